Source: an optimization exercise on an open RTL-to-GDS flow (aim: small area, a short achievable clock period and few clock cycles per item). Production flows keep margins and buffers that such runs may drop. Where RTL was checked, it was by simulation tests only, not by an equivalence proof against the original. Runs are listed by start time; runs that overlapped did not see each other's results, and the first one shown may already differ from the original design. The series may have gaps, and a smaller design here may also do less where the tests do not look. Only the layout flow was run in runs 1 to 6, 9 to 11 and 23; the RTL was not checked for function there. No activity file was given, so power comes from the tool's default toggle rates.

<file path="flow/run.sh">
#!/bin/bash
# synth_recipe.tcl (not shown) runs the flow's synth.tcl, then flattens the netlist and writes it again
# the make line also repeats each setting of config.mk as NAME=value (left out here)
make -C /OpenROAD-flow-scripts/flow DESIGN_CONFIG=/design/flow/config.mk WORK_HOME=/design/flow/orfs CLKGATE_MAP_FILE= SYNTH_SCRIPT=/design/flow/synth_recipe.tcl finish
</file>
<file path="flow/config.mk">
export PLATFORM = sky130hd
export DESIGN_NAME = reorder_buffer
export DESIGN_NICKNAME = reorder_buffer
export VERILOG_FILES = /design/flow/design.v
export SDC_FILE = /design/flow/constraint.sdc
export NUM_CORES = 4
export LEC_CHECK = 0
export CAP_MARGIN = 20
export CORE_MARGIN = 2
export CORE_UTILIZATION = 40
export SLEW_MARGIN = 20
</file>
<file path="flow/constraint.sdc">
create_clock -name core_clock -period 4.7 [get_ports {clk}]
set_input_delay 0.9400 -clock core_clock [delete_from_list [all_inputs] [get_ports {clk}]]
set_output_delay 0.9400 -clock core_clock [all_outputs]
set_load 0.01 [all_outputs]
</file>
<file path="flow/design.v">
`timescale 1ns / 1ps
module fifo(
  input  logic       clk_i,
  input  logic       resetn_i,
  input  logic       push_i,
  input  logic [3:0] data_i,
  input  logic       pop_i,
  output logic [3:0] head_o,
  output logic       hvalid_o
);
  logic [3:0] mem [15:0];
  logic [4:0] write, read, read1;
  logic [3:0] head;
  logic       hvalid;
  logic       more;        
  assign head_o   = head;
  assign hvalid_o = hvalid;
  assign more     = ( write != read ) && ( write != read1 );
  always @( posedge clk_i )
    if( push_i )
      mem[write[3:0]] <= data_i;
  always @( posedge clk_i )
    if( !resetn_i )
      begin
        write  <= 5'd0;
        read   <= 5'd0;
        read1  <= 5'd1;
        hvalid <= 1'b0;
      end
    else
      begin
        if( push_i )
          write <= write + 5'd1;
        if( pop_i )
          begin
            read  <= read1;
            read1 <= read1 + 5'd1;
          end
        hvalid <= pop_i ? ( more || push_i ) : ( hvalid || push_i );
      end
  always @( posedge clk_i )
    if( pop_i )
      head <= more ? mem[read1[3:0]] : data_i;
    else if( !hvalid )
      head <= data_i;
endmodule
`timescale 1ns / 1ps
module memory #(
  parameter DATA_WIDTH = 8
)(
  input  logic                  clk_i,
  input  logic                  resetn_i,
  input  logic [3:0]            waddr_i,
  input  logic                  wr_i,
  input  logic                  set_i,      
  input  logic [DATA_WIDTH-1:0] data_i,
  input  logic [15:0]           rsel_i,     
  input  logic                  clr_i,      
  output logic [DATA_WIDTH-1:0] data_o,
  output logic                  valid_o
);
  logic [15:0]           valid;
  logic [15:0]           wsel;
  logic [DATA_WIDTH-1:0] mem [15:0];
  always_comb
    for( int k = 0; k < 16; k++ )
      wsel[k] = wr_i && ( waddr_i == k[3:0] );
  always @( posedge clk_i )
    for( int k = 0; k < 16; k++ )
      if( wsel[k] )
        mem[k] <= data_i;
  always @( posedge clk_i )
    if( !resetn_i )
      valid <= '0;
    else
      for( int k = 0; k < 16; k++ )
        if( wsel[k] && set_i )
          valid[k] <= 1'b1;
        else if( rsel_i[k] && clr_i )
          valid[k] <= 1'b0;
  always_comb
    begin
      data_o  = '0;
      valid_o = 1'b0;
      for( int k = 0; k < 16; k++ )
        begin
          data_o  = data_o  | ( mem[k] & {DATA_WIDTH{rsel_i[k]}} );
          valid_o = valid_o | ( valid[k] & rsel_i[k] );
        end
    end
endmodule
`timescale 1ns / 1ps
module reorder_buffer #(
  parameter DATA_WIDTH = 32
)(
  input  logic                    clk,
  input  logic                    rst_n,
  input  logic            [3:0]   s_arid_i,
  input  logic                    s_arvalid_i,
  output logic                    s_arready_o,
  output logic [DATA_WIDTH-1:0]   s_rdata_o,
  output logic            [3:0]   s_rid_o,
  output logic                    s_rvalid_o,
  input  logic                    s_rready_i,
  output logic            [3:0]   m_arid_o,
  output logic                    m_arvalid_o,
  input  logic                    m_arready_i,
  input  logic [DATA_WIDTH-1:0]   m_rdata_i,
  input  logic            [3:0]   m_rid_i,
  input  logic                    m_rvalid_i,
  output logic                    m_rready_o
);
  logic                  ar_hand_shake;
  logic [3:0]            head_id;
  logic                  head_valid;
  logic [15:0]           head_sel;
  logic [DATA_WIDTH-1:0] stored_data;
  logic                  stored;
  logic                  arrives;
  logic                  load;
  logic                  out_valid;
  logic [3:0]            out_id;
  logic [DATA_WIDTH-1:0] out_data;
  assign m_arid_o      = s_arid_i;
  assign m_arvalid_o   = s_arvalid_i;
  assign s_arready_o   = m_arready_i;
  assign ar_hand_shake = s_arvalid_i && m_arready_i;
  assign m_rready_o    = 1'b1;
  fifo FIFO(
    .clk_i    ( clk ),
    .resetn_i ( rst_n ),
    .push_i   ( ar_hand_shake ),
    .data_i   ( s_arid_i ),
    .pop_i    ( load ),
    .head_o   ( head_id ),
    .hvalid_o ( head_valid )
  );
  always_comb
    for( int k = 0; k < 16; k++ )
      head_sel[k] = ( head_id == k[3:0] );
  memory #(
    .DATA_WIDTH ( DATA_WIDTH )
  ) MEM (
    .clk_i    ( clk ),
    .resetn_i ( rst_n ),
    .waddr_i  ( m_rid_i ),
    .wr_i     ( m_rvalid_i ),
    .set_i    ( !( load && !stored ) ),
    .data_i   ( m_rdata_i ),
    .rsel_i   ( head_sel ),
    .clr_i    ( load ),
    .data_o   ( stored_data ),
    .valid_o  ( stored )
  );
  assign arrives = m_rvalid_i && ( m_rid_i == head_id );
  assign load    = head_valid && ( !out_valid || s_rready_i ) && ( stored || arrives );
  always @( posedge clk )
    if( !rst_n )
      out_valid <= 1'b0;
    else if( load )
      out_valid <= 1'b1;
    else if( s_rready_i )
      out_valid <= 1'b0;
  always @( posedge clk )
    if( load )
      begin
        out_id   <= head_id;
        out_data <= stored ? stored_data : m_rdata_i;
      end
  assign s_rvalid_o = out_valid;
  assign s_rid_o    = out_id;
  assign s_rdata_o  = out_data;
endmodule
</file>
==> flow_summary_export.csv, run 1 <==
group,metric,value,unit
outcome,status,"timing/DRC/antenna clean",
yosys,yosys_warnings,4,
setup_path,max_stage_delay,0.74,ns
placement,dp_cells,2369,
setup_path,required,5.11,ns
yosys,seq_area_frac_synth,0.772,
die,num_rows,91,
placement,dp_hpwl,41.9,mm
detailed_routing,routed_wl,71.2,mm
timing,tns,0,ns
yosys,syn_area_per_cell,17.0,um2
layout,n_antenna_cell,0,
timing,skew,0.0353,ns
setup_path,crit_slowest_cell,"nor3_4",
detailed_routing,num_vias,14700,
power,peakVddDrop,0.000225,V
clock_tree,clk_latency,0.62,ns
clock_tree,clkTransAtPathRegs,0.06,ns
layout,layout.nets,1653,
yosys,synth_ff_type,"edfxtp_1",
setup_path,end_kind,"register",
job,max_cap_violations,0,
global_route,track_usage,0.224,
worst_hold_path,hold_path.class,"reg2reg",
clock_tree,cts_hold_buffers,0,
setup_path,worstPathArrival,3.78,ns
timing,hold_viol,0,
yosys,synth-compound-area-share,0.114,
placement,place_ws,1.04,ns
yosys,synth.distinct_cells,69,
global_route,grt_pass1_vias,14500,
layout,layout_commonest_cell,"edfxtp_1",
layout,drive_above_1_share,0.155,
timing,period_share,0.717,
detailed_routing,routed-wl-met2,33.5,mm
placement,io_buffers,88,
detailed_routing,top_layer,"met5",
yosys,synth_xor_area_frac,0.00698,
clock_tree,htree_levels,3,
die,start_util,0.404,
global_route,antenna_found_initial,1,
yosys,muxShareOfSynthArea,0.0341,
layout,final_cell_mix,"edfxtp_1 (616), a22oi_1 (109), clkdlybuf4s50_1 (87)",
layout,fin_util,0.478,
die,dieWidth,254,um
die,io_pins,90,
timing,rsz0062_at_grt,"no",
clock_tree,cts_resized,0,
detailed_routing,drt_iter0_markers,1757,
clock_tree,post_cts_buffers,0,
setup_path,path_max_fanout,23,
clock_tree,cts_sinks,653,
placement,placed_area,0.0272,mm2
clock_tree,tritoncts,"yes",
detailed_routing,drc,0,
detailed_routing,wire_per_inst,28.6,um
layout,fin_area,0.0295,mm2
detailed_routing,met3_length,7.37,mm
detailed_routing,wl_met1,28.2,mm
yosys,synthAdderAreaFrac,0.00251,
clock_tree,cts_made_buffers,68,
power,power_leakage,9.24,nW
setup_path,rrSetupSlack,1.33,ns
detailed_routing,dr.pass1.iters,5,
yosys,synth_edf_count,616,
timing,tightestPinTransition,1.05,ns
timing,setup_ws,1.33,ns
timing,finalSetupViolations,0,
timing,maxSlewViolCount,0,
setup_path,crit_type,"reg2reg",
global_route,overflow,0,
layout,fillerInstances,5205,
layout,syn2layout_area_growth,18.4,%
setup_path,path_cells,"buf_4 > nand2_1 > nor3_4 > buf_4 > a221oi_1 > o2111a_1 > a31oi_1",
yosys,synthArstFlopShare,0,
yosys,synth_fp_nets,1517,
die,dieArea,0.0643,mm2
timing,max_freq,297,MHz
yosys,postSynthCellCount,1466,
placement,gp_congestion,0.800,
die,die_h,254,um
yosys,syn-cell-area,0.0249,mm2
clock_tree,clock_path_buffers,3,
global_route,grt_max_degree,33,
die,core,0.0617,mm2
global_route,grt_pass1_wl,102,mm
setup_path,cp-start-kind,"register",
timing,min_period,3.37,ns
detailed_routing,avgViaCountPerCell,5.92,
detailed_routing,drt.antenna.violating_nets,0,
power,p_per_area,436,mW/mm2
layout,finalNonFillerCells,2492,
yosys,post_synth_and_or_nand_nor_area_fraction,0.0515,
yosys,synth_top_family_by_area,"compound AO/OA/AOI/OAI gates",
timing,relSlewSlack,0.300,
setup_path,cp_common_cell,"buf_4",
yosys,ys_ff_latch,653,
clock_tree,cts_root_buf,"clkbuf_16",
[worst paths after layout]
kind / from / end / depth (start not counted)
hold / removal: FIFO.read[3]$_SDFFE_PN0N_ / FIFO.read[3]$_SDFFE_PN0N_ / 2
setup reg to reg: FIFO.head[1]$_DFFE_PP_ / out_data[20]$_DFFE_PN_ / 7
hold reg to reg: FIFO.read[3]$_SDFFE_PN0N_ / FIFO.read[3]$_SDFFE_PN0N_ / 2
setup / recovery: FIFO.head[1]$_DFFE_PP_ / out_data[20]$_DFFE_PN_ / 7
[power breakdown]
part	internal [mW]	leakage, nW	switching (mW)
Combinational	0.250	2.26	0.548
Sequential	6.48	5.87	0.0382
Clock	3.32	1.12	2.22
[cells by family after synthesis]
group | Yosys count
compound gates | 361
xor+xnor | 19
fa+ha+maj | 5
buf+inv | 104
flops | 653
mux | 57
other cells | 1
simple gates | 266
[through the flow]
stage	power [mW]	hold slack, ns
6_report	12.9	0.474
5_1_grt	13.2	0.512
4_1_cts	12.9	0.476
3_5_place_dp	7.43	0.467
3_3_place_gp	7.42	0.459
2_1_floorplan	7.01	0.421
[worst max-delay path, delay by kind of cell (launching register included)]
kind | cells | cell delay, ns
buffers and inverters | 2 | 0.76
AO/OA/AOI/OAI | 3 | 0.75
AND/OR/NAND/NOR | 2 | 1.18
flip-flops | 1 | 0.45
[Yosys cell counts, types with 4 or more instances]
library cell | n | area share
and2_1 | 9 | 0.0023
a22oi_1 | 109 | 0.033
clkbuf_1 | 48 | 0.0072
nor2_1 | 88 | 0.013
buf_4 | 10 | 0.0030
a32oi_1 | 18 | 0.0063
o211ai_1 | 14 | 0.0042
o21ai_1 | 6 | 0.0012
a41oi_1 | 10 | 0.0035
nand3b_1 | 6 | 0.0018
a21oi_1 | 29 | 0.0058
o31ai_1 | 15 | 0.0045
nor3_1 | 28 | 0.0056
a221oi_1 | 28 | 0.0098
o2111a_1 | 5 | 0.0023
a22o_1 | 32 | 0.011
xor2_1 | 9 | 0.0032
xnor2_1 | 9 | 0.0032
o2111ai_1 | 6 | 0.0021
a31oi_1 | 10 | 0.0025
o311ai_1 | 4 | 0.0014
and3_1 | 8 | 0.0020
edfxtp_1 | 616 | 0.74
dfxtp_1 | 37 | 0.030
inv_1 | 8 | 0.0012
mux2i_1 | 14 | 0.0056
buf_2 | 30 | 0.0060
a222oi_1 | 22 | 0.0088
nor2b_1 | 9 | 0.0023
o21ai_0 | 17 | 0.0034
a32o_1 | 9 | 0.0036
nand2b_1 | 11 | 0.0028
mux4_2 | 20 | 0.018
nand4_1 | 7 | 0.0018
nand3_1 | 25 | 0.0050
ha_1 | 5 | 0.0025
nand2_1 | 58 | 0.0087
mux2_2 | 23 | 0.010
buf_1 | 6 | 0.00090
[layout make-up]
class                      instances  area, um2  share of cell area
sequential                       653      19200               0.652
clock buffer                      84       1780              0.0604
clock inverter                    39        504              0.0171
inverter                           8       30.0             0.00102
tap                              837       1050              0.0355
timing repair buffer             162       1520              0.0515
multi-input combinational        709       5390               0.182
[sequential cells by signal, indices dropped and copies added, names as in the netlist, named ones only]
register / count
MEM.mem: 512
FIFO.mem: 64
out_data: 32
MEM.valid: 16
FIFO.read1: 5
FIFO.read: 5
FIFO.write: 5
FIFO.head: 4
out_id: 4
FIFO.hvalid: 1
out_valid: 1
[metal layers]
| layer | global-route usage | vias up |
|---|---|---|
| met3 | 0.0576 | 132 |
| met5 | 0 | - |
| met2 | 0.357 | 816 |
| met4 | 0.0787 | 2 |
| met1 | 0.297 | 7505 |
| li1 | - | 6287 |
==> inputs of run 2 (changes only) <==
--- a/flow/config.mk
+++ b/flow/config.mk
@@ -9,3 +9,4 @@
 export CORE_MARGIN = 2
 export CORE_UTILIZATION = 40
+export SETUP_SLACK_MARGIN = 2.5
 export SLEW_MARGIN = 20
==> flow_summary_export.csv, run 2 <==
group,metric,value,unit
power,p_per_area,412,mW/mm2
die,dieArea,0.0643,mm2
detailed_routing,dr.pass1.iters,7,
detailed_routing,wire_per_inst,30.2,um
yosys,synth.most_common_cell,"edfxtp_1",
power,peakVddDrop,0.000247,V
detailed_routing,num_vias,15700,
placement,gp_congestion,0.835,
worst_hold_path,hold_path.class,"reg2reg",
placement,placed_area,0.0273,mm2
yosys,synth_ff_type,"edfxtp_1",
layout,regMostFlops,"MEM.mem",
detailed_routing,drt.antenna.violating_nets,0,
timing,maxSlewViolCount,0,
clock_tree,clkTransAtPathRegs,0.06,ns
yosys,synth_fp_nets,1517,
global_route,grt_max_degree,38,
detailed_routing,drt_iter0_markers,1968,
timing,tightestPinTransition,1.09,ns
power,swShare,0.227,
job,max_cap_violations,0,
yosys,ys_ff_latch,653,
power,power_leakage,10.0,nW
timing,period_share,0.586,
power,switchingPower,2.91,mW
global_route,grt_pass1_wl,110,mm
setup_path,path_cells,"buf_6 > buf_12 > nand2b_4 > a21oi_1 > or4_4 > buf_6 > or2_4 > buf_12 > clkbuf_16 > o22a_1",
setup_path,worstPathArrival,3.13,ns
timing,tns,0,ns
timing,max_freq,363,MHz
layout,syn2layout_area_growth,25.1,%
clock_tree,cts_hold_buffers,0,
yosys,synth_top_cell_area_share,0.742,
die,start_util,0.404,
clock_tree,cts_made_buffers,69,
detailed_routing,drc,0,
timing,rsz0062_at_grt,"yes",
layout,largest_reg_flops,512,
yosys,muxShareOfSynthArea,0.0341,
power,pwr-share-comb,0.076,
yosys,synth_top_cells_by_count,"edfxtp_1 (616), a22oi_1 (109), nor2_1 (88)",
yosys,synthAdderAreaFrac,0.00251,
layout,fin_area,0.0312,mm2
timing,skew,0.0179,ns
layout,layout.nets,1759,
yosys,synth_xor_area_frac,0.00698,
global_route,overflow,0,
global_route,track_usage,0.240,
power,p_int,9.92,mW
setup_path,max_stage_delay,0.57,ns
clock_tree,tritoncts,"yes",
setup_path,crit_slowest_cell,"or4_4",
layout,layout_commonest_cell,"edfxtp_1",
power,power,12.8,mW
layout,fillerInstances,5132,
power,sequentialPowerShare,0.507,
detailed_routing,avgViaCountPerCell,6.03,
layout,reg_top3,"MEM.mem: 512 flops, FIFO.mem: 64 flops, out_data: 32 flops",
timing,hold_viol,0,
yosys,yosys.area.top_type,"edfxtp_1",
clock_tree,htree_levels,3,
global_route,antenna_found_initial,2,
die,core,0.0617,mm2
setup_path,end_kind,"register",
die,io_pins,90,
global_route,grt_pass1_vias,15200,
yosys,post_synth_and_or_nand_nor_area_fraction,0.0515,
setup_path,cp-start-kind,"register",
setup_path,required,5.07,ns
yosys,synth.distinct_cells,69,
clock_tree,clk_latency,0.61,ns
yosys,seq_area_frac_synth,0.772,
die,num_rows,91,
clock_tree,clock_path_buffers,3,
yosys,syn_area_per_cell,17.0,um2
timing,relSlewSlack,0.271,
timing,min_period,2.76,ns
layout,drive_above_1_share,0.260,
clock_tree,cts_root_buf,"clkbuf_16",
yosys,postSynthCellCount,1466,
setup_path,crit_type,"reg2reg",
outcome,status,"timing/DRC/antenna clean",
yosys,synth-compound-area-share,0.114,
die,dieWidth,254,um
placement,io_buffers,88,
clock_tree,cts_sinks,653,
die,die_h,254,um
yosys,synth_top_family_by_area,"compound AO/OA/AOI/OAI gates",
yosys,synth_edf_count,616,
layout,final_cell_mix,"edfxtp_1 (616), buf_4 (109), a22oi_1 (108)",
power,p_clk_frac,0.416,
yosys,ys_top_cells_by_area,"edfxtp_1 (74%), a22oi_1 (3.3%), dfxtp_1 (3.0%), mux4_2 (1.8%), nor2_1 (1.3%)",
yosys,synthArstFlopShare,0,
yosys,syn-cell-area,0.0249,mm2
yosys,yosys_warnings,4,
detailed_routing,routed_wl,78.4,mm
setup_path,path_max_fanout,7,
layout,fin_util,0.505,
placement,dp_hpwl,42.6,mm
timing,finalSetupViolations,0,
## run 2: cell counts after synthesis
Identical to the previous run, type by type.
## run 2: worst max-delay path: cells and delay by family, from the launching register on
family          cells  cell delay, ns
compound gates      2            0.25
simple gates        3            0.93
buf+inv             5            0.81
flops               1            0.51
## run 2: through the flow
step	std cells	hold slack (ns)	worst slack, ns
2_1_floorplan	1466	0.421	1.91
3_5_place_dp	2376	0.474	0.943
6_report	2597	0.480	1.94
5_1_grt	2597	0.510	1.86
3_3_place_gp	2376	0.462	0.912
4_1_cts	2566	0.482	1.98
## run 2: layer usage
layer / wire, um / global-route usage / share of wire
met1: 30900 / 0.331 / 0.39
met2: 36500 / 0.380 / 0.47
met5: 0 / 0 / 0
met3: 8100 / 0.0431 / 0.10
met4: 2920 / 0.0913 / 0.037
## run 2: path summary, 6_finish.rpt
| path | start | endpoint | slack (ns) | cells past startpoint |
|---|---|---|---|---|
| max reg2reg | FIFO.head[1]$_DFFE_PP_ | out_data[5]$_DFFE_PN_ | 1.94 | 10 |
| min | FIFO.read[4]$_SDFFE_PN0N_ | FIFO.read[4]$_SDFFE_PN0N_ | 0.48 | 2 |
| min reg2reg | FIFO.read[4]$_SDFFE_PN0N_ | FIFO.read[4]$_SDFFE_PN0N_ | 0.48 | 2 |
| max | FIFO.head[1]$_DFFE_PP_ | out_data[5]$_DFFE_PN_ | 1.94 | 10 |
## run 2: repair_timing
action                     CTS  global route
setup endpoints to repair  674           265
setup buffers               62            24
gates resized for setup    271            93
pin swaps                   19            11
gates cloned                 7             5
## run 2: area by class of cell
type | count | area [um2] | area share
Sequential cell | 653 | 19200 | 0.617
Multi-Input combinational cell | 710 | 5920 | 0.190
Timing Repair Buffer | 266 | 2780 | 0.0891
Clock buffer | 90 | 1840 | 0.0589
Tap cell | 837 | 1050 | 0.0336
Clock inverter | 31 | 334 | 0.0107
Inverter | 8 | 33.8 | 0.00108
Antenna cell | 2 | 5.00 | 0.000160
## run 2: logic make-up after synthesis
family,count (synthesis)
AND/OR/NAND/NOR,266
adder cells (fa/ha/maj),5
buffers and inverters,104
XOR/XNOR,19
flip-flops,653
multiplexers,57
AO/OA/AOI/OAI,361
other,1
## run 2: power groups by stage
stage	clock, mW	combinational, mW	sequential [mW]
2_1_floorplan	0	0.406	6.62
3_3_place_gp	0	0.778	6.64
3_5_place_dp	0	0.784	6.65
4_1_cts	5.38	0.886	6.51
5_1_grt	5.59	1.02	6.52
6_report	5.34	0.980	6.51
==> inputs of run 3 (changes only) <==
--- a/flow/design.v
+++ b/flow/design.v
@@ -1,47 +1,48 @@
 `timescale 1ns / 1ps
 module fifo(
-  input  logic       clk_i,
-  input  logic       resetn_i,
-  input  logic       push_i,
-  input  logic [3:0] data_i,
-  input  logic       pop_i,
-  output logic [3:0] head_o,
-  output logic       hvalid_o
+  input  logic        clk_i,
+  input  logic        resetn_i,
+  input  logic        push_i,
+  input  logic [3:0]  data_i,
+  input  logic        pop_i,
+  output logic [3:0]  head_o,
+  output logic [15:0] hsel_o,
+  output logic        hvalid_o
 );
-  logic [3:0] mem [15:0];
-  logic [4:0] write, read, read1;
-  logic [3:0] head;
-  logic       hvalid;
-  logic       more;        
+  logic [3:0]  next [15:0];
+  logic [3:0]  head, tail, head_next, head_new;
+  logic [15:0] hsel;
+  logic        hvalid;
+  logic        more;
   assign head_o   = head;
+  assign hsel_o   = hsel;
   assign hvalid_o = hvalid;
-  assign more     = ( write != read ) && ( write != read1 );
+  assign more     = hvalid && ( head != tail );
+  always @( posedge clk_i )
+    for( int k = 0; k < 16; k++ )
+      if( push_i && tail == k[3:0] )
+        next[k] <= data_i;
   always @( posedge clk_i )
     if( push_i )
-      mem[write[3:0]] <= data_i;
+      tail <= data_i;
+  always_comb
+    begin
+      head_next = '0;
+      for( int k = 0; k < 16; k++ )
+        head_next = head_next | ( next[k] & {4{hsel[k]}} );
+    end
+  assign head_new = ( pop_i && more ) ? head_next : data_i;
   always @( posedge clk_i )
     if( !resetn_i )
+      hvalid <= 1'b0;
+    else
+      hvalid <= pop_i ? ( more || push_i ) : ( hvalid || push_i );
+  always @( posedge clk_i )
+    if( pop_i || !hvalid )
       begin
-        write  <= 5'd0;
-        read   <= 5'd0;
-        read1  <= 5'd1;
-        hvalid <= 1'b0;
+        head <= head_new;
+        for( int k = 0; k < 16; k++ )
+          hsel[k] <= ( head_new == k[3:0] );
       end
-    else
-      begin
-        if( push_i )
-          write <= write + 5'd1;
-        if( pop_i )
-          begin
-            read  <= read1;
-            read1 <= read1 + 5'd1;
-          end
-        hvalid <= pop_i ? ( more || push_i ) : ( hvalid || push_i );
-      end
-  always @( posedge clk_i )
-    if( pop_i )
-      head <= more ? mem[read1[3:0]] : data_i;
-    else if( !hvalid )
-      head <= data_i;
 endmodule
 `timescale 1ns / 1ps
@@ -134,9 +135,7 @@
     .pop_i    ( load ),
     .head_o   ( head_id ),
+    .hsel_o   ( head_sel ),
     .hvalid_o ( head_valid )
   );
-  always_comb
-    for( int k = 0; k < 16; k++ )
-      head_sel[k] = ( head_id == k[3:0] );
   memory #(
     .DATA_WIDTH ( DATA_WIDTH )
==> flow_summary_export.csv, run 3 <==
group,metric,value,unit
outcome,status,"timing/DRC/antenna clean",
die,start_util,0.405,
power,power_leakage,9.42,nW
layout,layout.nets,1618,
yosys,yosys.area.top_type,"edfxtp_1",
placement,placed_area,0.0263,mm2
timing,period_share,0.474,
layout,drive_above_1_share,0.174,
placement,io_buffers,88,
setup_path,critical-path-top-delay-family,"simple AND/OR/NAND/NOR gates",
setup_path,rrSetupSlack,2.47,ns
clock_tree,cts_root_buf,"clkbuf_16",
worst_hold_path,hold_path.class,"reg2reg",
yosys,synth_top_cells_by_count,"edfxtp_1 (636), a22oi_1 (150), nor2_1 (98)",
placement,dp_hpwl,32.3,mm
worst_hold_path,hold_depth,2,
detailed_routing,avgViaCountPerCell,6.03,
layout,layout_commonest_cell,"edfxtp_1",
layout,fillerInstances,4972,
die,io_pins,90,
detailed_routing,routed_wl,67.3,mm
setup_path,end_kind,"register",
placement,dp_cells,2234,
setup_path,crit_type,"reg2reg",
setup_path,crit-reg2reg-launch,"FIFO.hsel[4]$_DFFE_PP_",
worst_hold_path,min_to,"MEM.valid[3]$_SDFFE_PN0P_",
clock_tree,htree_levels,3,
timing,finalSetupViolations,0,
yosys,yosys_warnings,5,
layout,final_cell_mix,"edfxtp_1 (636), a22oi_1 (143), nor2_1 (82)",
global_route,grt_pass1_wl,95.7,mm
setup_path,max_stage_delay,0.64,ns
detailed_routing,dr.pass1.iters,5,
layout,regMostFlops,"MEM.mem",
timing,hold_viol,0,
yosys,ys_top_cells_by_area,"edfxtp_1 (78%), a22oi_1 (4.6%), a221oi_1 (2.4%), a22o_1 (2.4%), nor2_1 (1.5%)",
layout,finalNonFillerCells,2406,
yosys,seq_area_frac_synth,0.795,
die,dieArea,0.0632,mm2
setup_path,path_max_fanout,37,
power,peakVddDrop,0.000326,V
clock_tree,cts_made_buffers,68,
layout,fin_area,0.0294,mm2
setup_path,timing.critical_path.buf_inv,1,
power,p_per_area,469,mW/mm2
timing,min_period,2.23,ns
yosys,postSynthCellCount,1417,
detailed_routing,num_vias,14500,
yosys,synthArstFlopShare,0,
yosys,synth_edf_count,636,
timing,maxSlewViolCount,0,
setup_path,required,5.04,ns
yosys,synth.distinct_cells,43,
job,max_cap_violations,0,
placement,gp_congestion,0.790,
detailed_routing,drt_iter0_markers,1469,
global_route,grt_pass1_vias,14500,
detailed_routing,wire_per_inst,28.0,um
global_route,track_usage,0.208,
layout,syn2layout_area_growth,19.9,%
layout,final-seq-area,0.0195,mm2
setup_path,path_cells,"buf_12 > a22oi_2 > nand2_1 > or4_4 > mux2_2",
timing,tns,0,ns
yosys,synth_ff_type,"edfxtp_1",
layout,n_antenna_cell,0,
global_route,antenna_found_initial,1,
setup_path,cp-start-kind,"register",
layout,largest_reg_flops,512,
yosys,synth_fp_nets,1463,
clock_tree,tritoncts,"yes",
die,die_h,251,um
layout,reg_top3,"MEM.mem: 512 flops, FIFO.next: 64 flops, out_data: 32 flops",
timing,skew,0.0188,ns
clock_tree,clock_path_buffers,3,
yosys,ys_ff_latch,654,
setup_path,worstPathArrival,2.57,ns
setup_path,r2r_end,"FIFO.head[3]$_DFFE_PP_",
die,dieWidth,251,um
timing,rsz0062_at_grt,"yes",
timing,relSlewSlack,0.491,
timing,max_freq,448,MHz
die,core,0.0605,mm2
yosys,synth_top_cell_area_share,0.780,
setup_path,r2r_cells,5,
worst_hold_path,hp-start,"MEM.valid[3]$_SDFFE_PN0P_",
yosys,syn-cell-area,0.0245,mm2
clock_tree,clk_latency,0.60,ns
clock_tree,clkTransAtPathRegs,0.06,ns
yosys,syn_area_per_cell,17.3,um2
global_route,overflow,0,
timing,tightestPinTransition,0.758,ns
clock_tree,cts_sinks,654,
setup_path,crit_slowest_cell,"or4_4",
yosys,synth.most_common_cell,"edfxtp_1",
placement,place_ws,0.928,ns
layout,multi_input_area,0.00488,mm2
detailed_routing,drc,0,
detailed_routing,drt.antenna.violating_nets,0,
timing,setup_ws,2.47,ns
global_route,grt_max_degree,81,
clock_tree,cts_hold_buffers,0,
die,num_rows,90,
-- run 3: cell count changes after synthesis, sizes merged, moves of 20 or more --
cell,change
edfxtp,+20
nand4,+28
a22o,+36
a221oi,+40
mux4,-20
a22oi,+51
a222oi,-22
nor3,-26
-- run 3: where the power goes --
part	internal [mW]	switching (mW)	total [mW]
combinational	0.662	1.18	1.84
clock	2.99	2.17	5.16
sequential	6.65	0.107	6.76
-- run 3: worst min-delay path: cells and delay by family, from the launching register on --
kind | cells | cell delay (ns)
AO/OA/AOI/OAI | 1 | 0.10
flip-flops | 1 | 0.32
AND/OR/NAND/NOR | 1 | 0.06
-- run 3: area by class of cell --
type | count | share of cell area
Sequential cell | 654 | 0.663
Multi-Input combinational cell | 668 | 0.166
Inverter | 2 | 0.000256
Timing Repair Buffer | 178 | 0.0650
Clock inverter | 34 | 0.00989
Tap cell | 782 | 0.0333
Clock buffer | 88 | 0.0627
-- run 3: routing by layer --
metal  GRT usage  share of wire
met1       0.280           0.41
met2       0.336           0.48
met3      0.0435          0.084
met4      0.0718          0.032
met5           0        0.00019
-- run 3: kinds of logic (layout without fill, tap and decap cells) --
logic type | count (synthesis) | in the layout | share of synthesized area
simple gates | 267 | 270 | 0.0529
buf+inv | 99 | 302 | 0.0211
compound gates | 368 | 369 | 0.120
mux | 20 | 20 | 0.00838
flops | 654 | 654 | 0.795
other cells | 1 | 1 | 0.000153
xor+xnor | 8 | 8 | 0.00286
-- run 3: how the worst max path moves through the flow --
stage | depth (start not counted) | start | endpoint | slack [ns]
floorplan | 2 | m_rid_i[0] | MEM.mem[12][0]$_DFFE_PP_ | 2.38
global placement | 6 | m_rid_i[0] | out_data[4]$_DFFE_PN_ | 0.99
detailed placement | 6 | m_rid_i[0] | out_data[28]$_DFFE_PN_ | 0.93
CTS | 5 | FIFO.hsel[11]$_DFFE_PP_ | FIFO.head[2]$_DFFE_PP_ | 2.47
global route | 1 | out_data[1]$_DFFE_PN_ | s_rdata_o[1] | 2.44
finish | 5 | FIFO.hsel[4]$_DFFE_PP_ | FIFO.head[3]$_DFFE_PP_ | 2.47
-- run 3: repair_timing --
action,CTS,global route
gates resized for setup,181,70
cloned,4,7
pin swaps,11,6
setup endpoints to repair,696,171
buffers inserted,23,16
hold endpoints to repair,0,0
-- run 3: metrics by stage --
stage          utilization  hold WS [ns]  total power [mW]
2_1_floorplan            -         0.491              7.80
3_3_place_gp         0.435         0.514              8.42
3_5_place_dp         0.436         0.528              8.45
4_1_cts              0.479         0.536              13.7
5_1_grt              0.486         0.573              14.2
6_report             0.486         0.539              13.8
==> inputs of run 4 (changes only) <==
--- a/flow/config.mk
+++ b/flow/config.mk
@@ -9,4 +9,6 @@
 export CORE_MARGIN = 2
 export CORE_UTILIZATION = 40
+export CTS_CLUSTER_DIAMETER = 100
+export CTS_CLUSTER_SIZE = 30
 export SETUP_SLACK_MARGIN = 2.5
 export SLEW_MARGIN = 20
==> flow_summary_export.csv, run 4 <==
group,metric,value,unit
timing,hold_viol,0,
placement,dp_hpwl,32.3,mm
die,start_util,0.405,
timing,maxSlewViolCount,0,
power,power_leakage,8.69,nW
placement,gp_congestion,0.790,
worst_hold_path,min_to,"MEM.valid[3]$_SDFFE_PN0P_",
die,dieWidth,251,um
timing,max_freq,442,MHz
detailed_routing,drc,0,
yosys,yosys.area.top_type,"edfxtp_1",
clock_tree,clk_latency,0.60,ns
clock_tree,cts_hold_buffers,0,
layout,layout_commonest_cell,"edfxtp_1",
layout,syn2layout_area_growth,13.4,%
layout,layout.nets,1568,
layout,multi_input_area,0.00481,mm2
global_route,overflow,0,
worst_hold_path,hold_depth,2,
yosys,synth_edf_count,636,
timing,min_period,2.26,ns
layout,drive_above_1_share,0.140,
clock_tree,cts_root_buf,"clkbuf_16",
worst_hold_path,hp-start,"MEM.valid[3]$_SDFFE_PN0P_",
yosys,ys_ff_latch,654,
setup_path,crit_type,"reg2reg",
yosys,synthArstFlopShare,0,
global_route,track_usage,0.202,
clock_tree,tritoncts,"yes",
setup_path,rrSetupSlack,2.44,ns
detailed_routing,drt_iter0_markers,1362,
global_route,grt_pass1_wl,94.2,mm
yosys,syn_area_per_cell,17.3,um2
clock_tree,clock_path_buffers,3,
yosys,synth_fp_nets,1463,
layout,finalNonFillerCells,2308,
timing,tns,0,ns
clock_tree,htree_levels,1,
layout,reg_top3,"MEM.mem: 512 flops, FIFO.next: 64 flops, out_data: 32 flops",
setup_path,worstPathArrival,2.62,ns
die,dieArea,0.0632,mm2
timing,period_share,0.481,
layout,n_antenna_cell,0,
setup_path,crit_slowest_cell,"or4_4",
yosys,synth.distinct_cells,43,
yosys,synth.most_common_cell,"edfxtp_1",
setup_path,path_cells,"buf_12 > a22oi_1 > nand2_1 > or4_4 > mux2_2",
setup_path,crit_start,"FIFO.hsel[6]$_DFFE_PP_",
job,max_cap_violations,0,
detailed_routing,wire_per_inst,28.1,um
global_route,grt_max_degree,81,
die,num_rows,90,
global_route,grt_pass1_vias,14100,
power,p_per_area,410,mW/mm2
die,io_pins,90,
timing,rsz0062_at_grt,"yes",
worst_hold_path,hold_path.class,"reg2reg",
timing,relSlewSlack,0.464,
yosys,syn-cell-area,0.0245,mm2
detailed_routing,num_vias,14100,
detailed_routing,drt.antenna.violating_nets,0,
layout,final_cell_mix,"edfxtp_1 (636), a22oi_1 (149), nor2_1 (81)",
setup_path,cp-start-kind,"register",
placement,io_buffers,88,
yosys,synth_top_cells_by_count,"edfxtp_1 (636), a22oi_1 (150), nor2_1 (98)",
layout,fillerInstances,5138,
die,die_h,251,um
clock_tree,cts_made_buffers,26,
timing,tightestPinTransition,0.798,ns
detailed_routing,dr.pass1.iters,5,
setup_path,required,5.06,ns
setup_path,crit-reg2reg-launch,"FIFO.hsel[6]$_DFFE_PP_",
timing,finalSetupViolations,0,
setup_path,path_max_fanout,37,
yosys,ys_top_cells_by_area,"edfxtp_1 (78%), a22oi_1 (4.6%), a221oi_1 (2.4%), a22o_1 (2.4%), nor2_1 (1.5%)",
placement,dp_cells,2234,
layout,largest_reg_flops,512,
detailed_routing,routed_wl,64.7,mm
detailed_routing,avgViaCountPerCell,6.10,
setup_path,end_kind,"register",
yosys,yosys_warnings,5,
yosys,synth_top_cell_area_share,0.780,
yosys,postSynthCellCount,1417,
setup_path,max_stage_delay,0.63,ns
die,core,0.0605,mm2
global_route,antenna_found_initial,1,
setup_path,r2r_cells,5,
power,peakVddDrop,0.000348,V
layout,regMostFlops,"MEM.mem",
outcome,status,"timing/DRC/antenna clean",
timing,skew,0.0339,ns
yosys,synth_ff_type,"edfxtp_1",
clock_tree,clkTransAtPathRegs,0.12,ns
yosys,seq_area_frac_synth,0.795,
setup_path,r2r_end,"FIFO.head[2]$_DFFE_PP_",
clock_tree,cts_sinks,654,
layout,final-seq-area,0.0195,mm2
run 4: critical path: cells and delay by family (launching register included):
family,cells,cell delay (ns)
flip-flops,1,0.45
AO/OA/AOI/OAI,1,0.24
buffers and inverters,1,0.23
AND/OR/NAND/NOR,2,0.79
multiplexers,1,0.30
run 4: worst max path at each step:
stage                                     endpoint  slack (ns)  depth (start not counted)
after CTS                             s_rdata_o[1]        2.45                          1
after global routing        FIFO.head[1]$_DFFE_PP_        2.41                          8
after global placement       out_data[4]$_DFFE_PN_        0.99                          6
after floorplan           MEM.mem[12][0]$_DFFE_PP_        2.38                          2
after detailed placement    out_data[28]$_DFFE_PN_        0.93                          6
final                       FIFO.head[2]$_DFFE_PP_        2.44                          5
run 4: layout make-up:
cell class / instances / share of cell area
tap: 782 / 0.0352
sequential: 654 / 0.701
inverter: 2 / 0.000270
multi-input combinational: 667 / 0.173
timing repair buffer: 171 / 0.0626
clock inverter: 4 / 0.00342
clock buffer: 28 / 0.0245
run 4: metrics by stage:
step | instance area (um2) | worst slack [ns] | hold slack [ns] | util | total power [mW]
after global routing | 27800 | 2.41 | 0.580 | 0.459 | 11.8
after detailed placement | 26300 | 0.928 | 0.528 | 0.436 | 8.45
after floorplan | 24700 | 2.38 | 0.491 | - | 7.80
final | 27800 | 2.44 | 0.546 | 0.459 | 11.4
after CTS | 27600 | 2.45 | 0.545 | 0.457 | 11.4
after global placement | 26300 | 0.994 | 0.514 | 0.435 | 8.42
run 4: logic make-up (layout without fill, tap and decap cells):
| family | after synthesis | count (layout) | share of synthesized area |
|---|---|---|---|
| xor gates and xnor gates | 8 | 8 | 0.00286 |
| buffers and inverters | 99 | 205 | 0.0211 |
| and+or+nand+nor | 267 | 269 | 0.0529 |
| other | 1 | 1 | 0.000153 |
| DFF | 654 | 654 | 0.795 |
| muxes | 20 | 20 | 0.00838 |
| AOI/OAI and AO/OA | 368 | 369 | 0.120 |
run 4: what timing repair did:
action,in CTS,in global routing
gates resized for setup,202,52
pin swaps,10,3
setup endpoints to repair,684,218
gates cloned,4,3
setup buffers,26,9
run 4: where the power goes:
part | internal (mW) | leakage (nW) | total (mW) | switching [mW]
clock network | 1.16 | 0.377 | 2.85 | 1.68
registers | 6.64 | 5.93 | 6.74 | 0.104
logic | 0.646 | 2.38 | 1.79 | 1.15
total | 8.45 | 8.69 | 11.4 | 2.94
run 4: per-layer routing:
layer / global-route usage / vias up / share of wire
met1: 0.284 / 7434 / 0.42
met2: 0.337 / 565 / 0.48
li1: - / 5998 / -
met5: 0 / - / 0.00020
met4: 0.0514 / 2 / 0.027
met3: 0.0248 / 85 / 0.067
==> inputs of run 5 (changes only) <==
--- a/flow/config.mk
+++ b/flow/config.mk
@@ -8,5 +8,5 @@
 export CAP_MARGIN = 20
 export CORE_MARGIN = 2
-export CORE_UTILIZATION = 40
+export CORE_UTILIZATION = 60
 export CTS_CLUSTER_DIAMETER = 100
 export CTS_CLUSTER_SIZE = 30
==> flow_summary_export.csv, run 5 <==
group,metric,value,unit
setup_path,path_max_fanout,2,
yosys,synthArstFlopShare,0,
worst_hold_path,hold_path.class,"reg2reg",
detailed_routing,drt.antenna.violating_nets,0,
setup_path,path_cells,"buf_4 > buf_12 > buf_2",
yosys,synth_top_cells_by_count,"edfxtp_1 (636), a22oi_1 (150), nor2_1 (98)",
clock_tree,cts_hold_buffers,0,
detailed_routing,drt_iter0_markers,1693,
timing,hold_viol,0,
yosys,synth.most_common_cell,"edfxtp_1",
layout,largest_reg_flops,512,
power,power_leakage,8.82,nW
yosys,yosys_warnings,5,
clock_tree,clkTransAtPathRegs,0.11,ns
yosys,synth_top_cell_area_share,0.780,
placement,dp_hpwl,32.9,mm
global_route,track_usage,0.307,
global_route,overflow,0,
die,die_h,206,um
detailed_routing,avgViaCountPerCell,6.91,
placement,placed_area,0.0261,mm2
outcome,status,"timing/DRC/antenna clean",
yosys,synth_edf_count,636,
job,max_cap_violations,0,
layout,fin_util,0.684,
timing,maxSlewViolCount,0,
clock_tree,htree_levels,1,
yosys,ys_ff_latch,654,
detailed_routing,routed_wl,67.1,mm
timing,tns,0,ns
timing,tightestPinTransition,0.844,ns
layout,syn2layout_area_growth,13.4,%
die,num_rows,74,
layout,regMostFlops,"MEM.mem",
global_route,grt_max_degree,51,
yosys,synth_ff_type,"edfxtp_1",
yosys,ys_top_cells_by_area,"edfxtp_1 (78%), a22oi_1 (4.6%), a221oi_1 (2.4%), a22o_1 (2.4%), nor2_1 (1.5%)",
global_route,grt_pass1_wl,92.3,mm
yosys,synth.distinct_cells,43,
yosys,synth_fp_nets,1463,
timing,min_period,2.26,ns
placement,dp_cells,1988,
power,peakVddDrop,0.000319,V
yosys,syn_area_per_cell,17.3,um2
timing,relSlewSlack,0.433,
global_route,antenna_found_initial,0,
detailed_routing,num_vias,14400,
clock_tree,cts_made_buffers,25,
timing,max_freq,443,MHz
clock_tree,cts_sinks,654,
timing,period_share,0.480,
setup_path,max_stage_delay,0.13,ns
die,dieArea,0.0424,mm2
setup_path,critical-path-top-delay-family,"buffers and inverters",
timing,rsz0062_at_grt,"yes",
layout,final_cell_mix,"edfxtp_1 (636), a22oi_1 (145), nor2_1 (81)",
die,start_util,0.604,
die,dieWidth,206,um
clock_tree,clk_latency,0.60,ns
yosys,seq_area_frac_synth,0.795,
clock_tree,clock_path_buffers,3,
setup_path,timing.critical_path.buf_inv,3,
layout,drive_above_1_share,0.144,
yosys,postSynthCellCount,1417,
placement,io_buffers,88,
setup_path,crit_slowest_cell,"buf_4",
setup_path,worstPathArrival,1.32,ns
layout,fin_area,0.0278,mm2
yosys,yosys.area.top_type,"edfxtp_1",
clock_tree,cts_root_buf,"clkbuf_16",
layout,reg_top3,"MEM.mem: 512 flops, FIFO.next: 64 flops, out_data: 32 flops",
layout,layout_commonest_cell,"edfxtp_1",
timing,finalSetupViolations,0,
layout,finalNonFillerCells,2085,
power,p_per_area,408,mW/mm2
global_route,grt_pass1_vias,13500,
die,core,0.0406,mm2
detailed_routing,drc,0,
yosys,syn-cell-area,0.0245,mm2
placement,gp_congestion,0.795,
setup_path,required,3.76,ns
setup_path,crit_type,"in2out",
timing,skew,0.0234,ns
layout,layout.nets,1590,
setup_path,end_kind,"primary output",
clock_tree,tritoncts,"yes",
detailed_routing,wire_per_inst,32.2,um
setup_path,cp-start-kind,"input port",
detailed_routing,dr.pass1.iters,5,
die,io_pins,90,
[run 5: cell types whose count changed in the layout (fill, tap and decap cells not counted), moves of 4 or more]
cell	delta
buf_2	-6
a22oi_1	-4
nand2_1	-4
nand2_2	+4
buf_4	+17
buf_12	+7
clkdlybuf4s15_1	+16
clkbuf_1	+7
a22oi_2	+4
clkbuf_2	-12
[run 5: power breakdown]
| group | leakage, nW | internal [mW] | switching (mW) |
|---|---|---|---|
| Combinational | 2.56 | 0.714 | 1.22 |
| Clock | 0.326 | 0.997 | 1.66 |
| Sequential | 5.93 | 6.64 | 0.108 |
| Total | 8.82 | 8.35 | 2.99 |
[run 5: path summary, 6_finish.rpt]
kind	startpoint	endpoint	slack, ns	depth (start not counted)
max	s_arid_i[2]	m_arid_o[2]	2.44	3
min	MEM.valid[0]$_SDFFE_PN0P_	MEM.valid[0]$_SDFFE_PN0P_	0.54	2
max reg2reg	FIFO.hsel[6]$_DFFE_PP_	FIFO.hsel[6]$_DFFE_PP_	2.45	8
min reg2reg	MEM.valid[0]$_SDFFE_PN0P_	MEM.valid[0]$_SDFFE_PN0P_	0.54	2
[run 5: what timing repair did]
item                                   in CTS  in global routing
setup endpoints to repair                 676                210
buffers inserted                           30                 20
endpoints found under the hold margin       0                  0
resized for setup                         173                 68
pin swaps                                  13                  6
cloned                                      6                  5
[run 5: cell type report]
class	count	area (um2)
Sequential cell	654	19500
Fill cell	2731	12800
Inverter	2	7.51
Timing Repair Buffer	193	2100
Antenna cell	1	2.50
Multi-Input combinational cell	668	4850
Tap cell	532	666
Clock buffer	33	656
Clock inverter	2	17.5
[run 5: routing by layer]
metal  wire [um]  vias up  track usage
met5           0        -            0
met2       32800      776        0.511
met4        1930        0       0.0778
li1            -     6055            -
met3        6120      113       0.0342
met1       26200     7453        0.440
[run 5: stage by stage]
stage / hold slack (ns) / setup slack [ns] / power (mW)
after floorplan: 0.491 / 2.38 / 7.80
after global placement: 0.514 / 1.17 / 8.44
after detailed placement: 0.529 / 1.13 / 8.46
after CTS: 0.545 / 2.11 / 11.1
after global routing: 0.577 / 2.40 / 11.6
final: 0.543 / 2.44 / 11.3
[run 5: cells by family after synthesis]
logic type,Yosys count,synth area share
mux,20,0.00838
flops,654,0.795
buf+inv,99,0.0211
compound gates,368,0.120
simple gates,267,0.0529
xor+xnor,8,0.00286
other cells,1,0.000153
[run 5: worst reg2reg max path, delay by kind of cell, from the launching register on]
kind / cells / cell delay (ns)
AO/OA/AOI/OAI: 3 / 0.65
flip-flops: 1 / 0.49
AND/OR/NAND/NOR: 1 / 0.22
multiplexers: 1 / 0.23
buffers and inverters: 3 / 0.51
==> inputs of run 6 (changes only) <==
--- a/flow/config.mk
+++ b/flow/config.mk
@@ -11,4 +11,4 @@
 export CTS_CLUSTER_DIAMETER = 100
 export CTS_CLUSTER_SIZE = 30
-export SETUP_SLACK_MARGIN = 2.5
+export SETUP_SLACK_MARGIN = 2.3
 export SLEW_MARGIN = 20
==> flow_summary_export.csv, run 6 <==
group,metric,value,unit
power,p_per_area,405,mW/mm2
yosys,synth_top_cells_by_count,"edfxtp_1 (636), a22oi_1 (150), nor2_1 (98)",
power,p_int,8.17,mW
die,die_h,206,um
timing,maxSlewViolCount,0,
yosys,syn-cell-area,0.0245,mm2
timing,relSlewSlack,0.510,
detailed_routing,num_vias,13900,
layout,fin_util,0.671,
clock_tree,cts_made_buffers,25,
global_route,overflow,0,
layout,reg_top3,"MEM.mem: 512 flops, FIFO.next: 64 flops, out_data: 32 flops",
layout,layout.nets,1554,
clock_tree,clk_latency,0.60,ns
layout,fin_area,0.0272,mm2
detailed_routing,wl_met1,25.9,mm
power,power,11.0,mW
clock_tree,clock_path_buffers,3,
timing,rsz0062_at_grt,"yes",
detailed_routing,met3_length,4.86,mm
yosys,synth_top_cell_area_share,0.780,
yosys,synth_edf_count,636,
detailed_routing,routed_wl,63.3,mm
power,p_clk_frac,0.238,
layout,layout_commonest_cell,"edfxtp_1",
outcome,status,"timing/DRC/antenna clean",
timing,period_share,0.526,
power,switchingPower,2.84,mW
die,dieWidth,206,um
die,num_rows,74,
clock_tree,cts_sinks,654,
yosys,synth_ff_type,"edfxtp_1",
yosys,synth.distinct_cells,43,
layout,largest_reg_flops,512,
clock_tree,tritoncts,"yes",
detailed_routing,routed-wl-met2,30.6,mm
yosys,seq_area_frac_synth,0.795,
timing,tightestPinTransition,0.730,ns
detailed_routing,drt.antenna.violating_nets,0,
yosys,postSynthCellCount,1417,
detailed_routing,dr.pass1.iters,6,
yosys,synthArstFlopShare,0,
timing,min_period,2.47,ns
die,core,0.0406,mm2
layout,drive_above_1_share,0.104,
yosys,yosys_warnings,5,
placement,dp_hpwl,31.8,mm
global_route,grt_max_degree,73,
yosys,syn_area_per_cell,17.3,um2
timing,skew,0.0192,ns
setup_path,end_kind,"primary output",
placement,io_buffers,88,
layout,regMostFlops,"MEM.mem",
global_route,track_usage,0.300,
timing,setup_ws,2.23,ns
timing,hold_viol,0,
yosys,ys_top_cells_by_area,"edfxtp_1 (78%), a22oi_1 (4.6%), a221oi_1 (2.4%), a22o_1 (2.4%), nor2_1 (1.5%)",
power,swShare,0.258,
placement,gp_congestion,0.840,
power,sequentialPowerShare,0.611,
detailed_routing,wire_per_inst,30.9,um
worst_hold_path,hold_path.class,"reg2reg",
placement,place_ws,1.12,ns
setup_path,crit_type,"in2out",
timing,finalSetupViolations,0,
clock_tree,cts_root_buf,"clkbuf_16",
yosys,ys_ff_latch,654,
setup_path,worstPathArrival,1.53,ns
layout,syn2layout_area_growth,11.2,%
setup_path,cp-start-kind,"input port",
layout,fillerInstances,2816,
global_route,antenna_found_initial,1,
layout,final_cell_mix,"edfxtp_1 (636), a22oi_1 (149), nor2_1 (82)",
setup_path,required,3.76,ns
detailed_routing,drt_iter0_markers,1707,
yosys,synth_fp_nets,1463,
clock_tree,htree_levels,1,
timing,max_freq,405,MHz
global_route,grt_pass1_vias,13200,
placement,placed_area,0.0260,mm2
power,peakVddDrop,0.000333,V
die,io_pins,90,
yosys,synth.most_common_cell,"edfxtp_1",
die,dieArea,0.0424,mm2
job,max_cap_violations,0,
power,pwr-share-comb,0.151,
yosys,yosys.area.top_type,"edfxtp_1",
die,start_util,0.604,
timing,tns,0,ns
global_route,grt_pass1_wl,90.9,mm
detailed_routing,drc,0,
detailed_routing,top_layer,"met4",
power,power_leakage,8.61,nW
clock_tree,clkTransAtPathRegs,0.12,ns
setup_path,path_max_fanout,13,
detailed_routing,avgViaCountPerCell,6.79,
[run 6: through the flow]
step,hold slack [ns],cells
global route,0.567,2049
floorplan,0.491,1417
global placement,0.514,1984
CTS,0.549,2043
detailed placement,0.532,1984
finish,0.546,2049
[run 6: routing by layer]
layer  vias up  track usage
met5         -            0
met3       115       0.0334
met2       662        0.482
met4         0       0.0816
li1       5968            -
met1      7163        0.444
[run 6: timing repair]
item | CTS | global route
setup buffers | 21 | 4
resized for setup | 94 | 24
hold buffers | 0 | 0
gates cloned | 3 | 1
endpoints found under the setup margin | 621 | 261
pin swaps | 10 | 3
[run 6: final timing paths]
| check | from | endpoint | cells after the start | slack (ns) |
|---|---|---|---|---|
| setup reg to reg | FIFO.hsel[7]$_DFFE_PP_ | FIFO.head[2]$_DFFE_PP_ | 5 | 2.33 |
| setup / recovery | s_arid_i[2] | m_arid_o[2] | 3 | 2.23 |
| hold reg to reg | MEM.valid[5]$_SDFFE_PN0P_ | MEM.valid[5]$_SDFFE_PN0P_ | 2 | 0.55 |
| hold / removal | MEM.valid[5]$_SDFFE_PN0P_ | MEM.valid[5]$_SDFFE_PN0P_ | 2 | 0.55 |
[run 6: kinds of logic (layout without fill, tap and decap cells)]
kind of cell	count (synthesis)	count (layout)	synth area share
buffers and inverters	99	197	0.0211
flip-flops	654	654	0.795
AND/OR/NAND/NOR	267	267	0.0529
other	1	2	0.000153
multiplexers	20	20	0.00838
XOR/XNOR	8	8	0.00286
AO/OA/AOI/OAI	368	369	0.120
[run 6: critical path, cell delays in order]
cell and delay, ns:
dlymetal6s2s_1 0.26, buf_12 0.19, clkbuf_2 0.15
[run 6: power groups by stage]
stage          clock network [mW]  registers [mW]  logic (mW)
3_3_place_gp                    0            6.86        1.59
4_1_cts                      2.66            6.73        1.64
6_report                     2.63            6.73        1.66
2_1_floorplan                   0            6.85       0.937
3_5_place_dp                    0            6.86        1.60
5_1_grt                      2.85            6.75        1.77
[run 6: final cells by class]
cell class / count / area [um2] / area share
inverters: 2 / 7.51 / 0.000276
multi-input cells: 665 / 4730 / 0.174
repair buffers: 160 / 1690 / 0.0620
well taps: 532 / 666 / 0.0245
flip-flops and latches: 654 / 19500 / 0.715
clock buffers: 34 / 659 / 0.0242
clock inverters: 1 / 8.76 / 0.000322
diodes: 1 / 2.50 / 0.0000919
==> inputs of run 7 (changes only) <==
--- a/flow/design.v
+++ b/flow/design.v
@@ -86,5 +86,5 @@
       for( int k = 0; k < 16; k++ )
         begin
-          data_o  = data_o  | ( mem[k] & {DATA_WIDTH{rsel_i[k]}} );
+          data_o  = data_o  | ( mem[k] & {DATA_WIDTH{rsel_i[k] && valid[k]}} );
           valid_o = valid_o | ( valid[k] & rsel_i[k] );
         end
@@ -165,5 +165,5 @@
       begin
         out_id   <= head_id;
-        out_data <= stored ? stored_data : m_rdata_i;
+        out_data <= stored_data | ( m_rdata_i & {DATA_WIDTH{!stored}} );
       end
   assign s_rvalid_o = out_valid;
--- a/flow/config.mk
+++ b/flow/config.mk
@@ -8,7 +8,7 @@
 export CAP_MARGIN = 20
 export CORE_MARGIN = 2
-export CORE_UTILIZATION = 60
+export CORE_UTILIZATION = 40
 export CTS_CLUSTER_DIAMETER = 100
 export CTS_CLUSTER_SIZE = 30
-export SETUP_SLACK_MARGIN = 2.3
+export SETUP_SLACK_MARGIN = 2.5
 export SLEW_MARGIN = 20
==> flow_summary_export.csv, run 7 <==
group,metric,value,unit
outcome,status,"timing/DRC/antenna clean",
die,start_util,0.403,
timing,tns,0,ns
power,sequentialPowerShare,0.600,
global_route,antenna_found_initial,5,
clock_tree,cts_root_buf,"clkbuf_16",
detailed_routing,num_vias,14300,
yosys,synth_top_cell_area_share,0.790,
clock_tree,tritoncts,"yes",
yosys,synth_ff_type,"edfxtp_1",
setup_path,cp-start-kind,"register",
clock_tree,cts_hold_buffers,0,
clock_tree,cts_made_buffers,26,
layout,fillerInstances,5094,
setup_path,crit_type,"reg2reg",
die,core,0.0600,mm2
yosys,yosys_warnings,5,
detailed_routing,drt.antenna.violating_nets,0,
global_route,overflow,0,
die,io_pins,90,
setup_path,crit_path_end,"FIFO.head[2]$_DFFE_PP_",
layout,reg_top3,"MEM.mem: 512 flops, FIFO.next: 64 flops, out_data: 32 flops",
die,dieArea,0.0624,mm2
timing,skew,0.0232,ns
layout,layout.nets,1556,
clock_tree,clkTransAtPathRegs,0.12,ns
power,p_per_area,403,mW/mm2
setup_path,crit_start,"FIFO.hsel[8]$_DFFE_PP_",
layout,final_cell_mix,"edfxtp_1 (636), a22oi_1 (288), nand4_1 (82)",
setup_path,rrSetupSlack,2.12,ns
detailed_routing,avgViaCountPerCell,6.23,
power,p_clk_frac,0.245,
yosys,seq_area_frac_synth,0.805,
placement,dp_hpwl,32.8,mm
layout,final-seq-area,0.0195,mm2
timing,setup_ws,2.12,ns
clock_tree,clock_path_buffers,3,
setup_path,r2r_end,"FIFO.head[2]$_DFFE_PP_",
layout,syn2layout_area_growth,15.4,%
yosys,synth_fp_nets,1428,
timing,tightestPinTransition,0.875,ns
detailed_routing,routed_wl,70.4,mm
yosys,postSynthCellCount,1382,
die,num_rows,90,
detailed_routing,drt_iter0_markers,1964,
setup_path,path_max_fanout,6,
yosys,synth.most_common_cell,"edfxtp_1",
layout,multi_input_area,0.00475,mm2
global_route,grt_max_degree,33,
timing,finalSetupViolations,0,
yosys,syn-cell-area,0.0242,mm2
yosys,yosys.area.top_type,"edfxtp_1",
clock_tree,clk_latency,0.61,ns
timing,min_period,2.58,ns
job,max_cap_violations,0,
power,peakVddDrop,0.000305,V
detailed_routing,dr.pass1.iters,5,
yosys,ys_ff_latch,654,
setup_path,worstPathArrival,2.93,ns
clock_tree,htree_levels,1,
clock_tree,cts_sinks,654,
layout,drive_above_1_share,0.165,
power,pwr-share-comb,0.156,
yosys,synth_top_cells_by_count,"edfxtp_1 (636), a22oi_1 (288), nand4_1 (82)",
global_route,track_usage,0.221,
timing,rsz0062_at_grt,"yes",
placement,gp_congestion,0.863,
die,dieWidth,250,um
layout,regMostFlops,"MEM.mem",
detailed_routing,drc,0,
setup_path,r2r_cells,7,
global_route,grt_pass1_vias,14100,
timing,period_share,0.548,
die,die_h,250,um
worst_hold_path,hold_path.class,"reg2reg",
worst_hold_path,hp-start,"MEM.valid[10]$_SDFFE_PN0P_",
power,p_int,8.41,mW
power,swShare,0.252,
timing,hold_viol,0,
layout,largest_reg_flops,512,
yosys,synthArstFlopShare,0,
setup_path,required,5.06,ns
placement,place_ws,1.36,ns
timing,max_freq,388,MHz
timing,relSlewSlack,0.411,
yosys,ys_top_cells_by_area,"edfxtp_1 (79%), a22oi_1 (8.9%), nand4_1 (2.1%), dfxtp_1 (1.5%), a211o_1 (1.2%)",
global_route,grt_pass1_wl,100,mm
layout,layout_commonest_cell,"edfxtp_1",
yosys,synth.distinct_cells,39,
yosys,synth_edf_count,636,
setup_path,end_kind,"register",
detailed_routing,wire_per_inst,30.6,um
power,switchingPower,2.84,mW
setup_path,crit-reg2reg-launch,"FIFO.hsel[8]$_DFFE_PP_",
power,power_leakage,8.83,nW
timing,maxSlewViolCount,0,
placement,io_buffers,88,
yosys,syn_area_per_cell,17.5,um2
## run 7: how the worst min path moves through the flow
stage	endpoint	slack, ns	depth (start not counted)
finish	MEM.valid[10]$_SDFFE_PN0P_	0.53	2
global route	MEM.valid[6]$_SDFFE_PN0P_	0.57	2
CTS	MEM.valid[14]$_SDFFE_PN0P_	0.52	2
detailed placement	MEM.valid[6]$_SDFFE_PN0P_	0.52	2
global placement	MEM.valid[8]$_SDFFE_PN0P_	0.51	2
floorplan	out_id[0]$_DFFE_PN_	0.49	0
## run 7: cells by family after synthesis
family	after synthesis	share of synthesized area
simple gates	238	0.0526
compound gates	367	0.115
buf+inv	94	0.0162
other cells	1	0.000155
mux	20	0.00848
flops	654	0.805
xor+xnor	8	0.00290
## run 7: final cells by class
class | count | area share
multi-input cells | 640 | 0.170
repair buffers | 186 | 0.0713
flip-flops and latches | 654 | 0.697
well taps | 782 | 0.0351
clock buffers | 28 | 0.0236
inverters | 2 | 0.000269
diodes | 1 | 0.0000897
clock inverters | 4 | 0.00215
## run 7: routing by layer
metal / track usage / share of wire / vias up
met5: 0 / 0.00098 / -
met4: 0.0537 / 0.024 / 10
met3: 0.0329 / 0.093 / 117
met2: 0.354 / 0.47 / 818
met1: 0.318 / 0.41 / 7433
li1: - / - / 5943
## run 7: stage by stage
step	area, um2	utilization	power (mW)	instances	hold WS [ns]
finish	27900	0.465	11.2	2297	0.530
global route	27900	0.465	11.6	2296	0.568
CTS	27800	0.464	11.1	2286	0.524
detailed placement	26200	0.437	8.15	2200	0.516
global placement	26200	0.436	8.14	2200	0.506
floorplan	24400	-	7.56	1382	0.491
## run 7: timing repair
item | CTS | global route
gates cloned | 17 | 2
pin swaps | 26 | 24
setup endpoints to repair | 681 | 191
setup buffers | 37 | 8
endpoints found under the hold margin | 0 | 0
gates resized for setup | 225 | 47
## run 7: power by group through the flow
stage               sequential [mW]  combinational (mW)  clock (mW)
finish                         6.75                1.75        2.75
global route                   6.77                1.84        2.96
CTS                            6.74                1.61        2.78
detailed placement             6.88                1.27           0
global placement               6.88                1.26           0
floorplan                      6.86               0.696           0
## run 7: critical path, cell delays in order, from the launching register on
cell,delay [ns]
edfxtp_1,0.44
and2_4,0.17
buf_12,0.12
or4_4,0.55
nor4_4,0.34
buf_6,0.17
a211o_4,0.23
mux2_4,0.31
Testbench counts for the RTL of run 7, summed over its fixed seeds: cycles 15,082, items 8,192.
==> inputs of run 8 (changes only) <==
--- a/flow/config.mk
+++ b/flow/config.mk
@@ -6,5 +6,5 @@
 export NUM_CORES = 4
 export LEC_CHECK = 0
-export CAP_MARGIN = 20
+export CAP_MARGIN = 0
 export CORE_MARGIN = 2
 export CORE_UTILIZATION = 40
@@ -12,3 +12,3 @@
 export CTS_CLUSTER_SIZE = 30
 export SETUP_SLACK_MARGIN = 2.5
-export SLEW_MARGIN = 20
+export SLEW_MARGIN = 0
==> flow_summary_export.csv, run 8 <==
group,metric,value,unit
setup_path,max_stage_delay,0.53,ns
power,switchingPower,2.93,mW
detailed_routing,drt_iter0_markers,2034,
timing,rsz0062_at_grt,"yes",
timing,max_freq,381,MHz
setup_path,crit_type,"reg2reg",
layout,drive_above_1_share,0.170,
yosys,synth_edf_count,636,
setup_path,rrSetupSlack,2.08,ns
yosys,synth_fp_nets,1428,
layout,layout_commonest_cell,"edfxtp_1",
setup_path,crit-reg2reg-launch,"FIFO.hsel[6]$_DFFE_PP_",
yosys,yosys_warnings,5,
detailed_routing,drc,0,
yosys,ys_top_cells_by_area,"edfxtp_1 (79%), a22oi_1 (8.9%), nand4_1 (2.1%), dfxtp_1 (1.5%), a211o_1 (1.2%)",
die,dieWidth,250,um
worst_hold_path,hold_depth,2,
layout,regMostFlops,"MEM.mem",
clock_tree,tritoncts,"yes",
clock_tree,clkTransAtPathRegs,0.12,ns
die,core,0.0600,mm2
global_route,antenna_found_initial,6,
setup_path,path_max_fanout,8,
setup_path,end_kind,"register",
placement,io_buffers,88,
setup_path,r2r_end,"out_data[3]$_DFFE_PN_",
power,power,11.4,mW
timing,hold_viol,0,
detailed_routing,routed_wl,71.6,mm
power,p_clk_frac,0.251,
clock_tree,clock_path_buffers,3,
yosys,synthArstFlopShare,0,
die,start_util,0.403,
timing,finalSetupViolations,0,
yosys,ys_ff_latch,654,
setup_path,required,5.05,ns
outcome,status,"timing/DRC/antenna clean",
timing,min_period,2.62,ns
power,p_int,8.51,mW
job,max_cap_violations,0,
global_route,track_usage,0.224,
setup_path,path_cells,"and2_4 > buf_16 > or4_4 > nor4_4 > buf_6 > buf_12 > a21oi_4 > buf_8 > buf_12",
placement,dp_hpwl,32.8,mm
die,num_rows,90,
yosys,yosys.area.top_type,"edfxtp_1",
clock_tree,cts_root_buf,"clkbuf_16",
clock_tree,htree_levels,1,
layout,layout.nets,1568,
yosys,syn-cell-area,0.0242,mm2
layout,syn2layout_area_growth,16.6,%
die,die_h,250,um
timing,relSlewSlack,0.438,
setup_path,worstPathArrival,2.98,ns
yosys,synth_top_cell_area_share,0.790,
setup_path,cp-start-kind,"register",
detailed_routing,wire_per_inst,31.0,um
clock_tree,clk_latency,0.61,ns
layout,n_antenna_cell,0,
timing,period_share,0.558,
power,power_leakage,8.97,nW
global_route,grt_pass1_vias,14200,
worst_hold_path,hp-start,"MEM.valid[6]$_SDFFE_PN0P_",
timing,maxSlewViolCount,0,
power,p_per_area,406,mW/mm2
yosys,seq_area_frac_synth,0.805,
global_route,overflow,0,
setup_path,r2r_cells,9,
layout,final_cell_mix,"edfxtp_1 (636), a22oi_1 (288), nand4_1 (82)",
power,swShare,0.256,
power,sequentialPowerShare,0.590,
detailed_routing,num_vias,14400,
clock_tree,cts_sinks,654,
global_route,grt_pass1_wl,102,mm
detailed_routing,dr.pass1.iters,6,
setup_path,crit_start,"FIFO.hsel[6]$_DFFE_PP_",
layout,reg_top3,"MEM.mem: 512 flops, FIFO.next: 64 flops, out_data: 32 flops",
layout,largest_reg_flops,512,
timing,skew,0.0346,ns
yosys,synth.distinct_cells,39,
global_route,grt_max_degree,33,
yosys,synth.most_common_cell,"edfxtp_1",
yosys,postSynthCellCount,1382,
detailed_routing,avgViaCountPerCell,6.22,
placement,gp_congestion,0.863,
clock_tree,cts_made_buffers,27,
setup_path,cp_common_cell,"buf_12",
die,dieArea,0.0624,mm2
timing,tns,0,ns
die,io_pins,90,
yosys,synth_top_cells_by_count,"edfxtp_1 (636), a22oi_1 (288), nand4_1 (82)",
worst_hold_path,min_to,"MEM.valid[6]$_SDFFE_PN0P_",
detailed_routing,drt.antenna.violating_nets,0,
power,pwr-share-comb,0.159,
setup_path,crit_slowest_cell,"edfxtp_1",
power,peakVddDrop,0.000364,V
yosys,syn_area_per_cell,17.5,um2
worst_hold_path,hold_path.class,"reg2reg",
yosys,synth_ff_type,"edfxtp_1",
timing,tightestPinTransition,0.835,ns
run 8: cell counts after synthesis:
Identical to the previous run, type by type.
run 8: routing by layer:
metal	up-vias	share of wire	global-route usage
li1	5982	-	-
met1	7455	0.40	0.319
met2	812	0.47	0.359
met3	123	0.098	0.0411
met4	12	0.024	0.0504
met5	-	0.0011	0
run 8: how the worst max path moves through the flow:
stage                                         end  slack, ns  cells past startpoint
after CTS                  FIFO.head[2]$_DFFE_PP_       2.15                      7
after global routing       FIFO.hsel[8]$_DFFE_PP_       2.04                      8
after detailed placement  FIFO.hsel[15]$_DFFE_PP_       1.37                      7
after global placement     FIFO.hsel[8]$_DFFE_PP_       1.42                      7
final                       out_data[3]$_DFFE_PN_       2.08                      9
after floorplan            FIFO.head[0]$_DFFE_PP_       2.10                      7
run 8: cells by family after synthesis:
kind of cell    synth area share
compound gates             0.115
xor+xnor                 0.00290
buf+inv                   0.0162
flops                      0.805
mux                      0.00848
other cells             0.000155
simple gates              0.0526
run 8: power by group through the flow:
stage	registers (mW)	clock network, mW	logic [mW]
floorplan	6.86	0	0.696
global placement	6.88	0	1.26
detailed placement	6.88	0	1.26
CTS	6.75	2.90	1.64
global route	6.77	3.10	1.90
finish	6.75	2.87	1.82
run 8: layout make-up:
| type | count | area [um2] |
|---|---|---|
| Fill cell | 5066 | 31800 |
| Sequential cell | 654 | 19500 |
| Tap cell | 782 | 978 |
| Multi-Input combinational cell | 640 | 4730 |
| Clock inverter | 6 | 88.8 |
| Timing Repair Buffer | 197 | 2220 |
| Inverter | 2 | 7.51 |
| Clock buffer | 33 | 702 |
run 8: what timing repair did:
| item | in CTS | in global routing |
|---|---|---|
| gates cloned | 19 | 4 |
| endpoints found under the setup margin | 681 | 411 |
| hold buffers | 0 | 0 |
| buffers inserted | 42 | 10 |
| pin swaps | 26 | 29 |
| gates resized for setup | 255 | 35 |
| endpoints found under the hold margin | 0 | 0 |
run 8: critical path, delay by kind of cell (launching register included):
kind	cells	cell delay (ns)
AND/OR/NAND/NOR	3	0.98
buffers and inverters	5	0.73
flip-flops	1	0.53
AO/OA/AOI/OAI	1	0.09
run 8: through the flow:
| step | hold WS (ns) | worst slack [ns] | instances | instance area, um2 | util |
|---|---|---|---|---|---|
| 2_1_floorplan | 0.491 | 2.10 | 1382 | 24400 | - |
| 3_3_place_gp | 0.506 | 1.42 | 2200 | 26200 | 0.436 |
| 3_5_place_dp | 0.516 | 1.37 | 2200 | 26200 | 0.436 |
| 4_1_cts | 0.530 | 2.15 | 2300 | 28000 | 0.467 |
| 5_1_grt | 0.571 | 2.04 | 2314 | 28200 | 0.470 |
| 6_report | 0.543 | 2.08 | 2314 | 28200 | 0.470 |
==> inputs of run 9 (changes only) <==
--- a/flow/design.v
+++ b/flow/design.v
@@ -32,5 +32,5 @@
         head_next = head_next | ( next[k] & {4{hsel[k]}} );
     end
-  assign head_new = ( pop_i && more ) ? head_next : data_i;
+  assign head_new = more ? head_next : data_i;
   always @( posedge clk_i )
     if( !resetn_i )
--- a/flow/config.mk
+++ b/flow/config.mk
@@ -6,5 +6,5 @@
 export NUM_CORES = 4
 export LEC_CHECK = 0
-export CAP_MARGIN = 0
+export CAP_MARGIN = 20
 export CORE_MARGIN = 2
 export CORE_UTILIZATION = 40
@@ -12,3 +12,3 @@
 export CTS_CLUSTER_SIZE = 30
 export SETUP_SLACK_MARGIN = 2.5
-export SLEW_MARGIN = 0
+export SLEW_MARGIN = 20
==> flow_summary_export.csv, run 9 <==
group,metric,value,unit
outcome,status,"timing/DRC/antenna clean",
setup_path,crit_start,"FIFO.hsel[9]$_DFFE_PP_",
power,power_leakage,8.72,nW
setup_path,crit-reg2reg-launch,"FIFO.hsel[9]$_DFFE_PP_",
yosys,synthArstFlopShare,0,
clock_tree,clk_latency,0.62,ns
detailed_routing,drt.antenna.violating_nets,0,
setup_path,path_cells,"buf_6 > a22oi_1 > and4_1 > nand3_1 > buf_8 > a21oi_4 > clkinvlp_4 > buf_12 > buf_12",
timing,max_freq,432,MHz
layout,largest_reg_flops,512,
timing,min_period,2.31,ns
clock_tree,cts_made_buffers,26,
die,io_pins,90,
die,num_rows,89,
die,core,0.0592,mm2
layout,layout.nets,1535,
timing,maxSlewViolCount,0,
detailed_routing,wl_met1,27.2,mm
yosys,ys_ff_latch,654,
timing,skew,0.0370,ns
yosys,synth_top_cells_by_count,"edfxtp_1 (636), a22oi_1 (260), clkbuf_1 (81)",
setup_path,cp-start-kind,"register",
clock_tree,cts_root_buf,"clkbuf_16",
yosys,synth.distinct_cells,42,
global_route,grt_pass1_wl,94.5,mm
detailed_routing,avgViaCountPerCell,6.11,
setup_path,path_max_fanout,11,
timing,rsz0062_at_grt,"yes",
clock_tree,tritoncts,"yes",
timing,tns,0,ns
clock_tree,clkTransAtPathRegs,0.12,ns
detailed_routing,routed_wl,66.2,mm
setup_path,worstPathArrival,2.67,ns
setup_path,cp_common_cell,"buf_12",
power,peakVddDrop,0.000280,V
yosys,synth_edf_count,636,
placement,io_buffers,88,
clock_tree,clock_path_buffers,3,
detailed_routing,met3_length,5.21,mm
yosys,synth_top_cell_area_share,0.794,
layout,layout_commonest_cell,"edfxtp_1",
layout,syn2layout_area_growth,15.5,%
placement,dp_hpwl,33.2,mm
layout,n_antenna_cell,0,
setup_path,r2r_cells,9,
detailed_routing,num_vias,13900,
yosys,synth.most_common_cell,"edfxtp_1",
global_route,grt_pass1_vias,13600,
worst_hold_path,hold_path.class,"reg2reg",
setup_path,timing.critical_path.buf_inv,5,
layout,fillerInstances,5013,
setup_path,max_stage_delay,0.53,ns
power,p_per_area,387,mW/mm2
setup_path,crit_type,"reg2reg",
timing,tightestPinTransition,0.851,ns
detailed_routing,drt_iter0_markers,1527,
detailed_routing,routed-wl-met2,32.4,mm
global_route,track_usage,0.205,
timing,hold_viol,0,
yosys,yosys.area.top_type,"edfxtp_1",
placement,dp_cells,2143,
yosys,seq_area_frac_synth,0.809,
detailed_routing,wire_per_inst,29.2,um
setup_path,crit_path_end,"out_id[0]$_DFFE_PN_",
detailed_routing,dr.pass1.iters,5,
yosys,ys_top_cells_by_area,"edfxtp_1 (79%), a22oi_1 (8.1%), nand4_1 (1.8%), dfxtp_1 (1.5%), clkbuf_1 (1.3%)",
clock_tree,cts_sinks,654,
yosys,syn-cell-area,0.0241,mm2
layout,regMostFlops,"MEM.mem",
setup_path,critical-path-top-delay-family,"buffers and inverters",
clock_tree,cts_hold_buffers,0,
layout,final_cell_mix,"edfxtp_1 (636), a22oi_1 (259), buf_4 (91)",
timing,relSlewSlack,0.431,
layout,finalNonFillerCells,2270,
global_route,grt_max_degree,34,
setup_path,rrSetupSlack,2.39,ns
die,dieWidth,249,um
yosys,synth_fp_nets,1389,
global_route,overflow,0,
setup_path,required,5.05,ns
global_route,antenna_found_initial,4,
setup_path,crit_slowest_cell,"edfxtp_1",
detailed_routing,top_layer,"met5",
layout,reg_top3,"MEM.mem: 512 flops, FIFO.next: 64 flops, out_data: 32 flops",
detailed_routing,drc,0,
die,start_util,0.406,
die,die_h,249,um
die,dieArea,0.0621,mm2
timing,period_share,0.492,
yosys,yosys_warnings,5,
setup_path,end_kind,"register",
yosys,synth_ff_type,"edfxtp_1",
timing,finalSetupViolations,0,
setup_path,r2r_end,"out_id[0]$_DFFE_PN_",
placement,gp_congestion,0.830,
yosys,syn_area_per_cell,17.9,um2
job,max_cap_violations,0,
clock_tree,htree_levels,1,
yosys,postSynthCellCount,1343,
setup_path,crit_cells,9,
layout,drive_above_1_share,0.192,
==> run 9: changes by cell type in the layout (fill, tap and decap cells not counted), moves of 14 or more <==
| cell | change |
|---|---|
| mux2i_1 | -15 |
| o31ai_1 | +16 |
| nand4_1 | -14 |
| a22oi_1 | -29 |
| a22o_1 | +16 |
| a31oi_1 | +15 |
| buf_4 | +32 |
| nand2_1 | -47 |
==> run 9: routing by layer <==
layer / vias to the layer above / GRT usage
met5: - / 0
met4: 4 / 0.0408
met3: 84 / 0.0285
met2: 651 / 0.348
met1: 7234 / 0.285
li1: 5888 / -
==> run 9: per-stage QoR <==
stage	total power, mW	utilization	setup WS [ns]	hold slack (ns)	cell area [um2]
after CTS	10.7	0.464	2.10	0.638	27500
after floorplan	7.36	-	2.00	0.492	24400
after global routing	11.1	0.469	2.37	0.649	27800
after global placement	7.79	0.441	1.01	0.595	26100
after detailed placement	7.81	0.441	1.00	0.591	26100
final	10.7	0.469	2.39	0.626	27800
==> run 9: cell type report <==
cell class	count	area, um2	share of cell area
sequential	654	19500	0.701
tap	773	967	0.0348
multi-input combinational	586	4650	0.167
timing repair buffer	215	1940	0.0698
inverter	6	33.8	0.00122
clock inverter	3	52.6	0.00189
clock buffer	33	677	0.0244
==> run 9: timing repair <==
action | 4_1_cts | 5_1_grt
buffers inserted | 63 | 23
endpoints found under the setup margin | 670 | 145
gates cloned | 3 | 2
endpoints found under the hold margin | 0 | 0
pin swaps | 11 | 5
resized for setup | 205 | 62
==> run 9: cells by family (layout without fill, tap and decap cells) <==
group                  Yosys count  after routing  synth area share
AND/OR/NAND/NOR                177            180            0.0416
flip-flops                     654            654             0.809
XOR/XNOR                         8              8           0.00291
other                            1              1          0.000156
buffers and inverters          106            257            0.0185
AO/OA/AOI/OAI                  393            393             0.126
multiplexers                     4              4           0.00213
==> run 9: how the worst min path moves through the flow <==
stage / start / end / slack [ns] / depth (start not counted)
after floorplan: FIFO.head[3]$_DFFE_PP_ / out_id[3]$_DFFE_PN_ / 0.49 / 0
after global placement: MEM.valid[3]$_SDFFE_PN0P_ / MEM.valid[3]$_SDFFE_PN0P_ / 0.59 / 3
after detailed placement: FIFO.head[1]$_DFFE_PP_ / out_id[1]$_DFFE_PN_ / 0.59 / 0
after CTS: MEM.valid[3]$_SDFFE_PN0P_ / MEM.valid[3]$_SDFFE_PN0P_ / 0.64 / 3
after global routing: FIFO.head[1]$_DFFE_PP_ / out_id[1]$_DFFE_PN_ / 0.65 / 1
final: FIFO.head[1]$_DFFE_PP_ / out_id[1]$_DFFE_PN_ / 0.63 / 1
==> run 9: where the power goes <==
part | leakage [nW] | switching (mW) | total (mW) | internal [mW]
sequential | 5.92 | 0.121 | 6.74 | 6.62
combinational | 2.45 | 0.747 | 1.24 | 0.497
clock | 0.353 | 1.71 | 2.76 | 1.05
==> inputs of run 10 (changes only) <==
--- a/flow/design.v
+++ b/flow/design.v
@@ -86,5 +86,5 @@
       for( int k = 0; k < 16; k++ )
         begin
-          data_o  = data_o  | ( mem[k] & {DATA_WIDTH{rsel_i[k] && valid[k]}} );
+          data_o  = data_o  | ( mem[k] & {DATA_WIDTH{rsel_i[k]}} );
           valid_o = valid_o | ( valid[k] & rsel_i[k] );
         end
@@ -165,5 +165,5 @@
       begin
         out_id   <= head_id;
-        out_data <= stored_data | ( m_rdata_i & {DATA_WIDTH{!stored}} );
+        out_data <= stored ? stored_data : m_rdata_i;
       end
   assign s_rvalid_o = out_valid;
==> flow_summary_export.csv, run 10 <==
group,metric,value,unit
detailed_routing,avgViaCountPerCell,6.20,
die,num_rows,90,
die,io_pins,90,
worst_hold_path,hold_path.class,"reg2reg",
yosys,synth_ff_type,"edfxtp_1",
detailed_routing,num_vias,14500,
yosys,postSynthCellCount,1363,
placement,dp_cells,2183,
setup_path,path_max_fanout,16,
global_route,grt_pass1_vias,13900,
setup_path,required,5.06,ns
detailed_routing,drt_iter0_markers,1918,
timing,maxSlewViolCount,0,
yosys,synth_fp_nets,1409,
yosys,synth_edf_count,636,
yosys,synth_top_cell_area_share,0.791,
layout,multi_input_area,0.00530,mm2
yosys,syn-cell-area,0.0241,mm2
layout,reg_top3,"MEM.mem: 512 flops, FIFO.next: 64 flops, out_data: 32 flops",
global_route,overflow,0,
die,dieWidth,250,um
global_route,grt_max_degree,39,
timing,min_period,2.42,ns
layout,layout.nets,1581,
layout,finalNonFillerCells,2336,
clock_tree,clock_path_buffers,3,
layout,n_antenna_cell,0,
layout,syn2layout_area_growth,21.6,%
layout,drive_above_1_share,0.229,
worst_hold_path,hold_depth,0,
setup_path,critical-path-top-delay-family,"simple AND/OR/NAND/NOR gates",
clock_tree,cts_sinks,654,
worst_hold_path,hp-start,"FIFO.head[0]$_DFFE_PP_",
timing,relSlewSlack,0.387,
layout,final_cell_mix,"edfxtp_1 (636), a22oi_1 (139), a22o_1 (76)",
layout,regMostFlops,"MEM.mem",
timing,max_freq,413,MHz
setup_path,worstPathArrival,2.79,ns
timing,finalSetupViolations,0,
power,peakVddDrop,0.000247,V
die,die_h,250,um
yosys,syn_area_per_cell,17.7,um2
clock_tree,tritoncts,"yes",
detailed_routing,routed_wl,72.4,mm
placement,io_buffers,88,
placement,gp_congestion,0.769,
job,max_cap_violations,0,
die,start_util,0.402,
setup_path,r2r_end,"out_data[13]$_DFFE_PN_",
die,dieArea,0.0624,mm2
setup_path,crit_type,"reg2reg",
global_route,track_usage,0.220,
timing,rsz0062_at_grt,"yes",
timing,skew,0.0238,ns
setup_path,r2r_cells,7,
timing,hold_viol,0,
placement,dp_hpwl,31.8,mm
detailed_routing,wire_per_inst,31.0,um
yosys,synth.distinct_cells,42,
clock_tree,clk_latency,0.61,ns
detailed_routing,dr.pass1.iters,8,
yosys,synthArstFlopShare,0,
timing,tns,0,ns
setup_path,rrSetupSlack,2.28,ns
setup_path,cp-start-kind,"register",
yosys,synth_top_cells_by_count,"edfxtp_1 (636), a22oi_1 (144), a221oi_1 (76), a22o_1 (76), nor2_1 (75)",
yosys,seq_area_frac_synth,0.806,
timing,tightestPinTransition,0.912,ns
layout,fillerInstances,4783,
layout,layout_commonest_cell,"edfxtp_1",
setup_path,crit_slowest_cell,"or4_4",
clock_tree,cts_hold_buffers,0,
detailed_routing,drt.antenna.violating_nets,0,
yosys,synth.most_common_cell,"edfxtp_1",
yosys,yosys_warnings,5,
global_route,antenna_found_initial,1,
power,p_per_area,433,mW/mm2
worst_hold_path,min_to,"out_id[0]$_DFFE_PN_",
layout,final-seq-area,0.0195,mm2
layout,largest_reg_flops,512,
die,core,0.0600,mm2
clock_tree,cts_made_buffers,25,
clock_tree,cts_root_buf,"clkbuf_16",
setup_path,timing.critical_path.buf_inv,3,
setup_path,crit-reg2reg-launch,"FIFO.hsel[1]$_DFFE_PP_",
clock_tree,clkTransAtPathRegs,0.12,ns
setup_path,end_kind,"register",
yosys,ys_top_cells_by_area,"edfxtp_1 (79%), a22oi_1 (4.5%), a221oi_1 (2.8%), a22o_1 (2.8%), dfxtp_1 (1.5%)",
clock_tree,htree_levels,1,
setup_path,path_cells,"a22oi_2 > nand2_2 > or4_4 > a21oi_4 > clkinvlp_4 > buf_12 > buf_16",
yosys,yosys.area.top_type,"edfxtp_1",
global_route,grt_pass1_wl,98.8,mm
yosys,ys_ff_latch,654,
power,power_leakage,9.19,nW
outcome,status,"timing/DRC/antenna clean",
detailed_routing,drc,0,
setup_path,max_stage_delay,0.57,ns
timing,period_share,0.515,
==> run 10: cell count changes after synthesis, sizes merged, moves of 13 or more <==
cell | previous run | this run
nor3 | 9 | 27
nand4 | 68 | 22
a221oi | 16 | 76
a211o | 32 | 0
nand3 | 20 | 37
nor2 | 26 | 75
and2 | 17 | 1
a22oi | 260 | 144
buf | 18 | 47
clkbuf | 82 | 49
a22o | 16 | 76
and3 | 1 | 14
a41oi | 0 | 14
==> run 10: worst max-delay path by stage <==
| stage | end | from | cells after the start | slack [ns] |
|---|---|---|---|---|
| CTS | out_data[31]$_DFFE_PN_ | FIFO.hsel[2]$_DFFE_PP_ | 6 | 2.33 |
| global route | FIFO.hsel[3]$_DFFE_PP_ | FIFO.hsel[0]$_DFFE_PP_ | 8 | 2.23 |
| finish | out_data[13]$_DFFE_PN_ | FIFO.hsel[1]$_DFFE_PP_ | 7 | 2.28 |
| detailed placement | out_data[14]$_DFFE_PN_ | s_rready_i | 6 | 0.85 |
| global placement | out_data[13]$_DFFE_PN_ | s_rready_i | 6 | 0.95 |
| floorplan | MEM.valid[0]$_SDFFE_PN0P_ | m_rid_i[0] | 4 | 2.00 |
==> run 10: logic make-up after synthesis <==
group / count (synthesis) / synth area share
other cells: 1 / 0.000155
simple gates: 215 / 0.0443
xor+xnor: 8 / 0.00321
buf+inv: 102 / 0.0181
flops: 654 / 0.806
compound gates: 379 / 0.126
mux: 4 / 0.00212
==> run 10: final cells by class <==
class / count / area share
clock buffer: 44 / 0.0237
multi-input combinational: 609 / 0.181
clock inverter: 2 / 0.000596
sequential: 654 / 0.663
timing repair buffer: 239 / 0.0976
tap: 782 / 0.0333
inverter: 6 / 0.00149
==> run 10: power breakdown <==
part | switching [mW] | internal, mW | total (mW)
clock network | 1.70 | 1.03 | 2.73
registers | 0.114 | 6.62 | 6.73
logic | 2.02 | 1.25 | 3.26
==> run 10: worst reg2reg max path: cells and delay by family, from the launching register on <==
family | cells | cell delay, ns
AO/OA/AOI/OAI | 2 | 0.47
buffers and inverters | 3 | 0.52
flip-flops | 1 | 0.49
AND/OR/NAND/NOR | 2 | 0.70
==> run 10: per-layer routing <==
metal | GRT usage | part of all wire | wire (um)
met5 | 0 | 0.00018 | 13
met4 | 0.0556 | 0.018 | 1280
met3 | 0.0511 | 0.10 | 7350
met2 | 0.348 | 0.47 | 34100
met1 | 0.308 | 0.41 | 29600
==> run 10: through the flow <==
stage | utilization | total power, mW | hold slack [ns] | setup slack, ns | cell area [um2]
after floorplan | - | 8.13 | 0.492 | 2.00 | 24500
after global placement | 0.437 | 9.05 | 0.600 | 0.954 | 26200
after detailed placement | 0.437 | 9.07 | 0.584 | 0.851 | 26200
after CTS | 0.472 | 12.3 | 0.613 | 2.33 | 28400
after global routing | 0.489 | 13.1 | 0.625 | 2.23 | 29400
final | 0.489 | 12.7 | 0.600 | 2.28 | 29400
==> run 10: what timing repair did <==
action / in CTS / in global routing
setup endpoints to repair: 665 / 143
cloned: 12 / 6
pin swaps: 20 / 33
setup buffers: 57 / 32
resized for setup: 263 / 152
==> inputs of run 11 (changes only) <==
--- a/flow/design.v
+++ b/flow/design.v
@@ -54,8 +54,8 @@
   input  logic [3:0]            waddr_i,
   input  logic                  wr_i,
-  input  logic                  set_i,      
   input  logic [DATA_WIDTH-1:0] data_i,
+  input  logic [3:0]            caddr_i,    
+  input  logic                  clr_i,
   input  logic [15:0]           rsel_i,     
-  input  logic                  clr_i,      
   output logic [DATA_WIDTH-1:0] data_o,
   output logic                  valid_o
@@ -76,7 +76,7 @@
     else
       for( int k = 0; k < 16; k++ )
-        if( wsel[k] && set_i )
+        if( wsel[k] )
           valid[k] <= 1'b1;
-        else if( rsel_i[k] && clr_i )
+        else if( clr_i && caddr_i == k[3:0] )
           valid[k] <= 1'b0;
   always_comb
@@ -120,4 +120,5 @@
   logic                  arrives;
   logic                  load;
+  logic                  free;
   logic                  out_valid;
   logic [3:0]            out_id;
@@ -145,13 +146,13 @@
     .waddr_i  ( m_rid_i ),
     .wr_i     ( m_rvalid_i ),
-    .set_i    ( !( load && !stored ) ),
     .data_i   ( m_rdata_i ),
+    .caddr_i  ( s_arid_i ),
+    .clr_i    ( ar_hand_shake ),
     .rsel_i   ( head_sel ),
-    .clr_i    ( load ),
     .data_o   ( stored_data ),
     .valid_o  ( stored )
   );
   assign arrives = m_rvalid_i && ( m_rid_i == head_id );
-  assign load    = head_valid && ( !out_valid || s_rready_i ) && ( stored || arrives );
+  assign load    = head_valid && free && ( stored || arrives );
   always @( posedge clk )
     if( !rst_n )
@@ -161,6 +162,7 @@
     else if( s_rready_i )
       out_valid <= 1'b0;
+  assign free = !out_valid || s_rready_i;
   always @( posedge clk )
-    if( load )
+    if( free )
       begin
         out_id   <= head_id;
==> flow_summary_export.csv, run 11 <==
group,metric,value,unit
clock_tree,htree_levels,1,
detailed_routing,routed_wl,67.9,mm
global_route,grt_pass1_wl,95.8,mm
placement,placed_area,0.0259,mm2
detailed_routing,drc,0,
layout,fin_area,0.0282,mm2
global_route,grt_max_degree,37,
yosys,synth_top_cells_by_count,"edfxtp_1 (636), a22oi_1 (140), a22o_1 (78)",
detailed_routing,drt_iter0_markers,1768,
clock_tree,cts_sinks,654,
timing,finalSetupViolations,0,
yosys,syn-cell-area,0.0240,mm2
setup_path,end_kind,"register",
setup_path,crit_slowest_cell,"edfxtp_1",
setup_path,r2r_cells,8,
setup_path,max_stage_delay,0.52,ns
power,p_per_area,390,mW/mm2
yosys,yosys_warnings,5,
clock_tree,clock_path_buffers,3,
layout,multi_input_area,0.00465,mm2
worst_hold_path,hp-start,"MEM.valid[14]$_SDFFE_PN0P_",
yosys,synth_top_cell_area_share,0.797,
setup_path,path_cells,"buf_12 > a22o_1 > a221oi_2 > nand4_1 > mux2i_4 > clkinvlp_4 > buf_6 > nor4_4",
timing,relSlewSlack,0.353,
layout,final_cell_mix,"edfxtp_1 (636), a22oi_1 (140), buf_4 (90)",
detailed_routing,avgViaCountPerCell,6.14,
detailed_routing,drt.antenna.violating_nets,0,
placement,dp_hpwl,33.9,mm
clock_tree,clkTransAtPathRegs,0.11,ns
timing,period_share,0.501,
layout,syn2layout_area_growth,17.6,%
clock_tree,cts_hold_buffers,0,
layout,fin_util,0.476,
yosys,seq_area_frac_synth,0.812,
die,die_h,249,um
setup_path,rrSetupSlack,2.35,ns
clock_tree,cts_root_buf,"clkbuf_16",
outcome,status,"timing/DRC/antenna clean",
yosys,syn_area_per_cell,18.2,um2
yosys,yosys.area.top_type,"edfxtp_1",
global_route,grt_pass1_vias,13600,
yosys,ys_top_cells_by_area,"edfxtp_1 (80%), a22oi_1 (4.4%), a22o_1 (2.9%), a221oi_1 (2.6%), dfxtp_1 (1.5%)",
job,max_cap_violations,0,
layout,final-seq-area,0.0195,mm2
layout,regMostFlops,"MEM.mem",
placement,gp_congestion,0.784,
detailed_routing,wire_per_inst,29.8,um
clock_tree,tritoncts,"yes",
timing,maxSlewViolCount,0,
timing,min_period,2.35,ns
die,io_pins,90,
layout,layout_commonest_cell,"edfxtp_1",
clock_tree,cts_made_buffers,26,
power,power_leakage,8.86,nW
die,num_rows,89,
detailed_routing,dr.pass1.iters,20,
yosys,ys_ff_latch,654,
worst_hold_path,hold_path.class,"reg2reg",
setup_path,crit-reg2reg-launch,"FIFO.hsel[12]$_DFFE_PP_",
setup_path,timing.critical_path.buf_inv,3,
layout,n_antenna_cell,0,
timing,max_freq,425,MHz
setup_path,required,5.13,ns
setup_path,path_max_fanout,4,
die,start_util,0.405,
worst_hold_path,min_to,"MEM.valid[14]$_SDFFE_PN0P_",
setup_path,r2r_end,"FIFO.hsel[9]$_DFFE_PP_",
yosys,synthArstFlopShare,0,
die,dieWidth,249,um
layout,largest_reg_flops,512,
timing,hold_viol,0,
placement,io_buffers,88,
setup_path,cp-start-kind,"register",
timing,tns,0,ns
yosys,synth.most_common_cell,"edfxtp_1",
setup_path,worstPathArrival,2.79,ns
layout,layout.nets,1542,
setup_path,crit_type,"reg2reg",
yosys,postSynthCellCount,1319,
layout,fillerInstances,4905,
detailed_routing,num_vias,14000,
layout,drive_above_1_share,0.209,
die,core,0.0591,mm2
yosys,synth.distinct_cells,40,
timing,tightestPinTransition,0.971,ns
timing,rsz0062_at_grt,"yes",
die,dieArea,0.0619,mm2
setup_path,critical-path-top-delay-family,"buffers and inverters",
yosys,synth_fp_nets,1365,
global_route,track_usage,0.210,
yosys,synth_edf_count,636,
layout,reg_top3,"MEM.mem: 512 flops, FIFO.next: 64 flops, out_data: 32 flops",
yosys,synth_ff_type,"edfxtp_1",
global_route,overflow,0,
timing,skew,0.0411,ns
global_route,antenna_found_initial,3,
worst_hold_path,hold_depth,2,
power,peakVddDrop,0.000341,V
clock_tree,clk_latency,0.61,ns
-- run 11: cell count changes after synthesis, sizes merged, moves of 5 or more --
cell	delta
clkbuf	-9
nand3	-14
nor3	-20
a21boi	-12
o21ai	+9
o31ai	-16
nand2b	+5
a21oi	+18
a31oi	-16
-- run 11: area by class of cell --
type	instances	area share
clock buffer	35	0.0251
clock inverter	2	0.00164
inverter	10	0.00244
multi-input combinational	574	0.165
sequential	654	0.691
tap	773	0.0343
timing repair buffer	224	0.0788
timing repair inverter	6	0.00160
-- run 11: worst max-delay path by stage --
stage	start	end	slack (ns)	depth (start not counted)
finish	FIFO.hsel[12]$_DFFE_PP_	FIFO.hsel[9]$_DFFE_PP_	2.35	8
detailed placement	m_rid_i[0]	MEM.mem[2][8]$_DFFE_PP_	1.16	4
global placement	m_rid_i[0]	MEM.mem[2][8]$_DFFE_PP_	1.21	4
CTS	s_arid_i[0]	m_arid_o[0]	2.31	3
floorplan	m_rid_i[3]	MEM.mem[4][0]$_DFFE_PP_	2.10	2
global route	FIFO.hsel[12]$_DFFE_PP_	FIFO.hsel[10]$_DFFE_PP_	2.24	9
-- run 11: worst min-delay path, delay by kind of cell, from the launching register on --
| family | cells | cell delay [ns] |
|---|---|---|
| flops | 1 | 0.33 |
| compound gates | 2 | 0.15 |
-- run 11: through the flow --
| step | std cells | hold WS [ns] | setup WS, ns | power [mW] |
|---|---|---|---|---|
| floorplan | 1319 | 0.457 | 2.10 | 7.45 |
| global placement | 2139 | 0.522 | 1.21 | 8.03 |
| detailed placement | 2139 | 0.501 | 1.16 | 8.05 |
| CTS | 2253 | 0.517 | 2.31 | 10.9 |
| global route | 2278 | 0.550 | 2.24 | 11.3 |
| finish | 2278 | 0.523 | 2.35 | 11.0 |
-- run 11: kinds of logic (layout without fill, tap and decap cells) --
family / after synthesis / after routing / synth area share
multiplexers: 4 / 4 / 0.00376
XOR/XNOR: 8 / 8 / 0.00293
AND/OR/NAND/NOR: 193 / 196 / 0.0405
flip-flops: 654 / 654 / 0.812
buffers and inverters: 94 / 277 / 0.0184
other: 1 / 1 / 0.000157
AO/OA/AOI/OAI: 365 / 365 / 0.122
-- run 11: routing by layer --
metal,part of all wire,up-vias,global-route usage
met2,0.47,752,0.337
li1,-,5809,-
met4,0.019,6,0.0405
met3,0.095,77,0.0303
met1,0.41,7354,0.307
met5,0.00055,-,0
-- run 11: power breakdown --
| part | leakage, nW | internal, mW | switching (mW) |
|---|---|---|---|
| Sequential | 5.98 | 6.57 | 0.0900 |
| Combinational | 2.52 | 0.575 | 0.964 |
| Clock | 0.360 | 1.08 | 1.70 |
-- run 11: repair_timing --
action | 4_1_cts | 5_1_grt
gates cloned | 12 | 6
gates resized for setup | 215 | 100
buffers inserted | 65 | 19
pin swaps | 21 | 14
setup endpoints to repair | 662 | 116
==> inputs of run 12 (changes only) <==
--- a/flow/design.v
+++ b/flow/design.v
@@ -86,5 +86,5 @@
       for( int k = 0; k < 16; k++ )
         begin
-          data_o  = data_o  | ( mem[k] & {DATA_WIDTH{rsel_i[k]}} );
+          data_o  = data_o  | ( mem[k] & {DATA_WIDTH{rsel_i[k] && valid[k]}} );
           valid_o = valid_o | ( valid[k] & rsel_i[k] );
         end
@@ -167,5 +167,5 @@
       begin
         out_id   <= head_id;
-        out_data <= stored ? stored_data : m_rdata_i;
+        out_data <= stored_data | ( m_rdata_i & {DATA_WIDTH{!stored}} );
       end
   assign s_rvalid_o = out_valid;
==> flow_summary_export.csv, run 12 <==
group,metric,value,unit
setup_path,worstPathArrival,2.69,ns
die,dieWidth,248,um
worst_hold_path,hp-start,"FIFO.head[1]$_DFFE_PP_",
setup_path,path_max_fanout,7,
power,sequentialPowerShare,0.653,
setup_path,r2r_end,"out_data[20]$_DFFE_PN_",
setup_path,crit-reg2reg-launch,"FIFO.hsel[11]$_DFFE_PP_",
detailed_routing,drt_iter0_markers,2040,
detailed_routing,routed_wl,72.6,mm
clock_tree,cts_made_buffers,26,
placement,dp_hpwl,31.3,mm
setup_path,path_cells,"buf_4 > and2_4 > or4_4 > nor2_4 > and2_4 > buf_12 > a211o_1",
yosys,syn-cell-area,0.0239,mm2
global_route,grt_pass1_vias,13500,
clock_tree,cts_sinks,654,
clock_tree,clkTransAtPathRegs,0.12,ns
layout,reg_top3,"MEM.mem: 512 flops, FIFO.next: 64 flops, out_data: 32 flops",
outcome,status,"timing/DRC/antenna clean",
layout,drive_above_1_share,0.203,
yosys,synth_ff_type,"edfxtp_1",
timing,finalSetupViolations,0,
die,start_util,0.404,
power,pwr-share-comb,0.075,
yosys,yosys.area.top_type,"edfxtp_1",
detailed_routing,drc,0,
yosys,ys_ff_latch,654,
setup_path,cp_common_cell,"and2_4",
power,p_int,7.92,mW
global_route,overflow,0,
detailed_routing,dr.pass1.iters,5,
placement,gp_congestion,0.801,
timing,tns,0,ns
global_route,grt_use_met2,0.358,
layout,n_antenna_cell,0,
global_route,grt_max_degree,37,
worst_hold_path,min_to,"out_id[1]$_DFFE_PN_",
yosys,seq_area_frac_synth,0.815,
timing,tightestPinTransition,1.06,ns
yosys,postSynthCellCount,1295,
layout,layout_commonest_cell,"edfxtp_1",
global_route,use_met1,0.341,
setup_path,end_kind,"register",
setup_path,required,5.16,ns
power,p_clk_frac,0.272,
die,core,0.0590,mm2
power,p_per_area,370,mW/mm2
layout,finalNonFillerCells,2248,
layout,layout.nets,1512,
clock_tree,tritoncts,"yes",
yosys,synth.most_common_cell,"edfxtp_1",
placement,dp_cells,2098,
yosys,synth_fp_nets,1341,
yosys,syn_area_per_cell,18.4,um2
setup_path,crit_slowest_cell,"or4_4",
layout,regMostFlops,"MEM.mem",
power,power_leakage,8.72,nW
die,dieArea,0.0617,mm2
yosys,ys_top_cells_by_area,"edfxtp_1 (80%), a22oi_1 (8.1%), nand4_1 (1.8%), dfxtp_1 (1.5%), a211o_1 (1.2%)",
power,peakVddDrop,0.000264,V
timing,maxSlewViolCount,0,
clock_tree,htree_levels,1,
job,max_cap_violations,0,
placement,io_buffers,88,
timing,rsz0062_at_grt,"yes",
layout,largest_reg_flops,512,
detailed_routing,wire_per_inst,32.3,um
timing,skew,0.0277,ns
timing,relSlewSlack,0.290,
layout,syn2layout_area_growth,15.4,%
setup_path,timing.critical_path.buf_inv,2,
die,io_pins,90,
worst_hold_path,hold_depth,0,
timing,max_freq,447,MHz
setup_path,rrSetupSlack,2.46,ns
global_route,track_usage,0.234,
clock_tree,cts_root_buf,"clkbuf_16",
setup_path,r2r_cells,7,
detailed_routing,drt.antenna.violating_nets,0,
global_route,antenna_found_initial,4,
detailed_routing,avgViaCountPerCell,6.34,
yosys,synth.distinct_cells,45,
setup_path,critical-path-top-delay-family,"simple AND/OR/NAND/NOR gates",
yosys,synthArstFlopShare,0,
power,switchingPower,2.26,mW
yosys,synth_top_cells_by_count,"edfxtp_1 (636), a22oi_1 (256), nand4_1 (69)",
timing,hold_viol,0,
die,num_rows,89,
yosys,yosys_warnings,5,
global_route,grt_pass1_wl,101,mm
yosys,synth_top_cell_area_share,0.800,
global_route,gr-usage-met3,0.0436,
yosys,synth_edf_count,636,
detailed_routing,num_vias,14200,
clock_tree,clk_latency,0.61,ns
global_route,grt_most_used_layer,"met2",
power,swShare,0.222,
layout,fin_util,0.467,
clock_tree,clock_path_buffers,3,
timing,period_share,0.476,
worst_hold_path,hold_path.class,"reg2reg",
setup_path,cp-start-kind,"register",
timing,min_period,2.24,ns
die,die_h,248,um
layout,final_cell_mix,"edfxtp_1 (636), a22oi_1 (256), buf_4 (91)",
setup_path,max_stage_delay,0.49,ns
setup_path,crit_type,"reg2reg",
-- run 12: changes by cell type after synthesis, sizes merged, moves of 32 or more --
cell    delta
nor2      -48
a22oi    +116
a221oi    -62
nand4     +44
a22o      -62
a211o     +32
-- run 12: how the worst max path moves through the flow --
stage | slack, ns | start | depth (start not counted) | end
floorplan | 2.10 | m_rid_i[3] | 2 | MEM.mem[4][0]$_DFFE_PP_
global placement | 1.09 | m_rid_i[1] | 4 | MEM.mem[1][14]$_DFFE_PP_
detailed placement | 1.04 | m_rid_i[1] | 4 | MEM.mem[1][14]$_DFFE_PP_
CTS | 2.30 | s_arid_i[3] | 3 | m_arid_o[3]
global route | 2.42 | FIFO.hsel[13]$_DFFE_PP_ | 7 | FIFO.hsel[3]$_DFFE_PP_
finish | 2.46 | FIFO.hsel[11]$_DFFE_PP_ | 7 | out_data[20]$_DFFE_PN_
-- run 12: logic make-up (layout without fill, tap and decap cells) --
family                    after synthesis  after routing  synth area share
DFF                                   654            654             0.815
AOI/OAI and AO/OA                     357            357             0.115
and+or+nand+nor                       178            193            0.0445
buffers and inverters                  93            258            0.0193
xor gates and xnor gates                8              8           0.00294
muxes                                   4              4           0.00341
other                                   1              1          0.000157
-- run 12: metal layers --
layer / wire [um] / up-vias
li1: - / 5730
met1: 29300 / 7486
met2: 33100 / 875
met3: 7710 / 149
met4: 2440 / 4
met5: 30 / -
-- run 12: timing repair --
action	CTS	global route
pin swaps	27	15
setup endpoints to repair	666	226
hold buffers	0	0
buffers inserted	76	16
resized for setup	181	65
cloned	20	1
-- run 12: layout make-up --
cell class              count  area (um2)
fillers                  4957       31500
flip-flops and latches    654       19500
multi-input cells         563        4450
repair buffers            205        1830
well taps                 773         967
clock buffers              32         673
inverters                  12        71.3
clock inverters             5        60.1
repair inverters            4        30.0
-- run 12: through the flow --
| step | area (um2) | setup WS [ns] | hold slack, ns | power, mW |
|---|---|---|---|---|
| after global routing | 27500 | 2.42 | 0.558 | 10.4 |
| after global placement | 25700 | 1.09 | 0.500 | 7.35 |
| after floorplan | 24100 | 2.10 | 0.448 | 7.04 |
| final | 27500 | 2.46 | 0.557 | 10.2 |
| after CTS | 27400 | 2.30 | 0.551 | 10.2 |
| after detailed placement | 25700 | 1.04 | 0.477 | 7.37 |
-- run 12: power groups by stage --
stage	logic [mW]	registers [mW]	clock network, mW
after floorplan	0.250	6.79	0
after global placement	0.557	6.80	0
after detailed placement	0.564	6.80	0
after CTS	0.718	6.65	2.79
after global routing	0.796	6.67	2.97
final	0.761	6.65	2.77
Testbench counts for the RTL of run 12, summed over its fixed seeds: cycles 15,082, items 8,192.
==> inputs of run 13 (changes only) <==
--- a/flow/design.v
+++ b/flow/design.v
@@ -167,5 +167,5 @@
       begin
         out_id   <= head_id;
-        out_data <= stored_data | ( m_rdata_i & {DATA_WIDTH{!stored}} );
+        out_data <= stored_data | ( m_rdata_i & {DATA_WIDTH{arrives}} );
       end
   assign s_rvalid_o = out_valid;
--- a/flow/config.mk
+++ b/flow/config.mk
@@ -11,4 +11,4 @@
 export CTS_CLUSTER_DIAMETER = 100
 export CTS_CLUSTER_SIZE = 30
-export SETUP_SLACK_MARGIN = 2.5
+export SETUP_SLACK_MARGIN = 2.65
 export SLEW_MARGIN = 20
==> flow_summary_export.csv, run 13 <==
group,metric,value,unit
power,power_leakage,9.19,nW
timing,whs,0.509,ns
timing,tightestPinTransition,0.759,ns
setup_path,rrSetupSlack,2.40,ns
yosys,ys_ff_latch,654,
placement,io_buffers,88,
yosys,synth.most_common_cell,"edfxtp_1",
timing,hold_viol,0,
yosys,syn_area_per_cell,18.2,um2
setup_path,crit_slowest_cell,"edfxtp_1",
yosys,synth_ff_type,"edfxtp_1",
detailed_routing,drt.antenna.violating_nets,0,
timing,maxSlewViolCount,0,
yosys,synth_fp_nets,1348,
die,dieWidth,248,um
yosys,synth_edf_count,636,
die,start_util,0.403,
power,swShare,0.223,
timing,period_share,0.489,
yosys,synthArstFlopShare,0,
layout,largest_reg_flops,512,
die,core,0.0589,mm2
layout,drive_above_1_share,0.259,
detailed_routing,routed_wl,72.4,mm
detailed_routing,dr.pass1.iters,8,
global_route,track_usage,0.233,
timing,max_freq,435,MHz
power,pwr-share-comb,0.074,
timing,min_period,2.30,ns
clock_tree,clock_path_buffers,3,
yosys,ys_top_cells_by_area,"edfxtp_1 (80%), a22oi_1 (8.1%), nand4_1 (1.8%), dfxtp_1 (1.5%), a211o_1 (1.2%)",
power,p_per_area,357,mW/mm2
die,dieArea,0.0614,mm2
detailed_routing,num_vias,14100,
clock_tree,htree_levels,1,
setup_path,cp-start-kind,"register",
layout,layout_commonest_cell,"edfxtp_1",
power,switchingPower,2.27,mW
setup_path,crit_type,"reg2reg",
global_route,overflow,0,
global_route,grt_pass1_wl,101,mm
timing,rsz0062_at_grt,"yes",
yosys,synth_top_cell_area_share,0.804,
yosys,yosys_warnings,5,
detailed_routing,wire_per_inst,31.6,um
layout,syn2layout_area_growth,19.9,%
setup_path,worstPathArrival,2.74,ns
clock_tree,cts_made_buffers,26,
layout,layout.nets,1551,
worst_hold_path,hold_path.class,"reg2reg",
yosys,syn-cell-area,0.0238,mm2
clock_tree,clk_latency,0.62,ns
outcome,status,"timing/DRC/antenna clean",
detailed_routing,drt_iter0_markers,1965,
setup_path,path_max_fanout,4,
detailed_routing,drc,0,
setup_path,required,5.14,ns
clock_tree,clkTransAtPathRegs,0.12,ns
layout,final_cell_mix,"edfxtp_1 (636), a22oi_1 (229), buf_4 (75)",
power,peakVddDrop,0.000253,V
placement,dp_hpwl,32.4,mm
setup_path,timing.critical_path.buf_inv,3,
yosys,seq_area_frac_synth,0.819,
detailed_routing,avgViaCountPerCell,6.18,
die,num_rows,89,
setup_path,path_cells,"buf_6 > a22o_4 > a221oi_2 > nand4_1 > mux2i_4 > inv_4 > buf_8 > nor4_2",
die,die_h,248,um
clock_tree,cts_sinks,654,
layout,n_antenna_cell,0,
timing,finalSetupViolations,0,
setup_path,critical-path-top-delay-family,"flip-flops",
placement,gp_congestion,0.813,
clock_tree,tritoncts,"yes",
layout,reg_top3,"MEM.mem: 512 flops, FIFO.next: 64 flops, out_data: 32 flops",
timing,relSlewSlack,0.493,
power,p_int,7.91,mW
global_route,grt_max_degree,34,
global_route,antenna_found_initial,3,
job,max_cap_violations,0,
die,io_pins,90,
timing,setup_ws,2.40,ns
yosys,postSynthCellCount,1302,
setup_path,end_kind,"register",
yosys,yosys.area.top_type,"edfxtp_1",
power,sequentialPowerShare,0.653,
timing,skew,0.0223,ns
timing,tns,0,ns
layout,regMostFlops,"MEM.mem",
global_route,grt_pass1_vias,13700,
yosys,synth.distinct_cells,43,
power,p_clk_frac,0.273,
setup_path,max_stage_delay,0.53,ns
placement,place_ws,1.03,ns
clock_tree,cts_root_buf,"clkbuf_16",
yosys,synth_top_cells_by_count,"edfxtp_1 (636), a22oi_1 (256), clkbuf_1 (69)",
## run 13: cell count changes in the layout (fill, tap and decap cells not counted), moves of 8 or more
cell	previous run	this run
a21oi_1	1	15
a22oi_1	256	229
a22oi_2	0	27
and2_2	12	4
buf_12	15	36
buf_2	15	36
buf_4	91	75
buf_6	9	33
clkbuf_2	27	3
clkinvlp_4	9	23
nand2_2	0	11
o21a_1	20	1
## run 13: power by group through the flow
stage                     logic, mW  registers, mW  clock network [mW]
after floorplan               0.234           6.76                   0
after global placement        0.512           6.80                   0
after detailed placement      0.519           6.80                   0
after CTS                     0.694           6.65                2.79
after global routing          0.788           6.66                2.98
final                         0.751           6.65                2.78
## run 13: per-stage QoR
step	util	cells	cell area, um2	total power, mW
after floorplan	-	1302	24100	7.00
after global placement	0.437	2108	25700	7.31
after detailed placement	0.437	2108	25700	7.32
after CTS	0.475	2266	28000	10.1
after global routing	0.483	2288	28500	10.4
final	0.483	2288	28500	10.2
## run 13: area by class of cell
cell class                      count  area, um2
Clock buffer                       32        674
Clock inverter                      6       60.1
Fill cell                        4807      30400
Inverter                           17        120
Multi-Input combinational cell    565       4680
Sequential cell                   654      19500
Tap cell                          773        967
Timing Repair Buffer              229       2420
Timing Repair inverter             12       90.1
## run 13: timing repair
| item | CTS | global route |
|---|---|---|
| buffers inserted | 94 | 19 |
| resized for setup | 326 | 68 |
| endpoints found under the setup margin | 718 | 298 |
| hold buffers | 0 | 0 |
| gates cloned | 26 | 3 |
| pin swaps | 42 | 20 |
## run 13: cells by family (layout without fill, tap and decap cells)
logic type | Yosys count | in the layout | share of synthesized area
other cells | 1 | 1 | 0.000158
mux | 4 | 4 | 0.00379
xor+xnor | 8 | 8 | 0.00295
buf+inv | 97 | 296 | 0.0171
simple gates | 188 | 202 | 0.0450
flops | 654 | 654 | 0.819
compound gates | 350 | 350 | 0.112
## run 13: routing by layer
layer | wire (um) | GRT usage
met5 | 45 | 0
met2 | 33800 | 0.370
met4 | 1820 | 0.0629
met1 | 29100 | 0.339
met3 | 7550 | 0.0324
## run 13: worst register-to-register path: stages, from the launching register on
cell,delay (ns)
edfxtp_1,0.53
buf_6,0.17
a22o_4,0.26
a221oi_2,0.20
nand4_1,0.21
mux2i_4,0.29
inv_4,0.07
buf_8,0.14
nor4_2,0.27
## run 13: path summary, 6_finish.rpt
check                                  from                   endpoint  cells after the start
setup / recovery     FIFO.hsel[5]$_DFFE_PP_     FIFO.hsel[3]$_DFFE_PP_                      8
hold / removal    MEM.valid[3]$_SDFFE_PN0P_  MEM.valid[3]$_SDFFE_PN0P_                      2
setup reg to reg     FIFO.hsel[5]$_DFFE_PP_     FIFO.hsel[3]$_DFFE_PP_                      8
hold reg to reg   MEM.valid[3]$_SDFFE_PN0P_  MEM.valid[3]$_SDFFE_PN0P_                      2
Testbench counts for the RTL of run 13, summed over its fixed seeds: cycles 15,082, items 8,192.
==> inputs of run 14 (changes only) <==
--- a/flow/config.mk
+++ b/flow/config.mk
@@ -9,6 +9,6 @@
 export CORE_MARGIN = 2
 export CORE_UTILIZATION = 40
-export CTS_CLUSTER_DIAMETER = 100
-export CTS_CLUSTER_SIZE = 30
-export SETUP_SLACK_MARGIN = 2.65
+export CTS_CLUSTER_DIAMETER = 80
+export CTS_CLUSTER_SIZE = 25
+export SETUP_SLACK_MARGIN = 2.5
 export SLEW_MARGIN = 20
==> flow_summary_export.csv, run 14 <==
group,metric,value,unit
setup_path,worstPathArrival,2.56,ns
clock_tree,clock_path_buffers,3,
clock_tree,cts_sinks,654,
timing,max_freq,453,MHz
timing,whs,0.500,ns
global_route,grt_pass1_wl,104,mm
global_route,overflow,0,
yosys,synth_top_cell_area_share,0.804,
power,switchingPower,2.39,mW
power,pwr-share-comb,0.067,
detailed_routing,avgViaCountPerCell,6.31,
timing,min_period,2.21,ns
power,p_int,8.30,mW
timing,skew,0.0351,ns
global_route,grt_pass1_vias,14000,
power,p_per_area,380,mW/mm2
detailed_routing,wire_per_inst,33.0,um
setup_path,crit_slowest_cell,"edfxtp_1",
die,io_pins,90,
detailed_routing,num_vias,14500,
setup_path,max_stage_delay,0.55,ns
timing,period_share,0.470,
yosys,yosys_warnings,5,
detailed_routing,drc,0,
clock_tree,cts_made_buffers,34,
die,dieArea,0.0614,mm2
setup_path,crit_type,"reg2reg",
setup_path,crit_cells,5,
yosys,ys_ff_latch,654,
die,num_rows,89,
setup_path,critical-path-top-delay-family,"simple AND/OR/NAND/NOR gates",
layout,syn2layout_area_growth,18.3,%
clock_tree,tritoncts,"yes",
layout,layout_commonest_cell,"edfxtp_1",
layout,drive_above_1_share,0.224,
worst_hold_path,hold_path.class,"reg2reg",
global_route,track_usage,0.243,
clock_tree,clk_latency,0.60,ns
timing,rsz0062_at_grt,"yes",
placement,gp_congestion,0.840,
power,p_clk_frac,0.312,
timing,hold_viol,0,
power,swShare,0.224,
outcome,status,"timing/DRC/antenna clean",
yosys,synth_fp_nets,1348,
layout,multi_input_area,0.00443,mm2
layout,fillerInstances,4842,
layout,reg_top3,"MEM.mem: 512 flops, FIFO.next: 64 flops, out_data: 32 flops",
timing,maxSlewViolCount,0,
placement,io_buffers,88,
yosys,synth.most_common_cell,"edfxtp_1",
timing,tns,0,ns
setup_path,cp-start-kind,"register",
power,power_leakage,9.10,nW
yosys,synth_top_cells_by_count,"edfxtp_1 (636), a22oi_1 (256), clkbuf_1 (69)",
yosys,syn_area_per_cell,18.2,um2
layout,layout.nets,1550,
die,core,0.0589,mm2
yosys,synthArstFlopShare,0,
die,start_util,0.403,
timing,setup_ws,2.49,ns
detailed_routing,drt_iter0_markers,2266,
yosys,synth.distinct_cells,43,
layout,final-seq-area,0.0195,mm2
setup_path,r2r_cells,5,
clock_tree,cts_root_buf,"clkbuf_16",
detailed_routing,routed_wl,75.7,mm
yosys,synth_edf_count,636,
global_route,grt_max_degree,34,
power,peakVddDrop,0.000266,V
setup_path,rrSetupSlack,2.49,ns
setup_path,end_kind,"register",
yosys,ys_top_cells_by_area,"edfxtp_1 (80%), a22oi_1 (8.1%), nand4_1 (1.8%), dfxtp_1 (1.5%), a211o_1 (1.2%)",
detailed_routing,drt.antenna.violating_nets,0,
setup_path,path_max_fanout,16,
placement,dp_hpwl,30.7,mm
yosys,seq_area_frac_synth,0.819,
die,dieWidth,248,um
job,max_cap_violations,0,
yosys,synth_ff_type,"edfxtp_1",
clock_tree,cts_hold_buffers,0,
detailed_routing,dr.pass1.iters,6,
placement,place_ws,1.13,ns
layout,fin_util,0.477,
setup_path,required,5.05,ns
timing,relSlewSlack,0.445,
die,die_h,248,um
clock_tree,clkTransAtPathRegs,0.10,ns
yosys,yosys.area.top_type,"edfxtp_1",
layout,final_cell_mix,"edfxtp_1 (636), a22oi_1 (256), buf_4 (100)",
power,sequentialPowerShare,0.621,
worst_hold_path,hold_depth,2,
timing,tightestPinTransition,0.832,ns
setup_path,timing.critical_path.buf_inv,1,
global_route,antenna_found_initial,7,
layout,largest_reg_flops,512,
clock_tree,htree_levels,2,
timing,finalSetupViolations,0,
setup_path,path_cells,"buf_4 > and2_2 > a22oi_1 > nand4_1 > a211o_1",
yosys,postSynthCellCount,1302,
layout,regMostFlops,"MEM.mem",
yosys,syn-cell-area,0.0238,mm2
[run 14: cell counts after synthesis]
Identical to the previous run, type by type.
[run 14: path summary, 6_finish.rpt]
| kind | from | end |
|---|---|---|
| worst max-delay path | FIFO.hsel[3]$_DFFE_PP_ | out_data[17]$_DFFE_PN_ |
| worst min-delay path | MEM.valid[4]$_SDFFE_PN0P_ | MEM.valid[4]$_SDFFE_PN0P_ |
| worst max register to register | FIFO.hsel[3]$_DFFE_PP_ | out_data[17]$_DFFE_PN_ |
| worst min register to register | MEM.valid[4]$_SDFFE_PN0P_ | MEM.valid[4]$_SDFFE_PN0P_ |
[run 14: worst min-delay path, cell delays in order, from the launching register on]
cell and delay, ns:
dfxtp_1 0.32, o21ai_0 0.07, a21oi_1 0.07
[run 14: logic make-up after synthesis]
group | Yosys count | synth area share
flops | 654 | 0.819
other cells | 1 | 0.000158
xor+xnor | 8 | 0.00295
buf+inv | 97 | 0.0171
compound gates | 350 | 0.112
simple gates | 188 | 0.0450
mux | 4 | 0.00379
[run 14: per-layer routing]
layer / up-vias / GRT usage / wire (um)
met4: 8 / 0.0914 / 2890
met3: 179 / 0.0619 / 9320
met1: 7495 / 0.338 / 28900
met5: - / 0 / 50
li1: 5812 / - / -
met2: 985 / 0.371 / 34500
[run 14: through the flow]
stage | power (mW) | instance area (um2) | std cells
4_1_cts | 10.6 | 27600 | 2251
2_1_floorplan | 6.99 | 23900 | 1302
3_5_place_dp | 7.30 | 25600 | 2100
6_report | 10.7 | 28100 | 2293
5_1_grt | 11.0 | 28100 | 2292
3_3_place_gp | 7.30 | 25600 | 2100
[run 14: area by class of cell]
type / instances / share of cell area
Sequential cell: 654 / 0.692
Multi-Input combinational cell: 566 / 0.158
Timing Repair Buffer: 219 / 0.0713
Tap cell: 773 / 0.0344
Clock buffer: 39 / 0.0317
Clock inverter: 10 / 0.00499
Inverter: 17 / 0.00414
Timing Repair inverter: 12 / 0.00320
Antenna cell: 3 / 0.000267
[run 14: power by group through the flow]
stage	Sequential (mW)	Combinational, mW	Clock, mW
2_1_floorplan	6.76	0.225	0
3_3_place_gp	6.79	0.503	0
3_5_place_dp	6.79	0.509	0
4_1_cts	6.65	0.622	3.37
5_1_grt	6.66	0.748	3.56
6_report	6.65	0.714	3.33
[run 14: repair_timing]
item                                    4_1_cts  5_1_grt
pin swaps                                    18       14
setup buffers                                76       36
endpoints found under the setup margin      642      403
gates cloned                                 26        3
endpoints found under the hold margin         0        0
resized for setup                           201       67
==> inputs of run 15 (changes only) <==
==> flow/flow/run.sh (new file) <==
#!/bin/bash
# The standard layout, with the port buffers that buffer_ports inserts made
# plain sky130_fd_sc_hd__buf_2 cells instead of the delay cells it picks by
# default. The make output goes to standard.log in the work folder; each
# ORFS step keeps its own log under orfs/logs as usual.
set -euo pipefail
export BUFFER_PORTS_ARGS="-buffer_cell sky130_fd_sc_hd__buf_2"
bash standard.sh > standard.log 2>&1
==> flow/standard.sh (new file) <==
#!/bin/bash
# synth_recipe.tcl (not shown) runs the flow's synth.tcl, then flattens the netlist and writes it again
# the make line also repeats each setting of config.mk as NAME=value (left out here)
make -C /OpenROAD-flow-scripts/flow DESIGN_CONFIG=/design/flow/config.mk WORK_HOME=/design/flow/orfs CLKGATE_MAP_FILE= SYNTH_SCRIPT=/design/flow/synth_recipe.tcl "${@:-finish}"
removed: flow/run.sh
==> flow_summary_export.csv, run 15 <==
group,metric,value,unit
yosys,synth_xor_area_frac,0.00295,
global_route,grt_pass1_vias,13100,
clock_tree,clk_latency,0.65,ns
yosys,synth_edf_count,636,
die,start_util,0.403,
timing,rsz0062_at_grt,"yes",
setup_path,path_cells,"buf_4 > buf_4 > and2_2 > a22oi_1 > nand4_1 > a211o_1",
setup_path,cp_common_cell,"buf_4",
yosys,synthAdderAreaFrac,0,
layout,syn2layout_area_growth,13.0,%
worst_hold_path,hold_path.class,"reg2reg",
placement,gp_congestion,0.825,
yosys,muxShareOfSynthArea,0.00379,
yosys,synth_top_cell_area_share,0.804,
die,num_rows,89,
setup_path,end_kind,"register",
detailed_routing,dr.pass1.iters,6,
job,max_cap_violations,0,
yosys,ys_ff_latch,654,
global_route,antenna_found_initial,3,
timing,tightestPinTransition,0.775,ns
global_route,grt_pass1_wl,97.7,mm
setup_path,rrSetupSlack,2.50,ns
detailed_routing,avgViaCountPerCell,6.18,
yosys,synth_ff_type,"edfxtp_1",
setup_path,max_stage_delay,0.50,ns
timing,period_share,0.469,
yosys,seq_area_frac_synth,0.819,
yosys,synth.most_common_cell,"edfxtp_1",
global_route,track_usage,0.225,
global_route,grt_max_degree,34,
placement,placed_area,0.0251,mm2
yosys,synthArstFlopShare,0,
timing,min_period,2.20,ns
detailed_routing,drt.antenna.violating_nets,0,
setup_path,crit_type,"reg2reg",
setup_path,path_max_fanout,16,
yosys,yosys_warnings,5,
outcome,status,"timing/DRC/antenna clean",
layout,layout.nets,1478,
setup_path,r2r_cells,6,
timing,maxSlewViolCount,0,
setup_path,crit_slowest_cell,"edfxtp_1",
yosys,yosys.area.top_type,"edfxtp_1",
detailed_routing,wire_per_inst,32.1,um
setup_path,timing.critical_path.buf_inv,2,
die,core,0.0589,mm2
detailed_routing,drt_iter0_markers,2000,
yosys,postSynthCellCount,1302,
setup_path,crit_cells,6,
power,p_per_area,385,mW/mm2
yosys,synth_top_cells_by_count,"edfxtp_1 (636), a22oi_1 (256), clkbuf_1 (69)",
clock_tree,htree_levels,1,
timing,skew,0.0326,ns
layout,regMostFlops,"MEM.mem",
setup_path,crit_path_end,"out_data[10]$_DFFE_PN_",
clock_tree,clkTransAtPathRegs,0.10,ns
layout,reg_top3,"MEM.mem: 512 flops, FIFO.next: 64 flops, out_data: 32 flops",
placement,io_buffers,88,
yosys,syn_area_per_cell,18.2,um2
yosys,ys_top_cells_by_area,"edfxtp_1 (80%), a22oi_1 (8.1%), nand4_1 (1.8%), dfxtp_1 (1.5%), a211o_1 (1.2%)",
die,dieArea,0.0614,mm2
setup_path,worstPathArrival,2.58,ns
timing,hold_viol,0,
worst_hold_path,hp-start,"MEM.valid[6]$_SDFFE_PN0P_",
detailed_routing,drc,0,
yosys,synth_fp_nets,1348,
clock_tree,clock_path_buffers,3,
layout,final_cell_mix,"edfxtp_1 (636), a22oi_1 (256), buf_2 (83)",
detailed_routing,num_vias,13700,
timing,max_freq,454,MHz
setup_path,required,5.08,ns
layout,fillerInstances,4993,
clock_tree,cts_root_buf,"clkbuf_16",
yosys,synth-compound-area-share,0.112,
setup_path,cp-start-kind,"register",
layout,fin_util,0.456,
layout,drive_above_1_share,0.202,
global_route,overflow,0,
yosys,post_synth_and_or_nand_nor_area_fraction,0.0450,
layout,largest_reg_flops,512,
power,peakVddDrop,0.000317,V
clock_tree,tritoncts,"yes",
yosys,synth_top_family_by_area,"compound AO/OA/AOI/OAI gates",
yosys,synth.distinct_cells,43,
die,io_pins,90,
placement,dp_hpwl,32.1,mm
timing,tns,0,ns
power,power_leakage,8.61,nW
clock_tree,cts_made_buffers,31,
die,die_h,248,um
detailed_routing,routed_wl,71.4,mm
die,dieWidth,248,um
yosys,syn-cell-area,0.0238,mm2
layout,fin_area,0.0268,mm2
timing,finalSetupViolations,0,
setup_path,r2r_end,"out_data[10]$_DFFE_PN_",
layout,layout_commonest_cell,"edfxtp_1",
setup_path,critical-path-top-delay-family,"simple AND/OR/NAND/NOR gates",
setup_path,crit-reg2reg-launch,"FIFO.hsel[0]$_DFFE_PP_",
clock_tree,cts_sinks,654,
timing,relSlewSlack,0.483,
setup_path,crit_start,"FIFO.hsel[0]$_DFFE_PP_",
## run 15: final cells by class
type / count / area, um2 / share of cell area
multi-input combinational: 565 / 4250 / 0.158
timing repair buffer: 152 / 1060 / 0.0396
inverter: 17 / 113 / 0.00420
tap: 773 / 967 / 0.0360
clock inverter: 10 / 105 / 0.00392
clock buffer: 38 / 802 / 0.0299
sequential: 654 / 19500 / 0.725
timing repair inverter: 11 / 82.6 / 0.00308
antenna: 3 / 7.51 / 0.000280
## run 15: worst min-delay path, stage by stage, from the launching register on
cell and delay, ns:
dfxtp_1 0.32, o21ai_0 0.07, a21oi_1 0.06
## run 15: cells by family (layout without fill, tap and decap cells)
logic type	count (synthesis)	in the layout
xor+xnor	8	8
buf+inv	97	228
mux	4	4
other cells	1	4
flops	654	654
simple gates	188	202
compound gates	350	350
## run 15: report_power, final
group | switching [mW] | internal, mW | leakage [nW]
sequential | 0.0798 | 6.56 | 6.04
combinational | 0.410 | 0.210 | 2.13
clock | 1.78 | 1.29 | 0.445
total | 2.27 | 8.06 | 8.61
## run 15: how the worst min path moves through the flow
stage	endpoint	slack, ns	cells past startpoint
after floorplan	MEM.valid[12]$_SDFFE_PN0P_	0.44	2
after global placement	MEM.valid[9]$_SDFFE_PN0P_	0.46	2
after detailed placement	MEM.valid[5]$_SDFFE_PN0P_	0.46	2
after CTS	MEM.valid[6]$_SDFFE_PN0P_	0.48	2
after global routing	MEM.valid[6]$_SDFFE_PN0P_	0.52	2
final	MEM.valid[6]$_SDFFE_PN0P_	0.49	2
## run 15: what timing repair did
| item | CTS | global route |
|---|---|---|
| gates cloned | 20 | 5 |
| pin swaps | 16 | 11 |
| setup endpoints to repair | 389 | 106 |
| hold buffers | 0 | 0 |
| gates resized for setup | 45 | 23 |
| endpoints found under the hold margin | 0 | 0 |
| setup buffers | 29 | 24 |
## run 15: metrics by stage
stage          cells  worst slack, ns  hold slack (ns)  power (mW)
2_1_floorplan   1302             2.10            0.444        6.99
3_3_place_gp    2093             1.57            0.462        7.24
3_5_place_dp    2094             1.67            0.465        7.25
4_1_cts         2191             2.50            0.485        10.3
5_1_grt         2220             2.42            0.519        10.6
6_report        2223             2.50            0.491        10.3
## run 15: per-layer routing
layer / track usage / vias to the layer above / routed length [um]
met3: 0.0471 / 127 / 8050
met1: 0.321 / 7108 / 28600
met2: 0.356 / 833 / 32600
li1: - / 5668 / -
met5: 0 / - / 37
met4: 0.0551 / 6 / 2090
==> inputs of run 16 (changes only) <==
==> flow/flow/run.sh (replaced) <==
#!/bin/bash
# The standard layout, with the port buffers that buffer_ports inserts made
# plain sky130_fd_sc_hd__buf_1 cells instead of the delay cells it picks by
# default. The make output goes to standard.log in the work folder; each
# ORFS step keeps its own log under orfs/logs as usual.
set -euo pipefail
export BUFFER_PORTS_ARGS="-buffer_cell sky130_fd_sc_hd__buf_1"
bash standard.sh > standard.log 2>&1
==> flow_summary_export.csv, run 16 <==
group,metric,value,unit
yosys,syn-cell-area,0.0238,mm2
die,core,0.0589,mm2
detailed_routing,drt.antenna.violating_nets,0,
die,dieArea,0.0614,mm2
setup_path,path_max_fanout,2,
yosys,synthAdderAreaFrac,0,
clock_tree,tritoncts,"yes",
placement,io_buffers,88,
global_route,grt_most_used_layer,"met2",
power,power_leakage,8.59,nW
yosys,synth_edf_count,636,
placement,gp_congestion,0.805,
layout,final_cell_mix,"edfxtp_1 (636), a22oi_1 (256), buf_1 (83)",
yosys,synth_ff_type,"edfxtp_1",
yosys,synth_fp_nets,1348,
timing,period_share,0.467,
global_route,gr-usage-met3,0.0470,
yosys,postSynthCellCount,1302,
yosys,synth_top_cells_by_count,"edfxtp_1 (636), a22oi_1 (256), clkbuf_1 (69)",
timing,skew,0.0443,ns
clock_tree,cts_made_buffers,34,
setup_path,cp-start-kind,"input port",
placement,dp_cells,2103,
global_route,use_met1,0.339,
yosys,synth.distinct_cells,43,
setup_path,path_cells,"buf_8 > buf_12 > buf_6",
detailed_routing,wire_per_inst,31.7,um
yosys,synth-compound-area-share,0.112,
clock_tree,clkTransAtPathRegs,0.10,ns
timing,setup_ws,2.50,ns
setup_path,worstPathArrival,1.26,ns
layout,fin_area,0.0273,mm2
setup_path,max_stage_delay,0.11,ns
yosys,synthArstFlopShare,0,
job,max_cap_violations,0,
die,die_h,248,um
power,p_per_area,389,mW/mm2
power,power,10.6,mW
layout,fillerInstances,4943,
timing,tns,0,ns
layout,drive_above_1_share,0.169,
clock_tree,clock_path_buffers,3,
setup_path,timing.critical_path.buf_inv,3,
layout,reg_top3,"MEM.mem: 512 flops, FIFO.next: 64 flops, out_data: 32 flops",
setup_path,crit_type,"in2out",
setup_path,crit_start,"s_arid_i[0]",
timing,rsz0062_at_grt,"yes",
setup_path,critical-path-top-delay-family,"buffers and inverters",
yosys,post_synth_and_or_nand_nor_area_fraction,0.0450,
layout,largest_reg_flops,512,
detailed_routing,routed_wl,71.2,mm
placement,placed_area,0.0250,mm2
detailed_routing,dr.pass1.iters,7,
detailed_routing,num_vias,13900,
setup_path,r2r_cells,5,
detailed_routing,drc,0,
timing,finalSetupViolations,0,
setup_path,required,3.76,ns
setup_path,crit_slowest_cell,"buf_12",
clock_tree,htree_levels,2,
yosys,ys_ff_latch,654,
die,num_rows,89,
worst_hold_path,hold_depth,2,
die,start_util,0.403,
placement,place_ws,1.55,ns
layout,finalNonFillerCells,2245,
clock_tree,cts_root_buf,"clkbuf_16",
layout,layout_commonest_cell,"edfxtp_1",
global_route,grt_max_degree,38,
yosys,synth.most_common_cell,"edfxtp_1",
clock_tree,cts_sinks,654,
yosys,synth_xor_area_frac,0.00295,
global_route,overflow,0,
global_route,antenna_found_initial,3,
setup_path,crit-reg2reg-launch,"FIFO.hsel[0]$_DFFE_PP_",
yosys,syn_area_per_cell,18.2,um2
timing,maxSlewViolCount,0,
yosys,synth_top_family_by_area,"compound AO/OA/AOI/OAI gates",
global_route,grt_use_met2,0.358,
global_route,grt_pass1_vias,13400,
die,io_pins,90,
power,peakVddDrop,0.000357,V
timing,tightestPinTransition,0.913,ns
global_route,grt_pass1_wl,101,mm
timing,hold_viol,0,
clock_tree,clk_latency,0.61,ns
setup_path,crit_cells,3,
timing,relSlewSlack,0.391,
setup_path,end_kind,"primary output",
yosys,synth_top_cell_area_share,0.804,
yosys,yosys_warnings,5,
placement,dp_hpwl,32.4,mm
global_route,track_usage,0.233,
yosys,muxShareOfSynthArea,0.00379,
yosys,ys_top_cells_by_area,"edfxtp_1 (80%), a22oi_1 (8.1%), nand4_1 (1.8%), dfxtp_1 (1.5%), a211o_1 (1.2%)",
detailed_routing,avgViaCountPerCell,6.19,
layout,layout.nets,1500,
worst_hold_path,hold_path.class,"reg2reg",
worst_hold_path,hp-start,"MEM.valid[4]$_SDFFE_PN0P_",
detailed_routing,drt_iter0_markers,2102,
die,dieWidth,248,um
layout,syn2layout_area_growth,14.8,%
yosys,yosys.area.top_type,"edfxtp_1",
outcome,status,"timing/DRC/antenna clean",
timing,min_period,2.20,ns
layout,regMostFlops,"MEM.mem",
timing,max_freq,455,MHz
yosys,seq_area_frac_synth,0.819,
-- run 16: cell counts after synthesis --
Identical to the previous run, type by type.
-- run 16: layer usage --
| layer | routed length, um | share of wire |
|---|---|---|
| met5 | 12 | 0.00017 |
| met4 | 1940 | 0.027 |
| met3 | 7830 | 0.11 |
| met2 | 32600 | 0.46 |
| met1 | 28800 | 0.40 |
-- run 16: worst paths after layout --
kind                                    end  slack (ns)
setup / recovery                m_arid_o[0]        2.50
hold / removal    MEM.valid[4]$_SDFFE_PN0P_        0.49
setup reg to reg     out_data[18]$_DFFE_PN_        2.52
hold reg to reg   MEM.valid[4]$_SDFFE_PN0P_        0.49
-- run 16: worst register-to-register path, cell delays in order (launching register included) --
cell      delay (ns)
edfxtp_1        0.52
buf_4           0.22
and2_2          0.40
a22oi_1         0.32
nand4_1         0.21
a211o_1         0.27
-- run 16: kinds of logic after synthesis --
family | Yosys count
xor+xnor | 8
other cells | 1
simple gates | 188
flops | 654
compound gates | 350
mux | 4
buf+inv | 97
-- run 16: metrics by stage --
step           hold WS (ns)  utilization
2_1_floorplan         0.444            -
3_3_place_gp          0.464        0.425
3_5_place_dp          0.469        0.425
4_1_cts               0.490        0.455
5_1_grt               0.532        0.463
6_report              0.494        0.463
-- run 16: cell type report --
cell class,count,area [um2],share of cell area
Sequential cell,654,19500,0.713
Multi-Input combinational cell,563,4310,0.158
Timing Repair Buffer,177,1310,0.0480
Tap cell,773,967,0.0355
Clock buffer,40,905,0.0332
Clock inverter,11,143,0.00523
Inverter,17,116,0.00427
Timing Repair inverter,7,52.6,0.00193
Antenna cell,3,7.51,0.000275
-- run 16: power breakdown --
part / switching [mW] / internal [mW] / total (mW)
clock: 1.87 / 1.48 / 3.36
combinational: 0.413 / 0.205 / 0.618
sequential: 0.0818 / 6.56 / 6.64
total: 2.37 / 8.25 / 10.6
-- run 16: what timing repair did --
action / in CTS / in global routing
endpoints found under the hold margin: 0 / 0
pin swaps: 18 / 10
endpoints found under the setup margin: 404 / 298
hold buffers: 0 / 0
resized for setup: 50 / 35
gates cloned: 21 / 0
setup buffers: 45 / 22
==> inputs of run 17 (changes only) <==
==> flow/flow/run.sh (replaced) <==
#!/bin/bash
# The standard layout, with the port buffers that buffer_ports inserts made
# plain sky130_fd_sc_hd__buf_2 cells instead of the delay cells it picks by
# default, and gates off the critical paths downsized after global
# route. The make output goes to standard.log in the work folder; each
# ORFS step keeps its own log under orfs/logs as usual.
set -euo pipefail
export BUFFER_PORTS_ARGS="-buffer_cell sky130_fd_sc_hd__buf_2"
# after the timing repair at global route, downsize gates off the critical paths
export RECOVER_POWER=100
bash standard.sh > standard.log 2>&1
==> flow_summary_export.csv, run 17 <==
group,metric,value,unit
global_route,grt_pass1_vias,13100,
global_route,grt_pass1_wl,97.7,mm
yosys,ys_top_cells_by_area,"edfxtp_1 (80%), a22oi_1 (8.1%), nand4_1 (1.8%), dfxtp_1 (1.5%), a211o_1 (1.2%)",
timing,tightestPinTransition,2.09,ns
yosys,synth_ff_type,"edfxtp_1",
setup_path,worstPathArrival,3.73,ns
clock_tree,cts_sinks,654,
clock_tree,clkTransAtPathRegs,0.10,ns
worst_hold_path,hold_depth,2,
detailed_routing,routed_wl,71.7,mm
setup_path,path_cells,"clkbuf_1 > and2_0 > a22oi_1 > nand4_1 > a211o_1",
timing,maxSlewViolCount,74,
outcome,so.violations,"capacitance limit, slew limit",
clock_tree,cts_hold_buffers,0,
clock_tree,cts_root_buf,"clkbuf_16",
clock_tree,clk_latency,0.64,ns
placement,place_ws,1.67,ns
yosys,synth.most_common_cell,"edfxtp_1",
global_route,antenna_found_initial,3,
setup_path,r2r_end,"out_data[13]$_DFFE_PN_",
layout,layout_commonest_cell,"edfxtp_1",
timing,min_period,3.21,ns
timing,max_freq,312,MHz
yosys,synth_edf_count,636,
global_route,grt_max_degree,34,
yosys,yosys_warnings,5,
outcome,status,"complete, but fails checks",
timing,setup_ws,1.49,ns
setup_path,r2r_cells,5,
detailed_routing,drt_iter0_markers,2026,
die,start_util,0.403,
yosys,synth_top_cell_area_share,0.804,
die,dieArea,0.0614,mm2
timing,tns,0,ns
yosys,seq_area_frac_synth,0.819,
layout,syn2layout_area_growth,10.8,%
yosys,synthArstFlopShare,0,
yosys,synth_top_cells_by_count,"edfxtp_1 (636), a22oi_1 (256), clkbuf_1 (69)",
timing,period_share,0.683,
setup_path,required,5.22,ns
setup_path,path_max_fanout,16,
timing,rsz0062_at_grt,"yes",
worst_hold_path,min_to,"MEM.valid[6]$_SDFFE_PN0P_",
placement,gp_congestion,0.825,
yosys,syn-cell-area,0.0238,mm2
power,peakVddDrop,0.000312,V
setup_path,critical-path-top-delay-family,"simple AND/OR/NAND/NOR gates",
clock_tree,tritoncts,"yes",
setup_path,rrSetupSlack,1.49,ns
layout,drive_above_1_share,0.113,
die,num_rows,89,
yosys,synth_fp_nets,1348,
timing,whs,0.490,ns
setup_path,crit_slowest_cell,"and2_0",
yosys,syn_area_per_cell,18.2,um2
setup_path,crit-reg2reg-launch,"FIFO.hsel[5]$_DFFE_PP_",
layout,fin_util,0.447,
setup_path,max_stage_delay,1.51,ns
detailed_routing,dr.pass1.iters,7,
die,io_pins,90,
job,max_cap_violations,5,
setup_path,crit_type,"reg2reg",
power,power_leakage,8.19,nW
die,dieWidth,248,um
layout,layout.nets,1478,
worst_hold_path,hp-start,"MEM.valid[6]$_SDFFE_PN0P_",
worst_hold_path,hold_path.class,"reg2reg",
die,core,0.0589,mm2
setup_path,cp-start-kind,"register",
placement,io_buffers,88,
layout,reg_top3,"MEM.mem: 512 flops, FIFO.next: 64 flops, out_data: 32 flops",
detailed_routing,num_vias,13800,
clock_tree,htree_levels,1,
yosys,ys_ff_latch,654,
timing,hold_viol,0,
placement,dp_hpwl,32.1,mm
timing,skew,0.0212,ns
layout,final_cell_mix,"edfxtp_1 (636), a22oi_1 (256), clkbuf_1 (111)",
detailed_routing,drt.antenna.violating_nets,0,
setup_path,end_kind,"register",
detailed_routing,wire_per_inst,32.3,um
detailed_routing,avgViaCountPerCell,6.20,
detailed_routing,drc,0,
power,p_per_area,391,mW/mm2
clock_tree,clock_path_buffers,3,
yosys,yosys.area.top_type,"edfxtp_1",
layout,largest_reg_flops,512,
yosys,postSynthCellCount,1302,
global_route,overflow,0,
layout,fillerInstances,5079,
timing,finalSetupViolations,0,
layout,regMostFlops,"MEM.mem",
global_route,track_usage,0.225,
die,die_h,248,um
setup_path,timing.critical_path.buf_inv,1,
clock_tree,cts_made_buffers,31,
placement,dp_cells,2094,
yosys,synth.distinct_cells,43,
layout,finalNonFillerCells,2223,
timing,relSlewSlack,-0.392,
run 17: cell counts after synthesis:
No cell type changed its count.
run 17: what timing repair did:
item	4_1_cts	5_1_grt
endpoints found under the setup margin	389	106
gates cloned	20	5
pin swaps	16	11
setup buffers	29	24
resized for setup	45	23
run 17: power breakdown:
| group | switching [mW] | total [mW] | leakage, nW | internal, mW |
|---|---|---|---|---|
| logic | 0.396 | 0.563 | 1.70 | 0.167 |
| clock network | 1.79 | 3.08 | 0.445 | 1.29 |
| registers | 0.0795 | 6.64 | 6.04 | 6.56 |
| total | 2.26 | 10.3 | 8.19 | 8.02 |
run 17: per-layer routing:
metal | vias to the layer above | routed length (um) | GRT usage
met1 | 7105 | 28400 | 0.321
met5 | - | 26 | 0
met2 | 878 | 32700 | 0.356
li1 | 5671 | - | -
met3 | 126 | 8440 | 0.0471
met4 | 4 | 2230 | 0.0551
run 17: how the worst max path moves through the flow:
stage / startpoint / end / cells after the start
6_report: FIFO.hsel[5]$_DFFE_PP_ / out_data[13]$_DFFE_PN_ / 5
5_1_grt: FIFO.hsel[5]$_DFFE_PP_ / out_data[11]$_DFFE_PN_ / 5
4_1_cts: m_rid_i[2] / MEM.mem[11][27]$_DFFE_PP_ / 5
3_5_place_dp: m_rid_i[2] / MEM.mem[9][27]$_DFFE_PP_ / 4
3_3_place_gp: m_rid_i[2] / MEM.mem[11][19]$_DFFE_PP_ / 4
2_1_floorplan: m_rid_i[2] / MEM.mem[8][0]$_DFFE_PP_ / 2
run 17: cells by family after synthesis:
group,count (synthesis),share of synthesized area
other,1,0.000158
muxes,4,0.00379
DFF,654,0.819
and+or+nand+nor,188,0.0450
xor gates and xnor gates,8,0.00295
AOI/OAI and AO/OA,350,0.112
buffers and inverters,97,0.0171
run 17: cell type report:
class,instances,area (um2),area share
tap,773,967,0.0367
timing repair inverter,11,55.1,0.00209
multi-input combinational,565,4080,0.155
clock inverter,10,105,0.00399
clock buffer,38,802,0.0305
inverter,17,83.8,0.00318
sequential,654,19500,0.739
antenna,3,7.51,0.000285
timing repair buffer,152,766,0.0291
run 17: tightest hold or removal path, delay by kind of cell, from the launching register on:
family,cells,cell delay [ns]
compound gates,2,0.13
flops,1,0.32
run 17: metrics by stage:
stage               power (mW)  instance area [um2]
CTS                       10.3                26500
finish                    10.3                26300
detailed placement        7.25                25100
global placement          7.24                25100
floorplan                 6.99                23900
global route              10.5                26300
==> inputs of run 18 (changes only) <==
==> flow/flow/run.sh (replaced) <==
#!/bin/bash
# The standard layout, with the port buffers that buffer_ports inserts made
# plain sky130_fd_sc_hd__buf_2 cells instead of the delay cells it picks by
# default. The make output goes to standard.log in the work folder; each
# ORFS step keeps its own log under orfs/logs as usual.
set -euo pipefail
export BUFFER_PORTS_ARGS="-buffer_cell sky130_fd_sc_hd__buf_2"
bash standard.sh > standard.log 2>&1
--- a/flow/config.mk
+++ b/flow/config.mk
@@ -11,4 +11,5 @@
 export CTS_CLUSTER_DIAMETER = 80
 export CTS_CLUSTER_SIZE = 25
+export PLACE_DENSITY = 0.7
 export SETUP_SLACK_MARGIN = 2.5
 export SLEW_MARGIN = 20
==> flow_summary_export.csv, run 18 <==
group,metric,value,unit
die,num_rows,89,
layout,fillerInstances,4859,
layout,largest_reg_flops,512,
layout,drive_above_1_share,0.204,
yosys,yosys_warnings,5,
yosys,postSynthCellCount,1302,
timing,relSlewSlack,0.340,
yosys,synth_top_cells_by_count,"edfxtp_1 (636), a22oi_1 (256), clkbuf_1 (69)",
setup_path,r2r_cells,6,
detailed_routing,routed_wl,70.3,mm
detailed_routing,drt.antenna.violating_nets,0,
power,p_per_area,380,mW/mm2
worst_hold_path,min_to,"MEM.valid[14]$_SDFFE_PN0P_",
yosys,post_synth_and_or_nand_nor_area_fraction,0.0450,
worst_hold_path,hold_path.class,"reg2reg",
clock_tree,cts_made_buffers,30,
yosys,ys_ff_latch,654,
placement,dp_hpwl,30.3,mm
layout,syn2layout_area_growth,13.1,%
clock_tree,cts_hold_buffers,0,
layout,layout_commonest_cell,"edfxtp_1",
die,dieWidth,248,um
yosys,synth.most_common_cell,"edfxtp_1",
die,die_h,248,um
setup_path,worstPathArrival,2.55,ns
timing,period_share,0.488,
clock_tree,cts_root_buf,"clkbuf_16",
yosys,syn-cell-area,0.0238,mm2
yosys,synth-compound-area-share,0.112,
setup_path,cp-start-kind,"input port",
clock_tree,cts_sinks,654,
die,dieArea,0.0614,mm2
yosys,synthArstFlopShare,0,
die,core,0.0589,mm2
outcome,status,"timing/DRC/antenna clean",
timing,skew,0.0246,ns
yosys,synth_top_cell_area_share,0.804,
timing,max_freq,436,MHz
yosys,synth_fp_nets,1348,
yosys,synth_top_family_by_area,"compound AO/OA/AOI/OAI gates",
layout,fin_area,0.0269,mm2
power,power_leakage,8.61,nW
setup_path,r2r_end,"FIFO.hsel[0]$_DFFE_PP_",
timing,tightestPinTransition,0.988,ns
global_route,track_usage,0.217,
global_route,overflow,0,
detailed_routing,drc,0,
clock_tree,tritoncts,"yes",
setup_path,crit_type,"in2reg",
power,peakVddDrop,0.000279,V
yosys,synth_ff_type,"edfxtp_1",
setup_path,required,4.96,ns
layout,reg_top3,"MEM.mem: 512 flops, FIFO.next: 64 flops, out_data: 32 flops",
yosys,syn_area_per_cell,18.2,um2
layout,layout.nets,1484,
yosys,synth_xor_area_frac,0.00295,
job,max_cap_violations,0,
global_route,antenna_found_initial,11,
yosys,ys_top_cells_by_area,"edfxtp_1 (80%), a22oi_1 (8.1%), nand4_1 (1.8%), dfxtp_1 (1.5%), a211o_1 (1.2%)",
setup_path,end_kind,"register",
worst_hold_path,hold_depth,2,
clock_tree,clk_latency,0.63,ns
setup_path,rrSetupSlack,2.47,ns
global_route,grt_pass1_wl,95.4,mm
yosys,seq_area_frac_synth,0.819,
detailed_routing,num_vias,14000,
die,io_pins,90,
clock_tree,clkTransAtPathRegs,0.10,ns
setup_path,path_max_fanout,12,
placement,placed_area,0.0251,mm2
detailed_routing,avgViaCountPerCell,6.32,
clock_tree,clock_path_buffers,3,
layout,final_cell_mix,"edfxtp_1 (636), a22oi_1 (256), buf_2 (84)",
global_route,grt_pass1_vias,13500,
timing,maxSlewViolCount,0,
timing,whs,0.515,ns
timing,tns,0,ns
yosys,synthAdderAreaFrac,0,
yosys,muxShareOfSynthArea,0.00379,
yosys,yosys.area.top_type,"edfxtp_1",
detailed_routing,wire_per_inst,31.6,um
setup_path,crit-reg2reg-launch,"FIFO.hsel[3]$_DFFE_PP_",
yosys,synth_edf_count,636,
timing,min_period,2.29,ns
yosys,synth.distinct_cells,43,
detailed_routing,drt_iter0_markers,2386,
placement,io_buffers,88,
placement,gp_congestion,0.838,
timing,rsz0062_at_grt,"yes",
clock_tree,htree_levels,1,
detailed_routing,dr.pass1.iters,5,
timing,finalSetupViolations,0,
layout,regMostFlops,"MEM.mem",
worst_hold_path,hp-start,"MEM.valid[14]$_SDFFE_PN0P_",
global_route,grt_max_degree,39,
timing,hold_viol,0,
die,start_util,0.403,
-- run 18: worst max path at each step --
stage                       startpoint                   endpoint  slack [ns]  cells past startpoint
3_5_place_dp                m_rid_i[2]  MEM.mem[10][14]$_DFFE_PP_        1.68                      4
5_1_grt        FIFO.hsel[14]$_DFFE_PP_     FIFO.head[1]$_DFFE_PP_        2.43                      6
3_3_place_gp                m_rid_i[3]  MEM.mem[15][30]$_DFFE_PP_        1.70                      4
6_report                    m_rid_i[2]   MEM.mem[10][3]$_DFFE_PP_        2.41                      3
2_1_floorplan               m_rid_i[2]    MEM.mem[8][0]$_DFFE_PP_        2.10                      2
4_1_cts                     m_rid_i[2]  MEM.mem[10][28]$_DFFE_PP_        2.36                      4
-- run 18: repair_timing --
action	in CTS	in global routing
pin swaps	15	14
setup buffers	25	34
cloned	20	9
setup endpoints to repair	343	211
resized for setup	43	22
-- run 18: power breakdown --
| part | switching, mW | internal (mW) |
|---|---|---|
| clock | 1.73 | 1.19 |
| sequential | 0.0874 | 6.56 |
| combinational | 0.410 | 0.217 |
-- run 18: cell type report --
class | count | area [um2] | area share
well taps | 773 | 967 | 0.0360
clock buffers | 38 | 781 | 0.0291
diodes | 3 | 7.51 | 0.000280
multi-input cells | 569 | 4280 | 0.159
flip-flops and latches | 654 | 19500 | 0.725
inverters | 17 | 113 | 0.00419
clock inverters | 3 | 55.1 | 0.00205
repair buffers | 155 | 1110 | 0.0415
repair inverters | 11 | 82.6 | 0.00307
-- run 18: kinds of logic after synthesis --
group                  Yosys count
XOR/XNOR                         8
buffers and inverters           97
AO/OA/AOI/OAI                  350
AND/OR/NAND/NOR                188
multiplexers                     4
flip-flops                     654
other                            1
-- run 18: through the flow --
| stage | setup slack, ns | power, mW | utilization | std cells |
|---|---|---|---|---|
| after CTS | 2.36 | 10.1 | 0.448 | 2177 |
| final | 2.41 | 10.2 | 0.456 | 2223 |
| after detailed placement | 1.68 | 7.24 | 0.426 | 2091 |
| after floorplan | 2.10 | 6.99 | - | 1302 |
| after global routing | 2.43 | 10.4 | 0.456 | 2220 |
| after global placement | 1.70 | 7.22 | 0.425 | 2089 |
-- run 18: layer usage --
metal / wire length (um) / up-vias / track usage
li1: - / 5679 / -
met1: 25200 / 7068 / 0.298
met3: 10600 / 151 / 0.0580
met2: 31900 / 1124 / 0.342
met5: 117 / - / 0
met4: 2530 / 18 / 0.0590
-- run 18: critical path: stages --
cell      delay, ns
buf_2          0.13
nand3b_1       0.52
nor2_2         0.95
==> inputs of run 19 (changes only) <==
--- a/flow/config.mk
+++ b/flow/config.mk
@@ -11,5 +11,5 @@
 export CTS_CLUSTER_DIAMETER = 80
 export CTS_CLUSTER_SIZE = 25
-export PLACE_DENSITY = 0.7
 export SETUP_SLACK_MARGIN = 2.5
 export SLEW_MARGIN = 20
+export TNS_END_PERCENT = 0
==> flow_summary_export.csv, run 19 <==
group,metric,value,unit
yosys,synthArstFlopShare,0,
layout,syn2layout_area_growth,10.5,%
yosys,ys_top_cells_by_area,"edfxtp_1 (80%), a22oi_1 (8.1%), nand4_1 (1.8%), dfxtp_1 (1.5%), a211o_1 (1.2%)",
detailed_routing,drt.antenna.violating_nets,0,
layout,fillerInstances,5001,
setup_path,path_max_fanout,24,
detailed_routing,wire_per_inst,28.8,um
setup_path,crit-reg2reg-launch,"FIFO.hsel[9]$_DFFE_PP_",
layout,finalNonFillerCells,2156,
outcome,status,"timing/DRC/antenna clean",
timing,max_freq,424,MHz
clock_tree,clk_latency,0.59,ns
yosys,seq_area_frac_synth,0.819,
placement,dp_hpwl,33.0,mm
layout,final-seq-area,0.0195,mm2
clock_tree,tritoncts,"yes",
clock_tree,htree_levels,2,
detailed_routing,avgViaCountPerCell,6.05,
setup_path,crit_start,"m_rid_i[1]",
global_route,grt_pass1_wl,90.3,mm
setup_path,rrSetupSlack,2.40,ns
setup_path,worstPathArrival,2.62,ns
placement,place_ws,1.74,ns
die,start_util,0.403,
yosys,synth_ff_type,"edfxtp_1",
detailed_routing,drt_iter0_markers,1628,
timing,hold_viol,0,
layout,layout_commonest_cell,"edfxtp_1",
timing,period_share,0.502,
clock_tree,cts_root_buf,"clkbuf_16",
global_route,use_met1,0.294,
yosys,syn-cell-area,0.0238,mm2
layout,multi_input_area,0.00402,mm2
layout,final_cell_mix,"edfxtp_1 (636), a22oi_1 (256), buf_2 (84)",
global_route,grt_pass1_vias,13100,
clock_tree,cts_made_buffers,34,
setup_path,crit_type,"in2reg",
detailed_routing,dr.pass1.iters,5,
yosys,synth_edf_count,636,
yosys,synth_top_cell_area_share,0.804,
detailed_routing,num_vias,13000,
worst_hold_path,hold_path.class,"reg2reg",
layout,drive_above_1_share,0.151,
detailed_routing,routed_wl,62.0,mm
placement,io_buffers,88,
timing,tns,0,ns
global_route,grt_use_met2,0.326,
clock_tree,clock_path_buffers,3,
setup_path,r2r_cells,6,
die,dieWidth,248,um
timing,tightestPinTransition,1.09,ns
power,power,10.4,mW
yosys,synth_fp_nets,1348,
yosys,synth.most_common_cell,"edfxtp_1",
timing,skew,0.0333,ns
timing,relSlewSlack,0.270,
yosys,synth_top_cells_by_count,"edfxtp_1 (636), a22oi_1 (256), clkbuf_1 (69)",
clock_tree,cts_hold_buffers,0,
layout,regMostFlops,"MEM.mem",
layout,reg_top3,"MEM.mem: 512 flops, FIFO.next: 64 flops, out_data: 32 flops",
yosys,postSynthCellCount,1302,
placement,dp_cells,2098,
die,die_h,248,um
timing,min_period,2.36,ns
yosys,yosys_warnings,5,
power,power_leakage,8.42,nW
power,peakVddDrop,0.000286,V
clock_tree,clkTransAtPathRegs,0.10,ns
global_route,track_usage,0.203,
power,p_per_area,397,mW/mm2
global_route,antenna_found_initial,1,
die,io_pins,90,
placement,gp_congestion,0.863,
global_route,grt_most_used_layer,"met2",
setup_path,cp-start-kind,"input port",
global_route,gr-usage-met3,0.0313,
setup_path,max_stage_delay,0.68,ns
setup_path,required,4.96,ns
clock_tree,cts_sinks,654,
setup_path,crit_path_end,"MEM.mem[14][6]$_DFFE_PP_",
detailed_routing,drc,0,
yosys,synth.distinct_cells,43,
job,max_cap_violations,0,
setup_path,path_cells,"buf_2 > nor2b_1 > nand2_1 > inv_2 > buf_4",
layout,largest_reg_flops,512,
layout,n_antenna_cell,0,
yosys,yosys.area.top_type,"edfxtp_1",
die,num_rows,89,
timing,maxSlewViolCount,0,
layout,layout.nets,1416,
yosys,syn_area_per_cell,18.2,um2
setup_path,end_kind,"register",
die,dieArea,0.0614,mm2
timing,rsz0062_at_grt,"yes",
setup_path,r2r_end,"FIFO.hsel[0]$_DFFE_PP_",
die,core,0.0589,mm2
global_route,grt_max_degree,38,
yosys,ys_ff_latch,654,
timing,setup_ws,2.34,ns
global_route,overflow,0,
timing,finalSetupViolations,0,
setup_path,crit_slowest_cell,"inv_2",
==> run 19: cell counts after synthesis <==
No cell type changed its count.
==> run 19: worst min path at each step <==
stage	to	slack, ns	cells after the start	from
2_1_floorplan	MEM.valid[12]$_SDFFE_PN0P_	0.44	2	MEM.valid[12]$_SDFFE_PN0P_
3_3_place_gp	MEM.valid[7]$_SDFFE_PN0P_	0.47	2	MEM.valid[7]$_SDFFE_PN0P_
3_5_place_dp	MEM.valid[3]$_SDFFE_PN0P_	0.47	2	MEM.valid[3]$_SDFFE_PN0P_
4_1_cts	MEM.valid[3]$_SDFFE_PN0P_	0.50	2	MEM.valid[3]$_SDFFE_PN0P_
5_1_grt	MEM.valid[5]$_SDFFE_PN0P_	0.51	2	MEM.valid[5]$_SDFFE_PN0P_
6_report	MEM.valid[3]$_SDFFE_PN0P_	0.49	2	MEM.valid[3]$_SDFFE_PN0P_
==> run 19: repair_timing <==
item                                    in CTS  in global routing
endpoints found under the setup margin     231                291
hold endpoints to repair                     0                  0
pin swaps                                    2                  0
setup buffers                                2                  5
cloned                                       1                  0
gates resized for setup                     25                  3
==> run 19: where the power goes <==
group	internal [mW]	leakage, nW	switching, mW
Sequential	6.56	6.04	0.0807
Combinational	0.153	1.89	0.325
Clock	1.46	0.492	1.85
Total	8.17	8.42	2.26
==> run 19: kinds of logic (layout without fill, tap and decap cells) <==
| logic type | Yosys count | count (layout) | synth area share |
|---|---|---|---|
| buffers and inverters | 97 | 177 | 0.0171 |
| other | 1 | 1 | 0.000158 |
| multiplexers | 4 | 4 | 0.00379 |
| AND/OR/NAND/NOR | 188 | 189 | 0.0450 |
| flip-flops | 654 | 654 | 0.819 |
| XOR/XNOR | 8 | 8 | 0.00295 |
| AO/OA/AOI/OAI | 350 | 350 | 0.112 |
==> run 19: worst max-delay path, delay by kind of cell <==
family / cells / cell delay, ns
AND/OR/NAND/NOR: 2 / 0.40
buffers and inverters: 3 / 1.26
==> run 19: layer usage <==
metal | wire length [um] | vias up
li1 | - | 5519
met1 | 26700 | 6806
met2 | 29500 | 616
met3 | 4580 | 91
met4 | 1200 | 2
met5 | 15 | -
==> run 19: cell type report <==
class,instances,area share
clock buffers,40,0.0341
clock inverters,9,0.00453
inverters,17,0.00277
multi-input cells,552,0.153
flip-flops and latches,654,0.742
well taps,773,0.0369
repair buffers,111,0.0271
==> run 19: metrics by stage <==
stage / hold WS [ns] / util / cell area, um2
CTS: 0.496 / 0.444 / 26200
finish: 0.494 / 0.445 / 26200
global placement: 0.469 / 0.424 / 25000
detailed placement: 0.471 / 0.426 / 25100
global route: 0.513 / 0.445 / 26200
floorplan: 0.444 / - / 23800
==> inputs of run 20 (changes only) <==
--- a/flow/config.mk
+++ b/flow/config.mk
@@ -13,3 +13,3 @@
 export SETUP_SLACK_MARGIN = 2.5
 export SLEW_MARGIN = 20
-export TNS_END_PERCENT = 0
+export TNS_END_PERCENT = 20
==> flow_summary_export.csv, run 20 <==
group,metric,value,unit
outcome,status,"timing/DRC/antenna clean",
detailed_routing,wire_per_inst,28.9,um
timing,min_period,2.27,ns
yosys,synth_fp_nets,1348,
timing,maxSlewViolCount,0,
timing,max_freq,440,MHz
yosys,synth_edf_count,636,
power,pwr-share-comb,0.048,
placement,gp_congestion,0.864,
clock_tree,clkTransAtPathRegs,0.10,ns
placement,dp_hpwl,32.2,mm
clock_tree,clock_path_buffers,3,
global_route,overflow,0,
power,p_per_area,394,mW/mm2
setup_path,r2r_cells,6,
power,peakVddDrop,0.000210,V
global_route,grt_max_degree,38,
timing,hold_viol,0,
power,p_clk_frac,0.312,
layout,layout.nets,1423,
die,start_util,0.403,
timing,relSlewSlack,0.220,
layout,fin_area,0.0263,mm2
timing,tns,0,ns
setup_path,crit_type,"reg2reg",
placement,io_buffers,88,
clock_tree,cts_made_buffers,34,
timing,whs,0.480,ns
yosys,synth_top_cells_by_count,"edfxtp_1 (636), a22oi_1 (256), clkbuf_1 (69)",
yosys,seq_area_frac_synth,0.819,
yosys,ys_ff_latch,654,
die,core,0.0589,mm2
global_route,antenna_found_initial,0,
yosys,syn_area_per_cell,18.2,um2
yosys,postSynthCellCount,1302,
power,power_leakage,8.45,nW
layout,drive_above_1_share,0.158,
die,dieArea,0.0614,mm2
timing,tightestPinTransition,1.17,ns
clock_tree,cts_root_buf,"clkbuf_16",
yosys,synth_ff_type,"edfxtp_1",
placement,dp_cells,2094,
setup_path,cp-start-kind,"register",
yosys,synth_top_cell_area_share,0.804,
setup_path,end_kind,"register",
detailed_routing,num_vias,13000,
global_route,grt_pass1_vias,13000,
detailed_routing,routed_wl,62.6,mm
setup_path,path_max_fanout,9,
layout,largest_reg_flops,512,
power,swShare,0.217,
layout,regMostFlops,"MEM.mem",
yosys,synthArstFlopShare,0,
layout,reg_top3,"MEM.mem: 512 flops, FIFO.next: 64 flops, out_data: 32 flops",
clock_tree,tritoncts,"yes",
timing,rsz0062_at_grt,"yes",
worst_hold_path,hold_path.class,"reg2reg",
layout,n_antenna_cell,0,
power,p_int,8.13,mW
detailed_routing,drt_iter0_markers,1936,
timing,skew,0.0345,ns
detailed_routing,avgViaCountPerCell,6.03,
clock_tree,cts_hold_buffers,0,
detailed_routing,dr.pass1.iters,5,
setup_path,worstPathArrival,2.63,ns
layout,layout_commonest_cell,"edfxtp_1",
global_route,track_usage,0.206,
detailed_routing,drt.antenna.violating_nets,0,
setup_path,required,5.06,ns
timing,period_share,0.484,
global_route,grt_pass1_wl,91.3,mm
placement,placed_area,0.0250,mm2
layout,finalNonFillerCells,2162,
clock_tree,cts_sinks,654,
die,die_h,248,um
setup_path,crit-reg2reg-launch,"FIFO.hsel[13]$_DFFE_PP_",
worst_hold_path,hold_depth,2,
yosys,ys_top_cells_by_area,"edfxtp_1 (80%), a22oi_1 (8.1%), nand4_1 (1.8%), dfxtp_1 (1.5%), a211o_1 (1.2%)",
die,num_rows,89,
power,sequentialPowerShare,0.640,
setup_path,crit_start,"FIFO.hsel[13]$_DFFE_PP_",
job,max_cap_violations,0,
clock_tree,htree_levels,2,
detailed_routing,drc,0,
yosys,synth.distinct_cells,43,
layout,final_cell_mix,"edfxtp_1 (636), a22oi_1 (256), buf_2 (84)",
clock_tree,clk_latency,0.58,ns
layout,syn2layout_area_growth,10.8,%
worst_hold_path,hp-start,"MEM.valid[12]$_SDFFE_PN0P_",
yosys,syn-cell-area,0.0238,mm2
yosys,synth.most_common_cell,"edfxtp_1",
timing,finalSetupViolations,0,
yosys,yosys.area.top_type,"edfxtp_1",
power,switchingPower,2.25,mW
die,dieWidth,248,um
die,io_pins,90,
yosys,yosys_warnings,5,
==> run 20: cell counts after synthesis <==
Identical to the previous run, type by type.
==> run 20: metal layers <==
metal	up-vias	wire (um)	GRT usage
li1	5532	-	-
met1	6748	26800	0.305
met2	688	29100	0.324
met3	78	5510	0.0331
met4	0	1140	0.0442
met5	-	0	0
==> run 20: final cells by class <==
class	count	area [um2]
repair buffers	115	783
inverters	17	88.8
clock inverters	9	98.8
flip-flops and latches	654	19500
clock buffers	39	891
multi-input cells	555	4040
well taps	773	967
fillers	4997	32600
==> run 20: path summary, 6_finish.rpt <==
check | end | slack (ns)
setup / recovery | FIFO.hsel[0]$_DFFE_PP_ | 2.43
hold / removal | MEM.valid[12]$_SDFFE_PN0P_ | 0.48
setup reg to reg | FIFO.hsel[0]$_DFFE_PP_ | 2.43
hold reg to reg | MEM.valid[12]$_SDFFE_PN0P_ | 0.48
==> run 20: worst max-delay path, cell delays in order, from the launching register on <==
cell and delay (ns):
edfxtp_1 0.53, a22o_1 0.23, a221oi_1 0.33, nand4_1 0.23, mux2i_4 0.26, inv_4 0.10
nor4_1 0.39
==> run 20: logic make-up after synthesis <==
family                    after synthesis  synth area share
AOI/OAI and AO/OA                     350             0.112
xor gates and xnor gates                8           0.00295
buffers and inverters                  97            0.0171
DFF                                   654             0.819
muxes                                   4           0.00379
other                                   1          0.000158
and+or+nand+nor                       188            0.0450
==> run 20: repair_timing <==
item                       4_1_cts  5_1_grt
gates cloned                     4        0
setup endpoints to repair      192      365
pin swaps                        7        1
setup buffers                   12        3
resized for setup               36        9
==> run 20: through the flow <==
stage	power [mW]	setup slack, ns	utilization
5_1_grt	10.7	2.34	0.447
3_3_place_gp	7.21	1.72	0.424
3_5_place_dp	7.23	1.76	0.425
4_1_cts	10.4	2.39	0.446
6_report	10.4	2.43	0.447
2_1_floorplan	6.98	2.10	-
==> run 20: power by group through the flow <==
stage	sequential (mW)	clock, mW	combinational (mW)
global placement	6.77	0	0.443
finish	6.64	3.24	0.502
CTS	6.64	3.28	0.496
global route	6.66	3.48	0.539
detailed placement	6.77	0	0.452
floorplan	6.76	0	0.213
==> inputs of run 21 (changes only) <==
--- a/flow/config.mk
+++ b/flow/config.mk
@@ -11,5 +11,4 @@
 export CTS_CLUSTER_DIAMETER = 80
 export CTS_CLUSTER_SIZE = 25
-export SETUP_SLACK_MARGIN = 2.5
+export SETUP_SLACK_MARGIN = 2.55
 export SLEW_MARGIN = 20
-export TNS_END_PERCENT = 20
==> flow_summary_export.csv, run 21 <==
group,metric,value,unit
outcome,status,"timing/DRC/antenna clean",
detailed_routing,drt_iter0_markers,2164,
global_route,grt_pass1_wl,103,mm
yosys,syn-cell-area,0.0238,mm2
detailed_routing,num_vias,14200,
layout,fin_util,0.464,
power,p_per_area,380,mW/mm2
detailed_routing,routed_wl,74.7,mm
yosys,syn_area_per_cell,18.2,um2
placement,dp_hpwl,31.4,mm
setup_path,required,3.76,ns
setup_path,rrSetupSlack,2.57,ns
clock_tree,cts_root_buf,"clkbuf_16",
detailed_routing,dr.pass1.iters,6,
power,power_leakage,8.84,nW
yosys,synth.most_common_cell,"edfxtp_1",
setup_path,crit_type,"reg2out",
die,start_util,0.403,
setup_path,cp-start-kind,"register",
layout,multi_input_area,0.00437,mm2
yosys,ys_top_cells_by_area,"edfxtp_1 (80%), a22oi_1 (8.1%), nand4_1 (1.8%), dfxtp_1 (1.5%), a211o_1 (1.2%)",
timing,relSlewSlack,0.233,
timing,tns,0,ns
clock_tree,htree_levels,1,
setup_path,r2r_end,"out_data[26]$_DFFE_PN_",
die,dieArea,0.0614,mm2
yosys,synth.distinct_cells,43,
layout,reg_top3,"MEM.mem: 512 flops, FIFO.next: 64 flops, out_data: 32 flops",
yosys,synth_fp_nets,1348,
layout,fillerInstances,4934,
placement,io_buffers,88,
clock_tree,cts_made_buffers,31,
clock_tree,cts_hold_buffers,0,
clock_tree,tritoncts,"yes",
worst_hold_path,hold_path.class,"reg2reg",
timing,max_freq,439,MHz
timing,hold_viol,0,
setup_path,max_stage_delay,0.51,ns
clock_tree,clk_latency,0.64,ns
timing,skew,0.0270,ns
global_route,antenna_found_initial,5,
timing,tightestPinTransition,1.15,ns
timing,finalSetupViolations,0,
setup_path,critical-path-top-delay-family,"flip-flops",
layout,final_cell_mix,"edfxtp_1 (636), a22oi_1 (256), buf_2 (75)",
layout,layout.nets,1499,
detailed_routing,drt.antenna.violating_nets,0,
timing,min_period,2.28,ns
detailed_routing,wire_per_inst,33.3,um
setup_path,path_cells,"buf_2",
layout,syn2layout_area_growth,15.1,%
layout,drive_above_1_share,0.221,
die,io_pins,90,
power,peakVddDrop,0.000288,V
yosys,synth_ff_type,"edfxtp_1",
yosys,synthArstFlopShare,0,
yosys,yosys.area.top_type,"edfxtp_1",
clock_tree,clock_path_buffers,3,
setup_path,worstPathArrival,1.34,ns
global_route,track_usage,0.240,
setup_path,crit_slowest_cell,"edfxtp_1",
layout,regMostFlops,"MEM.mem",
yosys,synth_edf_count,636,
job,max_cap_violations,0,
die,num_rows,89,
clock_tree,clkTransAtPathRegs,0.10,ns
setup_path,crit_cells,1,
detailed_routing,drc,0,
setup_path,path_max_fanout,1,
yosys,yosys_warnings,5,
die,dieWidth,248,um
clock_tree,cts_sinks,654,
layout,final-seq-area,0.0195,mm2
timing,period_share,0.484,
yosys,ys_ff_latch,654,
setup_path,end_kind,"primary output",
setup_path,crit_start,"out_data[22]$_DFFE_PN_",
layout,layout_commonest_cell,"edfxtp_1",
power,power,10.4,mW
yosys,synth_top_cells_by_count,"edfxtp_1 (636), a22oi_1 (256), clkbuf_1 (69)",
timing,maxSlewViolCount,0,
die,core,0.0589,mm2
setup_path,timing.critical_path.buf_inv,1,
layout,finalNonFillerCells,2240,
setup_path,crit-reg2reg-launch,"FIFO.hsel[9]$_DFFE_PP_",
global_route,grt_pass1_vias,13400,
global_route,grt_max_degree,34,
die,die_h,248,um
layout,largest_reg_flops,512,
setup_path,r2r_cells,6,
yosys,seq_area_frac_synth,0.819,
yosys,postSynthCellCount,1302,
detailed_routing,avgViaCountPerCell,6.35,
timing,rsz0062_at_grt,"yes",
placement,dp_cells,2093,
yosys,synth_top_cell_area_share,0.804,
timing,whs,0.523,ns
global_route,overflow,0,
setup_path,crit_path_end,"s_rdata_o[22]",
placement,gp_congestion,0.811,
## run 21: worst min-delay path by stage
stage / from / endpoint / slack [ns] / cells past startpoint
floorplan: MEM.valid[12]$_SDFFE_PN0P_ / MEM.valid[12]$_SDFFE_PN0P_ / 0.44 / 2
global placement: MEM.valid[9]$_SDFFE_PN0P_ / MEM.valid[9]$_SDFFE_PN0P_ / 0.46 / 2
detailed placement: MEM.valid[12]$_SDFFE_PN0P_ / MEM.valid[12]$_SDFFE_PN0P_ / 0.46 / 2
CTS: MEM.valid[11]$_SDFFE_PN0P_ / MEM.valid[11]$_SDFFE_PN0P_ / 0.52 / 2
global route: MEM.valid[11]$_SDFFE_PN0P_ / MEM.valid[11]$_SDFFE_PN0P_ / 0.54 / 2
finish: MEM.valid[1]$_SDFFE_PN0P_ / MEM.valid[1]$_SDFFE_PN0P_ / 0.52 / 2
## run 21: power breakdown
group	internal, mW	total, mW	switching (mW)
clock network	1.30	3.09	1.79
registers	6.56	6.65	0.0898
logic	0.244	0.665	0.422
total	8.10	10.4	2.30
## run 21: metrics by stage
step	setup WS, ns	area [um2]
3_3_place_gp	1.68	25100
4_1_cts	2.32	26900
3_5_place_dp	1.64	25100
2_1_floorplan	2.10	24000
5_1_grt	2.38	27300
6_report	2.42	27300
## run 21: repair_timing
action                     4_1_cts  5_1_grt
pin swaps                       19       10
resized for setup               68       31
buffers inserted                46       22
gates cloned                    30        2
setup endpoints to repair      454      181
## run 21: layout make-up
cell class / count / share of cell area
repair buffers: 171 / 0.0530
multi-input cells: 568 / 0.160
flip-flops and latches: 654 / 0.712
repair inverters: 10 / 0.00275
well taps: 773 / 0.0354
clock inverters: 9 / 0.00366
inverters: 17 / 0.00425
clock buffers: 37 / 0.0296
diodes: 1 / 0.0000915
## run 21: metal layers
layer  global-route usage  routed length, um  vias to the layer above
met2                0.372              34200                      936
met5                    0                 51                        -
met4               0.0717               2300                        8
li1                     -                  -                     5719
met1                0.345              29600                     7404
met3               0.0483               8460                      149
## run 21: kinds of logic (layout without fill, tap and decap cells)
logic type             after synthesis  count (layout)  synth area share
other                                1               2          0.000158
XOR/XNOR                             8               8           0.00295
buffers and inverters               97             244            0.0171
flip-flops                         654             654             0.819
multiplexers                         4               4           0.00379
AO/OA/AOI/OAI                      350             350             0.112
AND/OR/NAND/NOR                    188             205            0.0450
==> inputs of run 22 (changes only) <==
--- a/flow/config.mk
+++ b/flow/config.mk
@@ -9,6 +9,6 @@
 export CORE_MARGIN = 2
 export CORE_UTILIZATION = 40
-export CTS_CLUSTER_DIAMETER = 80
-export CTS_CLUSTER_SIZE = 25
-export SETUP_SLACK_MARGIN = 2.55
+export CTS_CLUSTER_DIAMETER = 70
+export CTS_CLUSTER_SIZE = 30
+export SETUP_SLACK_MARGIN = 2.5
 export SLEW_MARGIN = 20
==> flow_summary_export.csv, run 22 <==
group,metric,value,unit
timing,finalSetupViolations,0,
die,start_util,0.403,
detailed_routing,drt.antenna.violating_nets,0,
setup_path,crit-reg2reg-launch,"FIFO.head[3]$_DFFE_PP_",
yosys,synth_fp_nets,1348,
clock_tree,cts_made_buffers,35,
timing,max_freq,444,MHz
layout,fillerInstances,4936,
die,io_pins,90,
clock_tree,tritoncts,"yes",
timing,relSlewSlack,0.485,
power,power,10.9,mW
worst_hold_path,hp-start,"MEM.valid[6]$_SDFFE_PN0P_",
yosys,yosys.area.top_type,"edfxtp_1",
placement,io_buffers,88,
global_route,track_usage,0.238,
yosys,synthArstFlopShare,0,
timing,min_period,2.25,ns
layout,finalNonFillerCells,2229,
global_route,grt_pass1_wl,101,mm
yosys,synth.most_common_cell,"edfxtp_1",
timing,hold_viol,0,
detailed_routing,dr.pass1.iters,7,
yosys,syn_area_per_cell,18.2,um2
timing,rsz0062_at_grt,"yes",
global_route,use_met1,0.334,
layout,regMostFlops,"MEM.mem",
yosys,yosys_warnings,5,
setup_path,rrSetupSlack,2.52,ns
worst_hold_path,hold_path.class,"reg2reg",
layout,fin_util,0.462,
setup_path,max_stage_delay,0.69,ns
timing,skew,0.0426,ns
detailed_routing,routed_wl,73.3,mm
die,core,0.0589,mm2
layout,fin_area,0.0272,mm2
outcome,status,"timing/DRC/antenna clean",
power,peakVddDrop,0.000329,V
detailed_routing,wire_per_inst,32.9,um
global_route,grt_pass1_vias,13300,
layout,syn2layout_area_growth,14.7,%
setup_path,required,4.84,ns
timing,period_share,0.479,
yosys,synth_top_cell_area_share,0.804,
global_route,overflow,0,
power,power_leakage,8.77,nW
placement,gp_congestion,0.825,
clock_tree,clkTransAtPathRegs,0.11,ns
timing,maxSlewViolCount,0,
yosys,postSynthCellCount,1302,
job,max_cap_violations,0,
setup_path,crit_type,"in2reg",
layout,layout.nets,1478,
setup_path,worstPathArrival,2.39,ns
layout,layout_commonest_cell,"edfxtp_1",
layout,largest_reg_flops,512,
clock_tree,clk_latency,0.60,ns
global_route,grt_max_degree,34,
layout,final_cell_mix,"edfxtp_1 (636), a22oi_1 (256), buf_2 (83)",
placement,placed_area,0.0251,mm2
setup_path,end_kind,"register",
power,p_per_area,399,mW/mm2
timing,tns,0,ns
detailed_routing,num_vias,13900,
yosys,synth_top_cells_by_count,"edfxtp_1 (636), a22oi_1 (256), clkbuf_1 (69)",
setup_path,path_cells,"buf_2 > and3_1 > nand2_1 > clkinvlp_4",
setup_path,path_max_fanout,16,
global_route,grt_use_met2,0.371,
timing,tightestPinTransition,0.773,ns
setup_path,cp-start-kind,"input port",
yosys,ys_ff_latch,654,
global_route,antenna_found_initial,3,
yosys,seq_area_frac_synth,0.819,
placement,dp_hpwl,32.1,mm
detailed_routing,avgViaCountPerCell,6.25,
layout,drive_above_1_share,0.214,
clock_tree,cts_root_buf,"clkbuf_16",
detailed_routing,drc,0,
die,dieArea,0.0614,mm2
yosys,ys_top_cells_by_area,"edfxtp_1 (80%), a22oi_1 (8.1%), nand4_1 (1.8%), dfxtp_1 (1.5%), a211o_1 (1.2%)",
setup_path,crit_start,"m_rid_i[3]",
yosys,synth.distinct_cells,43,
clock_tree,clock_path_buffers,3,
yosys,synth_ff_type,"edfxtp_1",
clock_tree,cts_sinks,654,
setup_path,crit_slowest_cell,"clkinvlp_4",
global_route,gr-usage-met3,0.0571,
placement,dp_cells,2094,
yosys,synth_edf_count,636,
die,die_h,248,um
layout,reg_top3,"MEM.mem: 512 flops, FIFO.next: 64 flops, out_data: 32 flops",
clock_tree,htree_levels,2,
detailed_routing,drt_iter0_markers,2090,
die,dieWidth,248,um
yosys,syn-cell-area,0.0238,mm2
global_route,grt_most_used_layer,"met2",
die,num_rows,89,
## run 22: cells by family (layout without fill, tap and decap cells)
family / Yosys count / in the layout / synth area share
other: 1 / 2 / 0.000158
flip-flops: 654 / 654 / 0.819
AO/OA/AOI/OAI: 350 / 350 / 0.112
buffers and inverters: 97 / 236 / 0.0171
XOR/XNOR: 8 / 8 / 0.00295
AND/OR/NAND/NOR: 188 / 202 / 0.0450
multiplexers: 4 / 4 / 0.00379
## run 22: timing repair
action / 4_1_cts / 5_1_grt
hold endpoints to repair: 0 / 0
setup buffers: 36 / 13
cloned: 24 / 1
pin swaps: 19 / 7
hold buffers: 0 / 0
setup endpoints to repair: 478 / 119
resized for setup: 46 / 35
## run 22: worst max-delay path, delay by kind of cell
family	cells	cell delay, ns
simple gates	2	0.61
buf+inv	2	0.84
## run 22: power by group
part,internal (mW),total (mW),switching (mW)
clock,1.55,3.60,2.05
combinational,0.210,0.620,0.410
sequential,6.56,6.65,0.0856
total,8.32,10.9,2.54
## run 22: layer usage
metal  part of all wire  vias up
met2               0.46      949
met5            0.00063        -
met4              0.029        6
met3               0.12      126
met1               0.39     7191
li1                   -     5668
## run 22: final cells by class
class                      instances  area [um2]  area share
clock buffer                      36         880      0.0323
antenna                            1        2.50   0.0000919
clock inverter                    24         335      0.0123
timing repair buffer             148        1120      0.0410
sequential                       654       19500       0.714
tap                              773         967      0.0355
timing repair inverter            11        82.6     0.00303
inverter                          17         113     0.00413
multi-input combinational        565        4280       0.157
## run 22: final timing paths
path / cells after the start / endpoint
setup reg to reg: 7 / FIFO.hvalid$_SDFF_PN0_
hold reg to reg: 2 / MEM.valid[6]$_SDFFE_PN0P_
hold / removal: 2 / MEM.valid[6]$_SDFFE_PN0P_
setup / recovery: 4 / MEM.mem[12][11]$_DFFE_PP_
## run 22: metrics by stage
step	worst slack (ns)	hold WS (ns)
after floorplan	2.10	0.444
after global placement	1.57	0.462
after detailed placement	1.67	0.465
after CTS	2.46	0.486
after global routing	2.47	0.523
final	2.45	0.499
==> inputs of run 23 (changes only) <==
--- a/flow/design.v
+++ b/flow/design.v
@@ -86,5 +86,5 @@
       for( int k = 0; k < 16; k++ )
         begin
-          data_o  = data_o  | ( mem[k] & {DATA_WIDTH{rsel_i[k] && valid[k]}} );
+          data_o  = data_o  | ( mem[k] & {DATA_WIDTH{rsel_i[k]}} );
           valid_o = valid_o | ( valid[k] & rsel_i[k] );
         end
@@ -167,5 +167,5 @@
       begin
         out_id   <= head_id;
-        out_data <= stored_data | ( m_rdata_i & {DATA_WIDTH{arrives}} );
+        out_data <= arrives ? m_rdata_i : stored_data;
       end
   assign s_rvalid_o = out_valid;
--- a/flow/config.mk
+++ b/flow/config.mk
@@ -9,6 +9,6 @@
 export CORE_MARGIN = 2
 export CORE_UTILIZATION = 40
-export CTS_CLUSTER_DIAMETER = 70
-export CTS_CLUSTER_SIZE = 30
+export CTS_CLUSTER_DIAMETER = 80
+export CTS_CLUSTER_SIZE = 25
 export SETUP_SLACK_MARGIN = 2.5
 export SLEW_MARGIN = 20
==> flow_summary_export.csv, run 23 <==
group,metric,value,unit
outcome,status,"timing/DRC/antenna clean",
die,io_pins,90,
detailed_routing,avgViaCountPerCell,6.07,
layout,fin_area,0.0275,mm2
die,die_h,249,um
yosys,yosys_warnings,5,
layout,fin_util,0.465,
clock_tree,cts_root_buf,"clkbuf_16",
layout,drive_above_1_share,0.203,
clock_tree,cts_made_buffers,31,
setup_path,crit-reg2reg-launch,"FIFO.hsel[15]$_DFFE_PP_",
power,p_per_area,414,mW/mm2
layout,syn2layout_area_growth,14.6,%
global_route,overflow,0,
yosys,synth_top_cells_by_count,"edfxtp_1 (636), a22oi_1 (144), a22o_1 (77)",
placement,gp_congestion,0.800,
die,start_util,0.406,
detailed_routing,drt.antenna.violating_nets,0,
layout,reg_top3,"MEM.mem: 512 flops, FIFO.next: 64 flops, out_data: 32 flops",
detailed_routing,wire_per_inst,29.7,um
layout,final_cell_mix,"edfxtp_1 (636), a22oi_1 (144), buf_2 (82)",
clock_tree,cts_hold_buffers,0,
global_route,grt_pass1_vias,13300,
timing,period_share,0.508,
global_route,antenna_found_initial,5,
timing,min_period,2.39,ns
global_route,grt_pass1_wl,94.0,mm
die,dieWidth,249,um
die,core,0.0591,mm2
detailed_routing,num_vias,13700,
yosys,synth_fp_nets,1371,
detailed_routing,drc,0,
yosys,synth_top_cell_area_share,0.796,
worst_hold_path,hold_path.class,"reg2reg",
yosys,syn-cell-area,0.0240,mm2
placement,placed_area,0.0254,mm2
layout,layout.nets,1519,
die,dieArea,0.0619,mm2
layout,regMostFlops,"MEM.mem",
yosys,synthArstFlopShare,0,
timing,maxSlewViolCount,0,
job,max_cap_violations,0,
timing,hold_viol,0,
setup_path,cp-start-kind,"register",
setup_path,path_cells,"buf_6 > buf_12 > a22o_1 > a221oi_2 > nand4_1 > mux2i_4 > clkinvlp_4 > nor4_2",
timing,relSlewSlack,0.321,
timing,finalSetupViolations,0,
setup_path,max_stage_delay,0.44,ns
yosys,synth_ff_type,"edfxtp_1",
setup_path,crit_slowest_cell,"edfxtp_1",
yosys,synth.distinct_cells,43,
yosys,seq_area_frac_synth,0.812,
yosys,ys_ff_latch,654,
yosys,syn_area_per_cell,18.1,um2
clock_tree,clkTransAtPathRegs,0.10,ns
clock_tree,cts_sinks,654,
detailed_routing,drt_iter0_markers,1660,
global_route,track_usage,0.208,
clock_tree,tritoncts,"yes",
timing,rsz0062_at_grt,"yes",
layout,finalNonFillerCells,2261,
clock_tree,clk_latency,0.63,ns
timing,whs,0.519,ns
setup_path,required,5.16,ns
setup_path,crit_type,"reg2reg",
timing,skew,0.0199,ns
yosys,yosys.area.top_type,"edfxtp_1",
timing,tns,0,ns
setup_path,path_max_fanout,4,
yosys,synth.most_common_cell,"edfxtp_1",
setup_path,crit_start,"FIFO.hsel[15]$_DFFE_PP_",
detailed_routing,dr.pass1.iters,5,
detailed_routing,routed_wl,67.1,mm
layout,layout_commonest_cell,"edfxtp_1",
clock_tree,htree_levels,1,
power,power_leakage,8.62,nW
layout,largest_reg_flops,512,
setup_path,worstPathArrival,2.84,ns
setup_path,end_kind,"register",
global_route,grt_max_degree,41,
placement,dp_cells,2136,
power,peakVddDrop,0.000313,V
yosys,ys_top_cells_by_area,"edfxtp_1 (80%), a22oi_1 (4.5%), a22o_1 (2.8%), a221oi_1 (2.6%), dfxtp_1 (1.5%)",
worst_hold_path,hp-start,"MEM.valid[2]$_SDFFE_PN0P_",
clock_tree,clock_path_buffers,3,
placement,io_buffers,88,
timing,tightestPinTransition,1.02,ns
placement,dp_hpwl,34.5,mm
die,num_rows,89,
yosys,postSynthCellCount,1325,
timing,max_freq,419,MHz
yosys,synth_edf_count,636,
-- run 23: cell types whose count changed after synthesis, moves of 18 or more --
cell,before,now
a221oi_1,15,72
a22o_1,14,77
nand4_1,68,24
clkbuf_1,69,40
o21a_1,1,19
nor2_1,27,74
buf_1,0,19
nand3_1,4,23
a211o_1,32,0
a22oi_1,256,144
-- run 23: layout make-up --
type | count | area, um2
fill | 4941 | 31600
sequential | 654 | 19500
multi-input combinational | 576 | 4440
timing repair buffer | 189 | 1550
tap | 773 | 967
clock buffer | 41 | 845
inverter | 14 | 91.3
clock inverter | 6 | 83.8
timing repair inverter | 7 | 50.0
antenna | 1 | 2.50
-- run 23: metal layers --
metal,vias up,wire length [um],GRT usage,part of all wire
met1,7208,27400,0.285,0.41
met4,6,1580,0.0523,0.024
met3,85,5730,0.0381,0.085
li1,5778,-,-,-
met5,-,44,0,0.00066
met2,655,32400,0.344,0.48
-- run 23: final timing paths --
check	to	slack, ns	cells after the start
worst max-delay path	FIFO.hsel[4]$_DFFE_PP_	2.31	8
worst min-delay path	MEM.valid[2]$_SDFFE_PN0P_	0.52	2
worst max register to register	FIFO.hsel[4]$_DFFE_PP_	2.31	8
worst min register to register	MEM.valid[2]$_SDFFE_PN0P_	0.52	2
-- run 23: logic make-up after synthesis --
family | count (synthesis) | share of synthesized area
AOI/OAI and AO/OA | 366 | 0.122
xor gates and xnor gates | 5 | 0.00183
buffers and inverters | 98 | 0.0190
DFF | 654 | 0.812
muxes | 4 | 0.00376
other | 1 | 0.000156
and+or+nand+nor | 197 | 0.0422
-- run 23: per-stage QoR --
step                      total power [mW]  setup slack [ns]
final                                 11.4              2.31
after global routing                  11.7              2.27
after CTS                             11.3              2.39
after detailed placement              8.14              1.66
after global placement                8.13              1.68
after floorplan                       7.56              2.10
-- run 23: timing repair --
item                       CTS  global route
setup endpoints to repair  329           151
gates resized for setup     57            41
buffers inserted            43            20
pin swaps                   18            14
gates cloned                 9             5
-- run 23: power breakdown --
| part | total (mW) | leakage, nW | switching [mW] | internal, mW |
|---|---|---|---|---|
| clock | 3.13 | 0.453 | 1.79 | 1.34 |
| combinational | 1.53 | 2.22 | 0.967 | 0.566 |
| sequential | 6.72 | 5.94 | 0.0955 | 6.63 |
| total | 11.4 | 8.62 | 2.85 | 8.53 |
-- run 23: worst max-delay path: cells and delay by family, from the launching register on --
kind | cells | cell delay (ns)
buffers and inverters | 3 | 0.51
multiplexers | 1 | 0.34
flip-flops | 1 | 0.44
AND/OR/NAND/NOR | 2 | 0.51
AO/OA/AOI/OAI | 2 | 0.40
==> inputs of run 24 (changes only) <==
--- a/flow/design.v
+++ b/flow/design.v
@@ -86,5 +86,5 @@
       for( int k = 0; k < 16; k++ )
         begin
-          data_o  = data_o  | ( mem[k] & {DATA_WIDTH{rsel_i[k]}} );
+          data_o  = data_o  | ( mem[k] & {DATA_WIDTH{rsel_i[k] && valid[k]}} );
           valid_o = valid_o | ( valid[k] & rsel_i[k] );
         end
@@ -167,5 +167,5 @@
       begin
         out_id   <= head_id;
-        out_data <= arrives ? m_rdata_i : stored_data;
+        out_data <= stored_data | ( m_rdata_i & {DATA_WIDTH{arrives}} );
       end
   assign s_rvalid_o = out_valid;
==> flow/flow/run.sh (replaced) <==
#!/bin/bash
# The standard layout, with the port buffers that buffer_ports inserts made
# plain sky130_fd_sc_hd__buf_4 cells instead of the delay cells it picks by
# default. The make output goes to standard.log in the work folder; each
# ORFS step keeps its own log under orfs/logs as usual.
set -euo pipefail
export BUFFER_PORTS_ARGS="-buffer_cell sky130_fd_sc_hd__buf_4"
bash standard.sh > standard.log 2>&1
==> flow_summary_export.csv, run 24 <==
group,metric,value,unit
yosys,synth.most_common_cell,"edfxtp_1",
global_route,overflow,0,
clock_tree,cts_sinks,654,
setup_path,path_max_fanout,21,
yosys,yosys_warnings,5,
layout,finalNonFillerCells,2226,
worst_hold_path,hold_depth,2,
global_route,antenna_found_initial,3,
setup_path,required,5.02,ns
setup_path,cp-start-kind,"input port",
setup_path,worstPathArrival,2.76,ns
power,pwr-share-comb,0.067,
setup_path,r2r_cells,7,
clock_tree,cts_hold_buffers,0,
timing,tightestPinTransition,1.09,ns
power,sequentialPowerShare,0.640,
global_route,grt_pass1_wl,97.4,mm
global_route,track_usage,0.225,
layout,syn2layout_area_growth,14.2,%
power,switchingPower,2.31,mW
placement,gp_congestion,0.822,
power,peakVddDrop,0.000243,V
clock_tree,tritoncts,"yes",
clock_tree,clk_latency,0.64,ns
clock_tree,htree_levels,1,
global_route,grt_max_degree,34,
timing,setup_ws,2.25,ns
detailed_routing,routed-wl-met2,33.5,mm
power,swShare,0.223,
timing,period_share,0.520,
timing,tns,0,ns
yosys,synth_top_cell_area_share,0.804,
layout,fin_area,0.0271,mm2
power,p_per_area,382,mW/mm2
layout,final_cell_mix,"edfxtp_1 (636), a22oi_1 (256), buf_4 (144)",
yosys,synthArstFlopShare,0,
yosys,ys_ff_latch,654,
power,power,10.4,mW
timing,whs,0.505,ns
clock_tree,clkTransAtPathRegs,0.10,ns
detailed_routing,wire_per_inst,32.5,um
die,io_pins,90,
timing,maxSlewViolCount,0,
detailed_routing,routed_wl,72.4,mm
detailed_routing,met3_length,7.73,mm
detailed_routing,num_vias,13800,
clock_tree,cts_made_buffers,31,
timing,max_freq,409,MHz
setup_path,path_cells,"buf_4 > nand3b_1 > nor2_4 > buf_4",
setup_path,crit_type,"in2reg",
worst_hold_path,min_to,"MEM.valid[13]$_SDFFE_PN0P_",
layout,regMostFlops,"MEM.mem",
die,die_h,248,um
timing,min_period,2.45,ns
layout,layout_commonest_cell,"edfxtp_1",
detailed_routing,avgViaCountPerCell,6.19,
detailed_routing,wl_met1,29.0,mm
worst_hold_path,hp-start,"MEM.valid[13]$_SDFFE_PN0P_",
power,power_leakage,8.68,nW
clock_tree,clock_path_buffers,3,
power,p_clk_frac,0.293,
timing,rsz0062_at_grt,"yes",
setup_path,crit-reg2reg-launch,"FIFO.hsel[0]$_DFFE_PP_",
yosys,synth.distinct_cells,43,
layout,reg_top3,"MEM.mem: 512 flops, FIFO.next: 64 flops, out_data: 32 flops",
timing,relSlewSlack,0.273,
timing,finalSetupViolations,0,
layout,n_antenna_cell,0,
global_route,grt_pass1_vias,13400,
job,max_cap_violations,0,
die,start_util,0.403,
placement,place_ws,1.66,ns
layout,largest_reg_flops,512,
setup_path,crit_slowest_cell,"nor2_4",
layout,drive_above_1_share,0.212,
placement,dp_hpwl,32.4,mm
detailed_routing,drc,0,
power,p_int,8.06,mW
layout,fin_util,0.461,
die,num_rows,89,
setup_path,max_stage_delay,0.87,ns
timing,skew,0.0327,ns
detailed_routing,drt_iter0_markers,2126,
die,dieArea,0.0614,mm2
detailed_routing,top_layer,"met5",
clock_tree,cts_root_buf,"clkbuf_16",
die,dieWidth,248,um
yosys,ys_top_cells_by_area,"edfxtp_1 (80%), a22oi_1 (8.1%), nand4_1 (1.8%), dfxtp_1 (1.5%), a211o_1 (1.2%)",
placement,dp_cells,2093,
detailed_routing,dr.pass1.iters,6,
yosys,synth_top_cells_by_count,"edfxtp_1 (636), a22oi_1 (256), clkbuf_1 (69)",
yosys,synth_edf_count,636,
setup_path,cp_common_cell,"buf_4",
placement,placed_area,0.0253,mm2
yosys,seq_area_frac_synth,0.819,
detailed_routing,drt.antenna.violating_nets,0,
yosys,syn-cell-area,0.0238,mm2
yosys,synth_ff_type,"edfxtp_1",
timing,hold_viol,0,
yosys,yosys.area.top_type,"edfxtp_1",
yosys,synth_fp_nets,1348,
setup_path,end_kind,"register",
setup_path,rrSetupSlack,2.36,ns
setup_path,r2r_end,"out_data[29]$_DFFE_PN_",
placement,io_buffers,88,
yosys,postSynthCellCount,1302,
outcome,status,"timing/DRC/antenna clean",
yosys,syn_area_per_cell,18.2,um2
worst_hold_path,hold_path.class,"reg2reg",
die,core,0.0589,mm2
layout,layout.nets,1484,
run 24: metal layers:
layer,vias up,GRT usage
met5,-,0
met4,2,0.0588
met3,111,0.0490
met2,813,0.357
met1,7179,0.315
li1,5685,-
run 24: cells by family (layout without fill, tap and decap cells):
kind of cell	count (synthesis)	count (layout)	synth area share
simple gates	188	205	0.0450
buf+inv	97	231	0.0171
other cells	1	1	0.000158
xor+xnor	8	8	0.00295
mux	4	4	0.00379
compound gates	350	350	0.112
flops	654	654	0.819
run 24: worst max-delay path: cells and delay by family:
family                 cells  cell delay, ns
AND/OR/NAND/NOR            2            1.27
buffers and inverters      2            0.52
run 24: layout make-up:
type | instances | area (um2)
Multi-Input combinational cell | 568 | 4340
Sequential cell | 654 | 19500
Inverter | 17 | 119
Timing Repair Buffer | 157 | 1290
Clock buffer | 39 | 816
Tap cell | 773 | 967
Clock inverter | 9 | 73.8
Fill cell | 4950 | 31800
Timing Repair inverter | 9 | 67.6
run 24: worst max-delay path by stage:
stage                     cells after the start       start                        end  slack (ns)
after floorplan                               2  m_rid_i[2]    MEM.mem[8][0]$_DFFE_PP_        2.10
after global placement                        4  m_rid_i[2]  MEM.mem[11][19]$_DFFE_PP_        1.70
after detailed placement                      4  m_rid_i[2]  MEM.mem[11][26]$_DFFE_PP_        1.66
after CTS                                     4  m_rid_i[2]  MEM.mem[11][19]$_DFFE_PP_        2.32
after global routing                          4  m_rid_i[2]  MEM.mem[11][26]$_DFFE_PP_        2.24
final                                         4  m_rid_i[2]  MEM.mem[11][26]$_DFFE_PP_        2.25
run 24: power groups by stage:
stage | Combinational, mW | Sequential, mW | Clock, mW
6_report | 0.690 | 6.64 | 3.04
5_1_grt | 0.724 | 6.66 | 3.23
4_1_cts | 0.605 | 6.65 | 3.05
3_5_place_dp | 0.497 | 6.78 | 0
3_3_place_gp | 0.488 | 6.78 | 0
2_1_floorplan | 0.225 | 6.76 | 0
run 24: repair_timing:
action,4_1_cts,5_1_grt
endpoints found under the hold margin,0,0
gates cloned,19,7
buffers inserted,35,24
endpoints found under the setup margin,247,202
resized for setup,36,38
pin swaps,18,9
Testbench counts for the RTL of run 24, summed over its fixed seeds: cycles 15,082, items 8,192.

[re-timing with driven ports]
The flow's constraints put no driver on any port. The routed layouts listed below were extracted and timed again, unchanged, in two steps. Step 1, drivers: a clkbuf_16 drives clk and a buf_2 each remaining input, both assumed. Step 2 adds t to the input delays and takes it off the output delays; t is the mean of the earliest and latest rising clock arrival at the registers after step 1. Input paths then give back, and output paths get back, about the clock's delay inside the block. a / b / c = ideal ports / drivers / drivers and shift; a / b = the first two.
run	t (ns)	slack for setup (ns)	worst setup path at the end	latest minus earliest clock arrival (ns)	worst register clock-pin slew, ns
run 1	0.671	1.328 / 1.328 / 0.958	input to register	0.038 / 0.037	0.06 / 0.06
run 2	0.663	1.944 / 1.944 / 1.404	input to register	0.020 / 0.020	0.06 / 0.06
run 3	0.651	2.470 / 2.428 / 1.915	input to register	0.029 / 0.029	0.06 / 0.06
run 4	0.644	2.439 / 2.407 / 1.944	input to register	0.034 / 0.034	0.12 / 0.12
run 5	0.646	2.443 / 2.421 / 1.919	input to register	0.024 / 0.024	0.12 / 0.12
run 6	0.647	2.229 / 2.200 / 1.741	input to register	0.023 / 0.023	0.12 / 0.12
run 7	0.659	2.122 / 2.122 / 1.765	input to register	0.026 / 0.026	0.12 / 0.12
run 8	0.653	2.079 / 2.079 / 1.731	input to register	0.043 / 0.043	0.12 / 0.12
run 9	0.659	2.386 / 2.386 / 1.827	input to register	0.041 / 0.041	0.12 / 0.12
run 10	0.655	2.279 / 2.279 / 1.717	input to register	0.025 / 0.024	0.12 / 0.12
run 11	0.641	2.346 / 2.346 / 1.902	input to register	0.041 / 0.041	0.12 / 0.12
run 12	0.657	2.464 / 2.462 / 1.896	input to register	0.033 / 0.032	0.12 / 0.12
run 13	0.669	2.401 / 2.401 / 2.026	input to register	0.030 / 0.029	0.12 / 0.12
run 14	0.643	2.492 / 2.458 / 1.947	input to register	0.037 / 0.037	0.10 / 0.10
run 15	0.700	2.495 / 2.459 / 1.856	input to register	0.036 / 0.036	0.10 / 0.10
run 16	0.645	2.504 / 2.460 / 1.934	input to register	0.045 / 0.045	0.10 / 0.10
run 17	0.698	1.490 / 1.490 / 0.938	input to register	0.026 / 0.026	0.10 / 0.10
run 18	0.675	2.407 / 2.432 / 1.767	input to register	0.030 / 0.030	0.10 / 0.10
run 19	0.629	2.340 / 2.367 / 1.739	input to register	0.036 / 0.037	0.10 / 0.10
run 20	0.621	2.426 / 2.426 / 1.950	input to register	0.039 / 0.039	0.11 / 0.11
run 21	0.683	2.424 / 2.362 / 1.786	input to register	0.040 / 0.040	0.10 / 0.10
run 22	0.631	2.447 / 2.460 / 1.852	input to register	0.064 / 0.065	0.11 / 0.11
run 23	0.677	2.313 / 2.313 / 1.873	input to register	0.021 / 0.021	0.10 / 0.10
run 24	0.682	2.255 / 2.293 / 1.610	input to register	0.032 / 0.033	0.11 / 0.11
For run 24, which loses most, drivers alone change the setup slack by +0.038 ns; drivers and shift together by -0.645 ns.
